This design comes from an exercise in tuning for small area on the open sky130 flow, not from production work. The RTL was checked by simulation tests, not by an equivalence proof against the original design. The runs stand in the order in which they began. Some may have run side by side, so a run need not build on the results above it, and the first need not be the original design. Some runs may be left out. An edit can pass the tests and still lose a function that they never use. Power and IR drop assume default switching activity.

[flow/design.v]
module sdrc_req_gen (clk,
		    reset_n,
		    cfg_colbits,
		    sdr_width,
		    req,	         
		    req_id,	         
		    req_addr,	         
		    req_len,	         
		    req_wrap,	         
		    req_wr_n,	         
		    req_ack,	         
		    r2x_idle,
		    r2b_req,	         
		    r2b_req_id,	         
		    r2b_start,	         
		    r2b_last,	         
		    r2b_wrap,	         
		    r2b_ba,	         
		    r2b_raddr,	         
		    r2b_caddr,	         
		    r2b_len,	         
		    r2b_write,	         
		    b2r_ack,
		    b2r_arb_ok
		    );
parameter  APP_AW   = 26;   
parameter  APP_DW   = 64;   
parameter  APP_BW   = 8;    
parameter  APP_RW   = 9;    
parameter  SDR_DW   = 64;   
parameter  SDR_BW   = 8;    
input                   clk           ;
input                   reset_n       ;
input [1:0]             cfg_colbits   ;  
input 			req           ;  
input [4-1:0] req_id      ;  
input [APP_AW-1:0] 	req_addr      ;  
input [APP_RW-1:0] 	req_len       ;  
input 			req_wr_n      ;  
input                   req_wrap      ;  
output 			req_ack       ;  
output 			r2x_idle      ; 
output                  r2b_req       ;  
output                  r2b_start     ;  
output                  r2b_last      ;  
output                  r2b_write     ;  
output                  r2b_wrap      ;  
output [4-1:0] 	r2b_req_id;
output [1:0] 		r2b_ba        ;  
output [12:0] 		r2b_raddr     ;  
output [12:0] 		r2b_caddr     ;  
output [(1'b1 == 1'b0) ? 6 : 12-1:0] 	r2b_len       ;  
input 			b2r_ack       ;  
input                   b2r_arb_ok    ;  
input [1:0] 	        sdr_width;  
   reg  [1:0]		req_st, next_req_st;
   reg 			r2x_idle, req_ack, r2b_req, r2b_start, 
			r2b_write, req_idle, req_ld, lcl_wrap;
   reg [4-1:0] 	r2b_req_id;
   reg [(1'b1 == 1'b0) ? 6 : 12-1:0] 	lcl_req_len;
   wire 		r2b_last, page_ovflw;
   reg page_ovflw_r;
   wire [(1'b1 == 1'b0) ? 6 : 12-1:0] 	r2b_len, next_req_len;
   wire [12:0] 	        max_r2b_len;
   reg  [12:0] 	        max_r2b_len_r;
   reg [1:0] 		r2b_ba;
   reg [12:0] 		r2b_raddr;
   reg [12:0] 		r2b_caddr;
   reg [APP_AW-1:0] 	curr_sdr_addr ;
   wire [APP_AW-1:0] 	next_sdr_addr ;
reg [APP_AW:0]           req_addr_int;
reg [APP_RW-1:0]         req_len_int;
always @(*) begin
   if(sdr_width == 2'b00) begin  
      req_addr_int     = {1'b0,req_addr};
      req_len_int      = req_len;
   end else if(sdr_width == 2'b01) begin  
      req_addr_int     = {req_addr,1'b0};
      req_len_int      = {req_len,1'b0};
   end else  begin  
      req_addr_int    = {req_addr,2'b0};
      req_len_int     = {req_len,2'b0};
   end
end
   assign max_r2b_len = (cfg_colbits == 2'b00) ? (12'h100 - {4'b0, req_addr_int[7:0]}) :
	                (cfg_colbits == 2'b01) ? (12'h200 - {3'b0, req_addr_int[8:0]}) :
			(cfg_colbits == 2'b10) ? (12'h400 - {2'b0, req_addr_int[9:0]}) : (12'h800 - {1'b0, req_addr_int[10:0]});
   assign page_ovflw = ({1'b0, req_len_int} > max_r2b_len) ? (req_ack && ~req_wrap) : 1'b0;  
   assign r2b_len = r2b_start ? ((page_ovflw_r) ? max_r2b_len_r : lcl_req_len) :
                      lcl_req_len;
   assign next_req_len = lcl_req_len - r2b_len;
   assign next_sdr_addr = curr_sdr_addr + r2b_len;
   assign r2b_wrap = lcl_wrap;
   assign r2b_last = (r2b_start & !page_ovflw_r) | (req_st == 2'b10);
   always @ (posedge clk) begin
      page_ovflw_r   <= (req_ack) ? page_ovflw: 'h0;
      max_r2b_len_r  <= (req_ack) ? max_r2b_len: 'h0;
      r2b_start      <= (req_ack) ? 1'b1 :
		        (b2r_ack) ? 1'b0 : r2b_start;
      r2b_write      <= (req_ack) ? ~req_wr_n : r2b_write;
      r2b_req_id     <= (req_ack) ? req_id : r2b_req_id;
      lcl_wrap       <= (req_ack) ? req_wrap : lcl_wrap;
      lcl_req_len    <= (req_ack) ? req_len_int  :
		        (req_ld) ? next_req_len : lcl_req_len;
      curr_sdr_addr  <= (req_ack) ? req_addr_int :
		        (req_ld) ? next_sdr_addr : curr_sdr_addr;
   end  
   always @ (*) begin
      r2x_idle    = 1'b0;
      req_idle    = 1'b0;
      req_ack     = 1'b0;
      req_ld      = 1'b0;
      r2b_req     = 1'b0;
      next_req_st = 2'b00;
      case (req_st)      
	2'b00 : begin
	   r2x_idle = ~req;
	   req_idle = 1'b1;
	   req_ack = req & b2r_arb_ok;
	   req_ld = 1'b0;
	   r2b_req = 1'b0;
	   next_req_st = (req & b2r_arb_ok) ? 2'b01 : 2'b00;
	end  
	2'b01 : begin
	   r2x_idle = 1'b0;
	   req_idle = 1'b0;
	   req_ack = 1'b0;
	   req_ld = b2r_ack;
	   r2b_req = 1'b1;                        
	   next_req_st = (b2r_ack ) ? ((page_ovflw_r) ? 2'b10 :2'b00) : 2'b01;
	end  
	2'b10 : begin
	   r2x_idle = 1'b0;
	   req_idle = 1'b0;
	   req_ack  = 1'b0;
	   req_ld = b2r_ack;
	   r2b_req = 1'b1;                        
	   next_req_st = (b2r_ack) ? 2'b00 : 2'b10;
	end  
      endcase  
   end  
   always @ (posedge clk)
      if (~reset_n) begin
	 req_st <= 2'b00;
      end  
      else begin
	 req_st <= next_req_st;
      end  
wire [APP_AW-1:0] 	map_address ;
assign      map_address  = (req_ack) ? req_addr_int :
		           (req_ld)  ? next_sdr_addr : curr_sdr_addr;
always @ (posedge clk) begin
    r2b_ba <= (cfg_colbits == 2'b00) ? {map_address[9:8]}   :
	      (cfg_colbits == 2'b01) ? {map_address[10:9]}  :
	      (cfg_colbits == 2'b10) ? {map_address[11:10]} : map_address[12:11];
    r2b_caddr <= (cfg_colbits == 2'b00) ? {5'b0, map_address[7:0]} :
	         (cfg_colbits == 2'b01) ? {4'b0, map_address[8:0]} :
	         (cfg_colbits == 2'b10) ? {3'b0, map_address[9:0]} : {2'b0, map_address[10:0]};
    r2b_raddr <= (cfg_colbits == 2'b00)  ? map_address[22:10] :
	         (cfg_colbits == 2'b01)  ? map_address[23:11] :
	         (cfg_colbits == 2'b10)  ? map_address[24:12] : map_address[25:13];
end	   
endmodule  
module sdrc_bank_fsm (clk,
		     reset_n,
		     r2b_req,	    
		     r2b_req_id,    
		     r2b_start,	    
		     r2b_last,	    
		     r2b_wrap,
		     r2b_raddr,	    
		     r2b_caddr,	    
		     r2b_len,	    
		     r2b_write,	    
		     b2r_ack,
                     sdr_dma_last,
		     b2x_req,	    
		     b2x_start,	    
		     b2x_last,	    
		     b2x_wrap,
		     b2x_id,	    
		     b2x_addr,	    
		     b2x_len,	    
		     b2x_cmd,	    
		     x2b_ack,	    
		     tras_ok,       
		     xfr_ok,
		     x2b_refresh,   
		     x2b_pre_ok,    
		     x2b_act_ok,    
		     x2b_rdok,	    
		     x2b_wrok,	    
		     bank_row,
		     tras_delay,    
		     trp_delay,	    
		     trcd_delay);   
parameter  SDR_DW   = 64;   
parameter  SDR_BW   = 8;    
   input                        clk, reset_n;
   input 			r2b_req, r2b_start, r2b_last,
				r2b_write, r2b_wrap;
   input [4-1:0] 	r2b_req_id;
   input [12:0] 		r2b_raddr;
   input [12:0] 		r2b_caddr;
   input [(1'b1 == 1'b0) ? 6 : 12-1:0] 	r2b_len;
   output 			b2r_ack;
   input                        sdr_dma_last;
   output 			b2x_req, b2x_start, b2x_last,
				tras_ok, b2x_wrap;
   output [4-1:0] 	b2x_id;
   output [12:0] 		b2x_addr;
   output [(1'b1 == 1'b0) ? 6 : 12-1:0] 	b2x_len;
   output [1:0] 		b2x_cmd;
   input 			x2b_ack;
   input 			x2b_refresh, x2b_act_ok, x2b_rdok,
				x2b_wrok, x2b_pre_ok, xfr_ok;
   input [3:0] 			tras_delay, trp_delay, trcd_delay;
   output [12:0] 			bank_row;
   reg [2:0] 			bank_st, next_bank_st;
   wire 			b2x_start, b2x_last;
   reg 				l_start, l_last;
   reg 				b2x_req, b2r_ack;
   wire [4-1:0] 	b2x_id;
   reg [4-1:0] 	l_id;
   reg [12:0] 			b2x_addr;
   reg [(1'b1 == 1'b0) ? 6 : 12-1:0] 	l_len;
   wire [(1'b1 == 1'b0) ? 6 : 12-1:0] 	b2x_len;
   reg [1:0] 			b2x_cmd_t;
   reg  			bank_valid;
   reg [12:0] 			bank_row;
   reg [3:0] 			tras_cntr, timer0;
   reg 				l_wrap, l_write;
   wire 			b2x_wrap;
   reg [12:0] 			l_raddr;
   reg [12:0] 			l_caddr;
   reg                          l_sdr_dma_last;
   reg                          bank_prech_page_closed;
   wire  			tras_ok_internal, tras_ok, activate_bank;
   wire 			page_hit, timer0_tc_t, ld_trp, ld_trcd;
   reg	x2b_wrok_r, xfr_ok_r , x2b_rdok_r;
   reg [1:0] b2x_cmd_r,timer0_tc_r,tras_ok_r,x2b_pre_ok_r,x2b_act_ok_r;
   always @ (posedge clk)
      if (~reset_n) begin
	 x2b_wrok_r <= 1'b0;
	 xfr_ok_r   <= 1'b0;
	 x2b_rdok_r <= 1'b0;
	 b2x_cmd_r  <= 2'b0;
	 timer0_tc_r  <= 1'b0;
	 tras_ok_r    <= 1'b0;
	 x2b_pre_ok_r <= 1'b0;
	 x2b_act_ok_r <= 1'b0;
      end
      else begin
	 x2b_wrok_r <= x2b_wrok;
	 xfr_ok_r   <= xfr_ok;
	 x2b_rdok_r <= x2b_rdok;
	 b2x_cmd_r  <= b2x_cmd_t;
	 timer0_tc_r <= (ld_trp | ld_trcd) ? 1'b0 : timer0_tc_t;
	 tras_ok_r   <= tras_ok_internal;
	 x2b_pre_ok_r  <= x2b_pre_ok;
	 x2b_act_ok_r  <= x2b_act_ok;
      end
 wire  x2b_wrok_t     = (1'b1 == 1'b0) ? x2b_wrok_r : x2b_wrok;
 wire  xfr_ok_t       = (1'b1 == 1'b0) ? xfr_ok_r : xfr_ok;
 wire  x2b_rdok_t     = (1'b1 == 1'b0) ? x2b_rdok_r : x2b_rdok;
 wire [1:0] b2x_cmd   = (1'b1 == 1'b0) ? b2x_cmd_r : b2x_cmd_t;
 wire  timer0_tc      = (1'b1 == 1'b0) ? timer0_tc_r : timer0_tc_t;
 assign  tras_ok      = (1'b1 == 1'b0) ? tras_ok_r : tras_ok_internal;
 wire  x2b_pre_ok_t   = (1'b1 == 1'b0) ? x2b_pre_ok_r : x2b_pre_ok;
 wire  x2b_act_ok_t   = (1'b1 == 1'b0) ? x2b_act_ok_r : x2b_act_ok;
   always @ (posedge clk)
      if (~reset_n) begin
	 bank_valid <= 1'b0;
	 tras_cntr <= 4'b0;
	 timer0 <= 4'b0;
	 bank_st <= 3'b000;
      end  
      else begin
	 bank_valid <= (x2b_refresh || bank_prech_page_closed) ? 1'b0 :   
		       (activate_bank) ? 1'b1 : bank_valid;
	 tras_cntr <= (activate_bank) ? tras_delay :
		      (~tras_ok_internal) ? tras_cntr - 4'b1 : 4'b0;
	 timer0 <= (ld_trp) ? trp_delay :
		   (ld_trcd) ? trcd_delay :
		   (timer0 != 'h0) ? timer0 - 4'b1 : timer0;
	 bank_st <= next_bank_st;
      end  
   always @ (posedge clk) begin 
      bank_row <= (bank_st == 3'b010) ? b2x_addr : bank_row;
      if (~reset_n) begin
	 l_start <= 1'b0;
	 l_last <= 1'b0;
	 l_id <= 1'b0;
	 l_len <= 1'b0;
	 l_wrap <= 1'b0;
	 l_write <= 1'b0;
	 l_raddr <= 1'b0;
	 l_caddr <= 1'b0;
         l_sdr_dma_last <= 1'b0;
      end
      else begin
        if (b2r_ack) begin
  	   l_start <= r2b_start;
  	   l_last <= r2b_last;
  	   l_id <= r2b_req_id;
  	   l_len <= r2b_len;
  	   l_wrap <= r2b_wrap;
  	   l_write <= r2b_write;
  	   l_raddr <= r2b_raddr;
  	   l_caddr <= r2b_caddr;
           l_sdr_dma_last <= sdr_dma_last;
        end  
      end
   end  
   assign tras_ok_internal = ~|tras_cntr;
   assign activate_bank = (b2x_cmd == 2'b01) & x2b_ack;
   assign page_hit = (r2b_raddr == bank_row) ? bank_valid : 1'b0;     
   assign timer0_tc_t = ~|timer0;
   assign ld_trp = (b2x_cmd == 2'b00) ? x2b_ack : 1'b0;
   assign ld_trcd = (b2x_cmd == 2'b01) ? x2b_ack : 1'b0;
   always @ (*) begin
       bank_prech_page_closed = 1'b0;
       b2x_req = 1'b0;
       b2x_cmd_t = 2'bx;
       b2r_ack = 1'b0;
       b2x_addr = 13'bx;
       next_bank_st = bank_st;
      case (bank_st)
	3'b000 : begin
		if(1'b1 == 1'b0) begin  
	             if (~r2b_req) begin
	                next_bank_st = 3'b000;
	             end  
	             else if (page_hit) begin 
	                b2r_ack = 1'b1;
	                b2x_cmd_t = (r2b_write) ? 2'b11 : 2'b10;
	                next_bank_st = 3'b011;  
	             end  
	             else begin   
	                b2r_ack = 1'b1;
	                b2x_cmd_t = 2'b00;
	                next_bank_st = 3'b001;   
	             end  
		end else begin  
	             if (~r2b_req) begin
                        bank_prech_page_closed = 1'b0;
	                b2x_req = 1'b0;
	                b2x_cmd_t = 2'bx;
	                b2r_ack = 1'b0;
	                b2x_addr = 13'bx;
	                next_bank_st = 3'b000;
	             end  
	             else if (page_hit) begin 
	                b2x_req = (r2b_write) ? x2b_wrok_t & xfr_ok_t : 
			                       x2b_rdok_t & xfr_ok_t;
	                b2x_cmd_t = (r2b_write) ? 2'b11 : 2'b10;
	                b2r_ack = 1'b1;
	                b2x_addr = r2b_caddr;
	                next_bank_st = (x2b_ack) ? 3'b000 : 3'b011;   
	             end  
	             else begin   
	                b2x_req = tras_ok & x2b_pre_ok_t;
	                b2x_cmd_t = 2'b00;
	                b2r_ack = 1'b1;
	                b2x_addr = r2b_raddr & 13'hBFF;	    
	                next_bank_st = (l_sdr_dma_last) ? 3'b001 : (x2b_ack) ? 3'b010 : 3'b001;   
	             end  
	        end
	end  
	3'b001 : begin
	   b2x_req = tras_ok & x2b_pre_ok_t;
	   b2x_cmd_t = 2'b00;
	   b2r_ack = 1'b0;
	   b2x_addr = l_raddr & 13'hBFF;	    
           bank_prech_page_closed = 1'b0;
	   next_bank_st = (x2b_ack) ? 3'b010 : 3'b001;
	end  
	3'b010 : begin
	   b2x_req = timer0_tc & x2b_act_ok_t;
	   b2x_cmd_t = 2'b01;
	   b2r_ack = 1'b0;
	   b2x_addr = l_raddr;
           bank_prech_page_closed = 1'b0;
	   next_bank_st = (x2b_ack) ? 3'b011 : 3'b010;
	end  
	3'b011 : begin
	   b2x_req = (l_write) ? timer0_tc & x2b_wrok_t & xfr_ok_t :
		     timer0_tc & x2b_rdok_t & xfr_ok_t; 
	   b2x_cmd_t = (l_write) ? 2'b11 : 2'b10;
	   b2r_ack = 1'b0;
	   b2x_addr = l_caddr;
           bank_prech_page_closed = 1'b0;
	   next_bank_st = (x2b_refresh) ? 3'b010 : 
                          (x2b_ack & l_sdr_dma_last) ? 3'b100 :
			  (x2b_ack) ? 3'b000 : 3'b011;
	end  
        3'b100 : begin
	   b2x_req = tras_ok & x2b_pre_ok_t;
	   b2x_cmd_t = 2'b00;
	   b2r_ack = 1'b0;
	   b2x_addr = l_raddr & 13'hBFF;	    
           bank_prech_page_closed = 1'b1;
	   next_bank_st = (x2b_ack) ? 3'b000 : 3'b100;
	end  
      endcase  
   end  
   assign b2x_start = (bank_st == 3'b000) ? r2b_start : l_start;
   assign b2x_last = (bank_st == 3'b000) ? r2b_last : l_last;
   assign b2x_id = (bank_st == 3'b000) ? r2b_req_id : l_id;
   assign b2x_len = (bank_st == 3'b000) ? r2b_len : l_len;
   assign b2x_wrap = (bank_st == 3'b000) ? r2b_wrap : l_wrap;
endmodule  
module sdrc_bank_ctl (clk,
		     reset_n,
		     a2b_req_depth,   
		     r2b_req,	    
		     r2b_req_id,    
		     r2b_start,	    
		     r2b_last,	    
		     r2b_wrap,
		     r2b_ba,	    
		     r2b_raddr,	    
		     r2b_caddr,	    
		     r2b_len,	    
		     r2b_write,	    
		     b2r_arb_ok,    
		     b2r_ack,
		     b2x_idle,	    
		     b2x_req,	    
		     b2x_start,	    
		     b2x_last,	    
		     b2x_wrap,
		     b2x_id,	    
		     b2x_ba,	    
		     b2x_addr,	    
		     b2x_len,	    
		     b2x_cmd,	    
		     x2b_ack,	    
		     b2x_tras_ok,   
		     x2b_refresh,   
		     x2b_pre_ok,    
		     x2b_act_ok,    
		     x2b_rdok,	    
		     x2b_wrok,	    
		     xfr_bank_sel,
                     sdr_req_norm_dma_last,
		     tras_delay,    
		     trp_delay,	    
		     trcd_delay);   
parameter  SDR_DW   = 64;   
parameter  SDR_BW   = 8;    
   input                        clk, reset_n;
   input [1:0] 			a2b_req_depth;
   input 			r2b_req, r2b_start, r2b_last,
				r2b_write, r2b_wrap;
   input [4-1:0] 	r2b_req_id;
   input [1:0] 			r2b_ba;
   input [12:0] 		r2b_raddr;
   input [12:0] 		r2b_caddr;
   input [(1'b1 == 1'b0) ? 6 : 12-1:0] 	        r2b_len;
   output 			b2r_arb_ok, b2r_ack;
   input                        sdr_req_norm_dma_last;
   output 			b2x_idle, b2x_req, b2x_start, b2x_last,
				b2x_tras_ok, b2x_wrap;
   output [4-1:0] 	b2x_id;
   output [1:0] 		b2x_ba;
   output [12:0] 		b2x_addr;
   output [(1'b1 == 1'b0) ? 6 : 12-1:0] 	b2x_len;
   output [1:0] 		b2x_cmd;
   input 			x2b_ack;
   input [3:0] 			x2b_pre_ok;
   input 			x2b_refresh, x2b_act_ok, x2b_rdok,
				x2b_wrok;
   input [3:0] 			tras_delay, trp_delay, trcd_delay;
   input [1:0] xfr_bank_sel;
   wire [3:0] 			r2i_req, i2r_ack, i2x_req, 
				i2x_start, i2x_last, i2x_wrap, tras_ok;
   wire [12:0] 			i2x_addr0, i2x_addr1, i2x_addr2, i2x_addr3;
   wire [(1'b1 == 1'b0) ? 6 : 12-1:0] 	i2x_len0, i2x_len1, i2x_len2, i2x_len3;
   wire [1:0] 			i2x_cmd0, i2x_cmd1, i2x_cmd2, i2x_cmd3;
   wire [4-1:0] 	i2x_id0, i2x_id1, i2x_id2, i2x_id3;
   reg 				b2x_req;
   wire 			b2x_idle, b2x_start, b2x_last, b2x_wrap;
   wire [4-1:0] 	b2x_id;
   wire [12:0] 			b2x_addr;
   wire [(1'b1 == 1'b0) ? 6 : 12-1:0] 	b2x_len;
   wire [1:0] 			b2x_cmd;
   wire [3:0] 			x2i_ack;
   reg [1:0] 			b2x_ba;
   reg [4-1:0] 	curr_id;
   wire [1:0] 			xfr_ba;
   wire  			xfr_ba_last;
   wire [3:0] 			xfr_ok;
   reg [7:0] 			rank_ba;
   reg [3:0] 			rank_ba_last;
   reg [2:0] 			rank_cnt;
   wire [3:0] 			rank_req, rank_wr_sel;
   wire 			rank_fifo_wr, rank_fifo_rd;
   wire 			rank_fifo_full, rank_fifo_mt;
   wire [12:0] bank0_row, bank1_row, bank2_row, bank3_row;
   assign  b2x_tras_ok        = &tras_ok;
   assign r2i_req[0] = (r2b_ba == 2'b00) ? r2b_req & ~rank_fifo_full : 1'b0;
   assign r2i_req[1] = (r2b_ba == 2'b01) ? r2b_req & ~rank_fifo_full : 1'b0;
   assign r2i_req[2] = (r2b_ba == 2'b10) ? r2b_req & ~rank_fifo_full : 1'b0;
   assign r2i_req[3] = (r2b_ba == 2'b11) ? r2b_req & ~rank_fifo_full : 1'b0;
   assign b2r_ack  =|i2r_ack; 
   assign b2r_arb_ok = ~rank_fifo_full;
   assign xfr_ba = (1'b1 == 1'b0) ? rank_ba[1:0]:
	           ((rank_fifo_mt) ? r2b_ba : rank_ba[1:0]);
   assign xfr_ba_last = (1'b1 == 1'b0) ? rank_ba_last[0]:
	                ((rank_fifo_mt) ? sdr_req_norm_dma_last : rank_ba_last[0]);
   assign rank_req[0] = i2x_req[xfr_ba];      
   assign rank_req[1] = (rank_cnt < 3'h2) ? 1'b0 :
			(rank_ba[3:2] == 2'b00) ? i2x_req[0] & ~i2x_cmd0[1] :
			(rank_ba[3:2] == 2'b01) ? i2x_req[1] & ~i2x_cmd1[1] :
			(rank_ba[3:2] == 2'b10) ? i2x_req[2] & ~i2x_cmd2[1] : 
			i2x_req[3] & ~i2x_cmd3[1];
   assign rank_req[2] = (rank_cnt < 3'h3) ? 1'b0 :
			(rank_ba[5:4] == 2'b00) ? i2x_req[0] & ~i2x_cmd0[1] :
			(rank_ba[5:4] == 2'b01) ? i2x_req[1] & ~i2x_cmd1[1] :
			(rank_ba[5:4] == 2'b10) ? i2x_req[2] & ~i2x_cmd2[1] : 
			i2x_req[3] & ~i2x_cmd3[1];
   assign rank_req[3] = (rank_cnt < 3'h4) ? 1'b0 :
			(rank_ba[7:6] == 2'b00) ? i2x_req[0] & ~i2x_cmd0[1] :
			(rank_ba[7:6] == 2'b01) ? i2x_req[1] & ~i2x_cmd1[1] :
			(rank_ba[7:6] == 2'b10) ? i2x_req[2] & ~i2x_cmd2[1] : 
			i2x_req[3] & ~i2x_cmd3[1];
   always @ (*) begin
      b2x_req = 1'b0;
      b2x_ba =   xfr_ba;
      if(1'b1 == 1'b1) begin  
         if (rank_req[0]) begin 
	    b2x_req = 1'b1;
	    b2x_ba = xfr_ba;
         end  
	 else if (rank_req[1]) begin 
	   b2x_req = 1'b1;
	   b2x_ba = rank_ba[3:2];
        end  
        else if (rank_req[2]) begin 
	  b2x_req = 1'b1;
	  b2x_ba = rank_ba[5:4];
        end  
        else if (rank_req[3]) begin 
	  b2x_req = 1'b1;
	  b2x_ba = rank_ba[7:6];
        end  
      end else begin  
         if (rank_req[0]) begin 
	    b2x_req = 1'b1;
	 end
      end
  end  
   assign b2x_idle = rank_fifo_mt;
   assign b2x_start = i2x_start[b2x_ba];
   assign b2x_last = i2x_last[b2x_ba];
   assign b2x_wrap = i2x_wrap[b2x_ba];
   assign b2x_addr = (b2x_ba == 2'b11) ? i2x_addr3 :
		     (b2x_ba == 2'b10) ? i2x_addr2 :
		     (b2x_ba == 2'b01) ? i2x_addr1 : i2x_addr0;
   assign b2x_len = (b2x_ba == 2'b11) ? i2x_len3 :
		    (b2x_ba == 2'b10) ? i2x_len2 :
		    (b2x_ba == 2'b01) ? i2x_len1 : i2x_len0;
   assign b2x_cmd = (b2x_ba == 2'b11) ? i2x_cmd3 :
		    (b2x_ba == 2'b10) ? i2x_cmd2 :
		    (b2x_ba == 2'b01) ? i2x_cmd1 : i2x_cmd0;
   assign b2x_id = (b2x_ba == 2'b11) ? i2x_id3 :
		   (b2x_ba == 2'b10) ? i2x_id2 :
		   (b2x_ba == 2'b01) ? i2x_id1 : i2x_id0;
   assign x2i_ack[0] = (b2x_ba == 2'b00) ? x2b_ack : 1'b0;
   assign x2i_ack[1] = (b2x_ba == 2'b01) ? x2b_ack : 1'b0;
   assign x2i_ack[2] = (b2x_ba == 2'b10) ? x2b_ack : 1'b0;
   assign x2i_ack[3] = (b2x_ba == 2'b11) ? x2b_ack : 1'b0;
   assign rank_fifo_wr = b2r_ack;
   assign rank_fifo_rd = b2x_req & b2x_cmd[1] & x2b_ack;
   assign rank_wr_sel[0] = (rank_cnt == 3'h0) ? rank_fifo_wr : 
			   (rank_cnt == 3'h1) ? rank_fifo_wr & rank_fifo_rd : 
			   1'b0;
   assign rank_wr_sel[1] = (rank_cnt == 3'h1) ? rank_fifo_wr & ~rank_fifo_rd :
			   (rank_cnt == 3'h2) ? rank_fifo_wr & rank_fifo_rd :
			   1'b0; 
   assign rank_wr_sel[2] = (rank_cnt == 3'h2) ? rank_fifo_wr & ~rank_fifo_rd :
			   (rank_cnt == 3'h3) ? rank_fifo_wr & rank_fifo_rd :
			   1'b0; 
   assign rank_wr_sel[3] = (rank_cnt == 3'h3) ? rank_fifo_wr & ~rank_fifo_rd :
			   (rank_cnt == 3'h4) ? rank_fifo_wr & rank_fifo_rd :
			   1'b0; 
   assign rank_fifo_mt = (rank_cnt == 3'b0) ? 1'b1 : 1'b0;
   assign rank_fifo_full = (rank_cnt[2]) ? 1'b1 : 
			   (rank_cnt[1:0] == a2b_req_depth) ? 1'b1 : 1'b0; 
   always @ (posedge clk)
      if (~reset_n) begin
	 rank_cnt <= 3'b0;
	 rank_ba <= 8'b0;
	 rank_ba_last <= 4'b0;
      end  
      else begin
	 rank_cnt <= (rank_fifo_wr & ~rank_fifo_rd) ? rank_cnt + 3'b1 :
		     (~rank_fifo_wr & rank_fifo_rd) ? rank_cnt - 3'b1 :
		     rank_cnt;
	 rank_ba[1:0] <= (rank_wr_sel[0]) ? r2b_ba :
			 (rank_fifo_rd) ? rank_ba[3:2] : rank_ba[1:0];
	 rank_ba[3:2] <= (rank_wr_sel[1]) ? r2b_ba :
			 (rank_fifo_rd) ? rank_ba[5:4] : rank_ba[3:2];
	 rank_ba[5:4] <= (rank_wr_sel[2]) ? r2b_ba :
			 (rank_fifo_rd) ? rank_ba[7:6] : rank_ba[5:4];
	 rank_ba[7:6] <= (rank_wr_sel[3]) ? r2b_ba :
			 (rank_fifo_rd) ? 2'b00 : rank_ba[7:6];
	 if(1'b1 == 1'b1) begin  
            rank_ba_last[0] <= (rank_wr_sel[0]) ? sdr_req_norm_dma_last :
                            (rank_fifo_rd) ?  rank_ba_last[1] : rank_ba_last[0];
            rank_ba_last[1] <= (rank_wr_sel[1]) ? sdr_req_norm_dma_last :
                               (rank_fifo_rd) ?  rank_ba_last[2] : rank_ba_last[1];
            rank_ba_last[2] <= (rank_wr_sel[2]) ? sdr_req_norm_dma_last :
                               (rank_fifo_rd) ?  rank_ba_last[3] : rank_ba_last[2];
            rank_ba_last[3] <= (rank_wr_sel[3]) ? sdr_req_norm_dma_last :
                               (rank_fifo_rd) ?  1'b0 : rank_ba_last[3];
         end
      end  
   assign xfr_ok[0] = (xfr_ba == 2'b00) ? 1'b1 : 1'b0;
   assign xfr_ok[1] = (xfr_ba == 2'b01) ? 1'b1 : 1'b0;
   assign xfr_ok[2] = (xfr_ba == 2'b10) ? 1'b1 : 1'b0;
   assign xfr_ok[3] = (xfr_ba == 2'b11) ? 1'b1 : 1'b0;
   sdrc_bank_fsm bank0_fsm (.clk (clk),
			   .reset_n (reset_n),
			   .r2b_req (r2i_req[0]),
			   .r2b_req_id (r2b_req_id),
			   .r2b_start (r2b_start),
			   .r2b_last (r2b_last),
			   .r2b_wrap (r2b_wrap),
			   .r2b_raddr (r2b_raddr),
			   .r2b_caddr (r2b_caddr),
			   .r2b_len (r2b_len),
			   .r2b_write (r2b_write),
			   .b2r_ack (i2r_ack[0]),
                           .sdr_dma_last(rank_ba_last[0]),
			   .b2x_req (i2x_req[0]),
			   .b2x_start (i2x_start[0]),
			   .b2x_last (i2x_last[0]),
			   .b2x_wrap (i2x_wrap[0]),
			   .b2x_id (i2x_id0),
			   .b2x_addr (i2x_addr0),
			   .b2x_len (i2x_len0),
			   .b2x_cmd (i2x_cmd0),
			   .x2b_ack (x2i_ack[0]),
			   .tras_ok (tras_ok[0]),
			   .xfr_ok (xfr_ok[0]),
			   .x2b_refresh (x2b_refresh),
			   .x2b_pre_ok (x2b_pre_ok[0]),
			   .x2b_act_ok (x2b_act_ok),
			   .x2b_rdok (x2b_rdok),
			   .x2b_wrok (x2b_wrok),
			   .bank_row(bank0_row),
			   .tras_delay (tras_delay),
			   .trp_delay (trp_delay),
			   .trcd_delay (trcd_delay));
   sdrc_bank_fsm bank1_fsm (.clk (clk),
			   .reset_n (reset_n),
			   .r2b_req (r2i_req[1]),
			   .r2b_req_id (r2b_req_id),
			   .r2b_start (r2b_start),
			   .r2b_last (r2b_last),
			   .r2b_wrap (r2b_wrap),
			   .r2b_raddr (r2b_raddr),
			   .r2b_caddr (r2b_caddr),
			   .r2b_len (r2b_len),
			   .r2b_write (r2b_write),
			   .b2r_ack (i2r_ack[1]),
                           .sdr_dma_last(rank_ba_last[1]),
			   .b2x_req (i2x_req[1]),
			   .b2x_start (i2x_start[1]),
			   .b2x_last (i2x_last[1]),
			   .b2x_wrap (i2x_wrap[1]),
			   .b2x_id (i2x_id1),
			   .b2x_addr (i2x_addr1),
			   .b2x_len (i2x_len1),
			   .b2x_cmd (i2x_cmd1),
			   .x2b_ack (x2i_ack[1]),
			   .tras_ok (tras_ok[1]),           
			   .xfr_ok (xfr_ok[1]),
			   .x2b_refresh (x2b_refresh),
			   .x2b_pre_ok (x2b_pre_ok[1]),
			   .x2b_act_ok (x2b_act_ok),
			   .x2b_rdok (x2b_rdok),
			   .x2b_wrok (x2b_wrok),
			   .bank_row(bank1_row),
			   .tras_delay (tras_delay),
			   .trp_delay (trp_delay),
			   .trcd_delay (trcd_delay));
   sdrc_bank_fsm bank2_fsm (.clk (clk),
			   .reset_n (reset_n),
			   .r2b_req (r2i_req[2]),
			   .r2b_req_id (r2b_req_id),
			   .r2b_start (r2b_start),
			   .r2b_last (r2b_last),
			   .r2b_wrap (r2b_wrap),
			   .r2b_raddr (r2b_raddr),
			   .r2b_caddr (r2b_caddr),
			   .r2b_len (r2b_len),
			   .r2b_write (r2b_write),
			   .b2r_ack (i2r_ack[2]),
                           .sdr_dma_last(rank_ba_last[2]),
			   .b2x_req (i2x_req[2]),
			   .b2x_start (i2x_start[2]),
			   .b2x_last (i2x_last[2]),
			   .b2x_wrap (i2x_wrap[2]),
			   .b2x_id (i2x_id2),
			   .b2x_addr (i2x_addr2),
			   .b2x_len (i2x_len2),
			   .b2x_cmd (i2x_cmd2),
			   .x2b_ack (x2i_ack[2]),
			   .tras_ok (tras_ok[2]),           
			   .xfr_ok (xfr_ok[2]),
			   .x2b_refresh (x2b_refresh),
			   .x2b_pre_ok (x2b_pre_ok[2]),
			   .x2b_act_ok (x2b_act_ok),
			   .x2b_rdok (x2b_rdok),
			   .x2b_wrok (x2b_wrok),
			   .bank_row(bank2_row),
			   .tras_delay (tras_delay),
			   .trp_delay (trp_delay),
			   .trcd_delay (trcd_delay));
   sdrc_bank_fsm bank3_fsm (.clk (clk),
			   .reset_n (reset_n),
			   .r2b_req (r2i_req[3]),
			   .r2b_req_id (r2b_req_id),
			   .r2b_start (r2b_start),
			   .r2b_last (r2b_last),
			   .r2b_wrap (r2b_wrap),
			   .r2b_raddr (r2b_raddr),
			   .r2b_caddr (r2b_caddr),
			   .r2b_len (r2b_len),
			   .r2b_write (r2b_write),
			   .b2r_ack (i2r_ack[3]),
                           .sdr_dma_last(rank_ba_last[3]),
			   .b2x_req (i2x_req[3]),
			   .b2x_start (i2x_start[3]),
			   .b2x_last (i2x_last[3]),
			   .b2x_wrap (i2x_wrap[3]),
			   .b2x_id (i2x_id3),
			   .b2x_addr (i2x_addr3),
			   .b2x_len (i2x_len3),
			   .b2x_cmd (i2x_cmd3),
			   .x2b_ack (x2i_ack[3]),
			   .tras_ok (tras_ok[3]),           
			   .xfr_ok (xfr_ok[3]),
			   .x2b_refresh (x2b_refresh),
			   .x2b_pre_ok (x2b_pre_ok[3]),
			   .x2b_act_ok (x2b_act_ok),
			   .x2b_rdok (x2b_rdok),
			   .x2b_wrok (x2b_wrok),
			   .bank_row(bank3_row),
			   .tras_delay (tras_delay),
			   .trp_delay (trp_delay),
			   .trcd_delay (trcd_delay));
wire [12:0] cur_row = (xfr_bank_sel==3) ? bank3_row:
			(xfr_bank_sel==2) ? bank2_row: 
			(xfr_bank_sel==1) ? bank1_row: bank0_row; 
endmodule  
module sdrc_xfr_ctl (clk,
		    reset_n,
		    r2x_idle,	    
		    b2x_idle,       
		    b2x_req,	    
		    b2x_start,	    
		    b2x_last,	    
		    b2x_id,	    
		    b2x_ba,	    
		    b2x_addr,	    
		    b2x_len,	    
		    b2x_cmd,	    
		    b2x_wrap,	    
		    x2b_ack,	    
		    b2x_tras_ok,    
		    x2b_refresh,    
		    x2b_pre_ok,	    
		    x2b_act_ok,	    
		    x2b_rdok,	    
		    x2b_wrok,	    
		    sdr_cs_n,
		    sdr_cke,
		    sdr_ras_n,
		    sdr_cas_n,
		    sdr_we_n,
		    sdr_dqm,
		    sdr_ba,
		    sdr_addr, 
		    sdr_din,
		    sdr_dout,
		    sdr_den_n,
		    x2a_rdstart,
		    x2a_wrstart,
		    x2a_rdlast,
		    x2a_wrlast,
		    x2a_id,
		    a2x_wrdt,
		    a2x_wren_n,
		    x2a_wrnext,
		    x2a_rddt,
		    x2a_rdok,
		    sdr_init_done,
		    sdram_enable,
		    sdram_mode_reg,
		    xfr_bank_sel,
		    cas_latency,
		    trp_delay,	    
		    trcar_delay,    
		    twr_delay,	    
		    rfsh_time,	    
		    rfsh_rmax);	    
parameter  SDR_DW   = 64;   
parameter  SDR_BW   = 8;    
input            clk, reset_n; 
input 			b2x_req, b2x_start, b2x_last, b2x_tras_ok,
				b2x_wrap, r2x_idle, b2x_idle; 
input [4-1:0] 	b2x_id;
input [1:0] 			b2x_ba;
input [12:0] 		b2x_addr;
input [(1'b1 == 1'b0) ? 6 : 12-1:0] 	b2x_len;
input [1:0] 			b2x_cmd;
output 			x2b_ack;
output [3:0] 		x2b_pre_ok;
output 			x2b_refresh, x2b_act_ok, x2b_rdok,
				x2b_wrok;
output 			x2a_rdstart, x2a_wrstart, x2a_rdlast, x2a_wrlast;
output [4-1:0] 	x2a_id;
input [SDR_DW-1:0] 	a2x_wrdt;
input [SDR_BW-1:0] 	a2x_wren_n;
output [SDR_DW-1:0] 	x2a_rddt;
output 			x2a_wrnext, x2a_rdok, sdr_init_done;
output 			sdr_cs_n, sdr_cke, sdr_ras_n, sdr_cas_n,
				sdr_we_n; 
output [SDR_BW-1:0] 	sdr_dqm;
output [1:0] 		sdr_ba;
output [12:0] 		sdr_addr;
input [SDR_DW-1:0] 	sdr_din;
output [SDR_DW-1:0] 	sdr_dout;
output [SDR_BW-1:0] 	sdr_den_n;
   output [1:0]			xfr_bank_sel;
   input 			sdram_enable;
   input [12:0] 		sdram_mode_reg;
   input [2:0] 			cas_latency;
   input [3:0] 			trp_delay, trcar_delay, twr_delay;
   input [12-1 : 0] rfsh_time;
   input [3-1:0] rfsh_rmax;
   reg init_delay_done;  
   reg mode_set;
   reg wr_mode_set;
   reg [1:0] 			xfr_st, next_xfr_st;
   reg [12:0] 			xfr_caddr;
   wire 			last_burst;
   wire 			x2a_rdstart, x2a_wrstart, x2a_rdlast, x2a_wrlast;
   reg 				l_start, l_last, l_wrap;
   wire [4-1:0] 	x2a_id;
   reg [4-1:0] 	l_id;
   wire [1:0] 			xfr_ba;
   reg [1:0] 			l_ba;
   wire [12:0] 			xfr_addr;
   wire [(1'b1 == 1'b0) ? 6 : 12-1:0] 	xfr_len, next_xfr_len;
   reg [(1'b1 == 1'b0) ? 6 : 12-1:0] 	l_len;
   reg 				mgmt_idle, mgmt_req;
   reg [3:0] 			mgmt_cmd;
   reg [12:0] 			mgmt_addr;
   reg [1:0] 			mgmt_ba;
   reg 				sel_mgmt, sel_b2x;
   reg 				cb_pre_ok, rdok, wrok, wr_next,
				rd_next, sdr_init_done, act_cmd, d_act_cmd;
   wire [3:0] 			b2x_sdr_cmd, xfr_cmd;
   reg [3:0] 			i_xfr_cmd;
   wire 			mgmt_ack, x2b_ack, b2x_read, b2x_write, 
				b2x_prechg, d_rd_next, dt_next, xfr_end,
				rd_pipe_mt, ld_xfr, rd_last, d_rd_last, 
				wr_last, l_xfr_end, rd_start, d_rd_start,
				wr_start, page_hit, burst_bdry, xfr_wrap,
				b2x_prechg_hit;
   reg [6:0] 			l_rd_next, l_rd_start, l_rd_last;
   reg[11:0]  rg_initial_delay;
   assign b2x_read = (b2x_cmd == 2'b10) ? 1'b1 : 1'b0;
   assign b2x_write = (b2x_cmd == 2'b11) ? 1'b1 : 1'b0;
   assign b2x_prechg = (b2x_cmd == 2'b00) ? 1'b1 : 1'b0;
   assign b2x_sdr_cmd = (b2x_cmd == 2'b00) ? 4'b0010 :
			(b2x_cmd == 2'b01) ? 4'b0011 :
			(b2x_cmd == 2'b10) ? 4'b0101 :
			(b2x_cmd == 2'b11) ? 4'b0100 : 4'b1111;
   assign page_hit = (b2x_ba == l_ba) ? 1'b1 : 1'b0;
   assign b2x_prechg_hit = b2x_prechg & page_hit;
   assign xfr_cmd = (sel_mgmt) ? mgmt_cmd :
		    (sel_b2x) ? b2x_sdr_cmd : i_xfr_cmd;
   assign xfr_addr = (sel_mgmt) ? mgmt_addr : 
		     (sel_b2x) ? b2x_addr : xfr_caddr+1;
   assign mgmt_ack = sel_mgmt;
   assign x2b_ack = sel_b2x;
   assign ld_xfr = sel_b2x & (b2x_read | b2x_write);
   assign xfr_len = (ld_xfr) ? b2x_len : l_len;
   assign next_xfr_len = (ld_xfr) ? b2x_len : 
	                 (l_xfr_end) ? l_len:  l_len - 1;
   assign d_rd_next = (cas_latency == 3'b001) ? l_rd_next[2] :
		      (cas_latency == 3'b010) ? l_rd_next[3] :
		      (cas_latency == 3'b011) ? l_rd_next[4] :
		      (cas_latency == 3'b100) ? l_rd_next[5] :
		      l_rd_next[6];
   assign d_rd_last = (cas_latency == 3'b001) ? l_rd_last[2] :
		      (cas_latency == 3'b010) ? l_rd_last[3] :
		      (cas_latency == 3'b011) ? l_rd_last[4] :
		      (cas_latency == 3'b100) ? l_rd_last[5] :
		      l_rd_last[6];
   assign d_rd_start = (cas_latency == 3'b001) ? l_rd_start[2] :
		       (cas_latency == 3'b010) ? l_rd_start[3] :
		       (cas_latency == 3'b011) ? l_rd_start[4] :
		       (cas_latency == 3'b100) ? l_rd_start[5] :
		       l_rd_start[6];
   assign rd_pipe_mt = (cas_latency == 3'b001) ? ~|l_rd_next[1:0] :
		       (cas_latency == 3'b010) ? ~|l_rd_next[2:0] :
		       (cas_latency == 3'b011) ? ~|l_rd_next[3:0] :
		       (cas_latency == 3'b100) ? ~|l_rd_next[4:0] :
		       ~|l_rd_next[5:0];
   assign dt_next = wr_next | d_rd_next;
   assign xfr_end = ~|xfr_len;
   assign l_xfr_end = ~|(l_len-1);
   assign rd_start = ld_xfr & b2x_read & b2x_start;
   assign wr_start = ld_xfr & b2x_write & b2x_start;
   assign rd_last = rd_next & last_burst & ~|xfr_len[(1'b1 == 1'b0) ? 6 : 12-1:1];
   assign wr_last = last_burst & ~|xfr_len[(1'b1 == 1'b0) ? 6 : 12-1:1];
   assign xfr_ba = (sel_mgmt) ? mgmt_ba : 
		   (sel_b2x) ? b2x_ba : l_ba;
   assign xfr_wrap = (ld_xfr) ? b2x_wrap : l_wrap;
   wire [1:0] xfr_caddr_lsb = (xfr_caddr[1:0]+1);
   assign burst_bdry = ~|(xfr_caddr_lsb[1:0]);
   always @ (posedge clk) begin
      if (~reset_n) begin
	 xfr_caddr <= 13'b0;
	 l_start <= 1'b0;
	 l_last <= 1'b0;
	 l_wrap <= 1'b0;
	 l_id <= 0;
	 l_ba <= 0;
	 l_len <= 0;
	 l_rd_next <= 7'b0;
	 l_rd_start <= 7'b0;
	 l_rd_last <= 7'b0;
	 act_cmd <= 1'b0;
	 d_act_cmd <= 1'b0;
	 xfr_st <= 2'b00;
      end  
      else begin
	 xfr_caddr <= (ld_xfr) ? b2x_addr :
		      (rd_next | wr_next) ? xfr_caddr + 1 : xfr_caddr; 
	 l_start <= (dt_next) ? 1'b0 : 
		   (ld_xfr) ? b2x_start : l_start;
	 l_last <= (ld_xfr) ? b2x_last : l_last;
	 l_wrap <= (ld_xfr) ? b2x_wrap : l_wrap;
	 l_id <= (ld_xfr) ? b2x_id : l_id;
	 l_ba <= (ld_xfr) ? b2x_ba : l_ba;
	 l_len <= next_xfr_len;
	 l_rd_next <= {l_rd_next[5:0], rd_next};
	 l_rd_start <= {l_rd_start[5:0], rd_start};
	 l_rd_last <= {l_rd_last[5:0], rd_last};
	 act_cmd <= (xfr_cmd == 4'b0011) ? 1'b1 : 1'b0;
	 d_act_cmd <= act_cmd;
	 xfr_st <= next_xfr_st;
      end  
   end  
   always @ (*) begin 
      case (xfr_st)
	2'b00 : begin
	   sel_mgmt = mgmt_req;
	   sel_b2x = ~mgmt_req & sdr_init_done & b2x_req;
	   i_xfr_cmd = 4'b1111;
	   rd_next = ~mgmt_req & sdr_init_done & b2x_req & b2x_read;
	   wr_next = ~mgmt_req & sdr_init_done & b2x_req & b2x_write;
	   rdok = ~mgmt_req;
	   cb_pre_ok = 1'b1;
	   wrok = ~mgmt_req;
	   next_xfr_st = (mgmt_req | ~sdr_init_done) ? 2'b00 :
			 (~b2x_req) ? 2'b00 :
			 (b2x_read) ? 2'b10 :
			 (b2x_write) ? 2'b01 : 2'b00;
	end  
	2'b10 : begin
	   rd_next = ~l_xfr_end |
		     l_xfr_end & ~mgmt_req & b2x_req & b2x_read;
	   wr_next = 1'b0;
	   rdok = l_xfr_end & ~mgmt_req;
	   cb_pre_ok = (1'b1 == 1'b0) ? 1'b0 : l_xfr_end;
	   wrok = 1'b0;
	   sel_mgmt = 1'b0;
	   if (l_xfr_end) begin		   
	      if (~l_wrap) begin
		 i_xfr_cmd = 4'b0110;
		 sel_b2x = b2x_req & ~mgmt_req & (b2x_read | b2x_prechg_hit);
	      end  
	      else begin
		 i_xfr_cmd = 4'b1111;
		 sel_b2x = b2x_req & ~mgmt_req & ~b2x_write;
	      end  
	      next_xfr_st = (sdr_init_done) ? ((b2x_req & ~mgmt_req & b2x_read) ? 2'b10 : 2'b11) : 2'b00;
	   end  
	   else begin
	      i_xfr_cmd = (burst_bdry & ~l_wrap) ? 4'b0101 : 4'b1111;
	      sel_b2x = ~(burst_bdry & ~l_wrap) & b2x_req;
	      next_xfr_st = 2'b10;
	   end  
	end  
	2'b11 : begin 
	   rd_next = ~mgmt_req & b2x_req & b2x_read;
	   wr_next = rd_pipe_mt & ~mgmt_req & b2x_req & b2x_write;
	   rdok = ~mgmt_req;
	   cb_pre_ok = 1'b1;
	   wrok = rd_pipe_mt & ~mgmt_req;
	   sel_mgmt = mgmt_req;
	   sel_b2x = ~mgmt_req & b2x_req;
	   i_xfr_cmd = 4'b1111;
	   next_xfr_st = (~mgmt_req & b2x_req & b2x_read) ? 2'b10 : 
			 (~rd_pipe_mt) ? 2'b11 :
			 (~mgmt_req & b2x_req & b2x_write) ? 2'b01 : 
			 2'b00;
	end  
	2'b01 : begin
	   rd_next = l_xfr_end & ~mgmt_req & b2x_req & b2x_read;
	   wr_next = ~l_xfr_end |
		     l_xfr_end & ~mgmt_req & b2x_req & b2x_write;
	   rdok = l_xfr_end & ~mgmt_req;
	   cb_pre_ok = 1'b0;
	   wrok = l_xfr_end & ~mgmt_req;
	   sel_mgmt = 1'b0;
	   if (l_xfr_end) begin		   
	      if (~l_wrap) begin
		 sel_b2x = b2x_req & ~mgmt_req & (b2x_read | b2x_write);
		 i_xfr_cmd = 4'b0110;
	      end  
	      else begin
		 sel_b2x = b2x_req & ~mgmt_req & ~b2x_prechg_hit;
		 i_xfr_cmd = 4'b1111;
	      end  
	      next_xfr_st = (~mgmt_req & b2x_req & b2x_read) ? 2'b10 : 
			    (~mgmt_req & b2x_req & b2x_write) ? 2'b01 : 
			    2'b00;
	   end  
	   else begin
	      if (burst_bdry & ~l_wrap) begin
		 sel_b2x = 1'b0;
		 i_xfr_cmd = 4'b0100;
	      end  
	      else begin
		 sel_b2x = b2x_req & ~mgmt_req;
		 i_xfr_cmd = 4'b1111;
	      end  
	      next_xfr_st = 2'b01;
	   end  
	end  
      endcase  
   end  
   assign x2b_refresh = (xfr_cmd == 4'b0001) ? 1'b1 : 1'b0;
   assign x2b_act_ok = ~act_cmd & ~d_act_cmd;
   assign x2b_rdok = rdok;
   assign x2b_wrok = wrok;
   assign x2b_pre_ok[0] = cb_pre_ok;
   assign x2b_pre_ok[1] = cb_pre_ok;
   assign x2b_pre_ok[2] = cb_pre_ok;
   assign x2b_pre_ok[3] = cb_pre_ok;
   assign last_burst = (ld_xfr) ? b2x_last : l_last;
   wire [SDR_DW-1:0] 	x2a_rddt;
   assign x2a_rdstart = d_rd_start;
   assign x2a_wrstart = wr_start;
   assign x2a_rdlast = d_rd_last;
   assign x2a_wrlast = wr_last;
   assign x2a_id = (ld_xfr) ? b2x_id : l_id;
   assign x2a_rddt = sdr_din;
   assign x2a_wrnext = wr_next;
   assign x2a_rdok = d_rd_next;
   reg 				sdr_cs_n, sdr_cke, sdr_ras_n, sdr_cas_n,
				sdr_we_n; 
   reg [SDR_BW-1:0] 	sdr_dqm;
   reg [1:0] 			sdr_ba;
   reg [12:0] 			sdr_addr;
   reg [SDR_DW-1:0] 	sdr_dout;
   reg [SDR_BW-1:0] 	sdr_den_n;
   always @ (posedge clk)
      if (~reset_n) begin
	 sdr_cs_n <= 1'b1;
	 sdr_cke <= 1'b1;
	 sdr_ras_n <= 1'b1;
	 sdr_cas_n <= 1'b1;
	 sdr_we_n <= 1'b1;
	 sdr_dqm   <= {SDR_BW{1'b1}};
	 sdr_den_n <= {SDR_BW{1'b1}};
      end  
      else begin
	 sdr_cs_n <= xfr_cmd[3];
	 sdr_ras_n <= xfr_cmd[2];
	 sdr_cas_n <= xfr_cmd[1];
     sdr_we_n <= xfr_cmd[0];
    if(init_delay_done) begin
         sdr_dqm <= (wr_next) ? a2x_wren_n : {SDR_BW{1'b0}};
         sdr_cke <= 1'b1;
     end
     sdr_den_n <= (wr_next) ? {SDR_BW{1'b0}} : {SDR_BW{1'b1}};
      end  
   always @ (posedge clk) begin 
      if (~xfr_cmd[3]) begin 
	 sdr_addr <= xfr_addr;
	 sdr_ba <= xfr_ba;
      end  
      sdr_dout <= (wr_next) ? a2x_wrdt : sdr_dout;
  end  
   reg [3:0]       mgmt_st, next_mgmt_st;
   reg [3:0] 	   tmr0, tmr0_d;
   reg [3:0] 	   cntr1, cntr1_d;
   wire 	   tmr0_tc, cntr1_tc, rfsh_timer_tc, ref_req, precharge_ok;
   reg 		   ld_tmr0, ld_cntr1, dec_cntr1, set_sdr_init_done;
   reg [12-1 : 0]  rfsh_timer;
   reg [3-1:0]  rfsh_row_cnt;
   always @ (posedge clk) 
      if (~reset_n) begin
	 mgmt_st <= 4'b0010;
	 tmr0 <= 4'b0;
	 cntr1 <= 4'h7;
	 rfsh_timer <= 0;
	 rfsh_row_cnt <= 0;
	 sdr_init_done <= 1'b0;
      end  
      else begin
	 mgmt_st <= next_mgmt_st;
	 tmr0 <= (ld_tmr0) ? tmr0_d :
		  (~tmr0_tc) ? tmr0 - 1 : tmr0;
	 cntr1 <= (ld_cntr1) ? cntr1_d :
		  (dec_cntr1) ? cntr1 - 1 : cntr1;
	 sdr_init_done <= (set_sdr_init_done | sdr_init_done) & sdram_enable;
	 rfsh_timer <= (rfsh_timer_tc) ? 0 : rfsh_timer + 1;
	 rfsh_row_cnt <= (~set_sdr_init_done) ? 0 :
			 (rfsh_timer_tc) ? rfsh_row_cnt + 1 : rfsh_row_cnt;
      end  
   assign tmr0_tc = ~|tmr0;
   assign cntr1_tc = ~|cntr1;
   assign rfsh_timer_tc = (rfsh_timer == rfsh_time) ? 1'b1 : 1'b0;
   assign ref_req = (rfsh_row_cnt >= rfsh_rmax) ? 1'b1 : 1'b0;
   assign precharge_ok = cb_pre_ok & b2x_tras_ok;
   assign xfr_bank_sel = l_ba;
   always @ (posedge clk) begin
       if(~reset_n) begin
           rg_initial_delay <= 0;
           init_delay_done <= 0;
       end
       else if(rg_initial_delay < 2048)  begin
            rg_initial_delay <= rg_initial_delay + 1;
            init_delay_done <= 0;
        end
        else begin 
         init_delay_done <= 1;
        end
    end
    always@(posedge clk) begin
        if(~reset_n) begin
           mode_set <= 0;
       end
       else
          mode_set <= wr_mode_set;
    end
   always @ (*) begin  
      case (mgmt_st)          
	4'b0010 : begin
	   mgmt_idle = 1'b0;
	   mgmt_req = 1'b0;
	   mgmt_cmd = 4'b1111;
	   mgmt_ba = 2'b0;
	   mgmt_addr = 13'h400;     
	   ld_tmr0 = 1'b0;
	   tmr0_d = 4'b0;
	   dec_cntr1 = 1'b0;
	   ld_cntr1 = 1'b1;
	   cntr1_d = 4'hf;  
	   set_sdr_init_done = 1'b0;
       wr_mode_set = 1'b0; 
	   next_mgmt_st = (sdram_enable) ? 4'b0000 : 4'b0010; 
	end  
	4'b0000 : begin	    
	   mgmt_idle = 1'b0;  
       set_sdr_init_done = 1'b0;
       wr_mode_set = 1'b0;
       mgmt_req = 0;
       mgmt_cmd =4'b1111;
       mgmt_ba = 2'bx;
       mgmt_addr = 13'bx;
       ld_tmr0 = 1'b0;
       tmr0_d = 4'h0;        
       ld_cntr1 = 1'b0;
       dec_cntr1 = 1'b0;
       cntr1_d = 4'b0;
	   next_mgmt_st = (init_delay_done) ? 4'b0001 : 4'b0000;
	end  
	4'b0001 : begin	    
	   mgmt_idle = 1'b0;
	   mgmt_req = 1'b1;
	   mgmt_cmd = 4'b0111;
	   mgmt_ba = 2'b0;
	   mgmt_addr = 13'h400;	    
	   wr_mode_set = 1'b0;
	   ld_tmr0 = mgmt_ack;
	   tmr0_d = trp_delay;
	   ld_cntr1 = 1'b0;
	   cntr1_d = 4'h7;
	   dec_cntr1 = 1'b0;
	   set_sdr_init_done = 1'b0;
	   next_mgmt_st = (mgmt_ack) ? 4'b0011 : 4'b0001;
	end  
	4'b0011 : begin	    
	   mgmt_idle = 1'b0;
	   mgmt_req = 1'b1;
	   mgmt_cmd = (precharge_ok) ? 4'b0010 : 4'b1111;
	   mgmt_ba = 2'b0;
	   mgmt_addr = 13'h400;	    
	   ld_tmr0 = mgmt_ack;
	   tmr0_d = trp_delay;
	   ld_cntr1 = 1'b0;
	   cntr1_d = 4'h7;
	   wr_mode_set = 1'b0;
	   dec_cntr1 = 1'b0;
	   set_sdr_init_done = 1'b0;
	   next_mgmt_st = (precharge_ok & mgmt_ack) ? 4'b0100 : 4'b0011;
	end  
	4'b0100 : begin	    
	   mgmt_idle = 1'b0;
	   mgmt_req = 1'b1;
	   mgmt_cmd = 4'b1111;
	   mgmt_ba = 2'b0;
	   mgmt_addr = 13'h400;	    
	   ld_tmr0 = 1'b0;
	   tmr0_d = trp_delay;
	   ld_cntr1 = 1'b0;
	   cntr1_d = 4'b0;
	   wr_mode_set = 1'b0;
	   dec_cntr1 = 1'b0;
	   set_sdr_init_done = 1'b0;
	   next_mgmt_st = (tmr0_tc) ? 4'b0101 : 4'b0100;
	end  
	4'b0101 : begin	    
	   mgmt_idle = 1'b0;
	   mgmt_req = 1'b1;
	   mgmt_cmd = 4'b0001;
	   mgmt_ba = 2'b0;
	   mgmt_addr = 13'h400;	    
	   ld_tmr0 = mgmt_ack;
	   tmr0_d = trcar_delay;
	   dec_cntr1 = mgmt_ack;
	   ld_cntr1 = 1'b0;
	   cntr1_d = 4'h7;
	   wr_mode_set = mode_set;
	   set_sdr_init_done = 1'b0;
	   next_mgmt_st = (mgmt_ack) ? 4'b0110 : 4'b0101;
	end  
	4'b0110 : begin	    
	   mgmt_idle = 1'b0;
	   mgmt_req = 1'b1;
	   mgmt_cmd = 4'b1111;
	   mgmt_ba = 2'b0;
	   mgmt_addr = 13'h400;	    
	   ld_tmr0 = 1'b0;
	   tmr0_d = trcar_delay;
	   dec_cntr1 = 1'b0;
	   ld_cntr1 = 1'b0;
	   wr_mode_set = mode_set;
	   cntr1_d = 4'h7;
	   set_sdr_init_done = 1'b0;
	   next_mgmt_st = (~tmr0_tc) ? 4'b0110 : 
			  (~cntr1_tc) ? 4'b0101 :
			  (sdr_init_done) ? 4'b1011 : (mode_set) ? 4'b1011 : 4'b0111;
	end  
	4'b0111 : begin	    
	   mgmt_idle = 1'b0;
	   mgmt_req = 1'b1;
	   mgmt_cmd = 4'b0000;
	   mgmt_ba = {1'b0, sdram_mode_reg[11]};
	   mgmt_addr = sdram_mode_reg;
	   ld_tmr0 = mgmt_ack;
	   tmr0_d = 4'h7;
	   dec_cntr1 = 1'b0;
	   ld_cntr1 = 1'b0;
	   wr_mode_set = 1'b0;
	   cntr1_d = 4'h7;
	   set_sdr_init_done = 1'b0;
	   next_mgmt_st = (mgmt_ack) ? 4'b1000 : 4'b0111;
	end  
	4'b1000 : begin	    
	   mgmt_idle = 1'b0;
	   mgmt_req = 1'b1;
	   mgmt_cmd = 4'b1111;
	   mgmt_ba = 2'bx;
	   mgmt_addr = 13'bx;
	   ld_tmr0 = 1'b0;
	   tmr0_d = 4'h7;
	   dec_cntr1 = 1'b0;
	   ld_cntr1 = 1'b0;
	   cntr1_d = 4'h7;
	   wr_mode_set = 1'b0;
	   set_sdr_init_done = 1'b0;
	   next_mgmt_st = (~tmr0_tc) ? 4'b1000 : 4'b1001;
	end  
	4'b1001 : begin	    
	   mgmt_idle = 1'b0;
	   mgmt_req = 1'b1;
	   mgmt_cmd = 4'b0000;
	   mgmt_ba = 2'b10;
	   mgmt_addr = 0; 
	   ld_tmr0 = mgmt_ack;
	   tmr0_d = 4'h7;
	   dec_cntr1 = 1'b0;
	   ld_cntr1 = 1'b0;
	   wr_mode_set = 1'b0;
	   cntr1_d = 4'h7;
	   set_sdr_init_done = 1'b0;
	   next_mgmt_st = (mgmt_ack) ? 4'b1010 : 4'b1001;
	end  
	4'b1010 : begin	    
	   mgmt_idle = 1'b0;
	   mgmt_req = 1'b1;
	   mgmt_cmd = 4'b1111;
	   mgmt_ba = 2'bx;
	   mgmt_addr = 13'bx;
	   ld_tmr0 = 1'b0;
	   tmr0_d = 4'h7;
	   dec_cntr1 = 1'b0;
	   ld_cntr1 = 1'b0;
	   cntr1_d = 4'h7;
       wr_mode_set = 1'b1;
	   set_sdr_init_done = 1'b0;
	   next_mgmt_st = (~tmr0_tc) ? 4'b1010 : 4'b0101;
	end  
	4'b1011 : begin	    
	   mgmt_idle = ~ref_req;
	   mgmt_req = 1'b0;
	   mgmt_cmd = 4'b1111;
	   mgmt_ba = 2'bx;
	   mgmt_addr = 13'bx;
	   ld_tmr0 = 1'b0;
	   tmr0_d = 4'h7;
	   dec_cntr1 = 1'b0;
	   ld_cntr1 = ref_req;
	   wr_mode_set = 1'b0;
	   cntr1_d = rfsh_row_cnt;
	   set_sdr_init_done = 1'b1;
	   next_mgmt_st =  (~sdram_enable) ? 4'b0010 :
                           (ref_req) ? 4'b0011 : 4'b1011;
     end  
      default: begin
           mgmt_idle = 0;
           mgmt_req = 0;
           mgmt_cmd =4'b1111;
           mgmt_ba = 2'bx;
           mgmt_addr = 13'bx;
           ld_tmr0 = 1'b0;
           tmr0_d = 4'h0;
           wr_mode_set = 0; 
           ld_cntr1 = 1'b0;
           dec_cntr1 = 1'b0;
           cntr1_d = 4'b0;    
           set_sdr_init_done = 1'b0;
           next_mgmt_st = 4'b0010;
	   end  
      endcase  
   end  
endmodule  
module sdrc_bs_convert (
                    clk                 ,
                    reset_n             ,
                    sdr_width           ,
                    x2a_rdstart         ,
                    x2a_wrstart         ,
                    x2a_rdlast          ,
                    x2a_wrlast          ,
                    x2a_rddt            ,
                    x2a_rdok            ,
                    a2x_wrdt            ,
                    a2x_wren_n          ,
                    x2a_wrnext          ,
                    app_wr_data         ,
                    app_wr_en_n         ,
                    app_wr_next         ,
                    app_last_wr         ,
                    app_rd_data         ,
                    app_rd_valid        ,
		    app_last_rd
		);
parameter  APP_AW   = 30;   
parameter  APP_DW   = 64;   
parameter  APP_BW   = 8;    
parameter  SDR_DW   = 64;   
parameter  SDR_BW   = 8;    
input                    clk              ;
input                    reset_n          ;
input [1:0]              sdr_width        ;  
input                    x2a_rdstart      ;  
input                    x2a_rdlast       ;  
input [SDR_DW-1:0]       x2a_rddt         ;
input                    x2a_rdok         ;
input                    x2a_wrstart      ;  
input                    x2a_wrlast       ;  
input                    x2a_wrnext       ;
output [SDR_DW-1:0]      a2x_wrdt         ;
output [SDR_BW-1:0]      a2x_wren_n       ;
input  [APP_DW-1:0]      app_wr_data      ;
input  [APP_BW-1:0]      app_wr_en_n      ;
output                   app_wr_next      ;
output                   app_last_wr      ;  
output [APP_DW-1:0]      app_rd_data      ;
output                   app_rd_valid     ;
output                   app_last_rd      ;  
reg [APP_DW-1:0]         app_rd_data      ;
reg                      app_rd_valid     ;
reg [SDR_DW-1:0]         a2x_wrdt         ;
reg [SDR_BW-1:0]         a2x_wren_n       ;
reg                      app_wr_next      ;
reg [23:0]               saved_rd_data    ;
reg [1:0]                rd_xfr_count     ;
reg [1:0]                wr_xfr_count     ;
assign  app_last_wr = x2a_wrlast;
assign  app_last_rd = x2a_rdlast;
always @(*) begin
        if(sdr_width == 2'b00)  
          begin
            a2x_wrdt             = app_wr_data;
            a2x_wren_n           = app_wr_en_n;
            app_wr_next          = x2a_wrnext;
            app_rd_data          = x2a_rddt;
            app_rd_valid         = x2a_rdok;
          end
        else if(sdr_width == 2'b01)  
        begin
            app_wr_next          = (x2a_wrnext & wr_xfr_count[0]);
            app_rd_valid         = (x2a_rdok & rd_xfr_count[0]);
            if(wr_xfr_count[0] == 1'b1)
              begin
                a2x_wren_n      = app_wr_en_n[3:2];
                a2x_wrdt        = app_wr_data[31:16];
              end
            else
              begin
                a2x_wren_n      = app_wr_en_n[1:0];
                a2x_wrdt        = app_wr_data[15:0];
              end
            app_rd_data = {x2a_rddt,saved_rd_data[15:0]};
        end else   
        begin
            app_wr_next         = (x2a_wrnext & (wr_xfr_count[1:0]== 2'b11));
            app_rd_valid        = (x2a_rdok &   (rd_xfr_count[1:0]== 2'b11));
            if(wr_xfr_count[1:0] == 2'b11)
            begin
                a2x_wren_n      = app_wr_en_n[3];
                a2x_wrdt        = app_wr_data[31:24];
            end
            else if(wr_xfr_count[1:0] == 2'b10)
            begin
                a2x_wren_n      = app_wr_en_n[2];
                a2x_wrdt        = app_wr_data[23:16];
            end
            else if(wr_xfr_count[1:0] == 2'b01)
            begin
                a2x_wren_n      = app_wr_en_n[1];
                a2x_wrdt        = app_wr_data[15:8];
            end
            else begin
                a2x_wren_n      = app_wr_en_n[0];
                a2x_wrdt        = app_wr_data[7:0];
            end
            app_rd_data         = {x2a_rddt,saved_rd_data[23:0]};
          end
     end
always @(posedge clk)
  begin
    if(!reset_n)
      begin
        rd_xfr_count    <= 8'b0;
        wr_xfr_count    <= 8'b0;
	saved_rd_data   <= 24'h0;
      end
    else begin
        if(x2a_wrlast) begin
           wr_xfr_count    <= 0;
        end
        else if(x2a_wrnext) begin
           wr_xfr_count <= wr_xfr_count + 1'b1;
        end
        if(x2a_rdlast) begin
           rd_xfr_count    <= 0;
        end
        else if(x2a_rdok) begin
           rd_xfr_count   <= rd_xfr_count + 1'b1;
	end
        if(x2a_rdok) begin
	   if(sdr_width == 2'b01)  
	      saved_rd_data[15:0]  <= x2a_rddt;
            else begin 
	       if(rd_xfr_count[1:0] == 2'b00)      saved_rd_data[7:0]   <= x2a_rddt[7:0];
	       else if(rd_xfr_count[1:0] == 2'b01) saved_rd_data[15:8]  <= x2a_rddt[7:0];
	       else if(rd_xfr_count[1:0] == 2'b10) saved_rd_data[23:16] <= x2a_rddt[7:0];
	    end
        end
    end
end
endmodule  
module sdrc_core 
           (
		clk,
                pad_clk,
		reset_n,
                sdr_width,
		cfg_colbits,
		app_req,	         
		app_req_addr,	         
		app_req_len,	         
		app_req_wrap,	         
		app_req_wr_n,	         
		app_req_ack,	         
		cfg_req_depth,	         
		app_wr_data,
                app_wr_en_n,
		app_last_wr,
		app_rd_data,
		app_rd_valid,
		app_last_rd,
		app_wr_next_req,
		sdr_init_done,
		app_req_dma_last,
		sdr_cs_n,
		sdr_cke,
		sdr_ras_n,
		sdr_cas_n,
		sdr_we_n,
		sdr_dqm,
		sdr_ba,
		sdr_addr, 
		pad_sdr_din,
		sdr_dout,
		sdr_den_n,
		cfg_sdr_en,
		cfg_sdr_mode_reg,
		cfg_sdr_tras_d,
		cfg_sdr_trp_d,
		cfg_sdr_trcd_d,
		cfg_sdr_cas,
		cfg_sdr_trcar_d,
		cfg_sdr_twr_d,
		cfg_sdr_rfsh,
		cfg_sdr_rfmax);
parameter  APP_AW   = 26;   
parameter  APP_DW   = 64;   
parameter  APP_BW   = 8;    
parameter  APP_RW   = 9;    
parameter  SDR_DW   = 64;   
parameter  SDR_BW   = 8;    
input                   clk                 ;  
input                   pad_clk             ;  
input                   reset_n             ;  
input [1:0]             sdr_width           ;  
input [1:0]             cfg_colbits         ;  
input 			app_req             ;  
input [APP_AW-1:0] 	app_req_addr        ;  
input 			app_req_wr_n        ;  
input                   app_req_wrap        ;  
output                  app_req_ack         ;  
input [APP_DW-1:0] 	app_wr_data         ;  
output 		        app_wr_next_req     ;  
input [APP_BW-1:0] 	app_wr_en_n         ;  
output                  app_last_wr         ;  
output [APP_DW-1:0] 	app_rd_data         ;  
output                  app_rd_valid        ;  
output                  app_last_rd         ;  
output                  sdr_cke             ;  
output 			sdr_cs_n            ;  
output                  sdr_ras_n           ;  
output                  sdr_cas_n           ;  
output			sdr_we_n            ;  
output [SDR_BW-1:0] 	sdr_dqm             ;  
output [1:0] 		sdr_ba              ;  
output [12:0] 		sdr_addr            ;  
input [SDR_DW-1:0] 	pad_sdr_din         ;  
output [SDR_DW-1:0] 	sdr_dout            ;  
output [SDR_BW-1:0] 	sdr_den_n           ;  
output                  sdr_init_done       ;  
input [3:0] 		cfg_sdr_tras_d      ;  
input [3:0]             cfg_sdr_trp_d       ;  
input [3:0]             cfg_sdr_trcd_d      ;  
input 			cfg_sdr_en          ;  
input [1:0] 		cfg_req_depth       ;  
input [APP_RW-1:0]	app_req_len         ;  
input [12:0] 		cfg_sdr_mode_reg    ;
input [2:0] 		cfg_sdr_cas         ;  
input [3:0] 		cfg_sdr_trcar_d     ;  
input [3:0]             cfg_sdr_twr_d       ;  
input [12-1 : 0] cfg_sdr_rfsh;
input [3 -1 : 0] cfg_sdr_rfmax;
input                   app_req_dma_last;     
wire [4-1:0]r2b_req_id;
wire [1:0] 		r2b_ba;
wire [12:0] 		r2b_raddr;
wire [12:0] 		r2b_caddr;
wire [(1'b1 == 1'b0) ? 6 : 12-1:0] 	r2b_len;
wire [4-1:0]b2x_id;
wire [1:0] 		b2x_ba;
wire [12:0] 		b2x_addr;
wire [(1'b1 == 1'b0) ? 6 : 12-1:0] 	b2x_len;
wire [1:0] 		b2x_cmd;
wire [3:0] 		x2b_pre_ok;
wire [4-1:0]xfr_id;
wire [APP_DW-1:0] 	app_rd_data;
wire 			sdr_cs_n, sdr_cke, sdr_ras_n, sdr_cas_n, sdr_we_n; 
wire [SDR_BW-1:0] 	sdr_dqm;
wire [1:0] 		sdr_ba;
wire [12:0] 		sdr_addr;
wire [SDR_DW-1:0] 	sdr_dout;
wire [SDR_DW-1:0] 	sdr_dout_int;
wire [SDR_BW-1:0] 	sdr_den_n;
wire [SDR_BW-1:0] 	sdr_den_n_int;
wire [1:0] 		xfr_bank_sel;
wire [APP_AW-1:0]        app_req_addr;
wire [APP_RW-1:0]        app_req_len;
wire [APP_DW-1:0]        app_wr_data;
wire [SDR_DW-1:0]        a2x_wrdt       ;
wire [APP_BW-1:0]        app_wr_en_n;
wire [SDR_BW-1:0]        a2x_wren_n;
wire [SDR_DW-1:0]        x2a_rddt;
   wire [3:0]           sdr_cmd;
   assign sdr_cmd = {sdr_cs_n, sdr_ras_n, sdr_cas_n, sdr_we_n}; 
assign sdr_den_n = sdr_den_n_int ; 
assign sdr_dout  = sdr_dout_int ;
reg [SDR_DW-1:0] pad_sdr_din1;
reg [SDR_DW-1:0] pad_sdr_din2;
always@(posedge pad_clk) begin
   pad_sdr_din1 <= pad_sdr_din;
end
always@(posedge clk) begin
   pad_sdr_din2 <= pad_sdr_din1;
end
sdrc_req_gen #(.SDR_DW(SDR_DW) , .SDR_BW(SDR_BW)) u_req_gen (
          .clk                (clk          ),
          .reset_n            (reset_n            ),
    	  .cfg_colbits        (cfg_colbits        ),
          .sdr_width          (sdr_width          ),
          .r2x_idle           (r2x_idle           ),
          .req                (app_req            ),
          .req_id             (4'b0               ),
          .req_addr           (app_req_addr       ),
          .req_len            (app_req_len        ),
          .req_wrap           (app_req_wrap       ),
          .req_wr_n           (app_req_wr_n       ),
          .req_ack            (app_req_ack        ),
          .r2b_req            (r2b_req            ),
          .r2b_req_id         (r2b_req_id         ),
          .r2b_start          (r2b_start          ),
          .r2b_last           (r2b_last           ),
          .r2b_wrap           (r2b_wrap           ),
          .r2b_ba             (r2b_ba             ),
          .r2b_raddr          (r2b_raddr          ),
          .r2b_caddr          (r2b_caddr          ),
          .r2b_len            (r2b_len            ),
          .r2b_write          (r2b_write          ),
          .b2r_ack            (b2r_ack            ),
          .b2r_arb_ok         (b2r_arb_ok         )
     );
sdrc_bank_ctl #(.SDR_DW(SDR_DW) ,  .SDR_BW(SDR_BW)) u_bank_ctl (
          .clk                (clk          ),
          .reset_n            (reset_n            ),
          .a2b_req_depth      (cfg_req_depth      ),
          .r2b_req            (r2b_req            ),
          .r2b_req_id         (r2b_req_id         ),
          .r2b_start          (r2b_start          ),
          .r2b_last           (r2b_last           ),
          .r2b_wrap           (r2b_wrap           ),
          .r2b_ba             (r2b_ba             ),
          .r2b_raddr          (r2b_raddr          ),
          .r2b_caddr          (r2b_caddr          ),
          .r2b_len            (r2b_len            ),
          .r2b_write          (r2b_write          ),
          .b2r_arb_ok         (b2r_arb_ok         ),
          .b2r_ack            (b2r_ack            ),
          .b2x_idle           (b2x_idle           ),
          .b2x_req            (b2x_req            ),
          .b2x_start          (b2x_start          ),
          .b2x_last           (b2x_last           ),
          .b2x_wrap           (b2x_wrap           ),
          .b2x_id             (b2x_id             ),
          .b2x_ba             (b2x_ba             ),
          .b2x_addr           (b2x_addr           ),
          .b2x_len            (b2x_len            ),
          .b2x_cmd            (b2x_cmd            ),
          .x2b_ack            (x2b_ack            ),
          .b2x_tras_ok        (b2x_tras_ok        ),
          .x2b_refresh        (x2b_refresh        ),
          .x2b_pre_ok         (x2b_pre_ok         ),
          .x2b_act_ok         (x2b_act_ok         ),
          .x2b_rdok           (x2b_rdok           ),
          .x2b_wrok           (x2b_wrok           ),
          .sdr_req_norm_dma_last(app_req_dma_last),
          .xfr_bank_sel       (xfr_bank_sel       ),
          .tras_delay         (cfg_sdr_tras_d     ),
          .trp_delay          (cfg_sdr_trp_d      ),
          .trcd_delay         (cfg_sdr_trcd_d     )
      );
sdrc_xfr_ctl #(.SDR_DW(SDR_DW) ,  .SDR_BW(SDR_BW)) u_xfr_ctl (
          .clk                (clk          ),
          .reset_n            (reset_n            ),
          .r2x_idle           (r2x_idle           ),
          .b2x_idle           (b2x_idle           ),
          .b2x_req            (b2x_req            ),
          .b2x_start          (b2x_start          ),
          .b2x_last           (b2x_last           ),
          .b2x_wrap           (b2x_wrap           ),
          .b2x_id             (b2x_id             ),
          .b2x_ba             (b2x_ba             ),
          .b2x_addr           (b2x_addr           ),
          .b2x_len            (b2x_len            ),
          .b2x_cmd            (b2x_cmd            ),
          .x2b_ack            (x2b_ack            ),
          .b2x_tras_ok        (b2x_tras_ok        ),
          .x2b_refresh        (x2b_refresh        ),
          .x2b_pre_ok         (x2b_pre_ok         ),
          .x2b_act_ok         (x2b_act_ok         ),
          .x2b_rdok           (x2b_rdok           ),
          .x2b_wrok           (x2b_wrok           ),
          .sdr_cs_n           (sdr_cs_n           ),
          .sdr_cke            (sdr_cke            ),
          .sdr_ras_n          (sdr_ras_n          ),
          .sdr_cas_n          (sdr_cas_n          ),
          .sdr_we_n           (sdr_we_n           ),
          .sdr_dqm            (sdr_dqm            ),
          .sdr_ba             (sdr_ba             ),
          .sdr_addr           (sdr_addr           ),
          .sdr_din            (pad_sdr_din2       ),
          .sdr_dout           (sdr_dout_int       ),
          .sdr_den_n          (sdr_den_n_int      ),
          .x2a_rdstart        (x2a_rdstart        ),
          .x2a_wrstart        (x2a_wrstart        ),
          .x2a_id             (xfr_id             ),
          .x2a_rdlast         (x2a_rdlast         ),
          .x2a_wrlast         (x2a_wrlast         ),
          .a2x_wrdt           (a2x_wrdt           ),
          .a2x_wren_n         (a2x_wren_n         ),
          .x2a_wrnext         (x2a_wrnext         ),
          .x2a_rddt           (x2a_rddt           ),
          .x2a_rdok           (x2a_rdok           ),
          .sdr_init_done      (sdr_init_done      ),
          .sdram_enable       (cfg_sdr_en         ),
          .sdram_mode_reg     (cfg_sdr_mode_reg   ),
          .xfr_bank_sel       (xfr_bank_sel       ),
          .cas_latency        (cfg_sdr_cas        ),
          .trp_delay          (cfg_sdr_trp_d      ),
          .trcar_delay        (cfg_sdr_trcar_d    ),
          .twr_delay          (cfg_sdr_twr_d      ),
          .rfsh_time          (cfg_sdr_rfsh       ),
          .rfsh_rmax          (cfg_sdr_rfmax      )
    );
sdrc_bs_convert #(.SDR_DW(SDR_DW) ,  .SDR_BW(SDR_BW)) u_bs_convert (
          .clk                (clk          ),
          .reset_n            (reset_n            ),
          .sdr_width          (sdr_width          ),
          .x2a_rdstart        (x2a_rdstart        ),
          .x2a_rdlast         (x2a_rdlast         ),
          .x2a_rdok           (x2a_rdok           ),
          .x2a_rddt           (x2a_rddt           ),
          .x2a_wrstart        (x2a_wrstart        ),
          .x2a_wrlast         (x2a_wrlast         ),
          .x2a_wrnext         (x2a_wrnext         ),
          .a2x_wrdt           (a2x_wrdt           ),
          .a2x_wren_n         (a2x_wren_n         ),
          .app_wr_data        (app_wr_data        ),
          .app_wr_en_n        (app_wr_en_n        ),
          .app_wr_next        (app_wr_next_req    ),
	  .app_last_wr        (app_last_wr        ),
          .app_rd_data        (app_rd_data        ),
          .app_rd_valid       (app_rd_valid       ),
	  .app_last_rd        (app_last_rd        )
       );   
endmodule  
`timescale 1ns/1ps
module sdrc_top 
           (
                   cfg_sdr_width       ,
                   cfg_colbits         ,
                    app_req        ,                   
                    app_req_addr   ,
                    app_req_len    ,
                    app_req_wr_n   ,
                    app_req_wrap   ,
                    app_req_ack    ,                  
                    app_wr_en_n    ,                   
                    app_wr_next_req,                   
                    app_rd_valid   ,                   
                    app_last_rd    ,                    
                    app_last_wr,
                    app_wr_data    ,
                    app_rd_data    ,
                    sdram_clk           ,
                    sdram_resetn        ,
                    sdr_cs_n            ,
                    sdr_cke             ,
                    sdr_ras_n           ,
                    sdr_cas_n           ,
                    sdr_we_n            ,
                    sdr_dqm             ,
                    sdr_ba              ,
                    sdr_addr            , 
                    pad_sdr_din         ,  
                    sdr_dout            ,  
                    sdr_den_n           ,  
                    sdr_init_done       ,
                    cfg_req_depth       ,	         
                    cfg_sdr_en          ,
                    cfg_sdr_mode_reg    ,
                    cfg_sdr_tras_d      ,
                    cfg_sdr_trp_d       ,
                    cfg_sdr_trcd_d      ,
                    cfg_sdr_cas         ,
                    cfg_sdr_trcar_d     ,
                    cfg_sdr_twr_d       ,
                    cfg_sdr_rfsh        ,
    	            cfg_sdr_rfmax
	    );
parameter      APP_AW   = 26;   
parameter      APP_DW   = 64;   
parameter      APP_BW   = 8;    
parameter      APP_RW   = 9;    
parameter      SDR_DW   = 64;   
parameter      SDR_BW   = 8;    
parameter      dw       = 64;   
parameter      tw       = 8;    
parameter      bl       = 9;    
input                   sdram_clk          ;  
input                   sdram_resetn       ;  
input [1:0]             cfg_sdr_width      ;  
input [1:0]             cfg_colbits        ;  
output                  sdr_cke             ;  
output 			        sdr_cs_n            ;  
output                  sdr_ras_n           ;  
output                  sdr_cas_n           ;  
output			        sdr_we_n            ;  
output [SDR_BW-1:0] 	sdr_dqm             ;  
output [1:0] 		    sdr_ba              ;  
output [12:0] 		    sdr_addr            ;  
input [SDR_DW-1:0] 	    pad_sdr_din         ;  
output [SDR_DW-1:0] 	sdr_dout            ;  
output [SDR_BW-1:0] 	sdr_den_n           ;  
output                           sdr_init_done       ;  
input [3:0] 	                 cfg_sdr_tras_d      ;  
input [3:0]                      cfg_sdr_trp_d       ;  
input [3:0]                      cfg_sdr_trcd_d      ;  
input 			                 cfg_sdr_en          ;  
input [1:0] 		             cfg_req_depth       ;  
input [12:0]       		         cfg_sdr_mode_reg    ;
input [2:0] 			         cfg_sdr_cas         ;  
input [3:0]       			     cfg_sdr_trcar_d     ;  
input [3:0]                      cfg_sdr_twr_d       ;  
input [12-1 : 0]  cfg_sdr_rfsh;
input [3 -1 : 0] cfg_sdr_rfmax;
input                  app_req            ;  
input                  app_req_wrap       ;  
input [APP_AW-1:0]     app_req_addr       ;  
input [bl-1:0]         app_req_len        ;
input                  app_req_wr_n       ;  
output                 app_req_ack        ;  
wire                   app_busy_n         ;  
input [dw/8-1:0]       app_wr_en_n        ;  
output                 app_wr_next_req    ;  
output                 app_rd_valid       ;  
output                 app_last_rd        ;  
output                 app_last_wr        ;  
input [dw-1:0]         app_wr_data        ;  
output  [dw-1:0]       app_rd_data        ;  
wire sdram_pad_clk;
assign sdram_pad_clk = sdram_clk;
sdrc_core #(.SDR_DW(SDR_DW) , .SDR_BW(SDR_BW)) u_sdrc_core (
          .clk                (sdram_clk          ) ,
          .pad_clk            (sdram_pad_clk      ) ,
          .reset_n            (sdram_resetn       ) ,
          .sdr_width          (cfg_sdr_width      ) ,
          .cfg_colbits        (cfg_colbits        ) ,
          .app_req            (app_req            ) , 
          .app_req_addr       (app_req_addr       ) , 
          .app_req_len        (app_req_len        ) , 
          .app_req_wrap       (app_req_wrap       ) , 
          .app_req_wr_n	      (app_req_wr_n       ) , 
          .app_req_ack        (app_req_ack        ) , 
          .cfg_req_depth      (cfg_req_depth      ) , 
          .app_wr_data        (app_wr_data        ) ,
          .app_wr_en_n        (app_wr_en_n        ) ,
          .app_rd_data        (app_rd_data        ) ,
          .app_rd_valid       (app_rd_valid       ) ,
		  .app_last_rd        (app_last_rd        ) ,
          .app_last_wr        (app_last_wr        ) ,
          .app_wr_next_req    (app_wr_next_req    ) ,
          .sdr_init_done      (sdr_init_done      ) ,
          .app_req_dma_last   (app_req            ) ,
          .sdr_cs_n           (sdr_cs_n           ) ,
          .sdr_cke            (sdr_cke            ) ,
          .sdr_ras_n          (sdr_ras_n          ) ,
          .sdr_cas_n          (sdr_cas_n          ) ,
          .sdr_we_n           (sdr_we_n           ) ,
          .sdr_dqm            (sdr_dqm            ) ,
          .sdr_ba             (sdr_ba             ) ,
          .sdr_addr           (sdr_addr           ) , 
          .pad_sdr_din        (pad_sdr_din        ) ,
          .sdr_dout           (sdr_dout           ) ,
          .sdr_den_n          (sdr_den_n          ) ,
          .cfg_sdr_en         (cfg_sdr_en         ) ,
          .cfg_sdr_mode_reg   (cfg_sdr_mode_reg   ) ,
          .cfg_sdr_tras_d     (cfg_sdr_tras_d     ) ,
          .cfg_sdr_trp_d      (cfg_sdr_trp_d      ) ,
          .cfg_sdr_trcd_d     (cfg_sdr_trcd_d     ) ,
          .cfg_sdr_cas        (cfg_sdr_cas        ) ,
          .cfg_sdr_trcar_d    (cfg_sdr_trcar_d    ) ,
          .cfg_sdr_twr_d      (cfg_sdr_twr_d      ) ,
          .cfg_sdr_rfsh       (cfg_sdr_rfsh       ) ,
          .cfg_sdr_rfmax      (cfg_sdr_rfmax      ) 
	       );
endmodule  
[flow/run.sh]
#!/bin/bash
# synth_recipe.tcl (not shown) runs the flow's synth.tcl, then flattens the netlist and writes it again
# the make line also repeats each setting of config.mk as NAME=value (left out here)
make -C /OpenROAD-flow-scripts/flow DESIGN_CONFIG=/design/flow/config.mk WORK_HOME=/design/flow/orfs CLKGATE_MAP_FILE= SYNTH_SCRIPT=/design/flow/synth_recipe.tcl finish
[flow/config.mk]
export PLATFORM = sky130hd
export DESIGN_NAME = sdrc_top
export DESIGN_NICKNAME = sdrc_top
export VERILOG_FILES = /design/flow/design.v
export SDC_FILE = /design/flow/constraint.sdc
export NUM_CORES = 4
export LEC_CHECK = 0
export CAP_MARGIN = 20
export CORE_MARGIN = 2
export CORE_UTILIZATION = 40
export SLEW_MARGIN = 20
[flow/constraint.sdc]
create_clock -name core_clock -period 12.0 [get_ports {sdram_clk}]
set_input_delay 2.4000 -clock core_clock [delete_from_list [all_inputs] [get_ports {sdram_clk}]]
set_output_delay 2.4000 -clock core_clock [all_outputs]
set_load 0.01 [all_outputs]
==> out/metrics.yaml, run 1 <==
outcome:
  outcome: "finished clean"
synthesis:
  synthFlopType: "dfxtp_1"
  synth.avg_cell_area_um2: 8.65
  netlist_instances: 4093
  yosysTopAreaCellShare: 0.303
  ys_types: 109
  synth_enable_flop_cells: 150
  synth_warnings: 31
  synth.area.top_cells: "dfxtp_1 (30%), edfxtp_1 (13%), mux2i_1 (6.8%), nand2_1 (6.5%), a21oi_1 (4.5%)"
  mappedNetlistArea_um2: 35400
  ys_seq_area_frac: 0.430
  syn_nets: 4410
  yosysTopAreaCell: "dfxtp_1"
  synthArstFlopShare: 0
  yosys_register_bits: 686
drt:
  top_layer_used: "met4"
  wl_met3_mm: 7.76
  routed_wl_mm: 113
  first_iter_violations: 2627
  dr.pass1.iters: 6
  met2WireLength_mm: 51.1
  num_vias: 30700
  drtAntennaViolNets: 0
  drt-met1-wl_mm: 51.3
  drc: 0
  vias_per_cell: 5.50
  avgRoutedWirePerCell_um: 20.2
power:
  leakage_nw: 15.9
  report.power.total_mw: 9.32
  p_per_area_nw_per_um2: 217
  irDropWorstVdd_mv: 0.201
critical_path:
  critical_path_arrival_ns: 9.03
  crit_path_top_delay_cell: "or4b_2"
  worstSetupEndpointType: "output port"
  worstSetupPathType: "in2out"
  cp_num_buf_inv: 4
  cp_data_required_time_ns: 9.60
  path_max_fanout: 8
  slowest_delay_ns: 0.68
  cp-start-kind: "input pin"
  path_delay_family: "compound AO/OA/AOI/OAI gates"
  cpMostUsedCell: "nor2_1"
clock_tree:
  post_cts_resized: 0
  clkLatencyLatePin_ns: 0.68
  cts_hold_buffers: 0
  post_cts_buffers: 0
  cts_tree: "yes"
  cts_buffers: 78
  h-tree-depth: 3
  clockBufferDepth: 3
  clock_sinks: 686
  cts_root_buffer: "clkbuf_16"
  clkTransAtPathRegs_ns: 0.07
worst_hold_path:
  holdCritPathClass: "reg2reg"
grt:
  grt_pass1_wl_mm: 173
  grt_max_degree: 138
  overflow: 0
  grt_pass1_vias: 28700
  antenna_found_initial: 2
  gr-usage-all-layers: 0.242
placement:
  numPortBuffers: 398
  dp_hpwl_mm: 81.1
  dp.cells: 5438
  gp_congestion: 0.933
layout:
  n_fill_cell: 8426
  mostFrequentLayoutCells: "nand2_1 (615), dfxtp_1 (536), clkdlybuf4s50_1 (395)"
  layout_commonest_cell: "nand2_1"
  area_delta_synth_final_pct: 21.6
  multi_input_area_um2: 18700
  drive_above_1_share: 0.0731
  final_nets: 4670
  final_cells: 5582
  seqCellArea_um2: 15200
  final_core_util: 0.489
sta:
  finalSetupViolations: 0
  finalCriticalPeriod_ns: 11.43
  drv_slew: 0
  rsz0062_at_grt: "no"
  skew_ns: 0.0578
  hold_viol: 0
  finalCritPeriodShare: 0.953
  worstMarginPinSlew_ns: 1.10
  max_freq_mhz: 87.5
  hold_ws_ns: 0.320
  maxSlewHeadroom: 0.268
  fin_tns_setup_ns: 0
floorplanning:
  num_io_pins: 404
  core-area_um2: 88100
  start_util: 0.402
  fp.dieH_um: 302
  die_w_um: 302
  die_area_um2: 90900
  fp-row-count: 109
flow_run:
  cap_violations: 0
[state kept, by name, summed over array words and instances, names as in the netlist, 13 cells and up]
register	count
u_sdrc_core.u_bank_ctl.bank0_fsm.bank_row	13
u_sdrc_core.u_req_gen.r2b_raddr	13
u_sdrc_core.u_xfr_ctl.sdr_addr	13
u_sdrc_core.u_bs_convert.saved_rd_data	24
u_sdrc_core.u_bank_ctl.bank2_fsm.bank_row	13
u_sdrc_core.u_xfr_ctl.xfr_caddr	13
u_sdrc_core.u_bank_ctl.bank3_fsm.bank_row	13
u_sdrc_core.pad_sdr_din1	64
u_sdrc_core.pad_sdr_din2	64
u_sdrc_core.u_bank_ctl.bank1_fsm.bank_row	13
u_sdrc_core.u_bank_ctl.bank2_fsm.l_raddr	13
u_sdrc_core.u_bank_ctl.bank1_fsm.l_raddr	13
u_sdrc_core.u_bank_ctl.bank3_fsm.l_raddr	13
u_sdrc_core.u_req_gen.curr_sdr_addr	26
u_sdrc_core.u_bank_ctl.bank0_fsm.l_raddr	13
u_sdrc_core.u_xfr_ctl.sdr_dout	64
[per-layer routing]
| layer | global-route usage | vias to the layer above |
|---|---|---|
| li1 | - | 15000 |
| met1 | 0.337 | 14600 |
| met2 | 0.386 | 989 |
| met3 | 0.0426 | 149 |
| met4 | 0.0654 | 0 |
| met5 | 0 | - |
[cell families after synthesis]
kind of cell | Yosys count | share of synthesized area
simple gates | 1475 | 0.188
other cells | 1 | 0.000106
xor+xnor | 176 | 0.0439
fa+ha+maj | 83 | 0.0297
compound gates | 987 | 0.181
flops | 686 | 0.430
buf+inv | 405 | 0.0452
mux | 280 | 0.0815
[cell usage after synthesis, types with 43 or more instances]
cell type  instances
nand2_1          615
dfxtp_1          536
inv_1            107
clkbuf_1         207
a211oi_1         130
xor2_1            43
buf_1             49
and3_1            43
nand3_1           88
a21oi_1          320
ha_1              81
mux2i_1          239
nor2_1           396
o21ai_0          214
nand4_1           44
xnor2_1          131
and2_1            88
edfxtp_1         150
[where the power goes]
| group | total, mW | leakage, nW | switching [mW] | internal (mW) |
|---|---|---|---|---|
| combinational | 3.78 | 8.88 | 2.36 | 1.42 |
| clock | 2.45 | 1.29 | 1.06 | 1.40 |
| sequential | 3.09 | 5.72 | 0.407 | 2.68 |
| total | 9.32 | 15.9 | 3.82 | 5.50 |
[worst paths after layout]
kind                                       endpoint  cells past startpoint                           start  slack, ns
setup / recovery                        app_last_wr                     26                  cfg_sdr_cas[0]       0.57
hold / removal          u_sdrc_core.pad_sdr_din2[3]                      0     u_sdrc_core.pad_sdr_din1[3]       0.32
setup reg to reg  u_sdrc_core.u_bank_ctl.rank_ba[4]                     33  u_sdrc_core.u_xfr_ctl.l_len[0]       3.35
hold reg to reg         u_sdrc_core.pad_sdr_din2[3]                      0     u_sdrc_core.pad_sdr_din1[3]       0.32
[per-stage QoR]
step | worst slack [ns] | instance area [um^2]
after global routing | 0.111 | 43100
after floorplan | 0.251 | 35400
after global placement | 0.154 | 40400
final | 0.569 | 43100
after CTS | 0.0873 | 43000
after detailed placement | 0.0934 | 40400
[area by class of cell]
| cell class | count | share of cell area |
|---|---|---|
| diodes | 1 | 0.0000581 |
| clock buffers | 104 | 0.0502 |
| clock inverters | 39 | 0.0116 |
| inverters | 113 | 0.0100 |
| multi-input cells | 3002 | 0.435 |
| flip-flops and latches | 686 | 0.354 |
| well taps | 1165 | 0.0339 |
| repair buffers | 472 | 0.105 |
==> inputs of run 2 (changes only) <==
==> flow/design.v (replaced) <==
`timescale 1ns/1ps
module sdrc_req_gen (
   input             clk,
   input             reset_n,
   input [1:0]       cfg_colbits,
   input [1:0]       sdr_width,
   input             req,
   input [25:0]      req_addr,
   input [8:0]       req_len,
   input             req_wr_n,
   input             req_wrap,
   output reg        req_ack,
   output reg        r2x_idle,
   output reg        r2b_req,
   output reg        r2b_start,
   output            r2b_last,
   output reg        r2b_write,
   output            r2b_wrap,
   output reg [1:0]  r2b_ba,
   output reg [12:0] r2b_raddr,
   output reg [10:0] r2b_caddr,
   output [8:0]      r2b_len,
   input             b2r_ack,
   input             b2r_arb_ok
);
   localparam REQ_IDLE      = 2'b00;
   localparam REQ_ACTIVE    = 2'b01;
   localparam REQ_PAGE_WRAP = 2'b10;
   reg  [1:0]  req_st, next_req_st;
   reg         req_ld, lcl_wrap, page_ovflw_r;
   reg  [8:0]  lcl_req_len;
   reg  [8:0]  max_r2b_len_r;
   reg  [25:0] curr_sdr_addr;
   reg  [25:0] req_addr_int;
   reg  [8:0]  req_len_int;
   always @(*) begin
      if (sdr_width == 2'b00) begin
         req_addr_int = req_addr;
         req_len_int  = req_len;
      end else if (sdr_width == 2'b01) begin
         req_addr_int = {req_addr[24:0], 1'b0};
         req_len_int  = {req_len[7:0], 1'b0};
      end else begin
         req_addr_int = {req_addr[23:0], 2'b0};
         req_len_int  = {req_len[6:0], 2'b0};
      end
   end
   wire [11:0] max_r2b_len = (cfg_colbits == 2'b00) ? (12'h100 - {4'b0, req_addr_int[7:0]}) :
                             (cfg_colbits == 2'b01) ? (12'h200 - {3'b0, req_addr_int[8:0]}) :
                             (cfg_colbits == 2'b10) ? (12'h400 - {2'b0, req_addr_int[9:0]}) :
                                                      (12'h800 - {1'b0, req_addr_int[10:0]});
   wire page_ovflw = ({3'b0, req_len_int} > max_r2b_len) & ~req_wrap;
   assign r2b_len  = (r2b_start & page_ovflw_r) ? max_r2b_len_r : lcl_req_len;
   wire [8:0]  next_req_len  = lcl_req_len - r2b_len;
   wire [25:0] next_sdr_addr = curr_sdr_addr + {17'b0, r2b_len};
   assign r2b_wrap = lcl_wrap;
   assign r2b_last = (r2b_start & ~page_ovflw_r) | (req_st == REQ_PAGE_WRAP);
   always @ (posedge clk) begin
      page_ovflw_r  <= req_ack & page_ovflw;
      if (req_ack) begin
         max_r2b_len_r <= max_r2b_len[8:0];
         r2b_write     <= ~req_wr_n;
         lcl_wrap      <= req_wrap;
      end
      r2b_start     <= (req_ack) ? 1'b1 : (b2r_ack) ? 1'b0 : r2b_start;
      lcl_req_len   <= (req_ack) ? req_len_int :
                       (req_ld) ? next_req_len : lcl_req_len;
      curr_sdr_addr <= (req_ack) ? req_addr_int :
                       (req_ld) ? next_sdr_addr : curr_sdr_addr;
   end
   always @ (*) begin
      r2x_idle    = 1'b0;
      req_ack     = 1'b0;
      req_ld      = 1'b0;
      r2b_req     = 1'b0;
      next_req_st = REQ_IDLE;
      case (req_st)
         REQ_IDLE : begin
            r2x_idle = ~req;
            req_ack = req & b2r_arb_ok;
            next_req_st = (req & b2r_arb_ok) ? REQ_ACTIVE : REQ_IDLE;
         end
         REQ_ACTIVE : begin
            req_ld = b2r_ack;
            r2b_req = 1'b1;
            next_req_st = (b2r_ack) ? ((page_ovflw_r) ? REQ_PAGE_WRAP : REQ_IDLE) : REQ_ACTIVE;
         end
         REQ_PAGE_WRAP : begin
            req_ld = b2r_ack;
            r2b_req = 1'b1;
            next_req_st = (b2r_ack) ? REQ_IDLE : REQ_PAGE_WRAP;
         end
         default : ;
      endcase
   end
   always @ (posedge clk)
      if (~reset_n) req_st <= REQ_IDLE;
      else          req_st <= next_req_st;
   always @ (*) begin
      case (cfg_colbits)
         2'b00: begin
            r2b_ba    = curr_sdr_addr[9:8];
            r2b_caddr = {3'b0, curr_sdr_addr[7:0]};
            r2b_raddr = curr_sdr_addr[22:10];
         end
         2'b01: begin
            r2b_ba    = curr_sdr_addr[10:9];
            r2b_caddr = {2'b0, curr_sdr_addr[8:0]};
            r2b_raddr = curr_sdr_addr[23:11];
         end
         2'b10: begin
            r2b_ba    = curr_sdr_addr[11:10];
            r2b_caddr = {1'b0, curr_sdr_addr[9:0]};
            r2b_raddr = curr_sdr_addr[24:12];
         end
         default: begin
            r2b_ba    = curr_sdr_addr[12:11];
            r2b_caddr = curr_sdr_addr[10:0];
            r2b_raddr = curr_sdr_addr[25:13];
         end
      endcase
   end
endmodule
`timescale 1ns/1ps
module sdrc_bank_fsm (
   input             clk,
   input             reset_n,
   input             r2b_req,
   input             r2b_start,
   input             r2b_last,
   input             r2b_wrap,
   input [12:0]      r2b_raddr,
   input [10:0]      r2b_caddr,
   input [8:0]       r2b_len,
   input             r2b_write,
   output reg        b2r_ack,
   input             sdr_dma_last,
   output reg        b2x_req,
   output            b2x_start,
   output            b2x_last,
   output            b2x_wrap,
   output reg [12:0] b2x_addr,
   output [8:0]      b2x_len,
   output reg [1:0]  b2x_cmd,
   input             x2b_ack,
   output            tras_ok,
   input             xfr_ok,
   input             x2b_refresh,
   input             x2b_pre_ok,
   input             x2b_act_ok,
   input             x2b_rdok,
   input             x2b_wrok,
   input [3:0]       tras_delay,
   input [3:0]       trp_delay,
   input [3:0]       trcd_delay
);
   localparam BANK_IDLE         = 3'b000;
   localparam BANK_PRE          = 3'b001;
   localparam BANK_ACT          = 3'b010;
   localparam BANK_XFR          = 3'b011;
   localparam BANK_DMA_LAST_PRE = 3'b100;
   reg [2:0]  bank_st, next_bank_st;
   reg        bank_valid;
   reg [3:0]  tras_cntr, timer0;
   reg        bank_prech_page_closed;
   reg        l_start, l_last, l_wrap, l_write;
   reg [8:0]  l_len;
   reg [12:0] l_raddr;
   reg [10:0] l_caddr;
   reg        l_sdr_dma_last;
   wire idle = (bank_st == BANK_IDLE);
   assign tras_ok = ~|tras_cntr;
   wire timer0_tc = ~|timer0;
   wire activate_bank = (b2x_cmd == 2'b01) & x2b_ack;
   wire ld_trp  = (b2x_cmd == 2'b00) & x2b_ack;
   wire page_hit = (r2b_raddr == l_raddr) & bank_valid;
   always @ (posedge clk)
      if (~reset_n) begin
         bank_valid <= 1'b0;
         tras_cntr <= 4'b0;
         timer0 <= 4'b0;
         bank_st <= BANK_IDLE;
         l_sdr_dma_last <= 1'b0;
      end
      else begin
         bank_valid <= (x2b_refresh || bank_prech_page_closed) ? 1'b0 :
                       (activate_bank) ? 1'b1 : bank_valid;
         tras_cntr <= (activate_bank) ? tras_delay :
                      (~tras_ok) ? tras_cntr - 4'b1 : 4'b0;
         timer0 <= (ld_trp) ? trp_delay :
                   (activate_bank) ? trcd_delay :
                   (~timer0_tc) ? timer0 - 4'b1 : timer0;
         bank_st <= next_bank_st;
         if (b2r_ack) l_sdr_dma_last <= sdr_dma_last;
      end
   always @ (posedge clk)
      if (b2r_ack) begin
         l_start <= r2b_start;
         l_last  <= r2b_last;
         l_len   <= r2b_len;
         l_wrap  <= r2b_wrap;
         l_write <= r2b_write;
         l_raddr <= r2b_raddr;
         l_caddr <= r2b_caddr;
      end
   always @ (*) begin
      bank_prech_page_closed = 1'b0;
      b2x_req = 1'b0;
      b2x_cmd = 2'b00;
      b2r_ack = 1'b0;
      b2x_addr = {2'b0, l_caddr};
      next_bank_st = bank_st;
      case (bank_st)
         BANK_IDLE : begin
            if (r2b_req) begin
               b2r_ack = 1'b1;
               if (page_hit) begin
                  b2x_req = xfr_ok & ((r2b_write) ? x2b_wrok : x2b_rdok);
                  b2x_cmd = {1'b1, r2b_write};
                  b2x_addr = {2'b0, r2b_caddr};
                  next_bank_st = (x2b_ack) ? BANK_IDLE : BANK_XFR;
               end
               else begin
                  b2x_req = tras_ok & x2b_pre_ok;
                  b2x_cmd = 2'b00;
                  b2x_addr = r2b_raddr & 13'hBFF;
                  next_bank_st = (~l_sdr_dma_last & x2b_ack) ? BANK_ACT : BANK_PRE;
               end
            end
         end
         BANK_PRE : begin
            b2x_req = tras_ok & x2b_pre_ok;
            b2x_cmd = 2'b00;
            b2x_addr = l_raddr & 13'hBFF;
            next_bank_st = (x2b_ack) ? BANK_ACT : BANK_PRE;
         end
         BANK_ACT : begin
            b2x_req = timer0_tc & x2b_act_ok;
            b2x_cmd = 2'b01;
            b2x_addr = l_raddr;
            next_bank_st = (x2b_ack) ? BANK_XFR : BANK_ACT;
         end
         BANK_XFR : begin
            b2x_req = timer0_tc & xfr_ok & ((l_write) ? x2b_wrok : x2b_rdok);
            b2x_cmd = {1'b1, l_write};
            b2x_addr = {2'b0, l_caddr};
            next_bank_st = (x2b_refresh) ? BANK_ACT :
                           (x2b_ack & l_sdr_dma_last) ? BANK_DMA_LAST_PRE :
                           (x2b_ack) ? BANK_IDLE : BANK_XFR;
         end
         BANK_DMA_LAST_PRE : begin
            b2x_req = tras_ok & x2b_pre_ok;
            b2x_cmd = 2'b00;
            b2x_addr = l_raddr & 13'hBFF;
            bank_prech_page_closed = 1'b1;
            next_bank_st = (x2b_ack) ? BANK_IDLE : BANK_DMA_LAST_PRE;
         end
         default : begin
            b2x_cmd = 2'b00;
         end
      endcase
   end
   assign b2x_start = idle ? r2b_start : l_start;
   assign b2x_last  = idle ? r2b_last  : l_last;
   assign b2x_len   = idle ? r2b_len   : l_len;
   assign b2x_wrap  = idle ? r2b_wrap  : l_wrap;
endmodule
`timescale 1ns/1ps
module sdrc_bank_ctl (
   input             clk,
   input             reset_n,
   input [1:0]       a2b_req_depth,
   input             r2b_req,
   input             r2b_start,
   input             r2b_last,
   input             r2b_wrap,
   input [1:0]       r2b_ba,
   input [12:0]      r2b_raddr,
   input [10:0]      r2b_caddr,
   input [8:0]       r2b_len,
   input             r2b_write,
   output            b2r_arb_ok,
   output            b2r_ack,
   output            b2x_idle,
   output reg        b2x_req,
   output            b2x_start,
   output            b2x_last,
   output            b2x_wrap,
   output reg [1:0]  b2x_ba,
   output [12:0]     b2x_addr,
   output [8:0]      b2x_len,
   output [1:0]      b2x_cmd,
   input             x2b_ack,
   output            b2x_tras_ok,
   input             x2b_refresh,
   input             x2b_pre_ok,
   input             x2b_act_ok,
   input             x2b_rdok,
   input             x2b_wrok,
   input             sdr_req_norm_dma_last,
   input [3:0]       tras_delay,
   input [3:0]       trp_delay,
   input [3:0]       trcd_delay
);
   wire [3:0]  r2i_req, i2r_ack, i2x_req, i2x_start, i2x_last, i2x_wrap, tras_ok;
   wire [12:0] i2x_addr [0:3];
   wire [8:0]  i2x_len  [0:3];
   wire [1:0]  i2x_cmd  [0:3];
   wire [3:0]  x2i_ack, xfr_ok;
   reg [1:0]   rank_cnt;
   reg [1:0]   rank_ba0, rank_ba1, rank_ba2;
   reg [2:0]   rank_ba_last;
   wire rank_fifo_mt   = (rank_cnt == 2'b00);
   wire rank_fifo_full = (rank_cnt == a2b_req_depth);
   assign b2x_tras_ok = &tras_ok;
   assign b2r_arb_ok  = ~rank_fifo_full;
   assign b2r_ack     = |i2r_ack;
   assign b2x_idle    = rank_fifo_mt;
   wire [1:0] xfr_ba = rank_fifo_mt ? r2b_ba : rank_ba0;
   genvar g;
   generate for (g = 0; g < 4; g = g + 1) begin : gb
      assign r2i_req[g] = (r2b_ba == g) & r2b_req & ~rank_fifo_full;
      assign x2i_ack[g] = (b2x_ba == g) & x2b_ack;
      assign xfr_ok[g]  = (xfr_ba == g);
   end endgenerate
   wire [3:0] pa_req = i2x_req & {~i2x_cmd[3][1], ~i2x_cmd[2][1], ~i2x_cmd[1][1], ~i2x_cmd[0][1]};
   wire rank_req0 = i2x_req[xfr_ba];
   wire rank_req1 = rank_cnt[1] & pa_req[rank_ba1];
   wire rank_req2 = (rank_cnt == 2'd3) & pa_req[rank_ba2];
   always @ (*) begin
      b2x_req = 1'b1;
      if (rank_req0)      b2x_ba = xfr_ba;
      else if (rank_req1) b2x_ba = rank_ba1;
      else if (rank_req2) b2x_ba = rank_ba2;
      else begin
         b2x_req = 1'b0;
         b2x_ba = xfr_ba;
      end
   end
   assign b2x_start = i2x_start[b2x_ba];
   assign b2x_last  = i2x_last[b2x_ba];
   assign b2x_wrap  = i2x_wrap[b2x_ba];
   assign b2x_addr  = i2x_addr[b2x_ba];
   assign b2x_len   = i2x_len[b2x_ba];
   assign b2x_cmd   = i2x_cmd[b2x_ba];
   wire rank_fifo_wr = b2r_ack;
   wire rank_fifo_rd = b2x_req & b2x_cmd[1] & x2b_ack;
   wire [2:0] rank_wr_sel;
   assign rank_wr_sel[0] = (rank_cnt == 2'd0) ? rank_fifo_wr :
                           (rank_cnt == 2'd1) ? rank_fifo_wr & rank_fifo_rd : 1'b0;
   assign rank_wr_sel[1] = (rank_cnt == 2'd1) ? rank_fifo_wr & ~rank_fifo_rd :
                           (rank_cnt == 2'd2) ? rank_fifo_wr & rank_fifo_rd : 1'b0;
   assign rank_wr_sel[2] = (rank_cnt == 2'd2) ? rank_fifo_wr & ~rank_fifo_rd :
                           (rank_cnt == 2'd3) ? rank_fifo_wr & rank_fifo_rd : 1'b0;
   always @ (posedge clk)
      if (~reset_n) begin
         rank_cnt <= 2'b0;
         rank_ba0 <= 2'b0;
         rank_ba1 <= 2'b0;
         rank_ba2 <= 2'b0;
         rank_ba_last <= 3'b0;
      end
      else begin
         rank_cnt <= (rank_fifo_wr & ~rank_fifo_rd) ? rank_cnt + 2'b1 :
                     (~rank_fifo_wr & rank_fifo_rd) ? rank_cnt - 2'b1 : rank_cnt;
         rank_ba0 <= (rank_wr_sel[0]) ? r2b_ba : (rank_fifo_rd) ? rank_ba1 : rank_ba0;
         rank_ba1 <= (rank_wr_sel[1]) ? r2b_ba : (rank_fifo_rd) ? rank_ba2 : rank_ba1;
         rank_ba2 <= (rank_wr_sel[2]) ? r2b_ba : (rank_fifo_rd) ? 2'b00 : rank_ba2;
         rank_ba_last[0] <= (rank_wr_sel[0]) ? sdr_req_norm_dma_last :
                            (rank_fifo_rd) ? rank_ba_last[1] : rank_ba_last[0];
         rank_ba_last[1] <= (rank_wr_sel[1]) ? sdr_req_norm_dma_last :
                            (rank_fifo_rd) ? rank_ba_last[2] : rank_ba_last[1];
         rank_ba_last[2] <= (rank_wr_sel[2]) ? sdr_req_norm_dma_last :
                            (rank_fifo_rd) ? 1'b0 : rank_ba_last[2];
      end
   wire [3:0] dma_last_i;
   generate for (g = 0; g < 4; g = g + 1) begin : gf
      sdrc_bank_fsm u_fsm (
         .clk (clk), .reset_n (reset_n),
         .r2b_req (r2i_req[g]), .r2b_start (r2b_start), .r2b_last (r2b_last),
         .r2b_wrap (r2b_wrap), .r2b_raddr (r2b_raddr), .r2b_caddr (r2b_caddr),
         .r2b_len (r2b_len), .r2b_write (r2b_write), .b2r_ack (i2r_ack[g]),
         .sdr_dma_last (dma_last_i[g]),
         .b2x_req (i2x_req[g]), .b2x_start (i2x_start[g]), .b2x_last (i2x_last[g]),
         .b2x_wrap (i2x_wrap[g]), .b2x_addr (i2x_addr[g]), .b2x_len (i2x_len[g]),
         .b2x_cmd (i2x_cmd[g]), .x2b_ack (x2i_ack[g]),
         .tras_ok (tras_ok[g]), .xfr_ok (xfr_ok[g]), .x2b_refresh (x2b_refresh),
         .x2b_pre_ok (x2b_pre_ok), .x2b_act_ok (x2b_act_ok),
         .x2b_rdok (x2b_rdok), .x2b_wrok (x2b_wrok),
         .tras_delay (tras_delay), .trp_delay (trp_delay), .trcd_delay (trcd_delay));
   end endgenerate
   assign dma_last_i = {1'b0, rank_ba_last};
endmodule
`timescale 1ns/1ps
module sdrc_xfr_ctl (
   input             clk,
   input             reset_n,
   input             b2x_req,
   input             b2x_start,
   input             b2x_last,
   input             b2x_wrap,
   input [1:0]       b2x_ba,
   input [12:0]      b2x_addr,
   input [8:0]       b2x_len,
   input [1:0]       b2x_cmd,
   input             b2x_tras_ok,
   output            x2b_ack,
   output            x2b_refresh,
   output            x2b_pre_ok,
   output            x2b_act_ok,
   output            x2b_rdok,
   output            x2b_wrok,
   output reg        sdr_cs_n,
   output reg        sdr_ras_n,
   output reg        sdr_cas_n,
   output reg        sdr_we_n,
   output reg [7:0]  sdr_dqm,
   output reg [1:0]  sdr_ba,
   output reg [12:0] sdr_addr,
   output reg [63:0] sdr_dout,
   output reg        sdr_den_n,
   output            x2a_rdlast,
   output            x2a_wrlast,
   input [63:0]      a2x_wrdt,
   input [7:0]       a2x_wren_n,
   output            x2a_wrnext,
   output            x2a_rdok,
   output reg        sdr_init_done,
   input             sdram_enable,
   input [12:0]      sdram_mode_reg,
   input             cas_latency_3,
   input [3:0]       trp_delay,
   input [3:0]       trcar_delay,
   input [11:0]      rfsh_time,
   input [2:0]       rfsh_rmax
);
   localparam SDR_DESEL     = 4'b1111;
   localparam SDR_NOOP      = 4'b0111;
   localparam SDR_ACTIVATE  = 4'b0011;
   localparam SDR_READ      = 4'b0101;
   localparam SDR_WRITE     = 4'b0100;
   localparam SDR_BT        = 4'b0110;
   localparam SDR_PRECHARGE = 4'b0010;
   localparam SDR_REFRESH   = 4'b0001;
   localparam SDR_MODE      = 4'b0000;
   localparam XFR_IDLE  = 2'b00;
   localparam XFR_WRITE = 2'b01;
   localparam XFR_READ  = 2'b10;
   localparam XFR_RDWT  = 2'b11;
   reg [1:0]   xfr_st, next_xfr_st;
   reg [12:0]  xfr_caddr;
   reg         l_last, l_wrap;
   reg [1:0]   l_ba;
   reg [11:0]  l_len;
   reg         mgmt_req;
   reg [3:0]   mgmt_cmd;
   reg [12:0]  mgmt_addr;
   reg [1:0]   mgmt_ba;
   reg         sel_mgmt, sel_b2x;
   reg         cb_pre_ok, rdok, wrok, wr_next, rd_next, act_cmd, d_act_cmd;
   reg [3:0]   i_xfr_cmd;
   reg [4:0]   l_rd_next, l_rd_last;
   reg         init_delay_done;
   wire b2x_read   = (b2x_cmd == 2'b10);
   wire b2x_write  = (b2x_cmd == 2'b11);
   wire b2x_prechg = (b2x_cmd == 2'b00);
   wire [3:0] b2x_sdr_cmd = {1'b0, b2x_cmd[1], ~b2x_cmd[1], b2x_cmd[1] ^ b2x_cmd[0]};
   wire b2x_prechg_hit = b2x_prechg & (b2x_ba == l_ba);
   wire [3:0]  xfr_cmd  = (sel_mgmt) ? mgmt_cmd : (sel_b2x) ? b2x_sdr_cmd : i_xfr_cmd;
   wire [12:0] xfr_addr = (sel_mgmt) ? mgmt_addr : (sel_b2x) ? b2x_addr : xfr_caddr + 13'd1;
   wire [1:0]  xfr_ba   = (sel_mgmt) ? mgmt_ba : (sel_b2x) ? b2x_ba : l_ba;
   wire mgmt_ack = sel_mgmt;
   assign x2b_ack = sel_b2x;
   wire ld_xfr = sel_b2x & b2x_cmd[1];
   wire [11:0] xfr_len  = (ld_xfr) ? {3'b0, b2x_len} : l_len;
   wire [11:0] l_len_m1 = l_len - 12'd1;
   wire l_xfr_end = ~|l_len_m1;
   wire [11:0] next_xfr_len = (ld_xfr) ? {3'b0, b2x_len} : (l_xfr_end) ? l_len : l_len_m1;
   wire d_rd_next  = cas_latency_3 ? l_rd_next[4] : l_rd_next[3];
   wire d_rd_last  = cas_latency_3 ? l_rd_last[4] : l_rd_last[3];
   wire rd_pipe_mt = ~|l_rd_next[2:0] & ~(cas_latency_3 & l_rd_next[3]);
   wire last_burst = (ld_xfr) ? b2x_last : l_last;
   wire len_le1 = ~|xfr_len[11:1];
   wire rd_last = rd_next & last_burst & len_le1;
   wire wr_last = last_burst & len_le1;
   wire burst_bdry = &xfr_caddr[1:0];
   always @ (posedge clk) begin
      xfr_caddr <= (ld_xfr) ? b2x_addr : (rd_next | wr_next) ? xfr_caddr + 13'd1 : xfr_caddr;
      if (ld_xfr) begin
         l_wrap <= b2x_wrap;
         l_ba <= b2x_ba;
      end
      l_len <= next_xfr_len;
      act_cmd <= (xfr_cmd == SDR_ACTIVATE);
      d_act_cmd <= act_cmd;
   end
   always @ (posedge clk)
      if (~reset_n) begin
         l_last <= 1'b0;
         l_rd_next <= 5'b0;
         l_rd_last <= 5'b0;
         xfr_st <= XFR_IDLE;
      end
      else begin
         l_last <= last_burst;
         l_rd_next <= {l_rd_next[3:0], rd_next};
         l_rd_last <= {l_rd_last[3:0], rd_last};
         xfr_st <= next_xfr_st;
      end
   always @ (*) begin
      case (xfr_st)
         XFR_IDLE : begin
            sel_mgmt = mgmt_req;
            sel_b2x = ~mgmt_req & sdr_init_done & b2x_req;
            i_xfr_cmd = SDR_DESEL;
            rd_next = ~mgmt_req & sdr_init_done & b2x_req & b2x_read;
            wr_next = ~mgmt_req & sdr_init_done & b2x_req & b2x_write;
            rdok = ~mgmt_req;
            cb_pre_ok = 1'b1;
            wrok = ~mgmt_req;
            next_xfr_st = (mgmt_req | ~sdr_init_done) ? XFR_IDLE :
                          (~b2x_req) ? XFR_IDLE :
                          (b2x_read) ? XFR_READ :
                          (b2x_write) ? XFR_WRITE : XFR_IDLE;
         end
         XFR_READ : begin
            rd_next = ~l_xfr_end | ~mgmt_req & b2x_req & b2x_read;
            wr_next = 1'b0;
            rdok = l_xfr_end & ~mgmt_req;
            cb_pre_ok = l_xfr_end;
            wrok = 1'b0;
            sel_mgmt = 1'b0;
            if (l_xfr_end) begin
               if (~l_wrap) begin
                  i_xfr_cmd = SDR_BT;
                  sel_b2x = b2x_req & ~mgmt_req & (b2x_read | b2x_prechg_hit);
               end
               else begin
                  i_xfr_cmd = SDR_DESEL;
                  sel_b2x = b2x_req & ~mgmt_req & ~b2x_write;
               end
               next_xfr_st = (sdr_init_done) ? ((b2x_req & ~mgmt_req & b2x_read) ? XFR_READ : XFR_RDWT) : XFR_IDLE;
            end
            else begin
               i_xfr_cmd = (burst_bdry & ~l_wrap) ? SDR_READ : SDR_DESEL;
               sel_b2x = ~(burst_bdry & ~l_wrap) & b2x_req;
               next_xfr_st = XFR_READ;
            end
         end
         XFR_RDWT : begin
            rd_next = ~mgmt_req & b2x_req & b2x_read;
            wr_next = rd_pipe_mt & ~mgmt_req & b2x_req & b2x_write;
            rdok = ~mgmt_req;
            cb_pre_ok = 1'b1;
            wrok = rd_pipe_mt & ~mgmt_req;
            sel_mgmt = mgmt_req;
            sel_b2x = ~mgmt_req & b2x_req;
            i_xfr_cmd = SDR_DESEL;
            next_xfr_st = (~mgmt_req & b2x_req & b2x_read) ? XFR_READ :
                          (~rd_pipe_mt) ? XFR_RDWT :
                          (~mgmt_req & b2x_req & b2x_write) ? XFR_WRITE : XFR_IDLE;
         end
         default : begin  
            rd_next = l_xfr_end & ~mgmt_req & b2x_req & b2x_read;
            wr_next = ~l_xfr_end | ~mgmt_req & b2x_req & b2x_write;
            rdok = l_xfr_end & ~mgmt_req;
            cb_pre_ok = 1'b0;
            wrok = l_xfr_end & ~mgmt_req;
            sel_mgmt = 1'b0;
            if (l_xfr_end) begin
               if (~l_wrap) begin
                  sel_b2x = b2x_req & ~mgmt_req & (b2x_read | b2x_write);
                  i_xfr_cmd = SDR_BT;
               end
               else begin
                  sel_b2x = b2x_req & ~mgmt_req & ~b2x_prechg_hit;
                  i_xfr_cmd = SDR_DESEL;
               end
               next_xfr_st = (~mgmt_req & b2x_req & b2x_read) ? XFR_READ :
                             (~mgmt_req & b2x_req & b2x_write) ? XFR_WRITE : XFR_IDLE;
            end
            else begin
               if (burst_bdry & ~l_wrap) begin
                  sel_b2x = 1'b0;
                  i_xfr_cmd = SDR_WRITE;
               end
               else begin
                  sel_b2x = b2x_req & ~mgmt_req;
                  i_xfr_cmd = SDR_DESEL;
               end
               next_xfr_st = XFR_WRITE;
            end
         end
      endcase
   end
   assign x2b_refresh = (xfr_cmd == SDR_REFRESH);
   assign x2b_act_ok  = ~act_cmd & ~d_act_cmd;
   assign x2b_rdok    = rdok;
   assign x2b_wrok    = wrok;
   assign x2b_pre_ok  = cb_pre_ok;
   assign x2a_rdlast = d_rd_last;
   assign x2a_wrlast = wr_last;
   assign x2a_wrnext = wr_next;
   assign x2a_rdok   = d_rd_next;
   always @ (posedge clk)
      if (~reset_n) begin
         sdr_cs_n  <= 1'b1;
         sdr_ras_n <= 1'b1;
         sdr_cas_n <= 1'b1;
         sdr_we_n  <= 1'b1;
         sdr_dqm   <= 8'hff;
         sdr_den_n <= 1'b1;
      end
      else begin
         sdr_cs_n  <= xfr_cmd[3];
         sdr_ras_n <= xfr_cmd[2];
         sdr_cas_n <= xfr_cmd[1];
         sdr_we_n  <= xfr_cmd[0];
         if (init_delay_done)
            sdr_dqm <= (wr_next) ? a2x_wren_n : 8'h00;
         sdr_den_n <= ~wr_next;
      end
   always @ (posedge clk) begin
      sdr_addr <= xfr_addr;
      sdr_ba   <= xfr_ba;
      sdr_dout <= a2x_wrdt;
   end
   localparam MGM_INIT_DELAY   = 4'b0000;
   localparam MGM_INIT_NOOP    = 4'b0001;
   localparam MGM_POWERUP      = 4'b0010;
   localparam MGM_PRECHARGE    = 4'b0011;
   localparam MGM_PCHWT        = 4'b0100;
   localparam MGM_REFRESH      = 4'b0101;
   localparam MGM_REFWT        = 4'b0110;
   localparam MGM_MODE_REG     = 4'b0111;
   localparam MGM_MODE_WT      = 4'b1000;
   localparam MGM_MODE_EXT_REG = 4'b1001;
   localparam MGM_MODE_EXT_WT  = 4'b1010;
   localparam MGM_ACTIVE       = 4'b1011;
   reg [3:0]  mgmt_st, next_mgmt_st;
   reg [3:0]  tmr0, tmr0_d;
   reg [3:0]  cntr1, cntr1_d;
   reg        ld_tmr0, ld_cntr1, dec_cntr1, set_sdr_init_done;
   reg [11:0] rfsh_timer;
   reg [2:0]  rfsh_row_cnt;
   reg [11:0] rg_initial_delay;
   reg        mode_set, wr_mode_set;
   wire tmr0_tc = ~|tmr0;
   wire cntr1_tc = ~|cntr1;
   wire rfsh_timer_tc = (rfsh_timer == rfsh_time);
   wire ref_req = (rfsh_row_cnt >= rfsh_rmax);
   wire precharge_ok = cb_pre_ok & b2x_tras_ok;
   always @ (posedge clk)
      if (~reset_n) begin
         mgmt_st <= MGM_POWERUP;
         tmr0 <= 4'b0;
         cntr1 <= 4'h7;
         rfsh_timer <= 12'b0;
         rfsh_row_cnt <= 3'b0;
         sdr_init_done <= 1'b0;
         rg_initial_delay <= 12'b0;
         init_delay_done <= 1'b0;
         mode_set <= 1'b0;
      end
      else begin
         mgmt_st <= next_mgmt_st;
         tmr0 <= (ld_tmr0) ? tmr0_d : (~tmr0_tc) ? tmr0 - 4'd1 : tmr0;
         cntr1 <= (ld_cntr1) ? cntr1_d : (dec_cntr1) ? cntr1 - 4'd1 : cntr1;
         sdr_init_done <= (set_sdr_init_done | sdr_init_done) & sdram_enable;
         rfsh_timer <= (rfsh_timer_tc) ? 12'b0 : rfsh_timer + 12'd1;
         rfsh_row_cnt <= (~set_sdr_init_done) ? 3'b0 :
                         (rfsh_timer_tc) ? rfsh_row_cnt + 3'd1 : rfsh_row_cnt;
         if (~rg_initial_delay[11])
            rg_initial_delay <= rg_initial_delay + 12'd1;
         init_delay_done <= rg_initial_delay[11];
         mode_set <= wr_mode_set;
      end
   always @ (*) begin
      mgmt_req = 1'b1;
      mgmt_cmd = SDR_DESEL;
      mgmt_ba = 2'b0;
      mgmt_addr = 13'h400;
      ld_tmr0 = 1'b0;
      tmr0_d = 4'h7;
      ld_cntr1 = 1'b0;
      dec_cntr1 = 1'b0;
      cntr1_d = {1'b0, rfsh_row_cnt};
      set_sdr_init_done = 1'b0;
      wr_mode_set = 1'b0;
      next_mgmt_st = MGM_POWERUP;
      case (mgmt_st)
         MGM_POWERUP : begin
            mgmt_req = 1'b0;
            ld_cntr1 = 1'b1;
            cntr1_d = 4'hf;
            next_mgmt_st = (sdram_enable) ? MGM_INIT_DELAY : MGM_POWERUP;
         end
         MGM_INIT_DELAY : begin
            mgmt_req = 1'b0;
            next_mgmt_st = (init_delay_done) ? MGM_INIT_NOOP : MGM_INIT_DELAY;
         end
         MGM_INIT_NOOP : begin
            mgmt_cmd = SDR_NOOP;
            ld_tmr0 = mgmt_ack;
            tmr0_d = trp_delay;
            next_mgmt_st = (mgmt_ack) ? MGM_PRECHARGE : MGM_INIT_NOOP;
         end
         MGM_PRECHARGE : begin
            mgmt_cmd = (precharge_ok) ? SDR_PRECHARGE : SDR_DESEL;
            ld_tmr0 = mgmt_ack;
            tmr0_d = trp_delay;
            next_mgmt_st = (precharge_ok & mgmt_ack) ? MGM_PCHWT : MGM_PRECHARGE;
         end
         MGM_PCHWT : begin
            next_mgmt_st = (tmr0_tc) ? MGM_REFRESH : MGM_PCHWT;
         end
         MGM_REFRESH : begin
            mgmt_cmd = SDR_REFRESH;
            ld_tmr0 = mgmt_ack;
            tmr0_d = trcar_delay;
            dec_cntr1 = mgmt_ack;
            wr_mode_set = mode_set;
            next_mgmt_st = (mgmt_ack) ? MGM_REFWT : MGM_REFRESH;
         end
         MGM_REFWT : begin
            wr_mode_set = mode_set;
            next_mgmt_st = (~tmr0_tc) ? MGM_REFWT :
                           (~cntr1_tc) ? MGM_REFRESH :
                           (sdr_init_done | mode_set) ? MGM_ACTIVE : MGM_MODE_REG;
         end
         MGM_MODE_REG : begin
            mgmt_cmd = SDR_MODE;
            mgmt_ba = {1'b0, sdram_mode_reg[11]};
            mgmt_addr = sdram_mode_reg;
            ld_tmr0 = mgmt_ack;
            next_mgmt_st = (mgmt_ack) ? MGM_MODE_WT : MGM_MODE_REG;
         end
         MGM_MODE_WT : begin
            next_mgmt_st = (~tmr0_tc) ? MGM_MODE_WT : MGM_MODE_EXT_REG;
         end
         MGM_MODE_EXT_REG : begin
            mgmt_cmd = SDR_MODE;
            mgmt_ba = 2'b10;
            mgmt_addr = 13'h0;
            ld_tmr0 = mgmt_ack;
            next_mgmt_st = (mgmt_ack) ? MGM_MODE_EXT_WT : MGM_MODE_EXT_REG;
         end
         MGM_MODE_EXT_WT : begin
            wr_mode_set = 1'b1;
            next_mgmt_st = (~tmr0_tc) ? MGM_MODE_EXT_WT : MGM_REFRESH;
         end
         MGM_ACTIVE : begin
            mgmt_req = 1'b0;
            ld_cntr1 = ref_req;
            set_sdr_init_done = 1'b1;
            next_mgmt_st = (~sdram_enable) ? MGM_POWERUP :
                           (ref_req) ? MGM_PRECHARGE : MGM_ACTIVE;
         end
         default : begin
            mgmt_req = 1'b0;
            next_mgmt_st = MGM_POWERUP;
         end
      endcase
   end
endmodule
`timescale 1ns/1ps
module sdrc_bs_convert (
   input             clk,
   input             reset_n,
   input [1:0]       sdr_width,
   input             x2a_rdlast,
   input [63:0]      x2a_rddt,
   input             x2a_rdok,
   input             x2a_wrlast,
   input             x2a_wrnext,
   output reg [63:0] a2x_wrdt,
   output reg [7:0]  a2x_wren_n,
   input [63:0]      app_wr_data,
   input [7:0]       app_wr_en_n,
   output reg        app_wr_next,
   output reg [63:0] app_rd_data,
   output reg        app_rd_valid
);
   reg [23:0] saved_rd_data;
   reg [1:0]  rd_xfr_count;
   reg [1:0]  wr_xfr_count;
   always @(*) begin
      if (sdr_width == 2'b00) begin
         a2x_wrdt     = app_wr_data;
         a2x_wren_n   = app_wr_en_n;
         app_wr_next  = x2a_wrnext;
         app_rd_data  = x2a_rddt;
         app_rd_valid = x2a_rdok;
      end
      else if (sdr_width == 2'b01) begin
         app_wr_next  = x2a_wrnext & wr_xfr_count[0];
         app_rd_valid = x2a_rdok & rd_xfr_count[0];
         if (wr_xfr_count[0]) begin
            a2x_wren_n = {6'b0, app_wr_en_n[3:2]};
            a2x_wrdt   = {48'b0, app_wr_data[31:16]};
         end
         else begin
            a2x_wren_n = {6'b0, app_wr_en_n[1:0]};
            a2x_wrdt   = {48'b0, app_wr_data[15:0]};
         end
         app_rd_data = {x2a_rddt[47:0], saved_rd_data[15:0]};
      end
      else begin
         app_wr_next  = x2a_wrnext & (wr_xfr_count == 2'b11);
         app_rd_valid = x2a_rdok & (rd_xfr_count == 2'b11);
         case (wr_xfr_count)
            2'b11: begin a2x_wren_n = {7'b0, app_wr_en_n[3]}; a2x_wrdt = {56'b0, app_wr_data[31:24]}; end
            2'b10: begin a2x_wren_n = {7'b0, app_wr_en_n[2]}; a2x_wrdt = {56'b0, app_wr_data[23:16]}; end
            2'b01: begin a2x_wren_n = {7'b0, app_wr_en_n[1]}; a2x_wrdt = {56'b0, app_wr_data[15:8]}; end
            default: begin a2x_wren_n = {7'b0, app_wr_en_n[0]}; a2x_wrdt = {56'b0, app_wr_data[7:0]}; end
         endcase
         app_rd_data = {x2a_rddt[39:0], saved_rd_data[23:0]};
      end
   end
   always @(posedge clk) begin
      if (!reset_n) begin
         rd_xfr_count  <= 2'b0;
         wr_xfr_count  <= 2'b0;
      end
      else begin
         if (x2a_wrlast)      wr_xfr_count <= 2'b0;
         else if (x2a_wrnext) wr_xfr_count <= wr_xfr_count + 2'b1;
         if (x2a_rdlast)      rd_xfr_count <= 2'b0;
         else if (x2a_rdok)   rd_xfr_count <= rd_xfr_count + 2'b1;
      end
      if (x2a_rdok) begin
            if (sdr_width == 2'b01)
               saved_rd_data[15:0] <= x2a_rddt[15:0];
            else begin
               if (rd_xfr_count == 2'b00)      saved_rd_data[7:0]   <= x2a_rddt[7:0];
               else if (rd_xfr_count == 2'b01) saved_rd_data[15:8]  <= x2a_rddt[7:0];
               else if (rd_xfr_count == 2'b10) saved_rd_data[23:16] <= x2a_rddt[7:0];
            end
      end
   end
endmodule
`timescale 1ns/1ps
module sdrc_core (
   input         clk,
   input         reset_n,
   input  [1:0]  sdr_width,
   input  [1:0]  cfg_colbits,
   input         app_req,
   input  [25:0] app_req_addr,
   input  [8:0]  app_req_len,
   input         app_req_wrap,
   input         app_req_wr_n,
   output        app_req_ack,
   input  [1:0]  cfg_req_depth,
   input  [63:0] app_wr_data,
   input  [7:0]  app_wr_en_n,
   output [63:0] app_rd_data,
   output        app_rd_valid,
   output        app_last_rd,
   output        app_last_wr,
   output        app_wr_next_req,
   output        sdr_init_done,
   output        sdr_cs_n,
   output        sdr_cke,
   output        sdr_ras_n,
   output        sdr_cas_n,
   output        sdr_we_n,
   output [7:0]  sdr_dqm,
   output [1:0]  sdr_ba,
   output [12:0] sdr_addr,
   input  [63:0] pad_sdr_din,
   output [63:0] sdr_dout,
   output [7:0]  sdr_den_n,
   input         cfg_sdr_en,
   input  [12:0] cfg_sdr_mode_reg,
   input  [3:0]  cfg_sdr_tras_d,
   input  [3:0]  cfg_sdr_trp_d,
   input  [3:0]  cfg_sdr_trcd_d,
   input  [2:0]  cfg_sdr_cas,
   input  [3:0]  cfg_sdr_trcar_d,
   input  [3:0]  cfg_sdr_twr_d,
   input  [11:0] cfg_sdr_rfsh,
   input  [2:0]  cfg_sdr_rfmax
);
   wire        r2b_req, r2b_start, r2b_last, r2b_wrap, r2b_write, r2x_idle;
   wire [1:0]  r2b_ba;
   wire [12:0] r2b_raddr;
   wire [10:0] r2b_caddr;
   wire [8:0]  r2b_len;
   wire        b2r_ack, b2r_arb_ok;
   wire        b2x_idle, b2x_req, b2x_start, b2x_last, b2x_wrap, b2x_tras_ok;
   wire [1:0]  b2x_ba, b2x_cmd;
   wire [12:0] b2x_addr;
   wire [8:0]  b2x_len;
   wire        x2b_ack, x2b_refresh, x2b_pre_ok, x2b_act_ok, x2b_rdok, x2b_wrok;
   wire        x2a_rdlast, x2a_wrlast, x2a_wrnext, x2a_rdok;
   wire [63:0] a2x_wrdt;
   wire [7:0]  a2x_wren_n;
   wire        den_n;
   reg [63:0] pad_sdr_din1, pad_sdr_din2;
   always @ (posedge clk) begin
      pad_sdr_din1 <= pad_sdr_din;
      pad_sdr_din2 <= pad_sdr_din1;
   end
   assign sdr_cke   = 1'b1;
   assign sdr_den_n = {8{den_n}};
   assign app_last_wr = x2a_wrlast;
   assign app_last_rd = x2a_rdlast;
   sdrc_req_gen u_req_gen (
      .clk (clk), .reset_n (reset_n), .cfg_colbits (cfg_colbits), .sdr_width (sdr_width),
      .req (app_req), .req_addr (app_req_addr), .req_len (app_req_len),
      .req_wr_n (app_req_wr_n), .req_wrap (app_req_wrap), .req_ack (app_req_ack),
      .r2x_idle (r2x_idle),
      .r2b_req (r2b_req), .r2b_start (r2b_start), .r2b_last (r2b_last),
      .r2b_write (r2b_write), .r2b_wrap (r2b_wrap), .r2b_ba (r2b_ba),
      .r2b_raddr (r2b_raddr), .r2b_caddr (r2b_caddr), .r2b_len (r2b_len),
      .b2r_ack (b2r_ack), .b2r_arb_ok (b2r_arb_ok));
   sdrc_bank_ctl u_bank_ctl (
      .clk (clk), .reset_n (reset_n), .a2b_req_depth (cfg_req_depth),
      .r2b_req (r2b_req), .r2b_start (r2b_start), .r2b_last (r2b_last),
      .r2b_wrap (r2b_wrap), .r2b_ba (r2b_ba), .r2b_raddr (r2b_raddr),
      .r2b_caddr (r2b_caddr), .r2b_len (r2b_len), .r2b_write (r2b_write),
      .b2r_arb_ok (b2r_arb_ok), .b2r_ack (b2r_ack),
      .b2x_idle (b2x_idle), .b2x_req (b2x_req), .b2x_start (b2x_start),
      .b2x_last (b2x_last), .b2x_wrap (b2x_wrap), .b2x_ba (b2x_ba),
      .b2x_addr (b2x_addr), .b2x_len (b2x_len), .b2x_cmd (b2x_cmd),
      .x2b_ack (x2b_ack), .b2x_tras_ok (b2x_tras_ok), .x2b_refresh (x2b_refresh),
      .x2b_pre_ok (x2b_pre_ok), .x2b_act_ok (x2b_act_ok), .x2b_rdok (x2b_rdok),
      .x2b_wrok (x2b_wrok), .sdr_req_norm_dma_last (app_req),
      .tras_delay (cfg_sdr_tras_d), .trp_delay (cfg_sdr_trp_d), .trcd_delay (cfg_sdr_trcd_d));
   sdrc_xfr_ctl u_xfr_ctl (
      .clk (clk), .reset_n (reset_n),
      .b2x_req (b2x_req), .b2x_start (b2x_start), .b2x_last (b2x_last),
      .b2x_wrap (b2x_wrap), .b2x_ba (b2x_ba), .b2x_addr (b2x_addr),
      .b2x_len (b2x_len), .b2x_cmd (b2x_cmd), .b2x_tras_ok (b2x_tras_ok),
      .x2b_ack (x2b_ack), .x2b_refresh (x2b_refresh), .x2b_pre_ok (x2b_pre_ok),
      .x2b_act_ok (x2b_act_ok), .x2b_rdok (x2b_rdok), .x2b_wrok (x2b_wrok),
      .sdr_cs_n (sdr_cs_n), .sdr_ras_n (sdr_ras_n), .sdr_cas_n (sdr_cas_n),
      .sdr_we_n (sdr_we_n), .sdr_dqm (sdr_dqm), .sdr_ba (sdr_ba), .sdr_addr (sdr_addr),
      .sdr_dout (sdr_dout), .sdr_den_n (den_n),
      .x2a_rdlast (x2a_rdlast), .x2a_wrlast (x2a_wrlast), .a2x_wrdt (a2x_wrdt),
      .a2x_wren_n (a2x_wren_n), .x2a_wrnext (x2a_wrnext), .x2a_rdok (x2a_rdok),
      .sdr_init_done (sdr_init_done),
      .sdram_enable (cfg_sdr_en), .sdram_mode_reg (cfg_sdr_mode_reg),
      .cas_latency_3 (cfg_sdr_cas[0]), .trp_delay (cfg_sdr_trp_d),
      .trcar_delay (cfg_sdr_trcar_d), .rfsh_time (cfg_sdr_rfsh), .rfsh_rmax (cfg_sdr_rfmax));
   sdrc_bs_convert u_bs_convert (
      .clk (clk), .reset_n (reset_n), .sdr_width (sdr_width),
      .x2a_rdlast (x2a_rdlast), .x2a_rddt (pad_sdr_din2), .x2a_rdok (x2a_rdok),
      .x2a_wrlast (x2a_wrlast), .x2a_wrnext (x2a_wrnext),
      .a2x_wrdt (a2x_wrdt), .a2x_wren_n (a2x_wren_n),
      .app_wr_data (app_wr_data), .app_wr_en_n (app_wr_en_n),
      .app_wr_next (app_wr_next_req), .app_rd_data (app_rd_data),
      .app_rd_valid (app_rd_valid));
endmodule
`timescale 1ns/1ps
module sdrc_top 
           (
                   cfg_sdr_width       ,
                   cfg_colbits         ,
                    app_req        ,                   
                    app_req_addr   ,
                    app_req_len    ,
                    app_req_wr_n   ,
                    app_req_wrap   ,
                    app_req_ack    ,                  
                    app_wr_en_n    ,                   
                    app_wr_next_req,                   
                    app_rd_valid   ,                   
                    app_last_rd    ,                    
                    app_last_wr,
                    app_wr_data    ,
                    app_rd_data    ,
                    sdram_clk           ,
                    sdram_resetn        ,
                    sdr_cs_n            ,
                    sdr_cke             ,
                    sdr_ras_n           ,
                    sdr_cas_n           ,
                    sdr_we_n            ,
                    sdr_dqm             ,
                    sdr_ba              ,
                    sdr_addr            , 
                    pad_sdr_din         ,  
                    sdr_dout            ,  
                    sdr_den_n           ,  
                    sdr_init_done       ,
                    cfg_req_depth       ,	         
                    cfg_sdr_en          ,
                    cfg_sdr_mode_reg    ,
                    cfg_sdr_tras_d      ,
                    cfg_sdr_trp_d       ,
                    cfg_sdr_trcd_d      ,
                    cfg_sdr_cas         ,
                    cfg_sdr_trcar_d     ,
                    cfg_sdr_twr_d       ,
                    cfg_sdr_rfsh        ,
    	            cfg_sdr_rfmax
	    );
parameter      APP_AW   = 26;   
parameter      APP_DW   = 64;   
parameter      APP_BW   = 8;    
parameter      APP_RW   = 9;    
parameter      SDR_DW   = 64;   
parameter      SDR_BW   = 8;    
parameter      dw       = 64;   
parameter      tw       = 8;    
parameter      bl       = 9;    
input                   sdram_clk          ;  
input                   sdram_resetn       ;  
input [1:0]             cfg_sdr_width      ;  
input [1:0]             cfg_colbits        ;  
output                  sdr_cke             ;  
output 			        sdr_cs_n            ;  
output                  sdr_ras_n           ;  
output                  sdr_cas_n           ;  
output			        sdr_we_n            ;  
output [SDR_BW-1:0] 	sdr_dqm             ;  
output [1:0] 		    sdr_ba              ;  
output [12:0] 		    sdr_addr            ;  
input [SDR_DW-1:0] 	    pad_sdr_din         ;  
output [SDR_DW-1:0] 	sdr_dout            ;  
output [SDR_BW-1:0] 	sdr_den_n           ;  
output                           sdr_init_done       ;  
input [3:0] 	                 cfg_sdr_tras_d      ;  
input [3:0]                      cfg_sdr_trp_d       ;  
input [3:0]                      cfg_sdr_trcd_d      ;  
input 			                 cfg_sdr_en          ;  
input [1:0] 		             cfg_req_depth       ;  
input [12:0]       		         cfg_sdr_mode_reg    ;
input [2:0] 			         cfg_sdr_cas         ;  
input [3:0]       			     cfg_sdr_trcar_d     ;  
input [3:0]                      cfg_sdr_twr_d       ;  
input [12-1 : 0]  cfg_sdr_rfsh;
input [3 -1 : 0] cfg_sdr_rfmax;
input                  app_req            ;  
input                  app_req_wrap       ;  
input [APP_AW-1:0]     app_req_addr       ;  
input [bl-1:0]         app_req_len        ;
input                  app_req_wr_n       ;  
output                 app_req_ack        ;  
wire                   app_busy_n         ;  
input [dw/8-1:0]       app_wr_en_n        ;  
output                 app_wr_next_req    ;  
output                 app_rd_valid       ;  
output                 app_last_rd        ;  
output                 app_last_wr        ;  
input [dw-1:0]         app_wr_data        ;  
output  [dw-1:0]       app_rd_data        ;  
sdrc_core u_sdrc_core (
   .clk (sdram_clk), .reset_n (sdram_resetn), .sdr_width (cfg_sdr_width), .cfg_colbits (cfg_colbits),
   .app_req (app_req), .app_req_addr (app_req_addr), .app_req_len (app_req_len),
   .app_req_wrap (app_req_wrap), .app_req_wr_n (app_req_wr_n), .app_req_ack (app_req_ack),
   .cfg_req_depth (cfg_req_depth), .app_wr_data (app_wr_data), .app_wr_en_n (app_wr_en_n),
   .app_rd_data (app_rd_data), .app_rd_valid (app_rd_valid), .app_last_rd (app_last_rd),
   .app_last_wr (app_last_wr), .app_wr_next_req (app_wr_next_req), .sdr_init_done (sdr_init_done),
   .sdr_cs_n (sdr_cs_n), .sdr_cke (sdr_cke), .sdr_ras_n (sdr_ras_n), .sdr_cas_n (sdr_cas_n),
   .sdr_we_n (sdr_we_n), .sdr_dqm (sdr_dqm), .sdr_ba (sdr_ba), .sdr_addr (sdr_addr),
   .pad_sdr_din (pad_sdr_din), .sdr_dout (sdr_dout), .sdr_den_n (sdr_den_n),
   .cfg_sdr_en (cfg_sdr_en), .cfg_sdr_mode_reg (cfg_sdr_mode_reg), .cfg_sdr_tras_d (cfg_sdr_tras_d),
   .cfg_sdr_trp_d (cfg_sdr_trp_d), .cfg_sdr_trcd_d (cfg_sdr_trcd_d), .cfg_sdr_cas (cfg_sdr_cas),
   .cfg_sdr_trcar_d (cfg_sdr_trcar_d), .cfg_sdr_twr_d (cfg_sdr_twr_d), .cfg_sdr_rfsh (cfg_sdr_rfsh),
   .cfg_sdr_rfmax (cfg_sdr_rfmax));
endmodule  
--- a/flow/config.mk
+++ b/flow/config.mk
@@ -7,2 +7,3 @@
 export LEC_CHECK = 0
+export ABC_AREA = 1
 export CAP_MARGIN = 20
==> run 2 against run 1 <==
Compared with the run above:
- worst hold slack worse by 0.011 ns
- first-iteration DRC count down 13%
- combinational power decreased by 15%
- register-to-register slack improved by 1.6 ns
- clock power fell by 9.4%
- clock-buffer cell count decreased by 6
- critical endpoint unchanged
==> out/metrics.yaml, run 2 <==
synthesis:
  synthFlopType: "dfxtp_1"  # unchanged
  ys_seq_area_frac: 0.469  # was 0.430
  synth_warnings: 6  # was 31
  yosysTopAreaCellShare: 0.237  # was 0.303
  mappedNetlistArea_um2: 30200  # was 35,400 um^2
  yosysTopAreaCell: "edfxtp_1"  # was dfxtp_1
  netlist_instances: 3807  # was 4,093
  ys_types: 78  # was 109
  synth_enable_flop_cells: 239  # was 150
  syn_nets: 4113  # was 4,410
  synth.area.top_cells: "edfxtp_1 (24%), dfxtp_1 (23%), nand2_1 (9.5%), inv_1 (6.1%), o21ai_0 (5.5%)"  # was dfxtp_1 (30%), edfxtp_1 (13%), mux2i_1 (6.8%), nand2_1 (6.5%), a21oi_1 (4.5%)
  yosys_register_bits: 589  # was 686
  synthArstFlopShare: 0  # unchanged
  synth_most_common_cell: "nand2_1"  # unchanged
  netlist_top_cells_count: "nand2_1 (766), inv_1 (489), nor2_1 (360)"  # was nand2_1 (615), dfxtp_1 (536), nor2_1 (396)
  synth.avg_cell_area_um2: 7.95  # was 8.65 um^2
clock_tree:
  h-tree-depth: 3  # unchanged
  clock_sinks: 589  # was 686
  cts_buffers: 70  # was 78
  cts_tree: "yes"  # unchanged
  clkLatencyLatePin_ns: 0.63  # was 0.68 ns
  clkTransAtPathRegs_ns: 0.06  # was 0.07 ns
  cts_hold_buffers: 0  # unchanged
  clockBufferDepth: 3  # unchanged
  cts_root_buffer: "clkbuf_16"  # unchanged
sta:
  fin_tns_setup_ns: 0  # unchanged
  max_freq_mhz: 87.2  # was 87.5 MHz
  hold_viol: 0  # unchanged
  skew_ns: 0.0269  # was 0.0578 ns
  worstMarginPinSlew_ns: 1.02  # was 1.10 ns
  drv_slew: 0  # unchanged
  finalCritPeriodShare: 0.956  # was 0.953
  hold_ws_ns: 0.309  # was 0.320 ns
  finalSetupViolations: 0  # unchanged
  finalCriticalPeriod_ns: 11.47  # was 11.43 ns
  rsz0062_at_grt: "no"  # unchanged
  maxSlewHeadroom: 0.316  # was 0.268
layout:
  layout_commonest_cell: "nand2_1"  # unchanged
  area_delta_synth_final_pct: 24.8  # was 21.6%
  final_nets: 4497  # was 4,670
  n_fill_cell: 7102  # was 8,426
  drive_above_1_share: 0.0744  # was 0.0731
  reg_top3: "u_sdrc_core.pad_sdr_din1: 64 flops, u_sdrc_core.pad_sdr_din2: 64 flops, u_sdrc_core.u_xfr_ctl.sdr_dout: 64 flops"  # unchanged
  mostFrequentLayoutCells: "nand2_1 (764), inv_1 (486), clkdlybuf4s50_1 (393)"  # was nand2_1 (615), dfxtp_1 (536), clkdlybuf4s50_1 (395)
  num_antenna_cells: 0  # was 1
placement:
  gp_congestion: 0.952  # was 0.933
  dp_hpwl_mm: 73.9  # was 81.1 mm
  numPortBuffers: 396  # was 398
grt:
  grt_pass1_wl_mm: 154  # was 173 mm
  grt_max_degree: 79  # was 138
  antenna_found_initial: 2  # unchanged
  grt_pass1_vias: 26300  # was 28.7k
  overflow: 0  # unchanged
  gr-usage-all-layers: 0.254  # was 0.242
worst_hold_path:
  hold_path_depth: 0  # unchanged
  holdCritPathClass: "reg2reg"  # unchanged
critical_path:
  crit_path_top_delay_cell: "clkdlybuf4s50_1"  # was or4b_2
  cp-start-kind: "input pin"  # unchanged
  reg2reg_depth: 45  # was 33
  cp_data_required_time_ns: 9.60  # about the same
  cp.depth: 44  # was 26
  cp_num_buf_inv: 10  # was 4
  path_delay_family: "simple AND/OR/NAND/NOR gates"  # was compound AO/OA/AOI/OAI gates
  cpMostUsedCell: "nand2_1"  # was nor2_1
  critical_path_arrival_ns: 9.07  # was 9.03 ns
  slowest_delay_ns: 0.55  # was 0.68 ns
  worstSetupEndpointType: "output port"  # unchanged
  worstSetupPathType: "in2out"  # unchanged
  path_max_fanout: 13  # was 8
floorplanning:
  num_io_pins: 404  # unchanged
  die_area_um2: 77800  # was 90,900 um^2
  fp.dieH_um: 279  # was 302 um
  start_util: 0.405  # was 0.402
  core-area_um2: 74700  # was 88,100 um^2
  fp-row-count: 100  # was 109
  die_w_um: 279  # was 302 um
drt:
  first_iter_violations: 2282  # was 2,627
  avgRoutedWirePerCell_um: 19.2  # was 20.2 um
  vias_per_cell: 5.25  # was 5.50
  routed_wl_mm: 100  # was 113 mm
  num_vias: 27400  # was 30.7k
  dr.pass1.iters: 6  # unchanged
  drtAntennaViolNets: 0  # unchanged
  drc: 0  # unchanged
flow_run:
  cap_violations: 0  # unchanged
power:
  leakage_nw: 15.9  # about the same
  irDropWorstVdd_mv: 0.122  # was 0.201 mV
  p_per_area_nw_per_um2: 217  # about the same
outcome:
  outcome: "finished clean"  # unchanged
[run 2: power breakdown]
part,internal [mW],switching [mW]
Sequential,2.51,0.220
Clock,1.32,0.904
Combinational,1.05,2.18
[run 2: area by class of cell]
cell class	instances	area, um^2	share of cell area
Multi-Input combinational cell	2546	13500	0.358
Tap cell	969	1210	0.0321
Inverter	522	1970	0.0523
Clock inverter	30	354	0.00938
Sequential cell	589	14200	0.376
Clock buffer	98	2050	0.0543
Timing Repair Buffer	462	4450	0.118
[run 2: final timing paths]
check	from	slack, ns	to
worst max register to register	u_sdrc_core.u_xfr_ctl.l_len[0]	4.98	u_sdrc_core.u_bank_ctl.rank_ba_last[0]
worst min-delay path	u_sdrc_core.pad_sdr_din1[46]	0.31	u_sdrc_core.pad_sdr_din2[46]
worst max-delay path	cfg_colbits[0]	0.53	app_last_wr
worst min register to register	u_sdrc_core.pad_sdr_din1[46]	0.31	u_sdrc_core.pad_sdr_din2[46]
[run 2: per-stage QoR]
| step | setup slack [ns] | total power [mW] | util | cell area, um^2 | std cells |
|---|---|---|---|---|---|
| after floorplan | 1.26 | 4.76 | - | 30200 | 3807 |
| after detailed placement | 0.269 | 5.92 | 0.472 | 35200 | 5086 |
| final | 0.534 | 8.18 | 0.505 | 37700 | 5216 |
| after global routing | 0.00153 | 8.69 | 0.505 | 37700 | 5216 |
| after global placement | 0.363 | 5.89 | 0.472 | 35200 | 5086 |
| after CTS | 0.253 | 8.16 | 0.504 | 37600 | 5214 |
[run 2: cells by family (layout without fill, tap and decap cells)]
group	after synthesis	in the layout	synth area share
simple gates	1541	1541	0.225
compound gates	844	844	0.163
buf+inv	672	1112	0.0875
flops	589	589	0.469
xor+xnor	84	84	0.0243
fa+ha+maj	72	72	0.0303
mux	4	4	0.00145
other cells	1	1	0.000124
[run 2: routing by layer]
metal | track usage | up-vias | wire [um]
met5 | 0 | - | 0
met4 | 0.0718 | 0 | 2300
met3 | 0.0616 | 162 | 8640
met2 | 0.416 | 991 | 46300
met1 | 0.332 | 12700 | 43200
li1 | - | 13600 | -
[run 2: what timing repair did]
item	4_1_cts	5_1_grt
hold endpoints to repair	0	0
setup endpoints to repair	0	1
buffers inserted	0	2
gates resized for setup	0	18
==> inputs of run 3 (changes only) <==
--- a/flow/design.v
+++ b/flow/design.v
@@ -128,18 +128,13 @@
    input             r2b_req,
-   input             r2b_start,
-   input             r2b_last,
-   input             r2b_wrap,
    input [12:0]      r2b_raddr,
-   input [10:0]      r2b_caddr,
-   input [8:0]       r2b_len,
    input             r2b_write,
-   output reg        b2r_ack,
+   input             page_hit,
+   output            b2r_ack,
    input             sdr_dma_last,
+   input             h_write,
    output reg        b2x_req,
-   output            b2x_start,
-   output            b2x_last,
-   output            b2x_wrap,
-   output reg [12:0] b2x_addr,
-   output [8:0]      b2x_len,
    output reg [1:0]  b2x_cmd,
+   output            idle,
+   output reg [12:0] l_raddr,
+   output reg        bank_valid,
    input             x2b_ack,
@@ -162,11 +157,6 @@
    reg [2:0]  bank_st, next_bank_st;
-   reg        bank_valid;
    reg [3:0]  tras_cntr, timer0;
-   reg        bank_prech_page_closed;
-   reg        l_start, l_last, l_wrap, l_write;
-   reg [8:0]  l_len;
-   reg [12:0] l_raddr;
-   reg [10:0] l_caddr;
    reg        l_sdr_dma_last;
-   wire idle = (bank_st == BANK_IDLE);
+   assign idle = (bank_st == BANK_IDLE);
+   assign b2r_ack = idle & r2b_req;
    assign tras_ok = ~|tras_cntr;
@@ -175,3 +165,3 @@
    wire ld_trp  = (b2x_cmd == 2'b00) & x2b_ack;
-   wire page_hit = (r2b_raddr == l_raddr) & bank_valid;
+   wire closed = (bank_st == BANK_DMA_LAST_PRE);
    always @ (posedge clk)
@@ -185,3 +175,3 @@
       else begin
-         bank_valid <= (x2b_refresh || bank_prech_page_closed) ? 1'b0 :
+         bank_valid <= (x2b_refresh | closed) ? 1'b0 :
                        (activate_bank) ? 1'b1 : bank_valid;
@@ -196,17 +186,6 @@
    always @ (posedge clk)
-      if (b2r_ack) begin
-         l_start <= r2b_start;
-         l_last  <= r2b_last;
-         l_len   <= r2b_len;
-         l_wrap  <= r2b_wrap;
-         l_write <= r2b_write;
-         l_raddr <= r2b_raddr;
-         l_caddr <= r2b_caddr;
-      end
+      if (b2r_ack) l_raddr <= r2b_raddr;
    always @ (*) begin
-      bank_prech_page_closed = 1'b0;
       b2x_req = 1'b0;
       b2x_cmd = 2'b00;
-      b2r_ack = 1'b0;
-      b2x_addr = {2'b0, l_caddr};
       next_bank_st = bank_st;
@@ -215,3 +194,2 @@
             if (r2b_req) begin
-               b2r_ack = 1'b1;
                if (page_hit) begin
@@ -219,3 +197,2 @@
                   b2x_cmd = {1'b1, r2b_write};
-                  b2x_addr = {2'b0, r2b_caddr};
                   next_bank_st = (x2b_ack) ? BANK_IDLE : BANK_XFR;
@@ -224,4 +201,2 @@
                   b2x_req = tras_ok & x2b_pre_ok;
-                  b2x_cmd = 2'b00;
-                  b2x_addr = r2b_raddr & 13'hBFF;
                   next_bank_st = (~l_sdr_dma_last & x2b_ack) ? BANK_ACT : BANK_PRE;
@@ -232,4 +207,2 @@
             b2x_req = tras_ok & x2b_pre_ok;
-            b2x_cmd = 2'b00;
-            b2x_addr = l_raddr & 13'hBFF;
             next_bank_st = (x2b_ack) ? BANK_ACT : BANK_PRE;
@@ -239,3 +212,2 @@
             b2x_cmd = 2'b01;
-            b2x_addr = l_raddr;
             next_bank_st = (x2b_ack) ? BANK_XFR : BANK_ACT;
@@ -243,5 +215,4 @@
          BANK_XFR : begin
-            b2x_req = timer0_tc & xfr_ok & ((l_write) ? x2b_wrok : x2b_rdok);
-            b2x_cmd = {1'b1, l_write};
-            b2x_addr = {2'b0, l_caddr};
+            b2x_req = timer0_tc & xfr_ok & ((h_write) ? x2b_wrok : x2b_rdok);
+            b2x_cmd = {1'b1, h_write};
             next_bank_st = (x2b_refresh) ? BANK_ACT :
@@ -252,16 +223,7 @@
             b2x_req = tras_ok & x2b_pre_ok;
-            b2x_cmd = 2'b00;
-            b2x_addr = l_raddr & 13'hBFF;
-            bank_prech_page_closed = 1'b1;
             next_bank_st = (x2b_ack) ? BANK_IDLE : BANK_DMA_LAST_PRE;
          end
-         default : begin
-            b2x_cmd = 2'b00;
-         end
+         default : ;
       endcase
    end
-   assign b2x_start = idle ? r2b_start : l_start;
-   assign b2x_last  = idle ? r2b_last  : l_last;
-   assign b2x_len   = idle ? r2b_len   : l_len;
-   assign b2x_wrap  = idle ? r2b_wrap  : l_wrap;
 endmodule
@@ -304,6 +266,5 @@
 );
-   wire [3:0]  r2i_req, i2r_ack, i2x_req, i2x_start, i2x_last, i2x_wrap, tras_ok;
-   wire [12:0] i2x_addr [0:3];
-   wire [8:0]  i2x_len  [0:3];
-   wire [1:0]  i2x_cmd  [0:3];
+   wire [3:0]  r2i_req, i2r_ack, i2x_req, tras_ok, idle, valid;
+   wire [12:0] row [0:3];
+   wire [1:0]  i2x_cmd [0:3];
    wire [3:0]  x2i_ack, xfr_ok;
@@ -312,2 +273,5 @@
    reg [2:0]   rank_ba_last;
+   reg [10:0]  f_caddr0, f_caddr1, f_caddr2;
+   reg [8:0]   f_len0, f_len1, f_len2;
+   reg [3:0]   f_flg0, f_flg1, f_flg2;    
    wire rank_fifo_mt   = (rank_cnt == 2'b00);
@@ -325,2 +289,3 @@
    end endgenerate
+   wire page_hit = valid[r2b_ba] & (r2b_raddr == row[r2b_ba]);
    wire [3:0] pa_req = i2x_req & {~i2x_cmd[3][1], ~i2x_cmd[2][1], ~i2x_cmd[1][1], ~i2x_cmd[0][1]};
@@ -339,8 +304,12 @@
    end
-   assign b2x_start = i2x_start[b2x_ba];
-   assign b2x_last  = i2x_last[b2x_ba];
-   assign b2x_wrap  = i2x_wrap[b2x_ba];
-   assign b2x_addr  = i2x_addr[b2x_ba];
-   assign b2x_len   = i2x_len[b2x_ba];
-   assign b2x_cmd   = i2x_cmd[b2x_ba];
+   assign b2x_cmd = i2x_cmd[b2x_ba];
+   wire [10:0] caddr = rank_fifo_mt ? r2b_caddr : f_caddr0;
+   assign b2x_len   = rank_fifo_mt ? r2b_len   : f_len0;
+   assign b2x_start = rank_fifo_mt ? r2b_start : f_flg0[3];
+   assign b2x_last  = rank_fifo_mt ? r2b_last  : f_flg0[2];
+   assign b2x_wrap  = rank_fifo_mt ? r2b_wrap  : f_flg0[1];
+   wire   h_write   = f_flg0[0];
+   wire [12:0] sel_row = idle[b2x_ba] ? r2b_raddr : row[b2x_ba];
+   assign b2x_addr = b2x_cmd[1] ? {2'b0, caddr} :
+                     {sel_row[12] & b2x_cmd[0], sel_row[11], sel_row[10] & b2x_cmd[0], sel_row[9:0]};
    wire rank_fifo_wr = b2r_ack;
@@ -375,3 +344,19 @@
       end
-   wire [3:0] dma_last_i;
+   wire [3:0] r2b_flg = {r2b_start, r2b_last, r2b_wrap, r2b_write};
+   always @ (posedge clk) begin
+      if (rank_wr_sel[0]) begin
+         f_caddr0 <= r2b_caddr; f_len0 <= r2b_len; f_flg0 <= r2b_flg;
+      end else if (rank_fifo_rd) begin
+         f_caddr0 <= f_caddr1; f_len0 <= f_len1; f_flg0 <= f_flg1;
+      end
+      if (rank_wr_sel[1]) begin
+         f_caddr1 <= r2b_caddr; f_len1 <= r2b_len; f_flg1 <= r2b_flg;
+      end else if (rank_fifo_rd) begin
+         f_caddr1 <= f_caddr2; f_len1 <= f_len2; f_flg1 <= f_flg2;
+      end
+      if (rank_wr_sel[2]) begin
+         f_caddr2 <= r2b_caddr; f_len2 <= r2b_len; f_flg2 <= r2b_flg;
+      end
+   end
+   wire [3:0] dma_last_i = {1'b0, rank_ba_last};
    generate for (g = 0; g < 4; g = g + 1) begin : gf
@@ -379,9 +364,7 @@
          .clk (clk), .reset_n (reset_n),
-         .r2b_req (r2i_req[g]), .r2b_start (r2b_start), .r2b_last (r2b_last),
-         .r2b_wrap (r2b_wrap), .r2b_raddr (r2b_raddr), .r2b_caddr (r2b_caddr),
-         .r2b_len (r2b_len), .r2b_write (r2b_write), .b2r_ack (i2r_ack[g]),
-         .sdr_dma_last (dma_last_i[g]),
-         .b2x_req (i2x_req[g]), .b2x_start (i2x_start[g]), .b2x_last (i2x_last[g]),
-         .b2x_wrap (i2x_wrap[g]), .b2x_addr (i2x_addr[g]), .b2x_len (i2x_len[g]),
-         .b2x_cmd (i2x_cmd[g]), .x2b_ack (x2i_ack[g]),
+         .r2b_req (r2i_req[g]), .r2b_raddr (r2b_raddr), .r2b_write (r2b_write),
+         .page_hit (page_hit), .b2r_ack (i2r_ack[g]), .sdr_dma_last (dma_last_i[g]),
+         .h_write (h_write),
+         .b2x_req (i2x_req[g]), .b2x_cmd (i2x_cmd[g]), .idle (idle[g]),
+         .l_raddr (row[g]), .bank_valid (valid[g]), .x2b_ack (x2i_ack[g]),
          .tras_ok (tras_ok[g]), .xfr_ok (xfr_ok[g]), .x2b_refresh (x2b_refresh),
@@ -391,3 +374,2 @@
    end endgenerate
-   assign dma_last_i = {1'b0, rank_ba_last};
 endmodule
@@ -645,3 +627,3 @@
    reg [2:0]  rfsh_row_cnt;
-   reg [11:0] rg_initial_delay;
+   reg [11:0] init_lfsr;
    reg        mode_set, wr_mode_set;
@@ -660,3 +642,3 @@
          sdr_init_done <= 1'b0;
-         rg_initial_delay <= 12'b0;
+         init_lfsr <= 12'h001;
          init_delay_done <= 1'b0;
@@ -672,5 +654,4 @@
                          (rfsh_timer_tc) ? rfsh_row_cnt + 3'd1 : rfsh_row_cnt;
-         if (~rg_initial_delay[11])
-            rg_initial_delay <= rg_initial_delay + 12'd1;
-         init_delay_done <= rg_initial_delay[11];
+         init_lfsr <= {init_lfsr[10:0], init_lfsr[11] ^ init_lfsr[5] ^ init_lfsr[3] ^ init_lfsr[0]};
+         init_delay_done <= init_delay_done | (init_lfsr == 12'hc83);
          mode_set <= wr_mode_set;
==> run 3 against run 2 <==
Compared with the run above:
- die area decreased by 9.4%
- combinational power increased by 5%
- global-route usage decreased by 1.9 points
- synthesized cell count decreased by 11%
- clock-buffer cell count decreased by 3
- maximum frequency increased by 1.6%
- clock power decreased by 2%
- worst setup slack improved by 0.18 ns
- final cell count decreased by 9.5%
- flip-flop and latch count decreased by 23
- synthesized area decreased by 9.5%
- critical endpoint unchanged
- highest routed layer is now met5
==> out/metrics.yaml, run 3 <==
power:
  leakage_nw: 15.0  # was 15.9 nW
  swShare: 0.403  # about the same
  irDropWorstVdd_mv: 0.148  # was 0.122 mV
  cell_internal_pwr_mw: 4.96  # was 4.88 mW
  p_seq_frac: 0.330  # was 0.334
  power.switching_mw: 3.35  # was 3.30 mW
  p_clk_frac: 0.263  # was 0.271
  p_per_area_nw_per_um2: 240  # was 217 nW/um^2
  combPwrFrac: 0.407  # was 0.395
  report.power.total_mw: 8.31  # was 8.18 mW
synthesis:
  synth_warnings: 6  # unchanged
  synth_most_common_cell: "nand2_1"  # unchanged
  synth.avg_cell_area_um2: 8.04  # was 7.95 um^2
  yosysTopAreaCell: "dfxtp_1"  # was edfxtp_1
  synthFlopType: "dfxtp_1"  # unchanged
  synth_top_family_by_area: "simple AND/OR/NAND/NOR gates"  # unchanged
  synthMuxAreaShare: 0.00114  # was 0.00145
  synth_compound_area_frac: 0.127  # was 0.163
  yosys_register_bits: 566  # was 589
  ys_seq_area_frac: 0.493  # was 0.469
  syn_nets: 3710  # was 4,113
  yosys.area_share.adder: 0.0339  # was 0.0303
  synth_enable_flop_cells: 216  # was 239
  mappedNetlistArea_um2: 27400  # was 30,200 um^2
  synthXorXnorAreaFrac: 0.0246  # was 0.0243
  yosysTopAreaCellShare: 0.256  # was 0.237
  ys_types: 62  # was 78
  synth-simple-area-share: 0.235  # was 0.225
  synthArstFlopShare: 0  # unchanged
  netlist_top_cells_count: "nand2_1 (864), inv_1 (437), dfxtp_1 (350)"  # was nand2_1 (766), inv_1 (489), nor2_1 (360)
  netlist_instances: 3403  # was 3,807
  synth.area.top_cells: "dfxtp_1 (26%), edfxtp_1 (24%), nand2_1 (12%), inv_1 (6.0%), o21ai_0 (4.6%)"  # was edfxtp_1 (24%), dfxtp_1 (23%), nand2_1 (9.5%), inv_1 (6.1%), o21ai_0 (5.5%)
critical_path:
  critical_path_arrival_ns: 8.89  # was 9.07 ns
  path_max_fanout: 12  # was 13
  cpMostUsedCell: "nand2_1"  # unchanged
  cp_data_required_time_ns: 9.60  # about the same
  slowest_delay_ns: 0.54  # was 0.55 ns
  crit_path_top_delay_cell: "clkdlybuf4s50_1"  # unchanged
  worstSetupPathType: "in2out"  # unchanged
  cp-start-kind: "input pin"  # unchanged
  worstSetupEndpointType: "output port"  # unchanged
worst_hold_path:
  holdCritPathClass: "reg2reg"  # unchanged
sta:
  max_freq_mhz: 88.6  # was 87.2 MHz
  fin_tns_setup_ns: 0  # unchanged
  worstMarginPinSlew_ns: 0.890  # was 1.02 ns
  finalSetupViolations: 0  # unchanged
  maxSlewHeadroom: 0.407  # was 0.316
  finalCritPeriodShare: 0.941  # was 0.956
  drv_slew: 0  # unchanged
  hold_ws_ns: 0.320  # was 0.309 ns
  hold_viol: 0  # unchanged
  rsz0062_at_grt: "no"  # unchanged
  timing.final.ws_setup_ns: 0.709  # was 0.534 ns
  skew_ns: 0.0274  # was 0.0269 ns
  finalCriticalPeriod_ns: 11.29  # was 11.47 ns
floorplanning:
  core-area_um2: 67500  # was 74,700 um^2
  fp.dieH_um: 266  # was 279 um
  num_io_pins: 404  # unchanged
  die_area_um2: 70500  # was 77,800 um^2
  fp-row-count: 95  # was 100
  die_w_um: 266  # was 279 um
  start_util: 0.405  # about the same
drt:
  dr.pass1.iters: 6  # unchanged
  drtAntennaViolNets: 0  # unchanged
  avgRoutedWirePerCell_um: 17.8  # was 19.2 um
  drc: 0  # unchanged
  vias_per_cell: 5.06  # was 5.25
  num_vias: 23900  # was 27.4k
  routed_wl_mm: 83.8  # was 100 mm
  first_iter_violations: 1597  # was 2,282
clock_tree:
  cts_root_buffer: "clkbuf_16"  # unchanged
  cts_hold_buffers: 0  # unchanged
  clockBufferDepth: 3  # unchanged
  clock_sinks: 566  # was 589
  cts_buffers: 67  # was 70
  cts_tree: "yes"  # unchanged
  clkLatencyLatePin_ns: 0.64  # was 0.63 ns
  clkTransAtPathRegs_ns: 0.06  # about the same
  h-tree-depth: 3  # unchanged
layout:
  n_fill_cell: 6436  # was 7,102
  final_nets: 4099  # was 4,497
  area_delta_synth_final_pct: 26.6  # was 24.8%
  multi_input_area_um2: 11600  # was 13,500 um^2
  drive_above_1_share: 0.0632  # was 0.0744
  layout_commonest_cell: "nand2_1"  # unchanged
  mostFrequentLayoutCells: "nand2_1 (863), inv_1 (436), clkdlybuf4s50_1 (393)"  # was nand2_1 (764), inv_1 (486), clkdlybuf4s50_1 (393)
  seqCellArea_um2: 13500  # was 14,200 um^2
  reg_top3: "u_sdrc_core.pad_sdr_din1: 64 flops, u_sdrc_core.pad_sdr_din2: 64 flops, u_sdrc_core.u_xfr_ctl.sdr_dout: 64 flops"  # unchanged
flow_run:
  cap_violations: 0  # unchanged
grt:
  grt_pass1_vias: 23100  # was 26.3k
  grt_pass1_wl_mm: 130  # was 154 mm
  grt_max_degree: 71  # was 79
  gr-usage-all-layers: 0.235  # was 0.254
  overflow: 0  # unchanged
  antenna_found_initial: 6  # was 2
placement:
  dp_slack_ns: 0.330  # was 0.269 ns
  gp_congestion: 0.939  # was 0.952
  dp_hpwl_mm: 61.1  # was 73.9 mm
  numPortBuffers: 396  # unchanged
outcome:
  outcome: "finished clean"  # unchanged
-- run 3: cell count changes in the layout (fill, tap and decap cells not counted), moves of 23 or more --
cell	delta
inv_1	-50
a21oi_1	-83
o21ai_0	-78
nand2_1	+99
nor2_1	-70
edfxtp_1	-23
nand3_1	-31
-- run 3: area by class of cell --
class / count / area share
tap: 873 / 0.0315
inverter: 457 / 0.0498
timing repair buffer: 446 / 0.125
multi-input combinational: 2254 / 0.334
antenna: 1 / 0.0000722
sequential: 566 / 0.389
clock inverter: 26 / 0.0120
clock buffer: 95 / 0.0577
-- run 3: metal layers --
metal,vias to the layer above,share of wire,GRT usage
li1,12000,-,-
met1,10900,0.43,0.301
met2,820,0.46,0.385
met3,127,0.084,0.0685
met4,8,0.026,0.0676
met5,-,0.00063,0
-- run 3: cell families after synthesis --
logic type,Yosys count
AND/OR/NAND/NOR,1503
AO/OA/AOI/OAI,597
buffers and inverters,583
flip-flops,566
XOR/XNOR,77
adder cells (fa/ha/maj),73
multiplexers,3
other,1
-- run 3: worst max-delay path: cells and delay by family --
family          cells  cell delay (ns)
fa+ha+maj           1             0.15
simple gates       36             4.38
compound gates      2             0.24
buf+inv             7             1.67
-- run 3: repair_timing --
item,in CTS,in global routing
gates resized for setup,0,3
buffers inserted,0,3
endpoints found under the setup margin,0,2
-- run 3: power by group through the flow --
stage,Combinational (mW),Clock (mW),Sequential [mW]
floorplan,2.23,0,2.73
global placement,3.30,0,2.77
detailed placement,3.33,0,2.78
CTS,3.36,2.23,2.74
global route,3.80,2.30,2.78
finish,3.38,2.18,2.75
-- run 3: metrics by stage --
step | std cells | util | cell area [um^2]
2_1_floorplan | 3403 | - | 27400
3_3_place_gp | 4592 | 0.477 | 32200
4_1_cts | 4713 | 0.513 | 34600
3_5_place_dp | 4592 | 0.477 | 32200
6_report | 4718 | 0.513 | 34600
5_1_grt | 4717 | 0.513 | 34600
-- run 3: worst paths after layout --
kind / start / endpoint / slack [ns] / cells after the start
max: cfg_colbits[0] / app_last_wr / 0.71 / 46
max reg2reg: u_sdrc_core.u_xfr_ctl.l_len[0] / u_sdrc_core.u_bank_ctl.rank_ba_last[0] / 4.59 / 47
min: u_sdrc_core.pad_sdr_din1[3] / u_sdrc_core.pad_sdr_din2[3] / 0.32 / 0
min reg2reg: u_sdrc_core.pad_sdr_din1[3] / u_sdrc_core.pad_sdr_din2[3] / 0.32 / 0
==> inputs of run 4 (changes only) <==
--- a/flow/design.v
+++ b/flow/design.v
@@ -18,5 +18,5 @@
    output            r2b_wrap,
-   output reg [1:0]  r2b_ba,
-   output reg [12:0] r2b_raddr,
-   output reg [10:0] r2b_caddr,
+   output [1:0]      r2b_ba,
+   output [12:0]     r2b_raddr,
+   output [10:0]     r2b_caddr,
    output [8:0]      r2b_len,
@@ -31,28 +31,45 @@
    reg  [8:0]  lcl_req_len;
-   reg  [8:0]  max_r2b_len_r;
-   reg  [25:0] curr_sdr_addr;
-   reg  [25:0] req_addr_int;
+   reg  [10:0] curr_col;     
+   reg  [14:0] curr_rb;      
+   wire [10:0] col_mask = {cfg_colbits == 2'b11, cfg_colbits[1], |cfg_colbits, 8'hff};
+   reg  [10:0] col_sh;
    reg  [8:0]  req_len_int;
    always @(*) begin
-      if (sdr_width == 2'b00) begin
-         req_addr_int = req_addr;
-         req_len_int  = req_len;
-      end else if (sdr_width == 2'b01) begin
-         req_addr_int = {req_addr[24:0], 1'b0};
-         req_len_int  = {req_len[7:0], 1'b0};
-      end else begin
-         req_addr_int = {req_addr[23:0], 2'b0};
-         req_len_int  = {req_len[6:0], 2'b0};
-      end
-   end
-   wire [11:0] max_r2b_len = (cfg_colbits == 2'b00) ? (12'h100 - {4'b0, req_addr_int[7:0]}) :
-                             (cfg_colbits == 2'b01) ? (12'h200 - {3'b0, req_addr_int[8:0]}) :
-                             (cfg_colbits == 2'b10) ? (12'h400 - {2'b0, req_addr_int[9:0]}) :
-                                                      (12'h800 - {1'b0, req_addr_int[10:0]});
-   wire page_ovflw = ({3'b0, req_len_int} > max_r2b_len) & ~req_wrap;
-   assign r2b_len  = (r2b_start & page_ovflw_r) ? max_r2b_len_r : lcl_req_len;
-   wire [8:0]  next_req_len  = lcl_req_len - r2b_len;
-   wire [25:0] next_sdr_addr = curr_sdr_addr + {17'b0, r2b_len};
-   assign r2b_wrap = lcl_wrap;
-   assign r2b_last = (r2b_start & ~page_ovflw_r) | (req_st == REQ_PAGE_WRAP);
+      case (sdr_width)
+         2'b00:   begin col_sh = req_addr[10:0];         req_len_int = req_len;               end
+         2'b01:   begin col_sh = {req_addr[9:0], 1'b0};  req_len_int = {req_len[7:0], 1'b0};  end
+         default: begin col_sh = {req_addr[8:0], 2'b0};  req_len_int = {req_len[6:0], 2'b0};  end
+      endcase
+   end
+   wire [10:0] col_in = col_sh & col_mask;
+   wire [1:0] w = (sdr_width == 2'b00) ? 2'd0 : (sdr_width == 2'b01) ? 2'd1 : 2'd2;
+   wire [3:0] s = 4'd8 + {2'b0, cfg_colbits} - {2'b0, w};
+   reg  [14:0] rb_in;
+   always @(*) begin
+      case (s)
+         4'd6:    rb_in = req_addr[20:6];
+         4'd7:    rb_in = req_addr[21:7];
+         4'd8:    rb_in = req_addr[22:8];
+         4'd9:    rb_in = req_addr[23:9];
+         4'd10:   rb_in = req_addr[24:10];
+         default: rb_in = req_addr[25:11];
+      endcase
+   end
+   wire [11:0] page   = 12'h100 << cfg_colbits;
+   wire [11:0] end_in = {1'b0, col_in} + {3'b0, req_len_int};
+   wire page_ovflw = (end_in > page) & ~req_wrap;
+   wire [11:0] room = page - {1'b0, curr_col};
+   assign r2b_len  = (r2b_start & page_ovflw_r) ? room[8:0] : lcl_req_len;
+   wire [8:0]  next_req_len = lcl_req_len - r2b_len;
+   wire [11:0] next_sum = {1'b0, curr_col} + {3'b0, r2b_len};
+   wire [10:0] next_col = next_sum[10:0] & col_mask;
+   wire [1:0]  next_cy  = (cfg_colbits == 2'b00) ? next_sum[9:8] :
+                          (cfg_colbits == 2'b01) ? {1'b0, next_sum[9]} :
+                          (cfg_colbits == 2'b10) ? {1'b0, next_sum[10]} : {1'b0, next_sum[11]};
+   wire [14:0] next_rb  = curr_rb + {13'b0, next_cy};
+   assign r2b_wrap  = lcl_wrap;
+   assign r2b_last  = (r2b_start & ~page_ovflw_r) | (req_st == REQ_PAGE_WRAP);
+   assign r2b_ba    = curr_rb[1:0];
+   assign r2b_raddr = curr_rb[14:2];
+   assign r2b_caddr = curr_col;
    always @ (posedge clk) begin
@@ -60,3 +77,2 @@
       if (req_ack) begin
-         max_r2b_len_r <= max_r2b_len[8:0];
          r2b_write     <= ~req_wr_n;
@@ -64,7 +80,7 @@
       end
-      r2b_start     <= (req_ack) ? 1'b1 : (b2r_ack) ? 1'b0 : r2b_start;
-      lcl_req_len   <= (req_ack) ? req_len_int :
-                       (req_ld) ? next_req_len : lcl_req_len;
-      curr_sdr_addr <= (req_ack) ? req_addr_int :
-                       (req_ld) ? next_sdr_addr : curr_sdr_addr;
+      r2b_start   <= (req_ack) ? 1'b1 : (b2r_ack) ? 1'b0 : r2b_start;
+      lcl_req_len <= (req_ack) ? req_len_int :
+                     (req_ld) ? next_req_len : lcl_req_len;
+      curr_col    <= (req_ack) ? col_in : (req_ld) ? next_col : curr_col;
+      curr_rb     <= (req_ack) ? rb_in  : (req_ld) ? next_rb  : curr_rb;
    end
@@ -98,26 +114,2 @@
       else          req_st <= next_req_st;
-   always @ (*) begin
-      case (cfg_colbits)
-         2'b00: begin
-            r2b_ba    = curr_sdr_addr[9:8];
-            r2b_caddr = {3'b0, curr_sdr_addr[7:0]};
-            r2b_raddr = curr_sdr_addr[22:10];
-         end
-         2'b01: begin
-            r2b_ba    = curr_sdr_addr[10:9];
-            r2b_caddr = {2'b0, curr_sdr_addr[8:0]};
-            r2b_raddr = curr_sdr_addr[23:11];
-         end
-         2'b10: begin
-            r2b_ba    = curr_sdr_addr[11:10];
-            r2b_caddr = {1'b0, curr_sdr_addr[9:0]};
-            r2b_raddr = curr_sdr_addr[24:12];
-         end
-         default: begin
-            r2b_ba    = curr_sdr_addr[12:11];
-            r2b_caddr = curr_sdr_addr[10:0];
-            r2b_raddr = curr_sdr_addr[25:13];
-         end
-      endcase
-   end
 endmodule
@@ -885,2 +877,9 @@
    end
+   reg [1:0] cfg_req_depth_r, cfg_colbits_r;
+   reg       cfg_cas3_r;
+   always @ (posedge clk) begin
+      cfg_req_depth_r <= cfg_req_depth;
+      cfg_colbits_r   <= cfg_colbits;
+      cfg_cas3_r      <= cfg_sdr_cas[0];
+   end
    assign sdr_cke   = 1'b1;
@@ -890,3 +889,3 @@
    sdrc_req_gen u_req_gen (
-      .clk (clk), .reset_n (reset_n), .cfg_colbits (cfg_colbits), .sdr_width (sdr_width),
+      .clk (clk), .reset_n (reset_n), .cfg_colbits (cfg_colbits_r), .sdr_width (sdr_width),
       .req (app_req), .req_addr (app_req_addr), .req_len (app_req_len),
@@ -899,3 +898,3 @@
    sdrc_bank_ctl u_bank_ctl (
-      .clk (clk), .reset_n (reset_n), .a2b_req_depth (cfg_req_depth),
+      .clk (clk), .reset_n (reset_n), .a2b_req_depth (cfg_req_depth_r),
       .r2b_req (r2b_req), .r2b_start (r2b_start), .r2b_last (r2b_last),
@@ -925,3 +924,3 @@
       .sdram_enable (cfg_sdr_en), .sdram_mode_reg (cfg_sdr_mode_reg),
-      .cas_latency_3 (cfg_sdr_cas[0]), .trp_delay (cfg_sdr_trp_d),
+      .cas_latency_3 (cfg_cas3_r), .trp_delay (cfg_sdr_trp_d),
       .trcar_delay (cfg_sdr_trcar_d), .rfsh_time (cfg_sdr_rfsh), .rfsh_rmax (cfg_sdr_rfmax));
==> run 4 against run 3 <==
Compared with the run above:
- cell area is 1.2% lower
- clock skew increased by 0.0070 ns
- via count up 0.27%
- critical endpoint unchanged
- sequential power fell by 2%
- worst setup slack improved by 0.50 ns
- global-route usage up 0.19 points
==> out/metrics.yaml, run 4 <==
layout:
  area_delta_synth_final_pct: 25.8  # was 26.6%
  reg_top3: "u_sdrc_core.pad_sdr_din1: 64 flops, u_sdrc_core.pad_sdr_din2: 64 flops, u_sdrc_core.u_xfr_ctl.sdr_dout: 64 flops"  # unchanged
  final_nets: 4053  # was 4,099
  final_cells: 4660  # was 4,718
  drive_above_1_share: 0.0568  # was 0.0632
  layout_commonest_cell: "nand2_1"  # unchanged
  num_antenna_cells: 0  # was 1
  mostFrequentLayoutCells: "nand2_1 (809), inv_1 (422), clkdlybuf4s50_1 (395)"  # was nand2_1 (863), inv_1 (436), clkdlybuf4s50_1 (393)
  n_fill_cell: 6426  # was 6,436
critical_path:
  worstSetupPathType: "reg2out"  # was in2out
  cpMostUsedCell: "nand2_1"  # unchanged
  cp_data_required_time_ns: 9.60  # about the same
  cp-start-kind: "register"  # was input pin
  critical_path_arrival_ns: 8.39  # was 8.89 ns
  reg2reg_from: "u_sdrc_core.u_req_gen.curr_rb[1]"  # was u_sdrc_core.u_xfr_ctl.l_len[0]
  worstSetupEndpointType: "output port"  # unchanged
  crit_path_top_delay_cell: "edfxtp_1"  # was clkdlybuf4s50_1
  worstSetupStartpoint: "u_sdrc_core.u_req_gen.curr_rb[1]"  # was cfg_colbits[0]
  slowest_delay_ns: 0.61  # was 0.54 ns
  path_max_fanout: 36  # was 12
synthesis:
  mappedNetlistArea_um2: 27200  # was 27,400 um^2
  yosysTopAreaCell: "dfxtp_1"  # unchanged
  syn_nets: 3671  # was 3,710
  synthFlopType: "dfxtp_1"  # unchanged
  yosys_register_bits: 562  # was 566
  ys_seq_area_frac: 0.490  # was 0.493
  ys_types: 67  # was 62
  synth.avg_cell_area_um2: 8.11  # was 8.04 um^2
  synth_warnings: 6  # unchanged
  synth_enable_flop_cells: 207  # was 216
  yosysTopAreaCellShare: 0.261  # was 0.256
  netlist_top_cells_count: "nand2_1 (809), inv_1 (425), dfxtp_1 (355)"  # was nand2_1 (864), inv_1 (437), dfxtp_1 (350)
  synth_most_common_cell: "nand2_1"  # unchanged
  synth.area.top_cells: "dfxtp_1 (26%), edfxtp_1 (23%), nand2_1 (11%), inv_1 (5.9%), o21ai_0 (4.8%)"  # was dfxtp_1 (26%), edfxtp_1 (24%), nand2_1 (12%), inv_1 (6.0%), o21ai_0 (4.6%)
  netlist_instances: 3354  # was 3,403
  synthArstFlopShare: 0  # unchanged
floorplanning:
  die_area_um2: 70100  # was 70,500 um^2
  start_util: 0.404  # was 0.405
  die_w_um: 265  # was 266 um
  fp.dieH_um: 265  # was 266 um
  fp-row-count: 95  # unchanged
  core-area_um2: 67300  # was 67,500 um^2
  num_io_pins: 404  # unchanged
worst_hold_path:
  holdCritPathClass: "reg2reg"  # unchanged
  min-delay-start: "u_sdrc_core.pad_sdr_din1[45]"  # was u_sdrc_core.pad_sdr_din1[3]
clock_tree:
  post_cts_buffers: 0  # unchanged
  clock_sinks: 562  # was 566
  cts_tree: "yes"  # unchanged
  clockBufferDepth: 3  # unchanged
  h-tree-depth: 3  # unchanged
  post_cts_resized: 0  # unchanged
  cts_root_buffer: "clkbuf_16"  # unchanged
  cts_hold_buffers: 0  # unchanged
  clkTransAtPathRegs_ns: 0.06  # about the same
  clkLatencyLatePin_ns: 0.62  # was 0.64 ns
  cts_buffers: 66  # was 67
placement:
  gp_congestion: 0.921  # was 0.939
  dp_slack_ns: 1.87  # was 0.330 ns
  numPortBuffers: 396  # unchanged
  dp_hpwl_mm: 63.4  # was 61.1 mm
  dp.cells: 4541  # was 4,592
drt:
  dr.pass1.iters: 5  # was 6
  num_vias: 23900  # about the same
  drc: 0  # unchanged
  drtAntennaViolNets: 0  # unchanged
  first_iter_violations: 2104  # was 1,597
  vias_per_cell: 5.14  # was 5.06
  routed_wl_mm: 84.9  # was 83.8 mm
  avgRoutedWirePerCell_um: 18.2  # was 17.8 um
power:
  cell_internal_pwr_mw: 4.60  # was 4.96 mW
  p_per_area_nw_per_um2: 222  # was 240 nW/um^2
  p_seq_frac: 0.355  # was 0.330
  irDropWorstVdd_mv: 0.135  # was 0.148 mV
  leakage_nw: 14.7  # was 15.0 nW
  swShare: 0.393  # was 0.403
  p_clk_frac: 0.268  # was 0.263
  power.switching_mw: 2.98  # was 3.35 mW
  combPwrFrac: 0.376  # was 0.407
grt:
  grt_pass1_vias: 22400  # was 23.1k
  antenna_found_initial: 3  # was 6
  overflow: 0  # unchanged
  gr-usage-all-layers: 0.237  # was 0.235
  grt_pass1_wl_mm: 130  # about the same
  grt_max_degree: 63  # was 71
sta:
  fin_tns_setup_ns: 0  # unchanged
  worstMarginPinSlew_ns: 1.09  # was 0.890 ns
  timing.final.ws_setup_ns: 1.21  # was 0.709 ns
  skew_ns: 0.0345  # was 0.0274 ns
  finalSetupViolations: 0  # unchanged
  drv_slew: 0  # unchanged
  finalCritPeriodShare: 0.899  # was 0.941
  maxSlewHeadroom: 0.269  # was 0.407
  hold_viol: 0  # unchanged
  max_freq_mhz: 92.7  # was 88.6 MHz
  rsz0062_at_grt: "no"  # unchanged
  finalCriticalPeriod_ns: 10.79  # was 11.29 ns
outcome:
  outcome: "finished clean"  # unchanged
flow_run:
  cap_violations: 0  # unchanged
run 4: logic make-up (layout without fill, tap and decap cells):
group                      count (synthesis)  count (layout)  share of synthesized area
adders and majority gates                 83              83                     0.0395
DFF                                      562             562                      0.490
and+or+nand+nor                         1405            1405                      0.218
AOI/OAI and AO/OA                        647             647                      0.141
buffers and inverters                    567            1000                     0.0823
other                                      1               1                   0.000138
muxes                                      5               5                    0.00189
xor gates and xnor gates                  84              84                     0.0270
run 4: final cells by class:
cell class                 count  area (um^2)  share of cell area
sequential                   562        13300               0.389
multi-input combinational   2225        11700               0.341
timing repair buffer         425         4180               0.122
clock buffer                  99         1990              0.0582
inverter                     456         1710              0.0501
tap                          873         1090              0.0319
clock inverter                20          254             0.00742
run 4: per-layer routing:
metal | share of wire | wire length, um | GRT usage
met1 | 0.46 | 38800 | 0.328
met2 | 0.45 | 38400 | 0.381
met3 | 0.071 | 6050 | 0.0475
met4 | 0.019 | 1590 | 0.0580
met5 | 0.00015 | 13 | 0
run 4: per-stage QoR:
stage | hold WS (ns) | instance area (um^2) | power, mW | util
floorplan | 0.310 | 27200 | 4.57 | -
global placement | 0.310 | 32000 | 5.53 | 0.475
detailed placement | 0.312 | 32000 | 5.56 | 0.475
CTS | 0.322 | 34200 | 7.62 | 0.509
global route | 0.328 | 34200 | 8.10 | 0.509
finish | 0.320 | 34200 | 7.59 | 0.509
run 4: critical path, delay by kind of cell, from the launching register on:
family	cells	cell delay [ns]
buf+inv	9	2.13
fa+ha+maj	1	0.25
compound gates	4	0.92
flops	1	0.61
simple gates	25	3.81
run 4: path summary, 6_finish.rpt:
kind | slack [ns] | cells past startpoint | endpoint
worst max-delay path | 1.21 | 39 | app_last_wr
worst max register to register | 3.44 | 45 | u_sdrc_core.u_bank_ctl.rank_ba1[1]
worst min-delay path | 0.32 | 0 | u_sdrc_core.pad_sdr_din2[45]
worst min register to register | 0.32 | 0 | u_sdrc_core.pad_sdr_din2[45]
run 4: power groups by stage:
stage               clock network, mW  registers, mW  logic (mW)
floorplan                           0           2.65        1.92
global placement                    0           2.72        2.81
detailed placement                  0           2.73        2.83
CTS                              2.08           2.69        2.85
global route                     2.16           2.74        3.21
finish                           2.03           2.70        2.86
==> inputs of run 5 (changes only) <==
==> flow/flow/run.sh (new file) <==
#!/bin/bash
# Own layout flow: the standard ORFS layout (standard.sh), with
#  - synthesis by flow/synth.tcl: the standard synthesis script with an
#    area-oriented ABC script for the combinational logic;
#  - every input and output port buffered with sky130_fd_sc_hd__buf_1;
#  - clock tree built from sky130_fd_sc_hd__clkbuf_8 without dummy loads.
# make's full output goes to flow_make.log; ORFS keeps each step's log
# under orfs/logs/.
set -euo pipefail
W=$(pwd)
export OWN_ABC_SCRIPT=$W/flow/abc_area.script
bash standard.sh \
  SYNTH_SCRIPT=$W/flow/synth.tcl \
  "BUFFER_PORTS_ARGS=-buffer_cell sky130_fd_sc_hd__buf_1" \
  "CTS_ARGS=-sink_clustering_enable -repair_clock_nets -dont_use_dummy_load -buf_list sky130_fd_sc_hd__clkbuf_8" \
  finish > $W/flow_make.log 2>&1
grep -q "own flow abc" $W/orfs/logs/*/sdrc_top/base/1_2_yosys.log
test -s $W/out/final.def
==> flow/flow/abc_area.script (new file) <==
strash
&get -n
&fraig -x
&put
scorr
dc2
strash
&get -n
&dch -f
&nf -R 1000
&put
==> flow/flow/synth.tcl (new file) <==
# The standard synthesis (synth_recipe.tcl), except that ABC maps the
# combinational logic with flow/abc_area.script (an area-oriented &nf
# mapping) instead of ORFS's abc script. Registers are mapped before ABC
# runs, so they keep the standard synthesis's cells and names.
proc synth {args} { yosys synth -nofsm -noshare {*}$args }
proc abc {args} {
  set newargs {}
  set skip 0
  foreach a $args {
    if {$skip} { set skip 0; lappend newargs $::env(OWN_ABC_SCRIPT); continue }
    if {$a eq "-script"} { set skip 1 }
    lappend newargs $a
  }
  puts "own flow abc: $newargs"
  yosys abc {*}$newargs
}
source $::env(SCRIPTS_DIR)/synth.tcl
# left out here: clear keep_hierarchy, flatten, clean up, hide names made inside functions, write 1_2_yosys.v
==> flow/standard.sh (new file) <==
#!/bin/bash
# synth_recipe.tcl (not shown) runs the flow's synth.tcl, then flattens the netlist and writes it again
# the make line also repeats each setting of config.mk as NAME=value (left out here)
make -C /OpenROAD-flow-scripts/flow DESIGN_CONFIG=/design/flow/config.mk WORK_HOME=/design/flow/orfs CLKGATE_MAP_FILE= SYNTH_SCRIPT=/design/flow/synth_recipe.tcl "${@:-finish}"
removed: flow/run.sh
==> run 5 against run 4 <==
Compared with the run above:
- utilization decreased by 3.8 points
- non-clock buffer count increased by 19
- die area decreased by 7.1%
- critical path type unchanged
- clock skew grew 0.13 ns
- highest routed layer unchanged
- still clean
- clock-buffer cell count shrank 3
==> out/metrics.yaml, run 5 <==
placement:
  numPortBuffers: 396  # unchanged
  gp_congestion: 0.927  # was 0.921
  dp_hpwl_mm: 57.0  # was 63.4 mm
sta:
  finalSetupViolations: 0  # unchanged
  maxSlewHeadroom: 0.297  # was 0.269
  max_freq_mhz: 88.4  # was 92.7 MHz
  finalCritPeriodShare: 0.942  # was 0.899
  drv_slew: 0  # unchanged
  finalCriticalPeriod_ns: 11.31  # was 10.79 ns
  worstMarginPinSlew_ns: 1.05  # was 1.09 ns
  fin_tns_setup_ns: 0  # unchanged
  skew_ns: 0.160  # was 0.0345 ns
  hold_viol: 0  # unchanged
synthesis:
  synthFlopType: "dfxtp_1"  # unchanged
  synth_top_family_by_area: "compound AO/OA/AOI/OAI gates"  # was simple AND/OR/NAND/NOR gates
  synth_compound_area_frac: 0.188  # was 0.141
  synthMuxAreaShare: 0.0160  # was 0.00189
  synthArstFlopShare: 0  # unchanged
  yosysTopAreaCellShare: 0.281  # was 0.261
  mappedNetlistArea_um2: 25300  # was 27,200 um^2
  synth-simple-area-share: 0.165  # was 0.218
  ys_seq_area_frac: 0.527  # was 0.490
  ys_types: 65  # was 67
  synth.area.top_cells: "dfxtp_1 (28%), edfxtp_1 (25%), nand2_1 (4.9%), ha_1 (3.9%), o21ai_0 (3.6%)"  # was dfxtp_1 (26%), edfxtp_1 (23%), nand2_1 (11%), inv_1 (5.9%), o21ai_0 (4.8%)
  synth_enable_flop_cells: 207  # unchanged
  yosysTopAreaCell: "dfxtp_1"  # unchanged
  yosys.area_share.adder: 0.0426  # was 0.0395
  synth.avg_cell_area_um2: 9.84  # was 8.11 um^2
  synthXorXnorAreaFrac: 0.0347  # was 0.0270
  syn_nets: 2884  # was 3,671
  yosys_register_bits: 562  # unchanged
  netlist_top_cells_count: "dfxtp_1 (355), nand2_1 (328), nor2_1 (239)"  # was nand2_1 (809), inv_1 (425), dfxtp_1 (355)
  synth_warnings: 6  # unchanged
  synth_most_common_cell: "dfxtp_1"  # was nand2_1
  netlist_instances: 2567  # was 3,354
layout:
  reg_top3: "u_sdrc_core.pad_sdr_din1: 64 flops, u_sdrc_core.pad_sdr_din2: 64 flops, u_sdrc_core.u_xfr_ctl.sdr_dout: 64 flops"  # unchanged
  final_core_util: 0.471  # was 0.509
  layout_commonest_cell: "buf_1"  # was nand2_1
  mostFrequentLayoutCells: "buf_1 (393), dfxtp_1 (355), nand2_1 (327)"  # was nand2_1 (809), inv_1 (422), clkdlybuf4s50_1 (395)
  n_fill_cell: 6017  # was 6,426
  drive_above_1_share: 0.0533  # was 0.0568
  area_delta_synth_final_pct: 16.9  # was 25.8%
  final_nets: 3417  # was 4,053
critical_path:
  cp_data_required_time_ns: 9.60  # about the same
  cpMostUsedCell: "clkinv_1"  # was nand2_1
  cp_num_buf_inv: 7  # was 9
  worstSetupEndpointType: "output port"  # unchanged
  critical_path_arrival_ns: 8.91  # was 8.39 ns
  crit_path_top_delay_cell: "edfxtp_1"  # unchanged
  path_delay_family: "compound AO/OA/AOI/OAI gates"  # was simple AND/OR/NAND/NOR gates
  slowest_delay_ns: 0.47  # was 0.61 ns
  cp-start-kind: "register"  # unchanged
  worstSetupPathType: "reg2out"  # unchanged
  path_max_fanout: 9  # was 36
drt:
  wl_met3_mm: 5.70  # was 6.05 mm
  drt-met1-wl_mm: 33.2  # was 38.8 mm
  num_vias: 22000  # was 23.9k
  avgRoutedWirePerCell_um: 19.7  # was 18.2 um
  first_iter_violations: 2381  # was 2,104
  met2WireLength_mm: 36.4  # was 38.4 mm
  vias_per_cell: 5.57  # was 5.14
  drc: 0  # unchanged
  top_layer_used: "met5"  # unchanged
  dr.pass1.iters: 10  # was 5
  drtAntennaViolNets: 0  # unchanged
  routed_wl_mm: 77.9  # was 84.9 mm
clock_tree:
  cts_root_buffer: "clkbuf_8"  # was clkbuf_16
  h-tree-depth: 3  # unchanged
  clock_sinks: 562  # unchanged
  cts_tree: "yes"  # unchanged
  clkTransAtPathRegs_ns: 0.06  # about the same
  clkLatencyLatePin_ns: 0.74  # was 0.62 ns
  clockBufferDepth: 3  # unchanged
  cts_buffers: 96  # was 66
floorplanning:
  die_w_um: 255  # was 265 um
  start_util: 0.403  # was 0.404
  fp.dieH_um: 255  # was 265 um
  core-area_um2: 62700  # was 67,300 um^2
  die_area_um2: 65200  # was 70,100 um^2
  fp-row-count: 92  # was 95
  num_io_pins: 404  # unchanged
grt:
  antenna_found_initial: 5  # was 3
  gr-usage-all-layers: 0.234  # was 0.237
  grt_max_degree: 86  # was 63
  overflow: 0  # unchanged
  grt_pass1_vias: 21300  # was 22.4k
  grt_pass1_wl_mm: 118  # was 130 mm
power:
  leakage_nw: 10.7  # was 14.7 nW
  p_per_area_nw_per_um2: 232  # was 222 nW/um^2
  irDropWorstVdd_mv: 0.146  # was 0.135 mV
worst_hold_path:
  holdCritPathClass: "reg2reg"  # unchanged
flow_run:
  cap_violations: 0  # unchanged
outcome:
  outcome: "finished clean"  # unchanged
## run 5: cell types whose count changed after synthesis, sizes merged, moves of 39 or more
cell	delta
clkbuf	-71
nor2	-76
clkinv	+153
and2	+80
o21ai	-97
inv	-451
nand2	-495
nand2b	+39
nand3	-89
a222oi	+88
## run 5: layer usage
metal / vias to the layer above / global-route usage
li1: 10500 / -
met1: 10500 / 0.304
met2: 855 / 0.377
met3: 146 / 0.0511
met4: 2 / 0.0996
met5: - / 0
## run 5: final cells by class
class                      count  area [um^2]  share of cell area
antenna                        3         7.51            0.000254
clock buffer                  96         1320              0.0447
sequential                   562        13300               0.451
multi-input combinational   1838        11400               0.385
tap                          846         1060              0.0358
timing repair buffer         444         1860              0.0629
inverter                     158          593              0.0201
## run 5: worst register-to-register path: cells and delay by family, from the launching register on
| family | cells | cell delay [ns] |
|---|---|---|
| AO/OA/AOI/OAI | 18 | 3.17 |
| adder cells (fa/ha/maj) | 2 | 0.50 |
| buffers and inverters | 7 | 2.15 |
| flip-flops | 1 | 0.47 |
| multiplexers | 1 | 0.13 |
| AND/OR/NAND/NOR | 13 | 2.55 |
## run 5: report_power, final
group	leakage (nW)	switching (mW)	internal [mW]
sequential	4.84	0.271	2.39
clock	0.690	0.688	0.700
combinational	5.18	1.79	1.00
total	10.7	2.75	4.09
## run 5: repair_timing
item                       4_1_cts  5_1_grt
resized for setup                1       13
hold buffers                     0        0
setup endpoints to repair        1        1
buffers inserted                 0        1
## run 5: cells by family after synthesis
kind of cell / after synthesis
buffers and inverters: 167
and+or+nand+nor: 903
adders and majority gates: 83
xor gates and xnor gates: 100
other: 1
DFF: 562
AOI/OAI and AO/OA: 713
muxes: 38
## run 5: worst paths after layout
kind                                    start                                  to  slack, ns  depth (start not counted)
max reg2reg  u_sdrc_core.u_req_gen.curr_rb[0]  u_sdrc_core.u_bank_ctl.f_caddr0[7]       2.47                         41
min reg2reg       u_sdrc_core.pad_sdr_din1[1]         u_sdrc_core.pad_sdr_din2[1]       0.32                          0
min               u_sdrc_core.pad_sdr_din1[1]         u_sdrc_core.pad_sdr_din2[1]       0.32                          0
max          u_sdrc_core.u_req_gen.curr_rb[0]                         app_last_wr       0.69                         41
## run 5: through the flow
| stage | power, mW | instances | hold slack [ns] | setup WS [ns] | instance area [um^2] |
|---|---|---|---|---|---|
| after floorplan | 4.47 | 2567 | 0.310 | 0.101 | 25300 |
| after global placement | 5.36 | 3846 | 0.310 | 0.851 | 28100 |
| after detailed placement | 5.41 | 3846 | 0.313 | 0.687 | 28100 |
| after CTS | 6.84 | 3942 | 0.319 | 0.190 | 29500 |
| after global routing | 7.31 | 3947 | 0.326 | -0.0324 | 29500 |
| final | 6.84 | 3947 | 0.318 | 0.693 | 29500 |
==> inputs of run 6 (changes only) <==
--- a/flow/design.v
+++ b/flow/design.v
@@ -592,4 +592,3 @@
          sdr_we_n  <= xfr_cmd[0];
-         if (init_delay_done)
-            sdr_dqm <= (wr_next) ? a2x_wren_n : 8'h00;
+         sdr_dqm <= (~init_delay_done) ? 8'hff : (wr_next) ? a2x_wren_n : 8'h00;
          sdr_den_n <= ~wr_next;
==> flow/flow/run.sh (replaced) <==
#!/bin/bash
# Own layout flow: the standard ORFS layout (standard.sh), with
#  - synthesis by flow/synth.tcl: the standard synthesis script, except that
#    ABC maps the combinational logic with flow/abc_area.script;
#  - every input and output port buffered with sky130_fd_sc_hd__buf_1;
#  - the clock tree built from sky130_fd_sc_hd__clkbuf_4, without dummy loads.
# make's full output goes to flow_make.log; ORFS keeps each step's own log
# under orfs/logs/.
set -euo pipefail
W=$(pwd)
export OWN_ABC_SCRIPT=$W/flow/abc_area.script
bash standard.sh \
  SYNTH_SCRIPT=$W/flow/synth.tcl \
  "BUFFER_PORTS_ARGS=-buffer_cell sky130_fd_sc_hd__buf_1" \
  "CTS_ARGS=-sink_clustering_enable -repair_clock_nets -dont_use_dummy_load -buf_list sky130_fd_sc_hd__clkbuf_4" \
  finish > $W/flow_make.log 2>&1
grep -q "own flow abc" $W/orfs/logs/*/sdrc_top/base/1_2_yosys.log
test -s $W/out/final.def
==> flow/flow/abc_area.script (replaced) <==
strash
&get -n
&fraig -x
&put
scorr
dc2
strash
dch -f
dc2
strash
&get -n
&dch -f
&nf -R 1000
&put
strash
&get -n
&dch -f
&nf -R 1000
&put
strash
&get -n
&dch -f
&nf -R 1000
&put
--- a/flow/config.mk
+++ b/flow/config.mk
@@ -10,3 +10,3 @@
 export CORE_MARGIN = 2
-export CORE_UTILIZATION = 40
+export CORE_UTILIZATION = 60
 export SLEW_MARGIN = 20
==> run 6 against run 5 <==
Compared with the run above:
- utilization increased by 23 points
- still clean on timing, DRC and antenna
- worst setup slack worse by 0.18 ns
- synthesized area shrank 1.1%
- worst hold slack got worse by 0.0054 ns
- register-to-register slack got worse by 0.27 ns
- first-iteration DRC count down 2.1%
- sequential share of layout area increased by 1.5 points
==> out/metrics.yaml, run 6 <==
outcome:
  outcome: "finished clean"  # unchanged
drt:
  dr.pass1.iters: 9  # was 10
  drtAntennaViolNets: 0  # unchanged
  num_vias: 22100  # was 22.0k
  first_iter_violations: 2331  # was 2,381
  drc: 0  # unchanged
  routed_wl_mm: 71.0  # was 77.9 mm
  vias_per_cell: 6.10  # was 5.57
  avgRoutedWirePerCell_um: 19.6  # was 19.7 um
synthesis:
  synthArstFlopShare: 0  # unchanged
  yosysTopAreaCellShare: 0.284  # was 0.281
  ys_types: 64  # was 65
  synth.area.top_cells: "dfxtp_1 (28%), edfxtp_1 (25%), nand2_1 (4.9%), ha_1 (3.9%), a21oi_1 (3.7%)"  # was dfxtp_1 (28%), edfxtp_1 (25%), nand2_1 (4.9%), ha_1 (3.9%), o21ai_0 (3.6%)
  syn_nets: 2831  # was 2,884
  synth_warnings: 6  # unchanged
  yosysTopAreaCell: "dfxtp_1"  # unchanged
  yosys_register_bits: 562  # unchanged
  netlist_top_cells_count: "dfxtp_1 (355), nand2_1 (326), edfxtp_1 (207)"  # was dfxtp_1 (355), nand2_1 (328), nor2_1 (239)
  synth_most_common_cell: "dfxtp_1"  # unchanged
  synth.avg_cell_area_um2: 9.94  # was 9.84 um^2
  mappedNetlistArea_um2: 25000  # was 25,300 um^2
  synthFlopType: "dfxtp_1"  # unchanged
  netlist_instances: 2514  # was 2,567
  synth_enable_flop_cells: 207  # unchanged
  ys_seq_area_frac: 0.533  # was 0.527
grt:
  grt_max_degree: 70  # was 86
  gr-usage-all-layers: 0.323  # was 0.234
  grt_pass1_vias: 21200  # was 21.3k
  overflow: 0  # unchanged
  antenna_found_initial: 3  # was 5
  grt_pass1_wl_mm: 110  # was 118 mm
critical_path:
  worstSetupStartpoint: "u_sdrc_core.u_xfr_ctl.l_len[0]"  # was u_sdrc_core.u_req_gen.curr_rb[0]
  cpMostUsedCell: "nor2_1"  # was clkinv_1
  worstSetupEndpointType: "output port"  # unchanged
  reg2reg_from: "u_sdrc_core.u_xfr_ctl.l_len[0]"  # was u_sdrc_core.u_req_gen.curr_rb[0]
  worstSetupPathType: "reg2out"  # unchanged
  cp-start-kind: "register"  # unchanged
  path_max_fanout: 13  # was 9
  critical_path_arrival_ns: 9.09  # was 8.91 ns
  slowest_delay_ns: 0.63  # was 0.47 ns
  cp_data_required_time_ns: 9.60  # about the same
  crit_path_top_delay_cell: "or4b_4"  # was edfxtp_1
layout:
  mostFrequentLayoutCells: "buf_1 (395), dfxtp_1 (355), nand2_1 (326)"  # was buf_1 (393), dfxtp_1 (355), nand2_1 (327)
  final_nets: 3409  # was 3,417
  layout_commonest_cell: "buf_1"  # unchanged
  drive_above_1_share: 0.0663  # was 0.0533
  area_delta_synth_final_pct: 14.3  # was 16.9%
  reg_top3: "u_sdrc_core.pad_sdr_din1: 64 flops, u_sdrc_core.pad_sdr_din2: 64 flops, u_sdrc_core.u_xfr_ctl.sdr_dout: 64 flops"  # unchanged
power:
  combPwrFrac: 0.395  # was 0.408
  swShare: 0.397  # was 0.402
  p_per_area_nw_per_um2: 223  # was 232 nW/um^2
  leakage_nw: 10.6  # was 10.7 nW
  p_seq_frac: 0.415  # was 0.389
  report.power.total_mw: 6.38  # was 6.84 mW
  p_clk_frac: 0.190  # was 0.203
  cell_internal_pwr_mw: 3.85  # was 4.09 mW
  power.switching_mw: 2.53  # was 2.75 mW
  irDropWorstVdd_mv: 0.122  # was 0.146 mV
worst_hold_path:
  min-delay-start: "u_sdrc_core.pad_sdr_din1[0]"  # was u_sdrc_core.pad_sdr_din1[1]
  holdCritPathClass: "reg2reg"  # unchanged
clock_tree:
  clkLatencyLatePin_ns: 1.00  # was 0.74 ns
  clockBufferDepth: 3  # unchanged
  clock_sinks: 562  # unchanged
  cts_buffers: 145  # was 96
  clkTransAtPathRegs_ns: 0.06  # about the same
  h-tree-depth: 4  # was 3
  cts_root_buffer: "clkbuf_4"  # was clkbuf_8
  cts_tree: "yes"  # unchanged
  cts_hold_buffers: 0  # unchanged
sta:
  max_freq_mhz: 87.0  # was 88.4 MHz
  finalCriticalPeriod_ns: 11.49  # was 11.31 ns
  finalCritPeriodShare: 0.957  # was 0.942
  finalSetupViolations: 0  # unchanged
  hold_ws_ns: 0.313  # was 0.318 ns
  skew_ns: 0.0857  # was 0.160 ns
  fin_tns_setup_ns: 0  # unchanged
  worstMarginPinSlew_ns: 0.986  # was 1.05 ns
  hold_viol: 0  # unchanged
  drv_slew: 0  # unchanged
  maxSlewHeadroom: 0.343  # was 0.297
floorplanning:
  start_util: 0.609  # was 0.403
  die_w_um: 208  # was 255 um
  fp.dieH_um: 208  # was 255 um
  die_area_um2: 43300  # was 65,200 um^2
  fp-row-count: 74  # was 92
  core-area_um2: 41000  # was 62,700 um^2
  num_io_pins: 404  # unchanged
placement:
  numPortBuffers: 396  # unchanged
  gp_congestion: 0.972  # was 0.927
  dp_hpwl_mm: 51.7  # was 57.0 mm
flow_run:
  cap_violations: 0  # unchanged
==> run 6: cell types whose count changed after synthesis, sizes merged, moves of 12 or more <==
cell	previous run	this run
a21o	11	29
nor2	239	204
a21oi	172	186
nand4	31	17
o21ai	183	168
and3	10	22
==> run 6: cell type report <==
type | instances | area [um^2]
antenna | 7 | 17.5
multi-input combinational | 1788 | 11100
tap | 532 | 666
clock buffer | 145 | 1090
inverter | 155 | 582
fill | 3322 | 12500
sequential | 562 | 13300
timing repair buffer | 440 | 1820
==> run 6: path summary, 6_finish.rpt <==
path,to,slack [ns],depth (start not counted)
max,app_last_wr,0.51,39
min,u_sdrc_core.pad_sdr_din2[0],0.31,0
max reg2reg,u_sdrc_core.u_bank_ctl.f_len1[8],2.20,38
min reg2reg,u_sdrc_core.pad_sdr_din2[0],0.31,0
==> run 6: timing repair <==
item	CTS	global route
endpoints found under the setup margin	1	1
pin swaps	0	2
buffers inserted	0	2
gates resized for setup	1	8
==> run 6: metrics by stage <==
step | cells | instance area, um^2 | utilization | setup WS, ns
3_5_place_dp | 3475 | 27400 | 0.668 | 1.04
6_report | 3629 | 28600 | 0.696 | 0.511
5_1_grt | 3625 | 28500 | 0.696 | -0.00765
2_1_floorplan | 2514 | 25000 | - | 0.341
4_1_cts | 3620 | 28500 | 0.695 | 0.0630
3_3_place_gp | 3474 | 27400 | 0.668 | 1.33
==> run 6: logic make-up after synthesis <==
| family | Yosys count | share of synthesized area |
|---|---|---|
| simple gates | 858 | 0.159 |
| compound gates | 725 | 0.194 |
| flops | 562 | 0.533 |
| buf+inv | 164 | 0.0260 |
| xor+xnor | 90 | 0.0315 |
| fa+ha+maj | 83 | 0.0431 |
| mux | 31 | 0.0132 |
| other cells | 1 | 0.000150 |
==> run 6: power by group through the flow <==
stage,Clock (mW),Sequential (mW),Combinational [mW]
2_1_floorplan,0,2.59,1.71
3_3_place_gp,0,2.65,2.38
3_5_place_dp,0,2.67,2.46
4_1_cts,1.24,2.63,2.48
5_1_grt,1.33,2.68,2.80
6_report,1.21,2.65,2.52
==> run 6: critical path, delay by kind of cell, from the launching register on <==
| kind | cells | cell delay [ns] |
|---|---|---|
| buffers and inverters | 6 | 0.98 |
| DFF | 1 | 0.43 |
| AOI/OAI and AO/OA | 10 | 2.18 |
| adders and majority gates | 2 | 0.37 |
| muxes | 2 | 0.51 |
| and+or+nand+nor | 18 | 3.40 |
| xor gates and xnor gates | 1 | 0.22 |
==> run 6: routing by layer <==
metal	vias up	track usage	share of wire
li1	10500	-	-
met1	10400	0.405	0.40
met2	1116	0.537	0.48
met3	157	0.0767	0.086
met4	0	0.140	0.035
met5	-	0	0
==> inputs of run 7 (changes only) <==
--- a/flow/design.v
+++ b/flow/design.v
@@ -61,9 +61,12 @@
    wire [11:0] room = page - {1'b0, curr_col};
-   assign r2b_len  = (r2b_start & page_ovflw_r) ? room[8:0] : lcl_req_len;
-   wire [8:0]  next_req_len = lcl_req_len - r2b_len;
-   wire [11:0] next_sum = {1'b0, curr_col} + {3'b0, r2b_len};
-   wire [10:0] next_col = next_sum[10:0] & col_mask;
-   wire [1:0]  next_cy  = (cfg_colbits == 2'b00) ? next_sum[9:8] :
-                          (cfg_colbits == 2'b01) ? {1'b0, next_sum[9]} :
-                          (cfg_colbits == 2'b10) ? {1'b0, next_sum[10]} : {1'b0, next_sum[11]};
+   wire split = r2b_start & page_ovflw_r;
+   assign r2b_len  = split ? room[8:0] : lcl_req_len;
+   wire [11:0] end_sum = {1'b0, curr_col} + {3'b0, lcl_req_len};
+   wire [11:0] rest    = end_sum - page;
+   wire [8:0]  next_req_len = split ? rest[8:0] : 9'd0;
+   wire [10:0] next_col = split ? 11'd0 : (end_sum[10:0] & col_mask);
+   wire [1:0]  end_cy   = (cfg_colbits == 2'b00) ? end_sum[9:8] :
+                          (cfg_colbits == 2'b01) ? {1'b0, end_sum[9]} :
+                          (cfg_colbits == 2'b10) ? {1'b0, end_sum[10]} : {1'b0, end_sum[11]};
+   wire [1:0]  next_cy  = split ? 2'd1 : end_cy;
    wire [14:0] next_rb  = curr_rb + {13'b0, next_cy};
--- a/flow/flow/run.sh
+++ b/flow/flow/run.sh
@@ -5,3 +5,4 @@
 #  - every input and output port buffered with sky130_fd_sc_hd__buf_1;
-#  - the clock tree built from sky130_fd_sc_hd__clkbuf_4, without dummy loads.
+#  - the clock tree built from sky130_fd_sc_hd__clkbuf_8 in sink clusters of
+#    up to 16 flip-flops within 50 um, without dummy loads.
 # make's full output goes to flow_make.log; ORFS keeps each step's own log
@@ -14,3 +15,3 @@
   "BUFFER_PORTS_ARGS=-buffer_cell sky130_fd_sc_hd__buf_1" \
-  "CTS_ARGS=-sink_clustering_enable -repair_clock_nets -dont_use_dummy_load -buf_list sky130_fd_sc_hd__clkbuf_4" \
+  "CTS_ARGS=-sink_clustering_enable -repair_clock_nets -dont_use_dummy_load -buf_list sky130_fd_sc_hd__clkbuf_8 -sink_clustering_size 16 -sink_clustering_max_diameter 50" \
   finish > $W/flow_make.log 2>&1
==> run 7 against run 6 <==
Compared with the run above:
- largest power group unchanged
- utilization decreased by 1.1 points
- via count decreased by 4.9%
- synthesized cell count down 3.5%
- die area decreased by 1.5%
- still clean on timing, DRC and antenna
- register-to-register slack got worse by 0.10 ns
- critical path depth is 3 higher
- clock skew up 0.0073 ns
- combinational power decreased by 3%
- first-iteration DRC count is 4.5% lower
- sequential power about the same
- clock power decreased by 21%
==> out/metrics.yaml, run 7 <==
floorplanning:
  die_w_um: 207  # was 208 um
  start_util: 0.605  # was 0.609
  core-area_um2: 40600  # was 41,000 um^2
  fp-row-count: 74  # unchanged
  fp.dieH_um: 207  # was 208 um
  die_area_um2: 42700  # was 43,300 um^2
  num_io_pins: 404  # unchanged
grt:
  overflow: 0  # unchanged
  antenna_found_initial: 2  # was 3
  gr-usage-all-layers: 0.302  # was 0.323
  grt_pass1_vias: 19500  # was 21.2k
  grt_max_degree: 108  # was 70
  grt_pass1_wl_mm: 102  # was 110 mm
layout:
  drive_above_1_share: 0.0420  # was 0.0663
  final_nets: 3220  # was 3,409
  area_delta_synth_final_pct: 13.1  # was 14.3%
  reg_top3: "u_sdrc_core.pad_sdr_din1: 64 flops, u_sdrc_core.pad_sdr_din2: 64 flops, u_sdrc_core.u_xfr_ctl.sdr_dout: 64 flops"  # unchanged
  final_cells: 3441  # was 3,629
  layout_commonest_cell: "buf_1"  # unchanged
  mostFrequentLayoutCells: "buf_1 (394), dfxtp_1 (355), nand2_1 (267)"  # was buf_1 (395), dfxtp_1 (355), nand2_1 (326)
power:
  p_per_area_nw_per_um2: 217  # was 223 nW/um^2
  irDropWorstVdd_mv: 0.131  # was 0.122 mV
  report.power.total_mw: 6.05  # was 6.38 mW
  leakage_nw: 10.2  # was 10.6 nW
sta:
  worstMarginPinSlew_ns: 1.03  # was 0.986 ns
  max_freq_mhz: 89.2  # was 87.0 MHz
  maxSlewHeadroom: 0.311  # was 0.343
  finalCriticalPeriod_ns: 11.22  # was 11.49 ns
  drv_slew: 0  # unchanged
  timing.final.ws_setup_ns: 0.784  # was 0.511 ns
  finalSetupViolations: 0  # unchanged
  hold_viol: 0  # unchanged
  finalCritPeriodShare: 0.935  # was 0.957
  skew_ns: 0.0930  # was 0.0857 ns
critical_path:
  path_max_fanout: 16  # was 13
  reg2reg_from: "u_sdrc_core.u_req_gen.curr_rb[0]"  # was u_sdrc_core.u_xfr_ctl.l_len[0]
  worstSetupPathType: "reg2out"  # unchanged
  crit_path_top_delay_cell: "edfxtp_1"  # was or4b_4
  worstSetupStartpoint: "u_sdrc_core.u_req_gen.curr_rb[0]"  # was u_sdrc_core.u_xfr_ctl.l_len[0]
  worstSetupEndpointType: "output port"  # unchanged
  cp_data_required_time_ns: 9.60  # about the same
  slowest_delay_ns: 0.51  # was 0.63 ns
  critical_path_arrival_ns: 8.82  # was 9.09 ns
  cp-start-kind: "register"  # unchanged
drt:
  first_iter_violations: 2227  # was 2,331
  routed_wl_mm: 66.0  # was 71.0 mm
  avgRoutedWirePerCell_um: 19.2  # was 19.6 um
  drc: 0  # unchanged
  dr.pass1.iters: 10  # was 9
  num_vias: 21000  # was 22.1k
  drtAntennaViolNets: 0  # unchanged
  vias_per_cell: 6.12  # was 6.10
clock_tree:
  cts_hold_buffers: 0  # unchanged
  cts_tree: "yes"  # unchanged
  h-tree-depth: 2  # was 4
  cts_root_buffer: "clkbuf_8"  # was clkbuf_4
  clkLatencyLatePin_ns: 0.67  # was 1.00 ns
  cts_buffers: 50  # was 145
  clockBufferDepth: 3  # unchanged
  clock_sinks: 562  # unchanged
  clkTransAtPathRegs_ns: 0.10  # was 0.06 ns
placement:
  dp_hpwl_mm: 47.9  # was 51.7 mm
  gp_congestion: 0.913  # was 0.972
  dp.cells: 3382  # was 3,475
  numPortBuffers: 396  # unchanged
  dp_slack_ns: 0.751  # was 1.04 ns
synthesis:
  yosysTopAreaCellShare: 0.289  # was 0.284
  synth.avg_cell_area_um2: 10.1  # was 9.94 um^2
  netlist_top_cells_count: "dfxtp_1 (355), nand2_1 (269), edfxtp_1 (207)"  # was dfxtp_1 (355), nand2_1 (326), edfxtp_1 (207)
  ys_types: 63  # was 64
  ys_seq_area_frac: 0.541  # was 0.533
  synth.area.top_cells: "dfxtp_1 (29%), edfxtp_1 (25%), nand2_1 (4.1%), a21oi_1 (3.7%), ha_1 (3.7%)"  # was dfxtp_1 (28%), edfxtp_1 (25%), nand2_1 (4.9%), ha_1 (3.9%), a21oi_1 (3.7%)
  synth_enable_flop_cells: 207  # unchanged
  yosysTopAreaCell: "dfxtp_1"  # unchanged
  syn_nets: 2735  # was 2,831
  mappedNetlistArea_um2: 24600  # was 25,000 um^2
  synth_warnings: 6  # unchanged
  synthArstFlopShare: 0  # unchanged
  synthFlopType: "dfxtp_1"  # unchanged
  yosys_register_bits: 562  # unchanged
  synth_most_common_cell: "dfxtp_1"  # unchanged
  netlist_instances: 2425  # was 2,514
worst_hold_path:
  min-delay-start: "u_sdrc_core.pad_sdr_din1[34]"  # was u_sdrc_core.pad_sdr_din1[0]
  holdCritPathClass: "reg2reg"  # unchanged
flow_run:
  cap_violations: 0  # unchanged
outcome:
  outcome: "finished clean"  # unchanged
## run 7: report_power, final
| part | total (mW) | internal (mW) | switching [mW] |
|---|---|---|---|
| Clock | 0.960 | 0.370 | 0.589 |
| Combinational | 2.44 | 0.888 | 1.56 |
| Sequential | 2.65 | 2.39 | 0.261 |
| Total | 6.05 | 3.65 | 2.41 |
## run 7: stage by stage
stage / util / setup TNS [ns] / hold WS (ns) / cell area, um^2
floorplan: - / 0 / 0.310 / 24600
global placement: 0.666 / 0 / 0.310 / 27100
detailed placement: 0.666 / 0 / 0.312 / 27100
CTS: 0.683 / 0 / 0.269 / 27700
global route: 0.685 / -0.0479 / 0.276 / 27800
finish: 0.685 / 0 / 0.267 / 27800
## run 7: repair_timing
| action | CTS | global route |
|---|---|---|
| cloned | 0 | 0 |
| buffers inserted | 0 | 7 |
| setup endpoints to repair | 1 | 1 |
| gates resized for setup | 1 | 7 |
| pin swaps | 0 | 2 |
## run 7: worst paths after layout
kind	to	cells after the start	slack, ns
setup / recovery	app_last_wr	42	0.78
setup reg to reg	u_sdrc_core.u_bank_ctl.f_flg0[0]	44	2.10
hold reg to reg	u_sdrc_core.pad_sdr_din2[34]	0	0.27
hold / removal	u_sdrc_core.pad_sdr_din2[34]	0	0.27
## run 7: cell type report
type                            instances  area, um^2
Antenna cell                            1        2.50
Clock buffer                           50         688
Fill cell                            3196       12800
Inverter                              141         531
Multi-Input combinational cell       1713       10800
Sequential cell                       562       13300
Tap cell                              532         666
Timing Repair Buffer                  442        1830
## run 7: logic make-up after synthesis
logic type,share of synthesized area
flip-flops,0.541
AND/OR/NAND/NOR,0.148
XOR/XNOR,0.0285
other,0.000152
adder cells (fa/ha/maj),0.0399
buffers and inverters,0.0243
multiplexers,0.0199
AO/OA/AOI/OAI,0.197
## run 7: worst max-delay path: cells and delay by family (launching register included)
family          cells  cell delay (ns)
compound gates     16             3.09
flops               1             0.51
buf+inv            11             2.05
fa+ha+maj           1             0.23
mux                 1             0.26
simple gates       13             1.96
## run 7: metal layers
metal | part of all wire | vias up | global-route usage | routed length [um]
met5 | 0.00026 | - | 0 | 17
met4 | 0.027 | 2 | 0.106 | 1780
met3 | 0.080 | 108 | 0.0478 | 5300
met2 | 0.48 | 950 | 0.509 | 31800
met1 | 0.41 | 9989 | 0.395 | 27100
li1 | - | 10000 | - | -
==> inputs of run 8 (changes only) <==
--- a/flow/flow/run.sh
+++ b/flow/flow/run.sh
@@ -3,3 +3,4 @@
 #  - synthesis by flow/synth.tcl: the standard synthesis script, except that
-#    ABC maps the combinational logic with flow/abc_area.script;
+#    ABC maps the combinational logic with flow/abc_area.script, and adders
+#    are left to ABC too (ADDER_MAP_FILE empty: no half/full-adder cells);
 #  - every input and output port buffered with sky130_fd_sc_hd__buf_1;
@@ -14,2 +15,3 @@
   SYNTH_SCRIPT=$W/flow/synth.tcl \
+  ADDER_MAP_FILE= \
   "BUFFER_PORTS_ARGS=-buffer_cell sky130_fd_sc_hd__buf_1" \
==> run 8 against run 7 <==
Compared with the run above:
- still clean
- first-iteration DRC count decreased by 3.3%
- sequential share of layout area increased by 1.7 points
- critical path depth decreased by 6
- critical path type unchanged
- largest power group unchanged
==> out/metrics.yaml, run 8 <==
grt:
  grt_pass1_wl_mm: 106  # was 102 mm
  overflow: 0  # unchanged
  grt_pass1_vias: 19800  # was 19.5k
  grt_max_degree: 118  # was 108
  antenna_found_initial: 1  # was 2
  grtUsageMet1: 0.410  # was 0.395
  gr-usage-all-layers: 0.322  # was 0.302
  grt_use_met3: 0.0605  # was 0.0478
  met2_usage: 0.553  # was 0.509
  grt.busiest_layer: "met2"  # unchanged
clock_tree:
  cts_root_buffer: "clkbuf_8"  # unchanged
  cts_tree: "yes"  # unchanged
  clkLatencyLatePin_ns: 0.66  # was 0.67 ns
  post_cts_resized: 0  # was 1
  clockBufferDepth: 3  # unchanged
  h-tree-depth: 2  # unchanged
  clkTransAtPathRegs_ns: 0.10  # about the same
  cts_buffers: 50  # unchanged
  clock_sinks: 562  # unchanged
  post_cts_buffers: 0  # unchanged
  cts_hold_buffers: 0  # unchanged
layout:
  drive_above_1_share: 0.0369  # was 0.0420
  area_delta_synth_final_pct: 13.3  # was 13.1%
  layout_commonest_cell: "buf_1"  # unchanged
  final_core_util: 0.693  # was 0.685
  final_nets: 3106  # was 3,220
  reg_top3: "u_sdrc_core.pad_sdr_din1: 64 flops, u_sdrc_core.pad_sdr_din2: 64 flops, u_sdrc_core.u_xfr_ctl.sdr_dout: 64 flops"  # unchanged
  mostFrequentLayoutCells: "buf_1 (394), dfxtp_1 (355), nand2_1 (303)"  # was buf_1 (394), dfxtp_1 (355), nand2_1 (267)
critical_path:
  cpMostUsedCell: "nand2_1"
  path_delay_family: "simple AND/OR/NAND/NOR gates"  # was compound AO/OA/AOI/OAI gates
  cp_data_required_time_ns: 9.60  # about the same
  worstSetupEndpointType: "output port"  # unchanged
  critical_path_arrival_ns: 8.78  # was 8.82 ns
  cp_num_buf_inv: 3  # was 11
  worstSetupPathType: "reg2out"  # unchanged
  cp-start-kind: "register"  # unchanged
  path_max_fanout: 15  # was 16
  slowest_delay_ns: 0.47  # was 0.51 ns
  crit_path_top_delay_cell: "or3_1"  # was edfxtp_1
floorplanning:
  fp.dieH_um: 203  # was 207 um
  core-area_um2: 38800  # was 40,600 um^2
  num_io_pins: 404  # unchanged
  start_util: 0.612  # was 0.605
  fp-row-count: 72  # was 74
  die_area_um2: 41200  # was 42,700 um^2
  die_w_um: 203  # was 207 um
drt:
  drc: 0  # unchanged
  num_vias: 20800  # was 21.0k
  avgRoutedWirePerCell_um: 20.0  # was 19.2 um
  drtAntennaViolNets: 0  # unchanged
  vias_per_cell: 6.14  # was 6.12
  dr.pass1.iters: 9  # was 10
  first_iter_violations: 2153  # was 2,227
  routed_wl_mm: 67.9  # was 66.0 mm
power:
  power.switching_mw: 2.09  # was 2.41 mW
  cell_internal_pwr_mw: 3.35  # was 3.65 mW
  swShare: 0.384  # was 0.397
  leakage_nw: 9.63  # was 10.2 nW
  p_per_area_nw_per_um2: 202  # was 217 nW/um^2
  report.power.total_mw: 5.44  # was 6.05 mW
  p_clk_frac: 0.177  # was 0.158
  p_seq_frac: 0.474  # was 0.438
  irDropWorstVdd_mv: 0.125  # was 0.131 mV
  combPwrFrac: 0.349  # was 0.404
synthesis:
  yosys_register_bits: 562  # unchanged
  synth_enable_flop_cells: 207  # unchanged
  synthFlopType: "dfxtp_1"  # unchanged
  yosysTopAreaCellShare: 0.299  # was 0.289
  mappedNetlistArea_um2: 23800  # was 24,600 um^2
  ys_types: 62  # was 63
  synth_compound_area_frac: 0.195  # was 0.197
  synthXorXnorAreaFrac: 0.0302  # was 0.0285
  ys_seq_area_frac: 0.561  # was 0.541
  synth_warnings: 6  # unchanged
  synth_top_family_by_area: "compound AO/OA/AOI/OAI gates"  # unchanged
  synth-simple-area-share: 0.177  # was 0.148
  synth.avg_cell_area_um2: 9.94  # was 10.1 um^2
  synth_most_common_cell: "dfxtp_1"  # unchanged
  netlist_top_cells_count: "dfxtp_1 (355), nand2_1 (303), nor2_1 (259)"  # was dfxtp_1 (355), nand2_1 (269), edfxtp_1 (207)
  netlist_instances: 2389  # was 2,425
  syn_nets: 2623  # was 2,735
  synthArstFlopShare: 0  # unchanged
  yosysTopAreaCell: "dfxtp_1"  # unchanged
  yosys.area_share.adder: 0.00211  # was 0.0399
  synth.area.top_cells: "dfxtp_1 (30%), edfxtp_1 (26%), nand2_1 (4.8%), nor2_1 (4.1%), o21ai_0 (3.4%)"  # was dfxtp_1 (29%), edfxtp_1 (25%), nand2_1 (4.1%), a21oi_1 (3.7%), ha_1 (3.7%)
  synthMuxAreaShare: 0.0172  # was 0.0199
sta:
  maxSlewHeadroom: 0.240  # was 0.311
  max_freq_mhz: 89.5  # was 89.2 MHz
  finalCritPeriodShare: 0.932  # was 0.935
  skew_ns: 0.0748  # was 0.0930 ns
  hold_viol: 0  # unchanged
  rsz0062_at_grt: "no"
  finalCriticalPeriod_ns: 11.18  # was 11.22 ns
  worstMarginPinSlew_ns: 1.14  # was 1.03 ns
  finalSetupViolations: 0  # unchanged
  hold_ws_ns: 0.301  # was 0.267 ns
  fin_tns_setup_ns: 0  # unchanged
  drv_slew: 0  # unchanged
placement:
  gp_congestion: 0.919  # was 0.913
  numPortBuffers: 396  # unchanged
  dp_hpwl_mm: 49.2  # was 47.9 mm
worst_hold_path:
  holdCritPathClass: "reg2reg"  # unchanged
outcome:
  outcome: "finished clean"  # unchanged
flow_run:
  cap_violations: 0  # unchanged
==> run 8: cell types whose count changed after synthesis, sizes merged, moves of 12 or more <==
cell | previous run | this run
ha | 72 | 0
nor2 | 191 | 259
clkinv | 141 | 95
a21oi | 184 | 150
nand2 | 269 | 303
a222oi | 88 | 69
a22o | 33 | 17
a221oi | 10 | 25
nor2b | 16 | 28
==> run 8: worst reg2reg max path, delay by kind of cell, from the launching register on <==
kind | cells | cell delay, ns
buffers and inverters | 3 | 1.46
xor gates and xnor gates | 1 | 0.41
DFF | 1 | 0.43
AOI/OAI and AO/OA | 9 | 1.94
and+or+nand+nor | 20 | 4.62
==> run 8: final cells by class <==
type | count | area, um^2
multi-input cells | 1723 | 10100
flip-flops and latches | 562 | 13300
repair buffers | 440 | 1820
well taps | 518 | 648
diodes | 1 | 2.50
fillers | 3081 | 11900
inverters | 95 | 357
clock buffers | 50 | 688
==> run 8: kinds of logic (layout without fill, tap and decap cells) <==
group	Yosys count	in the layout
other	1	2
AOI/OAI and AO/OA	684	684
muxes	39	39
adders and majority gates	5	5
and+or+nand+nor	912	912
xor gates and xnor gates	82	82
buffers and inverters	104	585
DFF	562	562
==> run 8: path summary, 6_finish.rpt <==
path,startpoint,cells past startpoint,slack (ns),endpoint
hold / removal,u_sdrc_core.pad_sdr_din1[31],0,0.30,u_sdrc_core.pad_sdr_din2[31]
setup / recovery,u_sdrc_core.u_xfr_ctl.l_len[1],36,0.82,app_last_wr
hold reg to reg,u_sdrc_core.pad_sdr_din1[31],0,0.30,u_sdrc_core.pad_sdr_din2[31]
setup reg to reg,u_sdrc_core.u_xfr_ctl.l_len[1],33,2.59,u_sdrc_core.u_bank_ctl.f_len1[0]
==> run 8: per-stage QoR <==
step	worst slack (ns)	instances	cell area, um^2
after global routing	0.137	3388	26900
after global placement	1.58	3337	26200
after detailed placement	1.36	3338	26200
after CTS	0.634	3388	26900
after floorplan	0.461	2389	23800
final	0.821	3389	26900
==> run 8: power by group through the flow <==
stage               Combinational (mW)  Sequential, mW  Clock [mW]
global route                      2.07            2.61        1.05
floorplan                         1.23            2.54           0
detailed placement                1.86            2.61           0
global placement                  1.81            2.59           0
finish                            1.90            2.58       0.964
CTS                               1.87            2.57       0.980
==> run 8: routing by layer <==
layer	wire length [um]	up-vias
met5	0	-
met4	1980	0
met3	5940	134
met2	32800	1015
met1	27100	9827
li1	-	9816
==> inputs of run 9 (changes only) <==
--- a/flow/config.mk
+++ b/flow/config.mk
@@ -10,3 +10,3 @@
 export CORE_MARGIN = 2
-export CORE_UTILIZATION = 60
+export CORE_UTILIZATION = 66
 export SLEW_MARGIN = 20
==> run 9 against run 8 <==
Compared with the run above:
- flip-flop and latch count is the same
- via count grew 2.2%
- clock power shrank 1%
- first-iteration DRC count shrank 0.93%
- critical path type unchanged
==> out/metrics.yaml, run 9 <==
outcome:
  outcome: "finished clean"  # unchanged
power:
  p_per_area_nw_per_um2: 204  # was 202 nW/um^2
  irDropWorstVdd_mv: 0.154  # was 0.125 mV
  report.power.total_mw: 5.48  # was 5.44 mW
  leakage_nw: 9.63  # about the same
floorplanning:
  fp.dieH_um: 194  # was 203 um
  start_util: 0.669  # was 0.612
  die_area_um2: 37500  # was 41,200 um^2
  fp-row-count: 69  # was 72
  die_w_um: 194  # was 203 um
  core-area_um2: 35500  # was 38,800 um^2
  num_io_pins: 404  # unchanged
synthesis:
  synth_enable_flop_cells: 207  # unchanged
  yosys_register_bits: 562  # unchanged
  yosysTopAreaCell: "dfxtp_1"  # unchanged
  yosysTopAreaCellShare: 0.299  # unchanged
  synth.avg_cell_area_um2: 9.94  # unchanged
  syn_nets: 2623  # unchanged
  netlist_instances: 2389  # unchanged
  synth.area.top_cells: "dfxtp_1 (30%), edfxtp_1 (26%), nand2_1 (4.8%), nor2_1 (4.1%), o21ai_0 (3.4%)"  # unchanged
  synth_warnings: 6  # unchanged
  synthFlopType: "dfxtp_1"  # unchanged
  synthArstFlopShare: 0  # unchanged
  ys_seq_area_frac: 0.561  # unchanged
  ys_types: 62  # unchanged
  synth_most_common_cell: "dfxtp_1"  # unchanged
  mappedNetlistArea_um2: 23800  # unchanged
  netlist_top_cells_count: "dfxtp_1 (355), nand2_1 (303), nor2_1 (259)"  # unchanged
grt:
  antenna_found_initial: 2  # was 1
  grt_pass1_vias: 20400  # was 19.8k
  grt_max_degree: 107  # was 118
  grt_pass1_wl_mm: 107  # was 106 mm
  gr-usage-all-layers: 0.355  # was 0.322
  overflow: 0  # unchanged
layout:
  mostFrequentLayoutCells: "buf_1 (394), dfxtp_1 (355), nand2_1 (302)"  # was buf_1 (394), dfxtp_1 (355), nand2_1 (303)
  area_delta_synth_final_pct: 13.0  # was 13.3%
  layout_commonest_cell: "buf_1"  # unchanged
  drive_above_1_share: 0.0369  # unchanged
  reg_top3: "u_sdrc_core.pad_sdr_din1: 64 flops, u_sdrc_core.pad_sdr_din2: 64 flops, u_sdrc_core.u_xfr_ctl.sdr_dout: 64 flops"  # unchanged
  stdcell_area_um2: 26800  # was 26,900 um^2
  final_nets: 3106  # unchanged
  n_fill_cell: 2489  # was 3,081
  final_core_util: 0.756  # was 0.693
sta:
  rsz0062_at_grt: "no"  # unchanged
  finalCritPeriodShare: 0.931  # was 0.932
  hold_viol: 0  # unchanged
  fin_tns_setup_ns: 0  # unchanged
  finalCriticalPeriod_ns: 11.17  # was 11.18 ns
  drv_slew: 0  # unchanged
  worstMarginPinSlew_ns: 1.20  # was 1.14 ns
  skew_ns: 0.0701  # was 0.0748 ns
  maxSlewHeadroom: 0.200  # was 0.240
  finalSetupViolations: 0  # unchanged
  max_freq_mhz: 89.5  # about the same
clock_tree:
  clockBufferDepth: 3  # unchanged
  cts_tree: "yes"  # unchanged
  cts_hold_buffers: 0  # unchanged
  cts_buffers: 49  # was 50
  clkLatencyLatePin_ns: 0.67  # was 0.66 ns
  clkTransAtPathRegs_ns: 0.09  # was 0.10 ns
  clock_sinks: 562  # unchanged
  post_cts_resized: 0  # unchanged
  h-tree-depth: 2  # unchanged
  cts_root_buffer: "clkbuf_8"  # unchanged
  post_cts_buffers: 0  # unchanged
critical_path:
  slowest_delay_ns: 0.45  # was 0.47 ns
  cp-start-kind: "register"  # unchanged
  worstSetupEndpointType: "output port"  # unchanged
  worstSetupPathType: "reg2out"  # unchanged
  cpMostUsedCell: "nand2_1"  # unchanged
  critical_path_arrival_ns: 8.77  # was 8.78 ns
  path_max_fanout: 17  # was 15
  cp_data_required_time_ns: 9.60  # about the same
  crit_path_top_delay_cell: "or3_1"  # unchanged
drt:
  first_iter_violations: 2133  # was 2,153
  avgRoutedWirePerCell_um: 20.7  # was 20.0 um
  routed_wl_mm: 69.0  # was 67.9 mm
  dr.pass1.iters: 10  # was 9
  num_vias: 21300  # was 20.8k
  vias_per_cell: 6.37  # was 6.14
  drc: 0  # unchanged
  drtAntennaViolNets: 0  # unchanged
worst_hold_path:
  holdCritPathClass: "reg2reg"  # unchanged
placement:
  dp_hpwl_mm: 50.0  # was 49.2 mm
  numPortBuffers: 396  # unchanged
  placed_area_um2: 26100  # was 26,200 um^2
  gp_congestion: 0.940  # was 0.919
flow_run:
  cap_violations: 0  # unchanged
==> run 9: path summary, 6_finish.rpt <==
check / slack [ns] / cells after the start / end / from
worst max-delay path: 0.83 / 38 / app_last_wr / u_sdrc_core.u_xfr_ctl.l_len[1]
worst min register to register: 0.32 / 0 / u_sdrc_core.pad_sdr_din2[31] / u_sdrc_core.pad_sdr_din1[31]
worst max register to register: 2.61 / 35 / u_sdrc_core.u_bank_ctl.f_flg1[2] / u_sdrc_core.u_xfr_ctl.l_len[1]
worst min-delay path: 0.32 / 0 / u_sdrc_core.pad_sdr_din2[31] / u_sdrc_core.pad_sdr_din1[31]
==> run 9: final cells by class <==
| cell class | count | area (um^2) | share of cell area |
|---|---|---|---|
| multi-input cells | 1723 | 10100 | 0.375 |
| well taps | 461 | 577 | 0.0215 |
| diodes | 3 | 7.51 | 0.000280 |
| repair buffers | 441 | 1830 | 0.0681 |
| clock buffers | 49 | 674 | 0.0251 |
| inverters | 95 | 357 | 0.0133 |
| flip-flops and latches | 562 | 13300 | 0.497 |
==> run 9: kinds of logic after synthesis <==
logic type / synth area share
multiplexers: 0.0172
flip-flops: 0.561
adder cells (fa/ha/maj): 0.00211
other: 0.000158
AO/OA/AOI/OAI: 0.195
buffers and inverters: 0.0179
XOR/XNOR: 0.0302
AND/OR/NAND/NOR: 0.177
==> run 9: metal layers <==
metal,track usage,vias to the layer above,wire length [um]
li1,-,9810,-
met4,0.165,0,2840
met3,0.0630,203,6640
met2,0.604,1264,33400
met5,0,-,0
met1,0.443,9973,26100
==> run 9: stage by stage <==
step           hold WS [ns]  std cells  worst slack (ns)
2_1_floorplan         0.310       2389             0.461
3_3_place_gp          0.310       3282              1.89
3_5_place_dp          0.312       3282              1.64
4_1_cts               0.317       3331             0.907
5_1_grt               0.324       3332             0.187
6_report              0.317       3334             0.826
==> run 9: where the power goes <==
part           total [mW]  switching (mW)  internal (mW)
registers            2.58           0.259           2.33
logic                1.95            1.28          0.667
clock network       0.950           0.586          0.364
total                5.48            2.12           3.36
==> run 9: worst max-delay path: cells and delay by family, from the launching register on <==
kind	cells	cell delay [ns]
XOR/XNOR	1	0.34
flip-flops	1	0.44
buffers and inverters	5	1.04
multiplexers	1	0.13
AO/OA/AOI/OAI	10	2.15
AND/OR/NAND/NOR	21	4.02
==> inputs of run 10 (changes only) <==
--- a/flow/flow/run.sh
+++ b/flow/flow/run.sh
@@ -6,4 +6,6 @@
 #  - every input and output port buffered with sky130_fd_sc_hd__buf_1;
-#  - the clock tree built from sky130_fd_sc_hd__clkbuf_8 in sink clusters of
-#    up to 16 flip-flops within 50 um, without dummy loads.
+#  - the clock tree built from sky130_fd_sc_hd__clkbuf_4 in sink clusters of
+#    up to 10 flip-flops within 40 um, without dummy loads;
+#  - power recovery (RECOVER_POWER 100) after global routing, which sizes
+#    down gates that have slack to spare.
 # make's full output goes to flow_make.log; ORFS keeps each step's own log
@@ -17,3 +19,4 @@
   "BUFFER_PORTS_ARGS=-buffer_cell sky130_fd_sc_hd__buf_1" \
-  "CTS_ARGS=-sink_clustering_enable -repair_clock_nets -dont_use_dummy_load -buf_list sky130_fd_sc_hd__clkbuf_8 -sink_clustering_size 16 -sink_clustering_max_diameter 50" \
+  "CTS_ARGS=-sink_clustering_enable -repair_clock_nets -dont_use_dummy_load -buf_list sky130_fd_sc_hd__clkbuf_4 -sink_clustering_size 10 -sink_clustering_max_diameter 40" \
+  RECOVER_POWER=100 \
   finish > $W/flow_make.log 2>&1
==> run 10 against run 9 <==
Compared with the run above:
- the layout now fails its checks (capacitance limit, slew limit)
- synthesized area is the same
- sequential power is essentially flat
- critical path type unchanged
- combinational power is essentially flat
- utilization shrank 0.59 points
- non-clock buffer count grew 1
- clock skew grew 0.060 ns
- cell area shrank 0.77%
- routed wire length shrank 0.60%
==> out/metrics.yaml, run 10 <==
sta:
  finalSetupViolations: 0  # unchanged
  drv_slew: 473  # was 0
  fin_tns_setup_ns: 0  # unchanged
  worstMarginPinSlew_ns: 4.16  # was 1.20 ns
  hold_viol: 0  # unchanged
  maxSlewHeadroom: -1.78  # was 0.200
  rsz0062_at_grt: "no"  # unchanged
  skew_ns: 0.130  # was 0.0701 ns
  finalCritPeriodShare: 0.936  # was 0.931
  finalCriticalPeriod_ns: 11.24  # was 11.17 ns
  hold_ws_ns: 0.297  # was 0.317 ns
  max_freq_mhz: 89.0  # was 89.5 MHz
layout:
  final_cells: 3369  # was 3,334
  multi_input_area_um2: 10000  # was 10,100 um^2
  seqCellArea_um2: 13300  # unchanged
  layout_commonest_cell: "buf_1"  # unchanged
  reg_top3: "u_sdrc_core.pad_sdr_din1: 64 flops, u_sdrc_core.pad_sdr_din2: 64 flops, u_sdrc_core.u_xfr_ctl.sdr_dout: 64 flops"  # unchanged
  n_fill_cell: 2552  # was 2,489
  drive_above_1_share: 0.0352  # was 0.0369
  area_delta_synth_final_pct: 12.1  # was 13.0%
  mostFrequentLayoutCells: "buf_1 (394), dfxtp_1 (355), nand2_1 (303)"  # was buf_1 (394), dfxtp_1 (355), nand2_1 (302)
  final_nets: 3137  # was 3,106
grt:
  gr-usage-all-layers: 0.355  # about the same
  grt_pass1_vias: 20700  # was 20.4k
  grt_max_degree: 107  # unchanged
  antenna_found_initial: 5  # was 2
  overflow: 0  # unchanged
  grt_pass1_wl_mm: 107  # about the same
clock_tree:
  clkLatencyLatePin_ns: 0.83  # was 0.67 ns
  post_cts_resized: 0  # unchanged
  cts_root_buffer: "clkbuf_4"  # was clkbuf_8
  clock_sinks: 562  # unchanged
  clkTransAtPathRegs_ns: 0.09  # about the same
  cts_tree: "yes"  # unchanged
  cts_buffers: 79  # was 49
  clockBufferDepth: 3  # unchanged
  post_cts_buffers: 0  # unchanged
  cts_hold_buffers: 0  # unchanged
  h-tree-depth: 3  # was 2
critical_path:
  worstSetupPathType: "reg2out"  # unchanged
  crit_path_top_delay_cell: "or3_1"  # unchanged
  cp-start-kind: "register"  # unchanged
  critical_path_arrival_ns: 8.84  # was 8.77 ns
  path_max_fanout: 17  # unchanged
  cp_data_required_time_ns: 9.60  # about the same
  slowest_delay_ns: 0.46  # was 0.45 ns
  cpMostUsedCell: "nand2_1"  # unchanged
  worstSetupEndpointType: "output port"  # unchanged
drt:
  avgRoutedWirePerCell_um: 20.4  # was 20.7 um
  routed_wl_mm: 68.6  # was 69.0 mm
  num_vias: 21400  # was 21.3k
  first_iter_violations: 2194  # was 2,133
  dr.pass1.iters: 9  # was 10
  drtAntennaViolNets: 0  # unchanged
  drc: 0  # unchanged
  vias_per_cell: 6.37  # about the same
flow_run:
  cap_violations: 10  # was 0
synthesis:
  yosysTopAreaCell: "dfxtp_1"  # unchanged
  mappedNetlistArea_um2: 23800  # unchanged
  synthFlopType: "dfxtp_1"  # unchanged
  synth_enable_flop_cells: 207  # unchanged
  synth.area.top_cells: "dfxtp_1 (30%), edfxtp_1 (26%), nand2_1 (4.8%), nor2_1 (4.1%), o21ai_0 (3.4%)"  # unchanged
  synth.avg_cell_area_um2: 9.94  # unchanged
  synth_warnings: 6  # unchanged
  syn_nets: 2623  # unchanged
  netlist_top_cells_count: "dfxtp_1 (355), nand2_1 (303), nor2_1 (259)"  # unchanged
  ys_seq_area_frac: 0.561  # unchanged
  yosysTopAreaCellShare: 0.299  # unchanged
  yosys_register_bits: 562  # unchanged
  synth_most_common_cell: "dfxtp_1"  # unchanged
  netlist_instances: 2389  # unchanged
  ys_types: 62  # unchanged
  synthArstFlopShare: 0  # unchanged
placement:
  gp_congestion: 0.940  # unchanged
  numPortBuffers: 396  # unchanged
  dp_hpwl_mm: 50.0  # unchanged
  dp.cells: 3282  # unchanged
power:
  leakage_nw: 9.52  # was 9.63 nW
  p_per_area_nw_per_um2: 203  # was 204 nW/um^2
  report.power.total_mw: 5.40  # was 5.48 mW
  irDropWorstVdd_mv: 0.160  # was 0.154 mV
floorplanning:
  num_io_pins: 404  # unchanged
  die_area_um2: 37500  # unchanged
  fp-row-count: 69  # unchanged
  core-area_um2: 35500  # unchanged
  fp.dieH_um: 194  # unchanged
  die_w_um: 194  # unchanged
  start_util: 0.669  # unchanged
outcome:
  outcome: "complete, but fails checks"  # was finished clean
  failed_checks: "capacitance limit, slew limit"
worst_hold_path:
  holdCritPathClass: "reg2reg"  # unchanged
[run 10: path summary, 6_finish.rpt]
kind	start	endpoint	slack [ns]	cells past startpoint
setup / recovery	u_sdrc_core.u_xfr_ctl.l_len[1]	app_last_wr	0.76	38
hold / removal	u_sdrc_core.pad_sdr_din1[8]	u_sdrc_core.pad_sdr_din2[8]	0.30	0
setup reg to reg	u_sdrc_core.u_xfr_ctl.l_len[1]	u_sdrc_core.u_bank_ctl.f_flg2[2]	1.61	34
hold reg to reg	u_sdrc_core.pad_sdr_din1[8]	u_sdrc_core.pad_sdr_din2[8]	0.30	0
[run 10: final cells by class]
class / instances / share of cell area
Antenna cell: 7 / 0.000658
Clock buffer: 79 / 0.0223
Inverter: 95 / 0.0134
Multi-Input combinational cell: 1723 / 0.377
Sequential cell: 562 / 0.500
Tap cell: 461 / 0.0217
Timing Repair Buffer: 442 / 0.0649
[run 10: power by group]
part | internal (mW) | switching, mW
combinational | 0.653 | 1.27
sequential | 2.33 | 0.258
clock | 0.302 | 0.587
total | 3.29 | 2.12
[run 10: stage by stage]
| step | worst slack [ns] | instance area, um^2 | utilization |
|---|---|---|---|
| final | 0.764 | 26600 | 0.750 |
| after global placement | 1.89 | 26100 | 0.737 |
| after CTS | 0.791 | 26700 | 0.754 |
| after detailed placement | 1.64 | 26100 | 0.737 |
| after floorplan | 0.461 | 23800 | - |
| after global routing | 0.0844 | 26600 | 0.750 |
[run 10: cell families after synthesis]
kind of cell | count (synthesis) | share of synthesized area
mux | 39 | 0.0172
buf+inv | 104 | 0.0179
fa+ha+maj | 5 | 0.00211
simple gates | 912 | 0.177
compound gates | 684 | 0.195
other cells | 1 | 0.000158
flops | 562 | 0.561
xor+xnor | 82 | 0.0302
[run 10: worst max-delay path, delay by kind of cell, from the launching register on]
kind	cells	cell delay, ns
XOR/XNOR	1	0.34
flip-flops	1	0.45
multiplexers	1	0.13
AO/OA/AOI/OAI	10	2.10
buffers and inverters	5	1.05
AND/OR/NAND/NOR	21	4.05
[run 10: per-layer routing]
layer  part of all wire  global-route usage  vias to the layer above  wire length [um]
met4              0.040               0.159                        0              2770
met1               0.38               0.434                    10100             25700
met2               0.48               0.602                     1217             33200
met5                  0                   0                        -                 0
li1                   -                   -                     9932                 -
met3              0.099              0.0811                      207              6820
==> inputs of run 11 (changes only) <==
--- a/flow/flow/run.sh
+++ b/flow/flow/run.sh
@@ -7,5 +7,3 @@
 #  - the clock tree built from sky130_fd_sc_hd__clkbuf_4 in sink clusters of
-#    up to 10 flip-flops within 40 um, without dummy loads;
-#  - power recovery (RECOVER_POWER 100) after global routing, which sizes
-#    down gates that have slack to spare.
+#    up to 10 flip-flops within 40 um, without dummy loads.
 # make's full output goes to flow_make.log; ORFS keeps each step's own log
@@ -20,3 +18,2 @@
   "CTS_ARGS=-sink_clustering_enable -repair_clock_nets -dont_use_dummy_load -buf_list sky130_fd_sc_hd__clkbuf_4 -sink_clustering_size 10 -sink_clustering_max_diameter 40" \
-  RECOVER_POWER=100 \
   finish > $W/flow_make.log 2>&1
==> run 11 against run 10 <==
Compared with the run above:
- the run now finishes clean
- clock-buffer cell count did not move
- non-clock buffer count unchanged
- power up 0.36%
- routed wire length rose by 0.46%
- flip-flop and latch count unchanged
- synthesized area did not move
- first-iteration DRC count rose by 6.7%
- utilization is 0.40 points higher
- maximum frequency is 0.23% lower
- worst hold slack better by 0.00057 ns
- critical path type unchanged
- largest cell class unchanged
==> out/metrics.yaml, run 11 <==
power:
  cell_internal_pwr_mw: 3.30  # was 3.29 mW
  leakage_nw: 9.64  # was 9.52 nW
  report.power.total_mw: 5.42  # was 5.40 mW
  power.switching_mw: 2.12  # about the same
  p_per_area_nw_per_um2: 202  # was 203 nW/um^2
  p_clk_frac: 0.165  # about the same
  swShare: 0.392  # about the same
  combPwrFrac: 0.359  # was 0.356
  irDropWorstVdd_mv: 0.160  # about the same
  p_seq_frac: 0.477  # was 0.479
layout:
  reg_top3: "u_sdrc_core.pad_sdr_din1: 64 flops, u_sdrc_core.pad_sdr_din2: 64 flops, u_sdrc_core.u_xfr_ctl.sdr_dout: 64 flops"  # unchanged
  final_nets: 3137  # unchanged
  seqCellArea_um2: 13300  # unchanged
  multi_input_area_um2: 10100  # was 10,000 um^2
  layout_commonest_cell: "buf_1"  # unchanged
  drive_above_1_share: 0.0469  # was 0.0352
  mostFrequentLayoutCells: "buf_1 (394), dfxtp_1 (355), nand2_1 (303)"  # unchanged
  area_delta_synth_final_pct: 12.7  # was 12.1%
  n_fill_cell: 2520  # was 2,552
sta:
  rsz0062_at_grt: "no"  # unchanged
  finalCritPeriodShare: 0.939  # was 0.936
  worstMarginPinSlew_ns: 1.20  # was 4.16 ns
  finalSetupViolations: 0  # unchanged
  hold_viol: 0  # unchanged
  maxSlewHeadroom: 0.203  # was -1.78
  max_freq_mhz: 88.8  # was 89.0 MHz
  skew_ns: 0.138  # was 0.130 ns
  fin_tns_setup_ns: 0  # unchanged
  finalCriticalPeriod_ns: 11.26  # was 11.24 ns
  drv_slew: 0  # was 473
synthesis:
  synth.area.top_cells: "dfxtp_1 (30%), edfxtp_1 (26%), nand2_1 (4.8%), nor2_1 (4.1%), o21ai_0 (3.4%)"  # unchanged
  yosys_register_bits: 562  # unchanged
  mappedNetlistArea_um2: 23800  # unchanged
  synthArstFlopShare: 0  # unchanged
  netlist_top_cells_count: "dfxtp_1 (355), nand2_1 (303), nor2_1 (259)"  # unchanged
  yosysTopAreaCellShare: 0.299  # unchanged
  synthFlopType: "dfxtp_1"  # unchanged
  synth.avg_cell_area_um2: 9.94  # unchanged
  synth_enable_flop_cells: 207  # unchanged
  ys_seq_area_frac: 0.561  # unchanged
  syn_nets: 2623  # unchanged
  synth_most_common_cell: "dfxtp_1"  # unchanged
  synth_warnings: 6  # unchanged
  netlist_instances: 2389  # unchanged
  yosysTopAreaCell: "dfxtp_1"  # unchanged
  ys_types: 62  # unchanged
floorplanning:
  die_area_um2: 37500  # unchanged
  num_io_pins: 404  # unchanged
  core-area_um2: 35500  # unchanged
  start_util: 0.669  # unchanged
  fp-row-count: 69  # unchanged
  die_w_um: 194  # unchanged
  fp.dieH_um: 194  # unchanged
drt:
  num_vias: 21500  # was 21.4k
  drc: 0  # unchanged
  routed_wl_mm: 68.9  # was 68.6 mm
  avgRoutedWirePerCell_um: 20.5  # was 20.4 um
  vias_per_cell: 6.37  # about the same
  dr.pass1.iters: 16  # was 9
  first_iter_violations: 2342  # was 2,194
  drtAntennaViolNets: 0  # unchanged
critical_path:
  critical_path_arrival_ns: 8.86  # was 8.84 ns
  cp-start-kind: "register"  # unchanged
  worstSetupEndpointType: "output port"  # unchanged
  slowest_delay_ns: 0.46  # about the same
  crit_path_top_delay_cell: "or3_1"  # unchanged
  cp_data_required_time_ns: 9.60  # about the same
  path_max_fanout: 17  # unchanged
  cpMostUsedCell: "nand2_1"  # unchanged
  worstSetupPathType: "reg2out"  # unchanged
clock_tree:
  clock_sinks: 562  # unchanged
  post_cts_buffers: 0  # unchanged
  cts_hold_buffers: 0  # unchanged
  cts_buffers: 79  # unchanged
  post_cts_resized: 0  # unchanged
  clkTransAtPathRegs_ns: 0.09  # about the same
  h-tree-depth: 3  # unchanged
  cts_tree: "yes"  # unchanged
  clkLatencyLatePin_ns: 0.84  # was 0.83 ns
  cts_root_buffer: "clkbuf_4"  # unchanged
  clockBufferDepth: 3  # unchanged
placement:
  gp_congestion: 0.940  # unchanged
  numPortBuffers: 396  # unchanged
  dp_hpwl_mm: 50.0  # unchanged
grt:
  overflow: 0  # unchanged
  grt_pass1_wl_mm: 107  # unchanged
  grt_pass1_vias: 20700  # unchanged
  grt_max_degree: 107  # unchanged
  gr-usage-all-layers: 0.355  # unchanged
  antenna_found_initial: 5  # unchanged
outcome:
  outcome: "finished clean"  # was complete, but fails checks
worst_hold_path:
  holdCritPathClass: "reg2reg"  # unchanged
flow_run:
  cap_violations: 0  # was 10
==> run 11: final timing paths <==
| kind | from | end | slack, ns | cells after the start |
|---|---|---|---|---|
| max reg2reg | u_sdrc_core.u_xfr_ctl.l_len[1] | u_sdrc_core.u_bank_ctl.f_len1[6] | 2.66 | 35 |
| min | u_sdrc_core.pad_sdr_din1[8] | u_sdrc_core.pad_sdr_din2[8] | 0.30 | 0 |
| max | u_sdrc_core.u_xfr_ctl.l_len[1] | app_last_wr | 0.74 | 38 |
| min reg2reg | u_sdrc_core.pad_sdr_din1[8] | u_sdrc_core.pad_sdr_din2[8] | 0.30 | 0 |
==> run 11: layer usage <==
layer | part of all wire | global-route usage | up-vias
met1 | 0.38 | 0.434 | 10100
li1 | - | - | 9911
met4 | 0.037 | 0.159 | 0
met5 | 0 | 0 | -
met2 | 0.49 | 0.602 | 1232
met3 | 0.097 | 0.0811 | 196
==> run 11: worst max-delay path, delay by kind of cell, from the launching register on <==
family	cells	cell delay, ns
flops	1	0.45
simple gates	21	4.03
xor+xnor	1	0.34
buf+inv	5	1.07
mux	1	0.13
compound gates	10	2.12
==> run 11: power by group through the flow <==
| stage | registers, mW | clock network [mW] | logic [mW] |
|---|---|---|---|
| global route | 2.62 | 0.975 | 2.11 |
| finish | 2.58 | 0.893 | 1.94 |
| CTS | 2.57 | 0.908 | 1.90 |
| floorplan | 2.54 | 0 | 1.23 |
| global placement | 2.60 | 0 | 1.82 |
| detailed placement | 2.62 | 0 | 1.88 |
==> run 11: layout make-up <==
type / instances / area share
flip-flops and latches: 562 / 0.498
well taps: 461 / 0.0215
inverters: 95 / 0.0133
multi-input cells: 1723 / 0.376
clock buffers: 79 / 0.0222
repair buffers: 442 / 0.0687
diodes: 6 / 0.000561
==> run 11: cell families after synthesis <==
logic type,after synthesis,share of synthesized area
AO/OA/AOI/OAI,684,0.195
XOR/XNOR,82,0.0302
adder cells (fa/ha/maj),5,0.00211
buffers and inverters,104,0.0179
flip-flops,562,0.561
multiplexers,39,0.0172
other,1,0.000158
AND/OR/NAND/NOR,912,0.177
==> run 11: through the flow <==
stage | cell area, um^2 | instances | worst slack, ns | util | hold slack [ns]
2_1_floorplan | 23800 | 2389 | 0.461 | - | 0.310
3_3_place_gp | 26100 | 3282 | 1.89 | 0.737 | 0.310
3_5_place_dp | 26100 | 3282 | 1.64 | 0.737 | 0.312
4_1_cts | 26700 | 3361 | 0.791 | 0.754 | 0.295
5_1_grt | 26800 | 3366 | 0.0596 | 0.754 | 0.303
6_report | 26800 | 3368 | 0.738 | 0.754 | 0.297

[re-timing with driven ports]
How much do the figures lean on ideal ports? The routed layouts below were timed once more, with nothing changed but the port constraints.
Step 1, drivers: a clkbuf_16 drives sdram_clk and a buf_2 each remaining input, both assumed.
Step 2 also shifts input and output timing later by t, the mid clock arrival at the registers, as if the neighbouring blocks saw the same clock.
a / b / c = no drivers / after step 1 / after step 2; a / b = the first two.
| run | t (ns) | setup slack, ns | hold slack, ns | worst register clock-pin slew, ns | pins driven straight from the clock port |
|---|---|---|---|---|---|
| run 1 | 0.726 | 0.569 / 0.529 / 0.529 | 0.320 / 0.320 / 0.320 | 0.07 / 0.07 | 1 |
| run 2 | 0.684 | 0.534 / 0.507 / 0.507 | 0.309 / 0.309 / 0.309 | 0.06 / 0.06 | 1 |
| run 3 | 0.688 | 0.709 / 0.654 / 0.654 | 0.320 / 0.320 / 0.320 | 0.06 / 0.06 | 1 |
| run 4 | 0.673 | 1.208 / 1.140 / 1.813 | 0.320 / 0.320 / 0.320 | 0.06 / 0.06 | 1 |
| run 5 | 0.723 | 0.693 / 0.629 / 1.352 | 0.318 / 0.318 / 0.318 | 0.06 / 0.06 | 1 |
| run 6 | 1.017 | 0.511 / 0.453 / 1.470 | 0.313 / 0.313 / 0.313 | 0.07 / 0.07 | 1 |
| run 7 | 0.678 | 0.784 / 0.734 / 1.412 | 0.267 / 0.267 / 0.267 | 0.10 / 0.10 | 1 |
| run 8 | 0.675 | 0.821 / 0.776 / 1.451 | 0.301 / 0.301 / 0.301 | 0.10 / 0.10 | 1 |
| run 9 | 0.678 | 0.826 / 0.785 / 1.463 | 0.317 / 0.317 / 0.317 | 0.10 / 0.10 | 1 |
| run 10 | 0.805 | 0.764 / 0.721 / 1.526 | 0.297 / 0.297 / 0.297 | 0.11 / 0.11 | 1 |
| run 11 | 0.816 | 0.738 / 0.695 / 1.511 | 0.297 / 0.297 / 0.297 | 0.11 / 0.11 | 1 |
The setup slack of run 3, which loses most, moves by -0.055 ns with the drivers and by -0.055 ns with both steps.
